This design comes from an exercise in tuning for small area on the open sky130 flow, not from production work.
At most, simulation tests tie the RTL to the original design; equivalence was not proved.
The runs stand in the order in which they began. Some may have run side by side, so a run need not build on the results above it, and the first need not be the original design.
The series may have gaps, and a smaller design here may also do less where the tests do not look.
The RTL of runs 1, 2 and 4 to 6 was laid out without a check of its function.
The clock port is modelled as an ideal driver; clocking choices that lean on that would not hold on a real chip.
Power figures rest on the tool's default switching activity, not on a simulated workload.

<file path="run.sh">
#!/bin/bash
# synth_recipe.tcl (not shown) runs the flow's synth.tcl, then flattens the netlist and writes it again
# the make line also repeats each setting of config.mk as NAME=value (left out here)
make -C /OpenROAD-flow-scripts/flow DESIGN_CONFIG=/design/flow/config.mk WORK_HOME=/design/flow/orfs CLKGATE_MAP_FILE= SYNTH_SCRIPT=/design/flow/synth_recipe.tcl finish
</file>
<file path="design.v">
module segment (seg_data,seg_led);
  input [3:0] seg_data;
  output [7:0] seg_led;
  reg [7:0] seg_led;
  always @(*) begin
    case (seg_data)
      4'd0: seg_led = 8'h3f;  4'd1: seg_led = 8'h06;  4'd2: seg_led = 8'h5b;
      4'd3: seg_led = 8'h4f;  4'd4: seg_led = 8'h66;  4'd5: seg_led = 8'h6d;
      4'd6: seg_led = 8'h7d;  4'd7: seg_led = 8'h07;  4'd8: seg_led = 8'h7f;
      4'd9: seg_led = 8'h6f;  default: seg_led = 8'h00;
    endcase
  end
endmodule
module counter38 (en, sw, led);
  input en;              
  input [2:0] sw;        
  output reg [7:0] led;  
  always @(*) begin
    if (en) begin
      case(sw)
        3'b000:	led = 8'b0000_0001;        3'b001:	led = 8'b0000_0011;
        3'b010:	led = 8'b0000_0111;        3'b011:	led = 8'b0000_1111;
        3'b100:	led = 8'b0001_1111;        3'b101:	led = 8'b0011_1111;
        3'b110:	led = 8'b0111_1111;        3'b111:	led = 8'b1111_1111;
        default:	;
      endcase
    end
    else    led = 8'b0;
  end
endmodule
module debounce (clk, rst, key, key_pulse);
  input clk;           
  input rst;           
  input key;           
  output key_pulse;    
  reg key_1st_pre;     
  reg key_1st_now;     
  wire key_edge;       
  always@(posedge clk or posedge rst)begin
      if (rst) begin
          key_1st_pre <= 1'b1;         
          key_1st_now <= 1'b1;
      end
      else begin
          key_1st_now <= key;          
          key_1st_pre <= key_1st_now;  
      end
  end
  assign key_edge = key_1st_pre & (~key_1st_now);
  reg [5:0] cnt;                       
  always@(posedge clk or posedge rst) begin
      if (rst)			cnt <= 6'h0;
      else if (key_edge)	cnt <= 6'h0;    
      else				cnt <= cnt + 1'h1;       
  end
  reg key_2nd_pre;                     
  reg key_2nd_now;
  always@(posedge clk or posedge rst)begin
      if (rst)                  key_2nd_now <= 1'b1;
      else if (cnt == 6'h3f)  key_2nd_now <= key;
  end
  always@(posedge clk or posedge rst)begin
      if (rst)  key_2nd_pre <= 1'b1;
      else    key_2nd_pre <= key_2nd_now;
  end
  assign key_pulse = key_2nd_pre & (~key_2nd_now);
endmodule
module divide #
(
  parameter	WIDTH	=	32,          
  parameter	N		=	50_000_000     
)
(
  input   clk,                   
  input   rst_n,                 
  output  clkout                 
);
  reg	[WIDTH-1:0]	cnt_p;
  always @(posedge clk or posedge rst_n) begin
      if(rst_n)                   cnt_p <= 1'b0;
      else if(cnt_p == (N-1))     cnt_p <= 1'b0;
      else                        cnt_p <= cnt_p + 1'b1;
  end
  assign clkout = (cnt_p == (N-1));
endmodule
module sound_divide
(
  input [31:0]  N,               
  input   clk,                   
  input   rst,                   
  input   clr,                   
  output  clkout                 
);
  reg	[31:0]	cnt_p;
  reg	clk_p;
  always @(posedge clk or posedge rst) begin
      if(rst)                     cnt_p <= 1'b0;
      else if(clr)                cnt_p <= 1'b0;
      else if(cnt_p == (N-1))     cnt_p <= 1'b0;
      else                        cnt_p <= cnt_p + 1'b1;
  end
  always @(posedge clk or posedge rst) begin
      if(rst)                     clk_p <= 1'b0;
      else if(clr)                clk_p <= 1'b0;
      else if(cnt_p < (N>>1))     clk_p <= 1'b0;
      else                        clk_p <= 1'b1;
  end
  assign clkout = clk_p;
endmodule
module buzzer(clk, enable, rst, buz_data, buz_sound);
  input clk, rst, enable;
  input [3:0] buz_data;
  output buz_sound;
  reg [19:0] sound_n;           
  wire clk_sound;
  always @(*) begin
    case (buz_data)
      4'd0:    sound_n = 20'd152;   4'd1:    sound_n = 20'd152;    
      4'd2:    sound_n = 20'd144;   4'd3:    sound_n = 20'd128;    
      4'd4:    sound_n = 20'd128;   4'd5:    sound_n = 20'd144;    
      4'd6:    sound_n = 20'd152;   4'd7:    sound_n = 20'd170;    
      4'd8:    sound_n = 20'd192;   4'd9:    sound_n = 20'd192;    
      4'd10:   sound_n = 20'd170;   4'd11:   sound_n = 20'd152;    
      4'd12:   sound_n = 20'd152;   4'd13:   sound_n = 20'd152;    
      default: sound_n = 20'd170;                                  
    endcase
  end
  sound_divide divideSOUND({12'd0,sound_n},clk,rst,~enable,clk_sound);
  assign buz_sound = (enable ? clk_sound : enable);
endmodule
module lattice (onride,lat_Vcnt,lat_Hcnt,lat_led);
  input onride;
  input [2:0] lat_Vcnt;
  input [3:0] lat_Hcnt;
  output reg [7:0] lat_led;
  reg [31:0] rowR;                
  reg [31:0] rowG;                
  always @(*) begin
    case (lat_Vcnt)
      3'd0: begin rowR = 32'h0808_0808; rowG = 32'h1320_1320; end
      3'd1: begin rowR = 32'h3E7F_3E7F; rowG = 32'h6A70_6A70; end
      3'd2: begin rowR = 32'h0455_0455; rowG = 32'h6B4F_6B4F; end
      3'd3: begin rowR = 32'h0A22_0A22; rowG = 32'h6A09_6A09; end
      3'd4: begin rowR = 32'h3F3E_3F3E; rowG = 32'h3A26_3A26; end
      3'd5: begin rowR = 32'h0808_0808; rowG = 32'h2A26_2A26; end
      3'd6: begin rowR = 32'h7F08_7F08; rowG = 32'h0229_0229; end
      default: begin rowR = 32'h087F_087F; rowG = 32'h7D50_7D50; end
    endcase
  end
  always @(*) begin
    if(onride)
      case(lat_Hcnt)
        4'h0:	lat_led = rowG[7:0];
        4'h1:	lat_led = rowG[8:1];
        4'h2:	lat_led = rowG[9:2];
        4'h3:	lat_led = rowG[10:3];
        4'h4:	lat_led = rowG[11:4];
        4'h5:	lat_led = rowG[12:5];
        4'h6:	lat_led = rowG[13:6];
        4'h7:	lat_led = rowG[14:7];
        4'h8:	lat_led = rowG[15:8];
        4'h9:	lat_led = rowG[16:9];
        4'ha:	lat_led = rowG[17:10];
        4'hb:	lat_led = rowG[18:11];
        4'hc:	lat_led = rowG[19:12];
        4'hd:	lat_led = rowG[20:13];
        4'he:	lat_led = rowG[21:14];
        4'hf:	lat_led = rowG[22:15];
        default:	lat_led = 8'b0;
      endcase
    else
      case(lat_Hcnt)
        4'h0:	lat_led = rowR[7:0];
        4'h1:	lat_led = rowR[8:1];
        4'h2:	lat_led = rowR[9:2];
        4'h3:	lat_led = rowR[10:3];
        4'h4:	lat_led = rowR[11:4];
        4'h5:	lat_led = rowR[12:5];
        4'h6:	lat_led = rowR[13:6];
        4'h7:	lat_led = rowR[14:7];
        4'h8:	lat_led = rowR[15:8];
        4'h9:	lat_led = rowR[16:9];
        4'ha:	lat_led = rowR[17:10];
        4'hb:	lat_led = rowR[18:11];
        4'hc:	lat_led = rowR[19:12];
        4'hd:	lat_led = rowR[20:13];
        4'he:	lat_led = rowR[21:14];
        4'hf:	lat_led = rowR[22:15];
        default:	lat_led = 8'b0;
      endcase
  end
endmodule
module lcd_1602_driver (input CLK,
                        input BTN_TRCK,
                        input [127:0]row_1,
                        input [127:0]row_2,
                        output LCD_E,
                        output reg LCD_RS,
                        output reg[7:0]LCD_DATA);
  parameter TIME_20MS  = 64;          
  parameter TIME_500HZ = 16;          
  parameter IDLE         = 8'h00;   parameter SET_FUNCTION = 8'h01;
  parameter DISP_OFF     = 8'h03;   parameter DISP_CLEAR   = 8'h02;
  parameter ENTRY_MODE   = 8'h06;   parameter DISP_ON      = 8'h07;
  parameter ROW1_ADDR    = 8'h05;   parameter ROW1_0       = 8'h04;
  parameter ROW1_1       = 8'h0C;   parameter ROW1_2       = 8'h0D;
  parameter ROW1_3       = 8'h0F;   parameter ROW1_4       = 8'h0E;
  parameter ROW1_5       = 8'h0A;   parameter ROW1_6       = 8'h0B;
  parameter ROW1_7       = 8'h09;   parameter ROW1_8       = 8'h08;
  parameter ROW1_9       = 8'h18;   parameter ROW1_A       = 8'h19;
  parameter ROW1_B       = 8'h1B;   parameter ROW1_C       = 8'h1A;
  parameter ROW1_D       = 8'h1E;   parameter ROW1_E       = 8'h1F;
  parameter ROW1_F       = 8'h1D;   parameter ROW2_ADDR    = 8'h1C;
  parameter ROW2_0       = 8'h14;   parameter ROW2_1       = 8'h15;
  parameter ROW2_2       = 8'h17;   parameter ROW2_3       = 8'h16;
  parameter ROW2_4       = 8'h12;   parameter ROW2_5       = 8'h13;
  parameter ROW2_6       = 8'h11;   parameter ROW2_7       = 8'h10;
  parameter ROW2_8       = 8'h30;   parameter ROW2_9       = 8'h31;
  parameter ROW2_A       = 8'h33;   parameter ROW2_B       = 8'h32;
  parameter ROW2_C       = 8'h36;   parameter ROW2_D       = 8'h37;
  parameter ROW2_E       = 8'h35;   parameter ROW2_F       = 8'h34;
  reg[19:0]cnt_20ms;
  always@(posedge CLK or posedge BTN_TRCK)
    if (BTN_TRCK)                         cnt_20ms <= 1'b0;
    else if (cnt_20ms == TIME_20MS-1'b1)  cnt_20ms <= cnt_20ms;
    else                            cnt_20ms <= cnt_20ms+1'b1 ;
  wire delay_done = (cnt_20ms == TIME_20MS-1)?1'b1:1'b0;
  reg[19:0]cnt_500hz;
  always@(posedge CLK or posedge BTN_TRCK)
    if (BTN_TRCK)         cnt_500hz <= 1'b0;
    else if (delay_done)
      if (cnt_500hz == TIME_500HZ-1'b1)   cnt_500hz <= 1'b0;
      else                      cnt_500hz <= cnt_500hz+1'b1;
    else                  cnt_500hz <= 1'b0;
  assign LCD_E      = (cnt_500hz>(TIME_500HZ-1'b1)/2)?1'b0:1'b1; 
  wire   write_flag;
  assign write_flag = (cnt_500hz == TIME_500HZ-1'b1)?1'b1:1'b0;
  reg[5:0]c_state;
  reg[5:0]n_state;
  always@(posedge CLK or posedge BTN_TRCK)
    if (BTN_TRCK)         c_state <= IDLE;
    else if (write_flag)  c_state <= n_state;
    else                  c_state <= c_state;
  always@(*)
    case (c_state)
      IDLE:n_state         = SET_FUNCTION;  SET_FUNCTION:n_state = DISP_OFF;
      DISP_OFF:n_state     = DISP_CLEAR;    DISP_CLEAR:n_state   = ENTRY_MODE;
      ENTRY_MODE:n_state   = DISP_ON;       DISP_ON:n_state      = ROW1_ADDR;
      ROW1_ADDR:n_state    = ROW1_0;        ROW1_0:n_state       = ROW1_1;
      ROW1_1:n_state       = ROW1_2;        ROW1_2:n_state       = ROW1_3;
      ROW1_3:n_state       = ROW1_4;        ROW1_4:n_state       = ROW1_5;
      ROW1_5:n_state       = ROW1_6;        ROW1_6:n_state       = ROW1_7;
      ROW1_7:n_state       = ROW1_8;        ROW1_8:n_state       = ROW1_9;
      ROW1_9:n_state       = ROW1_A;        ROW1_A:n_state       = ROW1_B;
      ROW1_B:n_state       = ROW1_C;        ROW1_C:n_state       = ROW1_D;
      ROW1_D:n_state       = ROW1_E;        ROW1_E:n_state       = ROW1_F;
      ROW1_F:n_state       = ROW2_ADDR;     ROW2_ADDR:n_state    = ROW2_0;
      ROW2_0:n_state       = ROW2_1;        ROW2_1:n_state       = ROW2_2;
      ROW2_2:n_state       = ROW2_3;        ROW2_3:n_state       = ROW2_4;
      ROW2_4:n_state       = ROW2_5;        ROW2_5:n_state       = ROW2_6;
      ROW2_6:n_state       = ROW2_7;        ROW2_7:n_state       = ROW2_8;
      ROW2_8:n_state       = ROW2_9;        ROW2_9:n_state       = ROW2_A;
      ROW2_A:n_state       = ROW2_B;        ROW2_B:n_state       = ROW2_C;
      ROW2_C:n_state       = ROW2_D;        ROW2_D:n_state       = ROW2_E;
      ROW2_E:n_state       = ROW2_F;        ROW2_F:n_state       = ROW1_ADDR;
      default:n_state      = IDLE;   
    endcase
  always@(posedge CLK or posedge BTN_TRCK)
    if (BTN_TRCK)       LCD_RS <= 1'b0; 
    else if (write_flag)
      if ((n_state == SET_FUNCTION)||(n_state == DISP_OFF)||
          (n_state == DISP_CLEAR)||(n_state == ENTRY_MODE)||
          (n_state == DISP_ON)||(n_state == ROW1_ADDR)||
          (n_state == ROW2_ADDR))         LCD_RS <= 1'b0;
      else  LCD_RS <= 1'b1;
    else                LCD_RS <= LCD_RS;
  always@(posedge CLK or posedge BTN_TRCK)
    if (BTN_TRCK)       LCD_DATA <= 1'b0;
    else if (write_flag)
      case(n_state)
        IDLE:LCD_DATA         <= 8'h00;
        SET_FUNCTION:LCD_DATA <= 8'h38; 
        DISP_OFF:LCD_DATA     <= 8'h08;
        DISP_CLEAR:LCD_DATA   <= 8'h01;
        ENTRY_MODE:LCD_DATA   <= 8'h06;
        DISP_ON:LCD_DATA      <= 8'h0c; 
        ROW1_ADDR:LCD_DATA <= 8'h80; 
        ROW1_0:LCD_DATA    <= row_1[127:120];
        ROW1_1:LCD_DATA    <= row_1[119:112];
        ROW1_2:LCD_DATA    <= row_1[111:104];
        ROW1_3:LCD_DATA    <= row_1[103: 96];
        ROW1_4:LCD_DATA    <= row_1[95: 88];
        ROW1_5:LCD_DATA    <= row_1[87: 80];
        ROW1_6:LCD_DATA    <= row_1[79: 72];
        ROW1_7:LCD_DATA    <= row_1[71: 64];
        ROW1_8:LCD_DATA    <= row_1[63: 56];
        ROW1_9:LCD_DATA    <= row_1[55: 48];
        ROW1_A:LCD_DATA    <= row_1[47: 40];
        ROW1_B:LCD_DATA    <= row_1[39: 32];
        ROW1_C:LCD_DATA    <= row_1[31: 24];
        ROW1_D:LCD_DATA    <= row_1[23: 16];
        ROW1_E:LCD_DATA    <= row_1[15:  8];
        ROW1_F:LCD_DATA    <= row_1[7:  0];
        ROW2_ADDR:LCD_DATA <= 8'hc0; 
        ROW2_0:LCD_DATA    <= row_2[127:120];
        ROW2_1:LCD_DATA    <= row_2[119:112];
        ROW2_2:LCD_DATA    <= row_2[111:104];
        ROW2_3:LCD_DATA    <= row_2[103: 96];
        ROW2_4:LCD_DATA    <= row_2[95: 88];
        ROW2_5:LCD_DATA    <= row_2[87: 80];
        ROW2_6:LCD_DATA    <= row_2[79: 72];
        ROW2_7:LCD_DATA    <= row_2[71: 64];
        ROW2_8:LCD_DATA    <= row_2[63: 56];
        ROW2_9:LCD_DATA    <= row_2[55: 48];
        ROW2_A:LCD_DATA    <= row_2[47: 40];
        ROW2_B:LCD_DATA    <= row_2[39: 32];
        ROW2_C:LCD_DATA    <= row_2[31: 24];
        ROW2_D:LCD_DATA    <= row_2[23: 16];
        ROW2_E:LCD_DATA    <= row_2[15:  8];
        ROW2_F:LCD_DATA    <= row_2[7:  0];
      endcase
    else                LCD_DATA <= LCD_DATA;
endmodule
module taxi (
  clk, rst, mile_v, onride, double, night, subtotal, waiting, stopped,
  seg_cat, seg_AX, speed_led, night_led, double_led, ride_led, clk_sound,
  lattice_row, lattice_Rcol, lattice_Gcol, lcd_en, lcd_rs, lcd_data
);
  input             clk;                 
  input             rst;                 
  input       [2:0] mile_v;              
  input             onride;              
  input             double;              
  input             night;               
  input             subtotal;            
  input             waiting;             
  input             stopped;             
  output reg  [7:0] seg_cat;             
  output      [7:0] seg_AX;              
  output      [7:0] speed_led;           
  output            night_led;           
  output            double_led;          
  output            ride_led;            
  output            clk_sound;           
  output reg  [7:0] lattice_row;         
  output      [7:0] lattice_Rcol;        
  output      [7:0] lattice_Gcol;        
  output            lcd_en;              
  output            lcd_rs;              
  output      [7:0] lcd_data;            
  reg         [3:0] snd_status;          
  reg               sound_on;            
  reg         [8:0] sound_cnt;           
  wire              sound_out;           
  assign clk_sound = sound_out;          
  reg         [3:0] seg_data [7:0];      
  reg         [2:0] seg_cnt;             
  reg         [2:0] lat_Vcnt;            
  reg         [3:0] lat_Hcnt;            
  reg         [8:0] lat_Htimer;          
  wire        [7:0] lattice_Rcol_data;   
  wire        [7:0] lattice_Gcol_data;   
  assign lattice_Rcol = {onride ? 8'b0 : lattice_Rcol_data};
  assign lattice_Gcol = {onride ? lattice_Gcol_data : 8'b0};
  reg         [9:0] mile_mcnt;           
  reg         [2:0] mile_speed;          
  reg         [6:0] mile_cnt;            
  reg         [9:0] wait_mcnt;           
  reg         [3:0] wait_cnt;            
  reg               wait_status;         
  reg               stop_cnt;            
  reg         [3:0] night_cnt;           
  reg         [7:0] people1_price [2:0]; 
  reg         [7:0] people2_price [2:0]; 
  reg         [1:0] sub_cnt;             
  reg         [3:0] Myuan;               
  reg         [3:0] Mjiao;               
  reg         [3:0] Wyuan;               
  reg         [3:0] Wjiao;               
  wire              clk1k;               
  wire              wait_dbs;            
  wire              stop_dbs;            
  wire              sub_dbs;             
  assign double_led = double;
  assign night_led  = night;
  assign ride_led   = ~onride;
  always @(double or night or sub_cnt) begin
    if(sub_cnt == 0)         
      case({double,night})   
        2'b00:    begin  Myuan = 2;  Mjiao = 0;  Wyuan = 1;  Wjiao = 0;  end
        2'b01:    begin  Myuan = 2;  Mjiao = 4;  Wyuan = 1;  Wjiao = 2;  end
        2'b10:    begin  Myuan = 1;  Mjiao = 2;  Wyuan = 0;  Wjiao = 6;  end
        2'b11:    begin  Myuan = 1;  Mjiao = 4;  Wyuan = 0;  Wjiao = 7;  end
        default:  begin  Myuan = 2;  Mjiao = 0;  Wyuan = 1;  Wjiao = 0;  end
      endcase
    else                     
      case({double,night})
        2'b00:    begin  Myuan = 2;  Mjiao = 0;  Wyuan = 1;  Wjiao = 0;  end
        2'b01:    begin  Myuan = 2;  Mjiao = 4;  Wyuan = 1;  Wjiao = 2;  end
        2'b10:    begin  Myuan = 2;  Mjiao = 0;  Wyuan = 1;  Wjiao = 0;  end
        2'b11:    begin  Myuan = 2;  Mjiao = 4;  Wyuan = 1;  Wjiao = 2;  end
        default:  begin  Myuan = 2;  Mjiao = 0;  Wyuan = 1;  Wjiao = 0;  end
      endcase
  end
  always @(posedge clk or posedge rst) begin
    if(rst) begin      
      seg_cnt <= 0;
      lat_Vcnt <= 0;
      snd_status  <=  4'b0;  sound_on    <=  1'b0;
      sound_cnt   <=  9'b0;
      mile_mcnt   <= 10'b0;  mile_speed  <=  3'b0;
      mile_cnt    <=  7'b0;
      wait_mcnt   <= 10'b0;  wait_cnt    <=  4'b0;
      night_cnt   <=  4'b0;
      seg_cat     <=  8'hff; lattice_row <=  8'hff;
      seg_data[0] <=  4'd3;  seg_data[1] <=  4'd1;
      seg_data[2] <=  4'd0;  seg_data[3] <=  4'd0;
      seg_data[4] <=  4'd0;  seg_data[5] <=  4'd9;
      seg_data[6] <=  4'd9;  seg_data[7] <=  4'd9;
      lat_Hcnt    <=  4'b0;  lat_Htimer  <=  9'b0;
      people1_price[0] <= 8'd0; people1_price[1] <= 8'd0; people1_price[2] <= 8'd0;
      people2_price[0] <= 8'd0; people2_price[1] <= 8'd0; people2_price[2] <= 8'd0;
    end
    else if(clk1k) begin     
      if(onride) begin
        seg_cnt <= seg_cnt + 1;              
        seg_cat[seg_cnt] <= 1'b1;            
        seg_cat[seg_cnt+3'b001] <= 1'b0;     
      end
      lat_Vcnt <= lat_Vcnt + 1;              
      lattice_row[lat_Vcnt] <= 1'b1;
      lattice_row[lat_Vcnt+3'b001] <= 1'b0;
      lat_Htimer <= lat_Htimer + 1;
      if(lat_Htimer == 9'd511)
        lat_Hcnt <= lat_Hcnt + 1;
      if(onride && (!stop_cnt && sub_cnt != 1)) begin
        if(sub_cnt == 0)  begin              
          people1_price[2] <= seg_data[2];
          people1_price[1] <= seg_data[1];
          people1_price[0] <= seg_data[0];
          people2_price[2] <= seg_data[2];
          people2_price[1] <= seg_data[1];
          people2_price[0] <= seg_data[0];
        end
        else begin                           
          people1_price[2] <= seg_data[2];
          people1_price[1] <= seg_data[1];
          people1_price[0] <= seg_data[0];
        end
        if(snd_status < 4'd15) begin
          if(sound_cnt == 9'b0_0000_1111)     sound_on <= 1;
          else if(sound_cnt == 9'b1_1111_1111) begin
            snd_status <= snd_status + 1;
            sound_on <= 0;
          end
          sound_cnt <= sound_cnt + 1;
        end
        else  sound_on <= 0;
        if (double && night && seg_data[0] == 4'd3 && seg_data[1] == 4'd1 &&
            seg_data[2] == 4'd0 && seg_data[3] == 4'd0 &&
            seg_data[4] == 4'd0 && seg_data[5] == 4'd0 &&
            seg_data[6] == 4'd0 && seg_data[7] == 4'd0) begin
          seg_data[0] <= 0;
          night_cnt <= 4'd6;
        end      
        else if(night && seg_data[0] == 4'd3 && seg_data[1] == 4'd1 &&
                seg_data[2] == 4'd0 && seg_data[3] == 4'd0 &&
                seg_data[4] == 4'd0 && seg_data[5] == 4'd0 &&
                seg_data[6] == 4'd0 && seg_data[7] == 4'd0) begin
          seg_data[0] <= 6;
          night_cnt <= 4'd6;
        end      
        else if(double && seg_data[0] == 4'd3 && seg_data[1] == 4'd1 &&
                seg_data[2] == 4'd0 && seg_data[3] == 4'd0 &&
                seg_data[4] == 4'd0 && seg_data[5] == 4'd0 &&
                seg_data[6] == 4'd0 && seg_data[7] == 4'd0) begin
          seg_data[1] <= 0;
          seg_data[0] <= 8;
          night_cnt <= 4'd8;
        end      
        if (wait_status) begin
          if(wait_mcnt == 10'd99) begin
            wait_mcnt <= 10'd0;
            if(seg_data[5]==4'd9 && seg_data[4]==4'd0 && seg_data[3]==4'd0);
            else if (seg_data[3] == 4'd9) begin
              seg_data[3] <= 0;
              if (seg_data[4] == 4'd9) begin
                seg_data[4] <= 0;
                seg_data[5] <= seg_data[5] + 1;
              end
              else
                seg_data[4] <= seg_data[4] + 1;
            end
            else
              seg_data[3] <= seg_data[3] + 1;
            if(wait_cnt == 3'h5) begin
              if(seg_data[5]==4'd9&&seg_data[4]==4'd0&&seg_data[3]==4'd0);
              else begin
                if (seg_data[0] + Wyuan + ((night_cnt + Wjiao > 4'd4 &&
                    night_cnt < 4'd5 || night_cnt + Wjiao < night_cnt &&
                    night_cnt + Wjiao + 4'd6 > 4'd4)?4'd1:4'd0) > 4'd9) begin
                  seg_data[0] <= seg_data[0] + Wyuan +
                          ((night_cnt + Wjiao > 4'd4 && night_cnt < 4'd5 ||
                          night_cnt + Wjiao < night_cnt &&
                          night_cnt + Wjiao + 4'd6 > 4'd4) ? 4'd7 : 4'd6);
                  if (seg_data[1] == 4'd9) begin
                    seg_data[1] <= 0;
                    seg_data[2] <= seg_data[2] + 1;
                  end
                  else
                    seg_data[1] <= seg_data[1] + 1;
                end
                else
                  seg_data[0] <= seg_data[0] + Wyuan +
                          ((night_cnt + Wjiao > 4'd4 && night_cnt < 4'd5 ||
                          night_cnt + Wjiao < night_cnt &&
                          night_cnt + Wjiao + 4'd6 > 4'd4) ? 4'd1 : 4'd0);
                night_cnt <= night_cnt + Wjiao +
                          ((night_cnt + Wjiao > 4'd9 ||
                          night_cnt + Wjiao < night_cnt) ? 4'd6 : 4'd0);
              end
              wait_cnt <= wait_cnt + 1;
            end
            else if (wait_cnt == 3'h7) begin
              wait_cnt <= 3'h5;
            end
            else
              wait_cnt <= wait_cnt + 1;
          end
          else
            wait_mcnt <= wait_mcnt + 1;
        end
        else begin
          if(mile_mcnt == 10'd99) begin
            mile_mcnt <= 10'd0;
            if(mile_speed >= mile_v) begin
              mile_speed <= 3'b0;
              if (seg_data[7] == 4'd9 && seg_data[6] == 4'd9);
              else if (seg_data[6] == 4'd9) begin
                seg_data[6] <= 0;
                seg_data[7] <= seg_data[7] + 1;
              end
              else
                seg_data[6] <= seg_data[6] + 1;
              if(mile_cnt > 6'd2) begin
                if (seg_data[7] == 4'd9 && seg_data[6] == 4'd9);
                else begin
                  if(seg_data[0] + Myuan + ((night_cnt + Mjiao > 4'd4 &&
                    night_cnt < 4'd5 || night_cnt + Mjiao < night_cnt &&
                    night_cnt + Mjiao + 4'd6 > 4'd4)?4'd1:4'd0) > 4'd9) begin
                    seg_data[0] <= seg_data[0] + Myuan +
                            ((night_cnt + Mjiao > 4'd4 && night_cnt < 4'd5 ||
                            night_cnt + Mjiao < night_cnt &&
                            night_cnt + Mjiao + 4'd6 > 4'd4) ? 4'd7 : 4'd6);
                    if (seg_data[1] == 4'd9) begin
                      seg_data[1] <= 0;
                      seg_data[2] <= seg_data[2] + 1;
                    end
                    else
                      seg_data[1] <= seg_data[1] + 1;
                  end
                  else
                    seg_data[0] <= seg_data[0] + Myuan +
                            ((night_cnt + Mjiao > 4'd4 && night_cnt < 4'd5 ||
                            night_cnt + Mjiao < night_cnt &&
                            night_cnt + Mjiao + 4'd6 > 4'd4) ? 4'd1 : 4'd0);
                  night_cnt <= night_cnt + Mjiao +
                            ((night_cnt + Mjiao > 4'd9 ||
                            night_cnt + Mjiao < night_cnt) ? 4'd6 : 4'd0);
                end
              end
              mile_cnt <= mile_cnt + 1;        
            end
            else
              mile_speed <= mile_speed + 1;    
          end
          else
            mile_mcnt <= mile_mcnt + 1;
        end
      end
      else if(onride && stop_cnt) begin
        if(snd_status > 4'd0) begin
          if(sound_cnt == 9'b0_0000_1111)     sound_on <= 1;
          else if(sound_cnt == 9'b1_1111_1111) begin
            snd_status <= snd_status - 1;
            sound_on <= 0;
          end
          sound_cnt <= sound_cnt + 1;
        end
        else  sound_on <= 0;
      end
      else if(~onride) begin
        mile_mcnt   <= 10'd0;       mile_speed  <= 3'd0;
        mile_cnt    <= 6'd0;        wait_mcnt   <= 10'd0;
        wait_cnt    <= 3'd0;        night_cnt   <= 4'b0;
        snd_status  <= 9'b0;        sound_on    <= 0;
        seg_cnt     <= 0;           seg_cat     <= 8'hff;
        seg_data[0] <= 4'd3;        seg_data[1] <= 4'd1;
        seg_data[2] <= 4'd0;        seg_data[3] <= 4'd0;
        seg_data[4] <= 4'd0;        seg_data[5] <= 4'd0;
        seg_data[6] <= 4'd0;        seg_data[7] <= 4'd0;
      end
    end
  end
  lattice EMPTY (onride,lat_Vcnt,lat_Hcnt,lattice_Rcol_data);
  lattice WELCOME (onride,lat_Vcnt,lat_Hcnt,lattice_Gcol_data);
  lcd_1602_driver LCD1602 (
    .CLK(clk),
    .BTN_TRCK(rst),
    .row_1(onride?{4'h3,seg_data[7],4'h3,seg_data[6],"km ",4'h3,seg_data[5],
           4'h3,seg_data[4],4'h3,seg_data[3],"s ",8'h31+mile_v,"s/km "}
           :" TAXI - WELCOME "),   
    .row_2(onride?(double?{"RMB 1:",8'h30+people1_price[2],
           8'h30+people1_price[1],8'h30+people1_price[0],", 2:",
           8'h30+people2_price[2],8'h30+people2_price[1],
           8'h30+people2_price[0]}:{"RMB:",4'h3,seg_data[2],
           4'h3,seg_data[1],4'h3,seg_data[0],"         "})
           :" Powered by LYR "),   
    .LCD_E(lcd_en),
    .LCD_RS(lcd_rs),
    .LCD_DATA(lcd_data)
  );
  always @(posedge clk or posedge rst) begin
    if(rst)              wait_status <= 1'b0;
    else if(!onride || stop_cnt)  wait_status <= 1'b0;
    else if(wait_dbs)        wait_status <= ~wait_status;
  end
  debounce waitingKEY (clk,rst,waiting,wait_dbs);         
  always @(posedge clk or posedge rst) begin
    if(rst)              stop_cnt <= 1'b0;
    else if(!onride)        stop_cnt <= 1'b0;
    else if(stop_dbs)        stop_cnt <= 1'b1;
  end
  debounce stoppedKEY (clk,rst,stopped,stop_dbs);         
  always @(posedge clk or posedge rst) begin
    if(rst)              sub_cnt <= 2'b0;
    else if(!onride)        sub_cnt <= 2'b0;
    else if(double&&sub_dbs&&sub_cnt < 2'd2)  sub_cnt <= sub_cnt + 1;
  end
  debounce subKEY (clk,rst,subtotal,sub_dbs);           
  buzzer soundBUZ (clk,sound_on,rst,snd_status,sound_out);   
  divide #(.WIDTH(32),.N(4)) divide1000 (
    .clk(clk),
    .rst_n(rst),
    .clkout(clk1k)
  );
  segment seg_high(seg_data[seg_cnt],seg_AX);           
  counter38 speedLED (onride,mile_speed,speed_led);       
endmodule
</file>
<file path="constraint.sdc">
create_clock -name core_clock -period 10.0 [get_ports {clk}]
set_input_delay 2.0000 -clock core_clock [delete_from_list [all_inputs] [get_ports {clk}]]
set_output_delay 2.0000 -clock core_clock [all_outputs]
set_load 0.01 [all_outputs]
</file>
<file path="config.mk">
export PLATFORM = sky130hd
export DESIGN_NAME = taxi
export DESIGN_NICKNAME = taxi
export VERILOG_FILES = /design/flow/design.v
export SDC_FILE = /design/flow/constraint.sdc
export NUM_CORES = 4
export LEC_CHECK = 0
export CAP_MARGIN = 20
export CORE_MARGIN = 2
export CORE_UTILIZATION = 40
export SLEW_MARGIN = 20
</file>
==> flow_summary_export.csv, run 1 <==
group,metric,value,unit
finish,nets,2423,
clocking,path_clk_slew,0.06,ns
die,rows,81,
timing,finalSetupTns,0,ns
timing,min_period,7.15,ns
timing,rsz0062_at_grt,"no",
clocking,numCtsBuffers,35,
finish,final_common_cell,"dfrtp_1",
place,place.port_buffers,71,
finish,area_growth,12.7,%
synth,syn_inst,2268,
worst_hold_path,hold_path.class,"reg -> reg",
clocking,postCtsSetupBuffers,0,
worst_setup_path,critPathMaxStageDelay,0.77,ns
pwr,power_leakage,0.00923,uW
clocking,cts_max_level,2,
flow_run,max-cap-violations,0,
synth,yosysUniqueCellTypes,95,
clocking,cts_resized,0,
pwr,vdd_drop_max,109,uV
worst_setup_path,start_kind,"flop",
synth,synth.ff_latch_count,297,
worst_setup_path,cp.required,8.00,ns
clocking,cts_sinks,297,
clocking,hold_buffers,0,
timing,finalClockSkew,0.0282,ns
worst_setup_path,cp_common_cell,"ha_1",
timing,report.final.hold_viol_count,0,
routing,vias_per_cell,5.89,
routing,wirelength,56.2,mm
synth,async_flop_share,100,%
clocking,cts_tree,"yes",
run_status,status,"no timing/DRC/antenna violations",
clocking,clockBufferDepth,3,
global_routing,grt_overflow,0,
worst_setup_path,worstPathMaxFanout,17,
worst_setup_path,cp.buffers_inverters,2,
clocking,clkLatencyLatePin,0.55,ns
die,die_w,227,um
routing,ant_nets,0,
routing,firstDrtPassIters,8,
place,place_inst,2919,
synth,synth-edff-count,0,
worst_setup_path,crit_chain,"inv_1 -> ha_1 -> ha_1 -> or4_1 -> nor2_1 -> a21oi_1 -> nand2b_1 -> a21o_1 -> a31oi_1 -> a221oi_1 -> clkdlybuf4s50_1",
routing,drt_iter0_drc,1644,
routing,vias,17600,
place,finalWeightedCongestion,0.989,
die,chipHeight,227,um
finish,final_cell_mix,"260 x dfrtp_1, 223 x nor2_1, 215 x nand2_1",
worst_setup_path,critical_path_class,"reg -> out",
worst_setup_path,crit_arrival,5.15,ns
global_routing,antenna_found_initial,0,
synth,ys_seq_area_share,37.8,%
synth,synth_fp_nets,2398,
worst_setup_path,cp_top_family,"simple AND/OR/NAND/NOR gates",
synth,synthesis.area,19800,um2
global_routing,grt_pass1_wl,91.7,mm
die,die_area,51300,um2
timing,tightest_slew,1.14,ns
timing,setup_viol,0,
synth,yosysWarnings,15,
timing,maxSlewHeadroom,23.9,%
timing,fin_crit_sh,71.5,%
synth,syn_avg_cell_area,8.73,um2
die,core,49000,um2
global_routing,grt_max_degree,181,
finish,final_util,45.6,%
die,start_util,40.5,%
worst_setup_path,end_kind,"output pin",
routing,route.detailed.drc,0,
routing,wl_per_cell,18.8,um
clocking,clock-root-buffer,"clkbuf_16",
die,io_pins,73,
global_routing,grt_pass1_vias,17000,
worst_setup_path,critPathSlowestCell,"nor2_1",
timing,slew_violations,0,
pwr,power_density,151,nW/um2
timing,fmax,140,MHz
finish,final_cells,2984,
global_routing,grt.total_usage,22.1,%
place,dp_hpwl,39.5,mm
synth,synth_flop_cell,"dfrtp_1",
finish,drive_above_1_share,8.15,%
## registers in the layout (all words and copies together) (netlist names), 4 cells and up
| signal | cells |
|---|---|
| LCD1602.LCD_DATA | 8 |
| divide1000.cnt_p | 32 |
| lat_Hcnt | 4 |
| seg_cat | 8 |
| soundBUZ.divideSOUND.cnt_p | 32 |
| LCD1602.cnt_500hz | 20 |
| mile_cnt | 7 |
| lat_Htimer | 9 |
| mile_mcnt | 10 |
| subKEY.cnt | 6 |
| snd_status | 4 |
| stoppedKEY.cnt | 6 |
| wait_mcnt | 10 |
| lattice_row | 8 |
| people2_price | 12 |
| LCD1602.c_state | 6 |
| waitingKEY.cnt | 6 |
| night_cnt | 4 |
| sound_cnt | 9 |
| seg_data | 32 |
| wait_cnt | 4 |
| LCD1602.cnt_20ms | 20 |
| people1_price | 12 |
## cell families (layout without fill, tap and decap cells)
family,Yosys count,after routing,synth area share (%)
AO/OA/AOI/OAI,544,544,17.9
XOR/XNOR,164,164,7.37
adder cells (fa/ha/maj),119,119,7.71
buffers and inverters,198,249,3.92
flip-flops,297,297,37.8
multiplexers,52,52,2.92
other,1,2,0.0189
AND/OR/NAND/NOR,893,893,22.4
## worst paths after layout
path | startpoint | to | slack [ns] | depth (start not counted)
setup reg to reg | sub_cnt[1]$_DFFE_PP0P_ | seg_data[2][0]$_DFFE_PP0P_ | 4.98 | 20
hold / removal | stoppedKEY.key_1st_now$_DFF_PP1_ | stoppedKEY.key_1st_pre$_DFF_PP1_ | 0.36 | 0
min in group asynchronous | rst | waitingKEY.cnt[3]$_DFF_PP0_ | 2.05 | 3
hold reg to reg | stoppedKEY.key_1st_now$_DFF_PP1_ | stoppedKEY.key_1st_pre$_DFF_PP1_ | 0.36 | 0
max in group asynchronous | rst | soundBUZ.divideSOUND.cnt_p[26]$_DFF_PP0_ | 6.58 | 4
setup / recovery | lat_Vcnt[0]$_DFFE_PP0N_ | lattice_Gcol[4] | 2.85 | 11
## routing by layer
| layer | GRT usage (%) | up-vias | wire length, um |
|---|---|---|---|
| met5 | 0 | - | 0 |
| met4 | 7.64 | 0 | 1560 |
| met3 | 3.54 | 124 | 4060 |
| met2 | 34.2 | 652 | 24900 |
| met1 | 31.3 | 8526 | 25700 |
| li1 | - | 8268 | - |
## layout make-up
type,count,area [um2]
diodes,1,2.50
multi-input cells,1773,11600
flip-flops and latches,297,7480
inverters,92,349
fillers,4743,26600
well taps,664,831
repair buffers,94,888
clock buffers,48,1000
clock inverters,15,173
## power by group
| group | internal [uW] | switching (uW) | leakage (uW) |
|---|---|---|---|
| Clock | 787 | 522 | 0.000591 |
| Combinational | 297 | 387 | 0.00474 |
| Sequential | 1280 | 96.8 | 0.00390 |
## worst reg2reg max path: cells and delay by family (launching register included)
family                   cells  cell delay, ns
AND/OR/NAND/NOR              4            0.64
buffers and inverters        3            0.28
XOR/XNOR                     2            0.76
flip-flops                   1            0.40
adder cells (fa/ha/maj)      5            1.46
AO/OA/AOI/OAI                6            1.33
## synthesized netlist by cell type, types with 21 or more instances
| library cell | n | area (um2) |
|---|---|---|
| a221oi_1 | 21 | 184 |
| clkbuf_1 | 75 | 282 |
| nand2_1 | 215 | 807 |
| nand4_1 | 43 | 269 |
| xnor2_1 | 102 | 893 |
| nor3_1 | 39 | 195 |
| nor2_1 | 223 | 837 |
| ha_1 | 114 | 1430 |
| o31ai_1 | 21 | 158 |
| and2_1 | 21 | 131 |
| o21ai_0 | 129 | 646 |
| inv_1 | 91 | 342 |
| and3_1 | 48 | 300 |
| a21oi_1 | 126 | 631 |
| o22ai_1 | 35 | 219 |
| nor4_1 | 46 | 288 |
| nand2b_1 | 39 | 244 |
| mux2_2 | 36 | 405 |
| dfstp_2 | 37 | 972 |
| a31oi_1 | 35 | 219 |
| nor2b_1 | 31 | 194 |
| dfrtp_1 | 260 | 6510 |
| nand3_1 | 108 | 541 |
| xor2_1 | 60 | 526 |
## per-stage QoR
step	setup slack, ns	power (uW)	cell area, um2	hold slack, ns
global route	2.41	3560	22300	0.372
finish	2.85	3370	22300	0.365
floorplan	3.73	1860	19800	0.354
CTS	2.86	3410	22300	0.366
detailed placement	2.99	2080	21100	0.359
global placement	3.15	2060	21100	0.357
==> run 2, diff against run 1 <==
==> design.v (replaced) <==
module debounce (clk, rst, key, key_pulse);
  input clk;           
  input rst;           
  input key;           
  output key_pulse;    
  reg key_1st_pre;     
  reg key_1st_now;     
  wire key_edge;       
  always@(posedge clk or posedge rst)begin
      if (rst) begin
          key_1st_pre <= 1'b1;         
          key_1st_now <= 1'b1;
      end
      else begin
          key_1st_now <= key;          
          key_1st_pre <= key_1st_now;  
      end
  end
  assign key_edge = key_1st_pre & (~key_1st_now);
  reg [5:0] cnt;                       
  always@(posedge clk or posedge rst) begin
      if (rst)			cnt <= 6'h0;
      else if (key_edge)	cnt <= 6'h0;    
      else				cnt <= cnt + 1'h1;       
  end
  reg key_2nd_pre;                     
  reg key_2nd_now;
  always@(posedge clk or posedge rst)begin
      if (rst)                  key_2nd_now <= 1'b1;
      else if (cnt == 6'h3f)  key_2nd_now <= key;
  end
  always@(posedge clk or posedge rst)begin
      if (rst)  key_2nd_pre <= 1'b1;
      else    key_2nd_pre <= key_2nd_now;
  end
  assign key_pulse = key_2nd_pre & (~key_2nd_now);
endmodule
module taxi (
  clk, rst, mile_v, onride, double, night, subtotal, waiting, stopped,
  seg_cat, seg_AX, speed_led, night_led, double_led, ride_led, clk_sound,
  lattice_row, lattice_Rcol, lattice_Gcol, lcd_en, lcd_rs, lcd_data
);
  input             clk;
  input             rst;
  input       [2:0] mile_v;
  input             onride;
  input             double;
  input             night;
  input             subtotal;
  input             waiting;
  input             stopped;
  output      [7:0] seg_cat;
  output reg  [7:0] seg_AX;
  output      [7:0] speed_led;
  output            night_led;
  output            double_led;
  output            ride_led;
  output            clk_sound;
  output      [7:0] lattice_row;
  output      [7:0] lattice_Rcol;
  output      [7:0] lattice_Gcol;
  output            lcd_en;
  output            lcd_rs;
  output      [7:0] lcd_data;
  assign double_led = double;
  assign night_led  = night;
  assign ride_led   = ~onride;
  reg  [14:0] gcnt;
  reg         lcd_go;                  
  always @(posedge clk or posedge rst)
    if (rst) gcnt <= 15'd0;
    else     gcnt <= gcnt + 15'd1;
  always @(posedge clk or posedge rst)
    if (rst)                     lcd_go <= 1'b0;
    else if (gcnt[5:0] == 6'd62) lcd_go <= 1'b1;
  wire tick = &gcnt[1:0];
  wire [2:0] lat_v  = gcnt[4:2];
  wire [3:0] lat_h  = gcnt[14:11];
  wire       lat_on = lcd_go | (|gcnt[5:2]);      
  assign lattice_row = lat_on ? ~(8'd1 << lat_v) : 8'hff;
  reg [15:0] patR, patG;
  always @(*) begin
    case (lat_v)
      3'd0: begin patR = 16'h0808; patG = 16'h1320; end
      3'd1: begin patR = 16'h3E7F; patG = 16'h6A70; end
      3'd2: begin patR = 16'h0455; patG = 16'h6B4F; end
      3'd3: begin patR = 16'h0A22; patG = 16'h6A09; end
      3'd4: begin patR = 16'h3F3E; patG = 16'h3A26; end
      3'd5: begin patR = 16'h0808; patG = 16'h2A26; end
      3'd6: begin patR = 16'h7F08; patG = 16'h0229; end
      default: begin patR = 16'h087F; patG = 16'h7D50; end
    endcase
  end
  wire [31:0] rotR = {patR, patR} >> lat_h;
  wire [31:0] rotG = {patG, patG} >> lat_h;
  assign lattice_Rcol = onride ? 8'b0 : rotR[7:0];
  assign lattice_Gcol = onride ? rotG[7:0] : 8'b0;
  wire wait_dbs, stop_dbs, sub_dbs;
  debounce waitingKEY (clk, rst, waiting,  wait_dbs);
  debounce stoppedKEY (clk, rst, stopped,  stop_dbs);
  debounce subKEY     (clk, rst, subtotal, sub_dbs);
  reg       wait_st;                   
  reg       stop_c;                    
  reg [1:0] sub_c;                     
  always @(posedge clk or posedge rst)
    if (rst)                    wait_st <= 1'b0;
    else if (!onride || stop_c) wait_st <= 1'b0;
    else if (wait_dbs)          wait_st <= ~wait_st;
  always @(posedge clk or posedge rst)
    if (rst)           stop_c <= 1'b0;
    else if (!onride)  stop_c <= 1'b0;
    else if (stop_dbs) stop_c <= 1'b1;
  always @(posedge clk or posedge rst)
    if (rst)                                  sub_c <= 2'd0;
    else if (!onride)                         sub_c <= 2'd0;
    else if (double && sub_dbs && !sub_c[1])  sub_c <= sub_c + 2'd1;
  reg  [2:0] seg_cnt;                  
  reg        seg_on;                   
  reg  [6:0] mile_ms, wait_ms;         
  reg  [2:0] mile_spd;                 
  reg  [2:0] wait_c;                   
  reg  [3:0] nc;                       
  reg  [3:0] d0, d1;                   
  reg  [2:0] d2;                       
  reg  [3:0] d3, d4, d5;               
  reg  [3:0] d6, d7;                   
  reg  [3:0] p1_0, p1_1, p2_0, p2_1;   
  reg  [2:0] p1_2, p2_2;
  reg  [3:0] snd;                      
  reg        snd_on;
  reg  [8:0] scnt;                     
  wire d3_9 = d3[3] & d3[0];
  wire d4_9 = d4[3] & d4[0];
  wire d1_9 = d1[3] & d1[0];
  wire d6_9 = d6[3] & d6[0];
  wire wsat = d5[3] & d5[0];           
  wire msat = d7[3] & d7[0] & d6_9;    
  wire km_gt2 = (d7 != 4'd0) | (d6 > 4'd2);
  wire fresh = (d7 == 4'd0) & (d6 == 4'd0) & (d5 == 4'd0) & (d4 == 4'd0) &
               (d3 == 4'd0) & d0[0];
  wire ride = onride & ~stop_c & (sub_c != 2'd1);
  wire pm   = double & (sub_c == 2'd0);    
  wire [1:0] fy = wait_st ? (pm ? 2'd0 : 2'd1) : (pm ? 2'd1 : 2'd2);
  wire [2:0] fj = wait_st ? (pm ? (night ? 3'd7 : 3'd6) : (night ? 3'd2 : 3'd0))
                          : (night ? 3'd4 : (pm ? 3'd2 : 3'd0));
  wire [4:0] ft   = {1'b0, nc} + {2'b0, fj};
  wire       fr   = (nc < 4'd5) ? (ft > 5'd4) : ft[4];
  wire [3:0] nc_n = (ft > 5'd9) ? ft[3:0] - 4'd10 : ft[3:0];
  wire [3:0] fu   = d0 + {2'b0, fy} + {3'b0, fr};
  wire       fc   = fu > 4'd9;
  wire [3:0] d0_n = fc ? fu - 4'd10 : fu;
  wire wait_sec = wait_st & (wait_ms == 7'd99);
  wire mile_km  = ~wait_st & (mile_ms == 7'd99) & (mile_spd >= mile_v);
  wire fee = wait_sec ? (wait_c == 3'd5) & ~wsat : mile_km & ~msat & km_gt2;
  wire music = ride ? (snd != 4'd15) : (snd != 4'd0);
  always @(posedge clk or posedge rst) begin
    if (rst) begin
      seg_cnt <= 3'd0;  seg_on <= 1'b0;
      mile_ms <= 7'd0;  wait_ms <= 7'd0;  mile_spd <= 3'd0;  wait_c <= 3'd0;
      nc <= 4'd0;
      d0 <= 4'd3;  d1 <= 4'd1;  d2 <= 3'd0;
      d3 <= 4'd0;  d4 <= 4'd0;  d5 <= 4'd9;  d6 <= 4'd9;  d7 <= 4'd9;
      p1_0 <= 4'd0; p1_1 <= 4'd0; p1_2 <= 3'd0;
      p2_0 <= 4'd0; p2_1 <= 4'd0; p2_2 <= 3'd0;
      snd <= 4'd0;  snd_on <= 1'b0;  scnt <= 9'd0;
    end
    else if (tick) begin
      if (onride) begin
        seg_cnt <= seg_cnt + 3'd1;
        seg_on  <= 1'b1;
      end
      if (onride && (ride || stop_c)) begin
        if (music) begin
          if (scnt == 9'd15) snd_on <= 1'b1;
          else if (scnt == 9'd511) begin
            snd    <= ride ? snd + 4'd1 : snd - 4'd1;
            snd_on <= 1'b0;
          end
          scnt <= scnt + 9'd1;
        end
        else snd_on <= 1'b0;
      end
      if (ride) begin
        p1_2 <= d2;  p1_1 <= d1;  p1_0 <= d0;
        if (sub_c == 2'd0) begin
          p2_2 <= d2;  p2_1 <= d1;  p2_0 <= d0;
        end
        if (fresh) begin
          if (double && night)  begin d0 <= 4'd0; nc <= 4'd6; end
          else if (night)       begin d0 <= 4'd6; nc <= 4'd6; end
          else if (double)      begin d1 <= 4'd0; d0 <= 4'd8; nc <= 4'd8; end
        end
        if (wait_st) begin
          if (wait_ms == 7'd99) begin
            wait_ms <= 7'd0;
            if (!wsat) begin
              if (d3_9) begin
                d3 <= 4'd0;
                if (d4_9) begin d4 <= 4'd0; d5 <= d5 + 4'd1; end
                else d4 <= d4 + 4'd1;
              end
              else d3 <= d3 + 4'd1;
            end
            if (wait_c == 3'd7) wait_c <= 3'd5;
            else                wait_c <= wait_c + 3'd1;
          end
          else wait_ms <= wait_ms + 7'd1;
        end
        else begin
          if (mile_ms == 7'd99) begin
            mile_ms <= 7'd0;
            if (mile_spd >= mile_v) begin
              mile_spd <= 3'd0;
              if (!msat) begin
                if (d6_9) begin d6 <= 4'd0; d7 <= d7 + 4'd1; end
                else d6 <= d6 + 4'd1;
              end
            end
            else mile_spd <= mile_spd + 3'd1;
          end
          else mile_ms <= mile_ms + 7'd1;
        end
        if (fee) begin
          d0 <= d0_n;
          nc <= nc_n;
          if (fc) begin
            if (d1_9) begin d1 <= 4'd0; d2 <= d2 + 3'd1; end
            else d1 <= d1 + 4'd1;
          end
        end
      end
      else if (!onride) begin
        mile_ms <= 7'd0;  mile_spd <= 3'd0;  wait_ms <= 7'd0;  wait_c <= 3'd0;
        nc <= 4'd0;  snd <= 4'd0;  snd_on <= 1'b0;
        seg_cnt <= 3'd0;  seg_on <= 1'b0;
        d0 <= 4'd3;  d1 <= 4'd1;  d2 <= 3'd0;  d3 <= 4'd0;
        d4 <= 4'd0;  d5 <= 4'd0;  d6 <= 4'd0;  d7 <= 4'd0;
      end
    end
  end
  assign seg_cat = seg_on ? ~(8'd1 << seg_cnt) : 8'hff;
  reg [3:0] dsel;
  always @(*) begin
    case (seg_cnt)
      3'd0: dsel = d0;          3'd1: dsel = d1;
      3'd2: dsel = {1'b0, d2};  3'd3: dsel = d3;
      3'd4: dsel = d4;          3'd5: dsel = d5;
      3'd6: dsel = d6;          default: dsel = d7;
    endcase
    case (dsel)
      4'd0: seg_AX = 8'h3f;  4'd1: seg_AX = 8'h06;  4'd2: seg_AX = 8'h5b;
      4'd3: seg_AX = 8'h4f;  4'd4: seg_AX = 8'h66;  4'd5: seg_AX = 8'h6d;
      4'd6: seg_AX = 8'h7d;  4'd7: seg_AX = 8'h07;  4'd8: seg_AX = 8'h7f;
      4'd9: seg_AX = 8'h6f;  default: seg_AX = 8'h00;
    endcase
  end
  assign speed_led = onride ? ~(8'hfe << mile_spd) : 8'h00;
  reg [6:0] bh;
  reg       bph, bclk;
  reg [6:0] half_m1;
  always @(*) begin
    case (snd)
      4'd0, 4'd1, 4'd6, 4'd11, 4'd12, 4'd13: half_m1 = 7'd75;    
      4'd2, 4'd5:                             half_m1 = 7'd71;    
      4'd3, 4'd4:                             half_m1 = 7'd63;    
      4'd8, 4'd9:                             half_m1 = 7'd95;    
      default:                                half_m1 = 7'd84;    
    endcase
  end
  wire bwrap = (bh == half_m1);
  always @(posedge clk or posedge rst)
    if (rst)          begin bh <= 7'd0; bph <= 1'b0; bclk <= 1'b0; end
    else if (!snd_on) begin bh <= 7'd0; bph <= 1'b0; bclk <= 1'b0; end
    else begin
      bh   <= bwrap ? 7'd0 : bh + 7'd1;
      bph  <= bph ^ bwrap;
      bclk <= bph;
    end
  assign clk_sound = snd_on & bclk;
  reg       lcd_row;
  reg [4:0] lcd_p;
  reg [6:0] lcd_d;
  wire lcd_wr   = lcd_go & (gcnt[3:0] == 4'd14);
  wire lcd_last = (lcd_p == 5'd15);
  wire [4:0] np = lcd_last ? 5'd31 : lcd_p + 5'd1;
  wire       nrow = lcd_row ^ lcd_last;
  reg [6:0] ch;
  always @(*) begin
    if (np[4]) begin
      case (np[2:0])
        3'd2: ch = 7'h38;  3'd3: ch = 7'h08;  3'd4: ch = 7'h01;
        3'd5: ch = 7'h06;  3'd6: ch = 7'h0c;  3'd7: ch = nrow ? 7'h40 : 7'h00;
        default: ch = 7'h00;
      endcase
    end
    else if (!nrow) begin
      if (onride)
        case (np[3:0])
          4'd0:  ch = {3'h3, d7};   4'd1:  ch = {3'h3, d6};
          4'd2:  ch = "k";          4'd3:  ch = "m";
          4'd4:  ch = " ";          4'd5:  ch = {3'h3, d5};
          4'd6:  ch = {3'h3, d4};   4'd7:  ch = {3'h3, d3};
          4'd8:  ch = "s";          4'd9:  ch = " ";
          4'd10: ch = 7'h31 + mile_v;
          4'd11: ch = "s";          4'd12: ch = "/";
          4'd13: ch = "k";          4'd14: ch = "m";
          default: ch = " ";
        endcase
      else
        case (np[3:0])
          4'd0:  ch = " ";  4'd1:  ch = "T";  4'd2:  ch = "A";  4'd3:  ch = "X";
          4'd4:  ch = "I";  4'd5:  ch = " ";  4'd6:  ch = "-";  4'd7:  ch = " ";
          4'd8:  ch = "W";  4'd9:  ch = "E";  4'd10: ch = "L";  4'd11: ch = "C";
          4'd12: ch = "O";  4'd13: ch = "M";  4'd14: ch = "E";  default: ch = " ";
        endcase
    end
    else begin
      if (onride && double)
        case (np[3:0])
          4'd0:  ch = "R";  4'd1:  ch = "M";  4'd2:  ch = "B";  4'd3:  ch = " ";
          4'd4:  ch = "1";  4'd5:  ch = ":";
          4'd6:  ch = {4'h6, p1_2};  4'd7:  ch = {3'h3, p1_1};  4'd8:  ch = {3'h3, p1_0};
          4'd9:  ch = ",";  4'd10: ch = " ";  4'd11: ch = "2";  4'd12: ch = ":";
          4'd13: ch = {4'h6, p2_2};  4'd14: ch = {3'h3, p2_1};  default: ch = {3'h3, p2_0};
        endcase
      else if (onride)
        case (np[3:0])
          4'd0:  ch = "R";  4'd1:  ch = "M";  4'd2:  ch = "B";  4'd3:  ch = ":";
          4'd4:  ch = {4'h6, d2};  4'd5:  ch = {3'h3, d1};  4'd6:  ch = {3'h3, d0};
          default: ch = " ";
        endcase
      else
        case (np[3:0])
          4'd0:  ch = " ";  4'd1:  ch = "P";  4'd2:  ch = "o";  4'd3:  ch = "w";
          4'd4:  ch = "e";  4'd5:  ch = "r";  4'd6:  ch = "e";  4'd7:  ch = "d";
          4'd8:  ch = " ";  4'd9:  ch = "b";  4'd10: ch = "y";  4'd11: ch = " ";
          4'd12: ch = "L";  4'd13: ch = "Y";  4'd14: ch = "R";  default: ch = " ";
        endcase
    end
  end
  always @(posedge clk or posedge rst)
    if (rst) begin
      lcd_row <= 1'b0;  lcd_p <= 5'd25;  lcd_d <= 7'd0;
    end
    else if (lcd_wr) begin
      lcd_row <= nrow;  lcd_p <= np;  lcd_d <= ch;
    end
  assign lcd_en   = ~(lcd_go & (gcnt[3:0] >= 4'd7) & (gcnt[3:0] != 4'd15));
  assign lcd_rs   = ~lcd_p[4];
  assign lcd_data = {lcd_p[4] & lcd_p[2] & lcd_p[1] & lcd_p[0], lcd_d};
endmodule
--- a/config.mk
+++ b/config.mk
@@ -7,2 +7,3 @@
 export LEC_CHECK = 0
+export ABC_AREA = 1
 export CAP_MARGIN = 20
==> run 2 against run 1 <==
Sequential power decreased by about 40%. Highest routed layer unchanged. Routed wire length down 41%. Clock-buffer cell count is 31 lower. First-iteration DRC count shrank 53%. Utilization rose by 0.58 points. Largest power group unchanged. Clock power down 44%.
==> flow_summary_export.csv, run 2 <==
group,metric,value,unit
flow_run,max-cap-violations,0,
clocking,postCtsSetupBuffers,0,
place,finalWeightedCongestion,0.968,
timing,maxSlewHeadroom,35.7,%
timing,finalSetupTns,0,ns
pwr,seq_power_share,42.9,%
clocking,cts_max_level,4,
finish,reg_top3,"gcnt (15), scnt (9)",
global_routing,top_usage_layer,"met2",
timing,fmax,162,MHz
synth,ys_top_cells_by_count,"397 x nand2_1, 197 x inv_1, 159 x o21ai_0, 143 x dfrtp_1, 137 x nor2_1",
place,place.port_buffers,71,
synth,synth.ff_latch_count,167,
clocking,path_clk_slew,0.08,ns
routing,firstDrtPassIters,5,
synth,yosysWarnings,2,
timing,fin_crit_sh,61.6,%
finish,antennaDiodeCount,0,
worst_setup_path,r2r_start,"sub_c[0]$_DFFE_PP0P_",
worst_setup_path,crit_arrival,4.16,ns
pwr,clockPowerShare,37.7,%
synth,ys_seq_area_share,35.3,%
global_routing,grt_max_degree,99,
synth,synth.most_common_cell,"nand2_1",
clocking,numCtsBuffers,17,
die,chipHeight,177,um
pwr,vdd_drop_max,103,uV
finish,final_common_cell,"nand2_1",
global_routing,grt.total_usage,22.2,%
pwr,switchingPower,638,uW
worst_hold_path,hold_path.class,"reg -> reg",
synth,syn_avg_cell_area,7.15,um2
pwr,combPwrFrac,19.4,%
place,dpl_worst_slack,3.78,ns
pwr,power_leakage,0.00644,uW
run_status,status,"no timing/DRC/antenna violations",
finish,nets,1808,
routing,ant_nets,0,
routing,wirelength,33.3,mm
global_routing,antenna_found_initial,0,
synth,synth_fp_nets,1758,
finish,largest_reg_flops,15,
timing,slew_violations,0,
worst_setup_path,worstPathMaxFanout,29,
die,io_pins,73,
clocking,clockBufferDepth,2,
worst_setup_path,start_kind,"input pin",
routing,vias,11200,
place,dp_hpwl,25.0,mm
die,core,29500,um2
clocking,cts_sinks,167,
clocking,clock-root-buffer,"clkbuf_16",
routing,drt_iter0_drc,777,
global_routing,grt_overflow,0,
synth,synth_flop_cell,"dfrtp_1",
synth,async_flop_share,100,%
clocking,hold_buffers,0,
worst_setup_path,cp.required,8.00,ns
global_routing,grt.met1_usage,29.4,%
die,rows,63,
pwr,switching_share,33.0,%
synth,synthesis.area,11900,um2
worst_hold_path,min_from,"stoppedKEY.key_2nd_now$_DFFE_PP1N_",
global_routing,gr-usage-met2,36.6,%
timing,tightest_slew,0.958,ns
finish,drive_above_1_share,7.39,%
timing,min_period,6.16,ns
timing,worst_slack,3.84,ns
worst_setup_path,critical_path_class,"in -> out",
synth,synth-edff-count,0,
global_routing,use_met3,3.52,%
finish,final_cell_mix,"397 x nand2_1, 196 x inv_1, 159 x o21ai_0",
clocking,cts_resized,0,
synth,yosys-top-cells-area,"dfrtp_1 30%, nand2_1 12%, ha_1 7.9%",
global_routing,grt_pass1_vias,10800,
die,die_w,177,um
clocking,cts_tree,"yes",
die,start_util,40.4,%
worst_setup_path,crit_start,"onride",
timing,report.final.hold_viol_count,0,
synth,yosysUniqueCellTypes,60,
timing,setup_viol,0,
clocking,clkLatencyLatePin,0.44,ns
finish,largest-register,"gcnt",
pwr,intPower,1290,uW
timing,rsz0062_at_grt,"no",
timing,finalClockSkew,0.0162,ns
die,die_area,31200,um2
synth,syn_inst,1668,
routing,vias_per_cell,5.29,
finish,final_util,46.2,%
worst_setup_path,end_kind,"output pin",
pwr,power_density,142,nW/um2
synth,yosysTopAreaCellShare,30.0,%
routing,wl_per_cell,15.7,um
global_routing,grt_pass1_wl,55.5,mm
synth,yosys.area.top_type,"dfrtp_1",
finish,area_growth,14.1,%
routing,route.detailed.drc,0,
## run 2: cell types whose count changed after synthesis, moves of 39 or more
cell	delta
dfrtp_1	-117
clkbuf_1	-51
and3_1	-47
xnor2_1	-92
ha_1	-39
nor2_1	-86
nand2_1	+182
nand2b_1	-39
inv_1	+106
nor4_1	-44
## run 2: path summary, 6_finish.rpt
path / to / cells past startpoint / slack [ns]
min in group asynchronous: stoppedKEY.cnt[2]$_DFF_PP0_ / 2 / 2.12
max reg2reg: d2[1]$_DFFE_PP0P_ / 20 / 5.74
max in group asynchronous: lcd_d[3]$_DFFE_PP0P_ / 3 / 6.32
min: stoppedKEY.key_2nd_pre$_DFF_PP1_ / 0 / 0.37
max: speed_led[2] / 6 / 3.84
min reg2reg: stoppedKEY.key_2nd_pre$_DFF_PP1_ / 0 / 0.37
## run 2: layout make-up
| cell class | instances | area [um2] |
|---|---|---|
| clock buffer | 17 | 425 |
| clock inverter | 15 | 231 |
| inverter | 215 | 812 |
| timing repair buffer | 76 | 748 |
| multi-input combinational | 1241 | 6700 |
| sequential | 167 | 4210 |
| fill | 3047 | 15900 |
| tap | 390 | 488 |
## run 2: power groups by stage
stage | registers (uW) | logic [uW] | clock network [uW]
after floorplan | 817 | 261 | 0
after global placement | 840 | 368 | 0
after detailed placement | 841 | 376 | 0
after CTS | 828 | 379 | 747
after global routing | 841 | 433 | 773
final | 829 | 376 | 728
## run 2: critical path, cell delays in order
cell and delay (ns):
clkdlybuf4s50_1 0.46, buf_4 0.34, inv_1 0.31, buf_4 0.33
a21oi_1 0.15, clkdlybuf4s50_1 0.55
## run 2: logic make-up after synthesis
kind of cell | synth area share [%]
buffers and inverters | 8.54
adder cells (fa/ha/maj) | 8.54
AO/OA/AOI/OAI | 15.5
XOR/XNOR | 2.86
multiplexers | 0.0839
AND/OR/NAND/NOR | 29.2
other | 0.0314
flip-flops | 35.3
## run 2: stage by stage
stage / total power, uW / cells / hold slack, ns / instance area [um2]
detailed placement: 1220 / 2089 / 0.357 / 13000
CTS: 1950 / 2121 / 0.368 / 13600
finish: 1930 / 2121 / 0.367 / 13600
global route: 2050 / 2121 / 0.372 / 13600
floorplan: 1080 / 1668 / 0.354 / 11900
global placement: 1210 / 2089 / 0.354 / 13000
## run 2: per-layer routing
layer	wire, um	vias to the layer above
met1	15400	5287
li1	-	5601
met5	0	-
met3	1520	66
met4	896	0
met2	15500	273
==> run 3, diff against run 2 <==
--- a/design.v
+++ b/design.v
@@ -1,36 +1,31 @@
 module debounce (clk, rst, key, key_pulse);
-  input clk;           
-  input rst;           
-  input key;           
-  output key_pulse;    
-  reg key_1st_pre;     
-  reg key_1st_now;     
-  wire key_edge;       
-  always@(posedge clk or posedge rst)begin
-      if (rst) begin
-          key_1st_pre <= 1'b1;         
-          key_1st_now <= 1'b1;
-      end
-      else begin
-          key_1st_now <= key;          
-          key_1st_pre <= key_1st_now;  
-      end
-  end
-  assign key_edge = key_1st_pre & (~key_1st_now);
-  reg [5:0] cnt;                       
-  always@(posedge clk or posedge rst) begin
-      if (rst)			cnt <= 6'h0;
-      else if (key_edge)	cnt <= 6'h0;    
-      else				cnt <= cnt + 1'h1;       
-  end
-  reg key_2nd_pre;                     
+  input  clk;
+  input  rst;
+  input  key;
+  output key_pulse;
+  reg key_1st_pre;
+  reg key_1st_now;
+  always @(posedge clk or posedge rst)
+    if (rst) begin
+      key_1st_pre <= 1'b1;
+      key_1st_now <= 1'b1;
+    end
+    else begin
+      key_1st_now <= key;
+      key_1st_pre <= key_1st_now;
+    end
+  wire key_edge = key_1st_pre & (~key_1st_now);
+  reg [5:0] cnt;
+  always @(posedge clk or posedge rst)
+    if (rst)           cnt <= 6'h0;
+    else if (key_edge) cnt <= 6'h0;
+    else               cnt <= {cnt[4:0], cnt[5] ^ cnt[4] ^ (cnt[4:0] == 5'd0)};
+  reg key_2nd_pre;
   reg key_2nd_now;
-  always@(posedge clk or posedge rst)begin
-      if (rst)                  key_2nd_now <= 1'b1;
-      else if (cnt == 6'h3f)  key_2nd_now <= key;
-  end
-  always@(posedge clk or posedge rst)begin
-      if (rst)  key_2nd_pre <= 1'b1;
-      else    key_2nd_pre <= key_2nd_now;
-  end
+  always @(posedge clk or posedge rst)
+    if (rst)                     key_2nd_now <= 1'b1;
+    else if (cnt == 6'b100000)   key_2nd_now <= key;
+  always @(posedge clk or posedge rst)
+    if (rst)  key_2nd_pre <= 1'b1;
+    else      key_2nd_pre <= key_2nd_now;
   assign key_pulse = key_2nd_pre & (~key_2nd_now);
@@ -80,19 +75,21 @@
   assign lattice_row = lat_on ? ~(8'd1 << lat_v) : 8'hff;
-  reg [15:0] patR, patG;
+  reg [14:0] pat;
   always @(*) begin
-    case (lat_v)
-      3'd0: begin patR = 16'h0808; patG = 16'h1320; end
-      3'd1: begin patR = 16'h3E7F; patG = 16'h6A70; end
-      3'd2: begin patR = 16'h0455; patG = 16'h6B4F; end
-      3'd3: begin patR = 16'h0A22; patG = 16'h6A09; end
-      3'd4: begin patR = 16'h3F3E; patG = 16'h3A26; end
-      3'd5: begin patR = 16'h0808; patG = 16'h2A26; end
-      3'd6: begin patR = 16'h7F08; patG = 16'h0229; end
-      default: begin patR = 16'h087F; patG = 16'h7D50; end
+    case ({onride, lat_v})
+      4'd0:  pat = 15'h0808;  4'd1:  pat = 15'h3E7F;
+      4'd2:  pat = 15'h0455;  4'd3:  pat = 15'h0A22;
+      4'd4:  pat = 15'h3F3E;  4'd5:  pat = 15'h0808;
+      4'd6:  pat = 15'h7F08;  4'd7:  pat = 15'h087F;
+      4'd8:  pat = 15'h1320;  4'd9:  pat = 15'h6A70;
+      4'd10: pat = 15'h6B4F;  4'd11: pat = 15'h6A09;
+      4'd12: pat = 15'h3A26;  4'd13: pat = 15'h2A26;
+      4'd14: pat = 15'h0229;  default: pat = 15'h7D50;
     endcase
   end
-  wire [31:0] rotR = {patR, patR} >> lat_h;
-  wire [31:0] rotG = {patG, patG} >> lat_h;
-  assign lattice_Rcol = onride ? 8'b0 : rotR[7:0];
-  assign lattice_Gcol = onride ? rotG[7:0] : 8'b0;
+  wire [14:0] rs1 = lat_h[3] ? {pat[6:0], 1'b0, pat[14:8]} : pat;
+  wire [10:0] rs2 = lat_h[2] ? rs1[14:4] : rs1[10:0];
+  wire [8:0]  rs3 = lat_h[1] ? rs2[10:2] : rs2[8:0];
+  wire [7:0]  rs4 = lat_h[0] ? rs3[8:1]  : rs3[7:0];
+  assign lattice_Rcol = onride ? 8'b0 : rs4;
+  assign lattice_Gcol = onride ? rs4 : 8'b0;
   wire wait_dbs, stop_dbs, sub_dbs;
@@ -120,3 +117,3 @@
   reg  [2:0] mile_spd;                 
-  reg  [2:0] wait_c;                   
+  reg  [1:0] wait_m3;                  
   reg  [3:0] nc;                       
@@ -137,2 +134,3 @@
   wire msat = d7[3] & d7[0] & d6_9;    
+  wire w_ge5 = (d5 != 4'd0) | (d4 != 4'd0) | (d3 > 4'd4);
   wire km_gt2 = (d7 != 4'd0) | (d6 > 4'd2);
@@ -146,3 +144,4 @@
   wire [4:0] ft   = {1'b0, nc} + {2'b0, fj};
-  wire       fr   = (nc < 4'd5) ? (ft > 5'd4) : ft[4];
+  wire       nc5  = nc[3] | (nc[2] & (nc[1] | nc[0]));    
+  wire       fr   = ((ft > 5'd4) & ~nc5) | ft[4];
   wire [3:0] nc_n = (ft > 5'd9) ? ft[3:0] - 4'd10 : ft[3:0];
@@ -153,3 +152,3 @@
   wire mile_km  = ~wait_st & (mile_ms == 7'd99) & (mile_spd >= mile_v);
-  wire fee = wait_sec ? (wait_c == 3'd5) & ~wsat : mile_km & ~msat & km_gt2;
+  wire fee = wait_sec ? (wait_m3 == 2'd2) & w_ge5 & ~wsat : mile_km & ~msat & km_gt2;
   wire music = ride ? (snd != 4'd15) : (snd != 4'd0);
@@ -158,3 +157,3 @@
       seg_cnt <= 3'd0;  seg_on <= 1'b0;
-      mile_ms <= 7'd0;  wait_ms <= 7'd0;  mile_spd <= 3'd0;  wait_c <= 3'd0;
+      mile_ms <= 7'd0;  wait_ms <= 7'd0;  mile_spd <= 3'd0;  wait_m3 <= 2'd0;
       nc <= 4'd0;
@@ -203,4 +202,3 @@
             end
-            if (wait_c == 3'd7) wait_c <= 3'd5;
-            else                wait_c <= wait_c + 3'd1;
+            wait_m3 <= wait_m3[1] ? 2'd0 : wait_m3 + 2'd1;
           end
@@ -232,3 +230,3 @@
       else if (!onride) begin
-        mile_ms <= 7'd0;  mile_spd <= 3'd0;  wait_ms <= 7'd0;  wait_c <= 3'd0;
+        mile_ms <= 7'd0;  mile_spd <= 3'd0;  wait_ms <= 7'd0;  wait_m3 <= 2'd0;
         nc <= 4'd0;  snd <= 4'd0;  snd_on <= 1'b0;
@@ -249,28 +247,31 @@
     endcase
-    case (dsel)
-      4'd0: seg_AX = 8'h3f;  4'd1: seg_AX = 8'h06;  4'd2: seg_AX = 8'h5b;
-      4'd3: seg_AX = 8'h4f;  4'd4: seg_AX = 8'h66;  4'd5: seg_AX = 8'h6d;
-      4'd6: seg_AX = 8'h7d;  4'd7: seg_AX = 8'h07;  4'd8: seg_AX = 8'h7f;
-      4'd9: seg_AX = 8'h6f;  default: seg_AX = 8'h00;
-    endcase
+    seg_AX[0] = dsel[3] | dsel[1] | (dsel[2] & dsel[0]) | (~dsel[2] & ~dsel[0]);
+    seg_AX[1] = ~dsel[2] | (dsel[1] & dsel[0]) | (~dsel[1] & ~dsel[0]);
+    seg_AX[2] = dsel[2] | ~dsel[1] | dsel[0];
+    seg_AX[3] = dsel[3] | (~dsel[2] & ~dsel[0]) | (dsel[1] & ~dsel[0]) |
+                (~dsel[2] & dsel[1]) | (dsel[2] & ~dsel[1] & dsel[0]);
+    seg_AX[4] = (~dsel[2] & ~dsel[0]) | (dsel[1] & ~dsel[0]);
+    seg_AX[5] = dsel[3] | (~dsel[1] & ~dsel[0]) | (dsel[2] & ~dsel[1]) | (dsel[2] & ~dsel[0]);
+    seg_AX[6] = dsel[3] | (dsel[2] & ~dsel[1]) | (~dsel[2] & dsel[1]) | (dsel[1] & ~dsel[0]);
+    seg_AX[7] = 1'b0;
   end
   assign speed_led = onride ? ~(8'hfe << mile_spd) : 8'h00;
-  reg [6:0] bh;
+  reg [6:0] bs;
   reg       bph, bclk;
-  reg [6:0] half_m1;
+  reg [6:0] bst;
   always @(*) begin
     case (snd)
-      4'd0, 4'd1, 4'd6, 4'd11, 4'd12, 4'd13: half_m1 = 7'd75;    
-      4'd2, 4'd5:                             half_m1 = 7'd71;    
-      4'd3, 4'd4:                             half_m1 = 7'd63;    
-      4'd8, 4'd9:                             half_m1 = 7'd95;    
-      default:                                half_m1 = 7'd84;    
+      4'd0, 4'd1, 4'd6, 4'd11, 4'd12, 4'd13: bst = 7'b0010011;    
+      4'd2, 4'd5:                             bst = 7'b0110110;    
+      4'd3, 4'd4:                             bst = 7'b0110111;    
+      4'd8, 4'd9:                             bst = 7'b0011111;    
+      default:                                bst = 7'b0011100;    
     endcase
   end
-  wire bwrap = (bh == half_m1);
+  wire bwrap = (bs == 7'd10);
   always @(posedge clk or posedge rst)
-    if (rst)          begin bh <= 7'd0; bph <= 1'b0; bclk <= 1'b0; end
-    else if (!snd_on) begin bh <= 7'd0; bph <= 1'b0; bclk <= 1'b0; end
+    if (rst)          begin bs <= 7'b0010011; bph <= 1'b0; bclk <= 1'b0; end
+    else if (!snd_on) begin bs <= bst; bph <= 1'b0; bclk <= 1'b0; end
     else begin
-      bh   <= bwrap ? 7'd0 : bh + 7'd1;
+      bs   <= bwrap ? bst : {bs[5:0], bs[6] ^ bs[5]};
       bph  <= bph ^ bwrap;
==> flow/run.sh (new file) <==
#!/bin/bash
# Own layout flow: the standard ORFS flow, with an area-oriented synthesis
# (no half/full-adder cell extraction, an area-recovering ABC script) and small
# port buffers / clock-tree buffers. Registers are those of the standard synthesis.
set -euo pipefail
W=$(pwd)
F=$W/flow
export MY_ABC_SCRIPT=$F/area.abc
cat > $W/own_synth.tcl <<EOT
proc abc {args} {
  set i [lsearch \$args -script]
  if {\$i >= 0} { lset args [expr {\$i+1}] \$::env(MY_ABC_SCRIPT) }
  yosys abc {*}\$args
}
proc extract_fa {args} {}
source $W/synth_recipe.tcl
EOT
bash standard.sh SYNTH_SCRIPT=$W/own_synth.tcl synth > $W/synth.log 2>&1
bash standard.sh "BUFFER_PORTS_ARGS=-buffer_cell sky130_fd_sc_hd__buf_1" \
  "CTS_ARGS=-sink_clustering_enable -repair_clock_nets -dont_use_dummy_load -buf_list sky130_fd_sc_hd__clkbuf_8" \
  finish > $W/layout.log 2>&1
==> flow/area.abc (new file) <==
strash
&get -n
&st
&dch -f
&nf -R 1000
&put
mfs2 -a
strash
&get -n
&st
&dch -f
&nf -R 1000
&put
==> standard.sh (new file) <==
#!/bin/bash
# synth_recipe.tcl (not shown) runs the flow's synth.tcl, then flattens the netlist and writes it again
# the make line also repeats each setting of config.mk as NAME=value (left out here)
make -C /OpenROAD-flow-scripts/flow DESIGN_CONFIG=/design/flow/config.mk WORK_HOME=/design/flow/orfs CLKGATE_MAP_FILE= SYNTH_SCRIPT=/design/flow/synth_recipe.tcl "${@:-finish}"
--- a/config.mk
+++ b/config.mk
@@ -10,3 +10,3 @@
 export CORE_MARGIN = 2
-export CORE_UTILIZATION = 40
+export CORE_UTILIZATION = 55
 export SLEW_MARGIN = 20
removed: run.sh
==> run 3 against run 2 <==
Sequential cell count is 1 lower. Clock-buffer cell count did not move. Non-clock buffer count increased by 4. Global-route usage rose by 5.9 points. Critical path depth up 5. Utilization rose by 15 points. Design area shrank 27%. Critical path type unchanged. Clock power down 49%. Largest power group unchanged. Maximum frequency is 12% lower. Sequential power increased by 11%. Register-to-register slack got worse by 0.68 ns. Still clean on timing, DRC and antenna. Highest routed layer unchanged.
==> flow_summary_export.csv, run 3 <==
group,metric,value,unit
routing,wirelength,24.3,mm
pwr,combPwrFrac,21.5,%
routing,route.detailed.drc,0,
timing,report.final.hold_viol_count,0,
finish,largest_reg_flops,15,
worst_setup_path,end_kind,"output pin",
flow_run,max-cap-violations,0,
clocking,cts_resized,0,
global_routing,grt_max_degree,98,
die,core,16300,um2
worst_setup_path,critPathSlowestCell,"clkinv_1",
global_routing,grt.total_usage,28.1,%
synth,synth_compound_area_share,20.6,%
synth,synth_mux_area_share,2.08,%
pwr,clockPowerShare,22.6,%
synth,synth_adder_area_share,0.440,%
timing,slew_violations,0,
clocking,clockBufferDepth,2,
synth,synth.most_common_cell,"nor2_1",
clocking,cts_sinks,166,
routing,vias,8379,
global_routing,antenna_found_initial,0,
timing,setup_viol,0,
synth,yosys-top-cells-area,"dfrtp_1 38%, nor2_1 8.1%, dfstp_2 7.8%",
pwr,intPower,1090,uW
worst_setup_path,cp_top_family,"buffers and inverters",
global_routing,grt_overflow,0,
timing,fmax,143,MHz
finish,largest-register,"gcnt",
place,dp_hpwl,17.0,mm
synth,yosysWarnings,2,
synth,synth_top_family_by_area,"simple AND/OR/NAND/NOR gates",
synth,async_flop_share,100,%
clocking,postCtsSetupBuffers,0,
clocking,hold_buffers,0,
place,finalWeightedCongestion,0.983,
synth,ys_top_cells_by_count,"196 x nor2_1, 139 x dfrtp_1, 134 x a21oi_1, 126 x nand2_1, 81 x o21ai_0",
pwr,power_density,166,nW/um2
worst_setup_path,cp.buffers_inverters,3,
synth,ys_seq_area_share,46.0,%
timing,min_period,7.01,ns
pwr,seq_power_share,55.9,%
finish,area_growth,9.08,%
routing,vias_per_cell,5.99,
routing,drt_iter0_drc,878,
clocking,clock-root-buffer,"clkbuf_8",
routing,wl_per_cell,17.4,um
finish,final_util,60.7,%
clocking,cts_tree,"yes",
clocking,clkLatencyLatePin,0.48,ns
finish,reg_top3,"gcnt (15), scnt (9)",
finish,nets,1191,
die,chipHeight,133,um
worst_setup_path,cp.required,8.00,ns
die,rows,47,
die,die_area,17600,um2
finish,final_cell_mix,"196 x nor2_1, 139 x dfrtp_1, 134 x a21oi_1",
clocking,numCtsBuffers,17,
finish,antennaDiodeCount,0,
routing,firstDrtPassIters,5,
synth,syn_avg_cell_area,8.38,um2
finish,final_common_cell,"nor2_1",
pwr,power,1640,uW
global_routing,grt_pass1_vias,7592,
timing,finalClockSkew,0.0461,ns
worst_setup_path,crit_chain,"clkbuf_2 -> clkinv_1 -> a21oi_1 -> nor2_1 -> nand2_1 -> o21ai_0 -> mux2_1 -> mux2_1 -> o21ai_0 -> nor2_1 -> buf_1",
synth,synthesis.area,9090,um2
worst_hold_path,hold_path.class,"reg -> reg",
worst_setup_path,crit_arrival,5.01,ns
global_routing,grt_pass1_wl,39.4,mm
synth,synth_flop_cell,"dfrtp_1",
timing,tightest_slew,1.07,ns
routing,ant_nets,0,
finish,drive_above_1_share,4.75,%
pwr,switchingPower,555,uW
die,die_w,133,um
clocking,cts_max_level,4,
timing,finalSetupTns,0,ns
pwr,vdd_drop_max,132,uV
synth,synth-simple-area-share,26.3,%
worst_setup_path,critPathMaxStageDelay,0.81,ns
worst_setup_path,worstPathMaxFanout,24,
worst_setup_path,critical_path_class,"in -> out",
synth,yosys.area.top_type,"dfrtp_1",
die,io_pins,73,
timing,maxSlewHeadroom,28.7,%
timing,rsz0062_at_grt,"no",
pwr,switching_share,33.8,%
pwr,power_leakage,0.00409,uW
synth,yosysUniqueCellTypes,57,
clocking,path_clk_slew,0.09,ns
worst_setup_path,start_kind,"input pin",
synth,synth.ff_latch_count,166,
synth,yosysTopAreaCellShare,38.2,%
die,start_util,55.6,%
timing,fin_crit_sh,70.1,%
synth,synth_fp_nets,1096,
synth,synth-edff-count,0,
place,place.port_buffers,71,
synth,syn_inst,1085,
synth,synth_xor_area_share,3.27,%
run_status,status,"no timing/DRC/antenna violations",
[run 3: cell count changes after synthesis, moves of 17 or more]
cell | before | now
ha_1 | 75 | 0
nor3_1 | 23 | 40
nand2_1 | 397 | 126
clkbuf_1 | 24 | 0
nor2_1 | 137 | 196
and2_0 | 0 | 31
inv_1 | 197 | 0
a21oi_1 | 98 | 134
nand4_1 | 36 | 10
nand3_1 | 127 | 30
nand2_2 | 18 | 0
o21ai_0 | 159 | 81
[run 3: layer usage]
metal	share of wire [%]	GRT usage (%)	up-vias
met3	6.6	5.82	42
met2	43	41.6	305
met5	0	0	-
li1	-	-	4101
met4	2.3	8.72	0
met1	48	41.7	3931
[run 3: kinds of logic after synthesis]
family	after synthesis
adder cells (fa/ha/maj)	4
other	1
XOR/XNOR	34
AND/OR/NAND/NOR	520
multiplexers	17
buffers and inverters	26
flip-flops	166
AO/OA/AOI/OAI	317
[run 3: path summary, 6_finish.rpt]
check	from	cells past startpoint	slack [ns]	to
setup / recovery	onride	11	2.99	lattice_Gcol[3]
hold / removal	waitingKEY.key_1st_now$_DFF_PP1_	0	0.37	waitingKEY.key_1st_pre$_DFF_PP1_
setup reg to reg	sub_c[1]$_DFFE_PP0P_	12	5.06	d5[2]$_DFFE_PP0P_
hold reg to reg	waitingKEY.key_1st_now$_DFF_PP1_	0	0.37	waitingKEY.key_1st_pre$_DFF_PP1_
max in group asynchronous	rst	3	6.83	d7[1]$_DFFE_PP0P_
min in group asynchronous	rst	2	1.72	stoppedKEY.cnt[5]$_DFF_PP0_
[run 3: cell type report]
| type | instances | area, um2 |
|---|---|---|
| Multi-Input combinational cell | 893 | 4800 |
| Sequential cell | 166 | 4190 |
| Timing Repair Buffer | 80 | 335 |
| Inverter | 22 | 87.6 |
| Clock buffer | 17 | 234 |
| Fill cell | 1558 | 6430 |
| Tap cell | 220 | 275 |
[run 3: worst register-to-register path: cells and delay by family, from the launching register on]
family / cells / cell delay [ns]
AND/OR/NAND/NOR: 6 / 2.58
AO/OA/AOI/OAI: 5 / 1.67
buffers and inverters: 1 / 0.19
flip-flops: 1 / 0.41
[run 3: power by group through the flow]
stage / clock network, uW / registers, uW / logic (uW)
after detailed placement: 0 / 926 / 354
final: 372 / 918 / 354
after global routing: 401 / 936 / 403
after global placement: 0 / 924 / 348
after CTS: 378 / 915 / 355
after floorplan: 0 / 885 / 273
[run 3: stage by stage]
stage / std cells / worst slack (ns) / hold slack (ns) / instance area, um2
finish: 1398 / 2.99 / 0.368 / 9920
global route: 1398 / 2.68 / 0.373 / 9920
CTS: 1398 / 3.06 / 0.369 / 9920
detailed placement: 1381 / 2.91 / 0.355 / 9690
global placement: 1381 / 3.15 / 0.356 / 9690
floorplan: 1085 / 4.28 / 0.351 / 9090
==> run 4, diff against run 3 <==
--- a/design.v
+++ b/design.v
@@ -115,2 +115,5 @@
   reg        seg_on;                   
+  localparam [6:0] MS_END = 7'b1001011;
+  localparam [8:0] SC_ON  = 9'b000110000;
+  localparam [8:0] SC_END = 9'b100000000;
   reg  [6:0] mile_ms, wait_ms;         
@@ -150,4 +153,4 @@
   wire [3:0] d0_n = fc ? fu - 4'd10 : fu;
-  wire wait_sec = wait_st & (wait_ms == 7'd99);
-  wire mile_km  = ~wait_st & (mile_ms == 7'd99) & (mile_spd >= mile_v);
+  wire wait_sec = wait_st & (wait_ms == MS_END);
+  wire mile_km  = ~wait_st & (mile_ms == MS_END) & (mile_spd >= mile_v);
   wire fee = wait_sec ? (wait_m3 == 2'd2) & w_ge5 & ~wsat : mile_km & ~msat & km_gt2;
@@ -172,4 +175,4 @@
         if (music) begin
-          if (scnt == 9'd15) snd_on <= 1'b1;
-          else if (scnt == 9'd511) begin
+          if (scnt == SC_ON) snd_on <= 1'b1;
+          else if (scnt == SC_END) begin
             snd    <= ride ? snd + 4'd1 : snd - 4'd1;
@@ -177,3 +180,3 @@
           end
-          scnt <= scnt + 9'd1;
+          scnt <= {scnt[7:0], scnt[8] ^ scnt[4] ^ (scnt[7:0] == 8'd0)};
         end
@@ -192,3 +195,3 @@
         if (wait_st) begin
-          if (wait_ms == 7'd99) begin
+          if (wait_ms == MS_END) begin
             wait_ms <= 7'd0;
@@ -204,6 +207,6 @@
           end
-          else wait_ms <= wait_ms + 7'd1;
+          else wait_ms <= {wait_ms[5:0], ~(wait_ms[6] ^ wait_ms[5])};
         end
         else begin
-          if (mile_ms == 7'd99) begin
+          if (mile_ms == MS_END) begin
             mile_ms <= 7'd0;
@@ -218,3 +221,3 @@
           end
-          else mile_ms <= mile_ms + 7'd1;
+          else mile_ms <= {mile_ms[5:0], ~(mile_ms[6] ^ mile_ms[5])};
         end
--- a/flow/run.sh
+++ b/flow/run.sh
@@ -19,3 +19,3 @@
 bash standard.sh "BUFFER_PORTS_ARGS=-buffer_cell sky130_fd_sc_hd__buf_1" \
-  "CTS_ARGS=-sink_clustering_enable -repair_clock_nets -dont_use_dummy_load -buf_list sky130_fd_sc_hd__clkbuf_8" \
+  "CTS_ARGS=-sink_clustering_enable -repair_clock_nets -dont_use_dummy_load -buf_list sky130_fd_sc_hd__clkbuf_8 -sink_clustering_size 20" \
   finish > $W/layout.log 2>&1
==> run 4 against run 3 <==
Clock power fell by 3%. Design area grew 0.11%. Worst hold slack better by 0.0017 ns. Global-route usage fell by 0.65 points. Sequential share of layout area hardly changed. Register-to-register slack gained 0.39 ns. Final cell count fell by 3.8%. Routed wire length decreased by 3.3%. Critical path type unchanged. Sequential cell count unchanged. Maximum frequency up 13%. Sequential power is 5.6% higher. Setup slack gained 0.83 ns.
==> flow_summary_export.csv, run 4 <==
group,metric,value,unit
timing,tightest_slew,0.916,ns
clocking,numCtsBuffers,17,
routing,wirelength,23.5,mm
die,core,16000,um2
pwr,intPower,1150,uW
die,io_pins,73,
routing,route.detailed.drc,0,
finish,n_fill_cell,1471,
global_routing,antenna_found_initial,0,
clocking,cts_resized,0,
finish,multi_input_area,4780,um2
routing,ant_nets,0,
timing,fin_crit_sh,61.8,%
timing,finalClockSkew,0.0356,ns
pwr,combPwrFrac,24.3,%
worst_setup_path,end_kind,"output pin",
global_routing,grt_overflow,0,
routing,met2_length,10.5,mm
finish,largest_reg_flops,15,
worst_setup_path,worstRegToRegCells,21,
finish,largest-register,"gcnt",
routing,top_layer,"met4",
routing,firstDrtPassIters,8,
die,die_w,132,um
pwr,switching_share,34.4,%
worst_setup_path,crit_start,"onride",
routing,vias_per_cell,6.14,
synth,synth_fp_nets,1042,
timing,report.final.hold_viol_count,0,
synth,synth_mux_area_share,4.55,%
worst_setup_path,worstPathMaxFanout,29,
synth,synth_adder_area_share,0.110,%
synth,synth_flop_cell,"dfrtp_1",
timing,setup_viol,0,
place,finalWeightedCongestion,0.967,
finish,drive_above_1_share,5.40,%
synth,yosys.area.top_type,"dfrtp_1",
routing,drt_iter0_drc,883,
synth,synth.ff_latch_count,166,
flow_run,max-cap-violations,0,
finish,final_common_cell,"dfrtp_1",
die,rows,46,
pwr,seq_power_share,55.3,%
worst_setup_path,cp.required,8.00,ns
synth,ys_seq_area_share,46.1,%
place,place.port_buffers,71,
worst_hold_path,holdPathStages,0,
synth,yosys-top-cells-area,"dfrtp_1 38%, dfstp_2 7.8%, a21oi_1 6.1%",
routing,vias,8264,
die,die_area,17600,um2
synth,syn_inst,1031,
routing,wl_per_cell,17.5,um
global_routing,grt_max_degree,100,
synth,syn_avg_cell_area,8.81,um2
synth,synth-simple-area-share,22.9,%
clocking,cts_tree,"yes",
worst_setup_path,critical_path_class,"in -> out",
timing,slew_violations,0,
clocking,clkLatencyLatePin,0.46,ns
die,start_util,56.7,%
timing,min_period,6.18,ns
clocking,clockBufferDepth,2,
worst_setup_path,start_kind,"input pin",
clocking,postCtsSetupBuffers,0,
clocking,cts_sinks,166,
pwr,vdd_drop_max,148,uV
synth,yosysTopAreaCellShare,38.3,%
clocking,hold_buffers,0,
die,chipHeight,132,um
synth,synth.most_common_cell,"dfrtp_1",
synth,synthesis.area,9080,um2
clocking,cts_max_level,4,
synth,synth_xor_area_share,3.38,%
routing,wl_met1,10.9,mm
pwr,clockPowerShare,20.4,%
finish,reg_top3,"gcnt (15), scnt (9)",
worst_hold_path,hold_path.class,"reg -> reg",
pwr,power_leakage,0.00405,uW
timing,rsz0062_at_grt,"no",
synth,synth_top_family_by_area,"simple AND/OR/NAND/NOR gates",
finish,antennaDiodeCount,0,
pwr,switchingPower,603,uW
timing,finalSetupTns,0,ns
timing,fmax,162,MHz
global_routing,grt_pass1_vias,7651,
finish,seqCellArea,4190,um2
place,dp_hpwl,16.6,mm
synth,yosysUniqueCellTypes,56,
synth,ys_top_cells_by_count,"139 x dfrtp_1, 134 x nand2_1, 132 x nor2_1, 110 x a21oi_1, 90 x o21ai_0",
synth,synth-edff-count,0,
worst_setup_path,r2r_start,"wait_st$_DFFE_PP0P_",
synth,async_flop_share,100,%
run_status,status,"no timing/DRC/antenna violations",
timing,maxSlewHeadroom,38.7,%
worst_setup_path,crit_arrival,4.18,ns
worst_hold_path,min_from,"stoppedKEY.key_1st_now$_DFF_PP1_",
synth,synth_compound_area_share,21.6,%
finish,area_growth,9.38,%
finish,nets,1142,
pwr,power,1750,uW
clocking,path_clk_slew,0.10,ns
clocking,clock-root-buffer,"clkbuf_8",
finish,final_cell_mix,"139 x dfrtp_1, 134 x nand2_1, 132 x nor2_1",
global_routing,grt.total_usage,27.4,%
routing,wl_met3,1.67,mm
synth,yosysWarnings,2,
pwr,power_density,177,nW/um2
global_routing,grt_pass1_wl,39.2,mm
[run 4: cell types whose count changed after synthesis, sizes merged, moves of 7 or more]
cell,previous run,this run
mux2,15,32
nand2,126,134
nor2b,13,6
nor2,196,132
a32o,2,10
nor3,40,28
a21oi,134,110
o21ai,81,90
a222oi,2,9
[run 4: path summary, 6_finish.rpt]
kind | end | slack [ns]
max | lattice_Gcol[5] | 3.82
min in group asynchronous | subKEY.cnt[1]$_DFF_PP0_ | 1.74
max in group asynchronous | d5[1]$_DFFE_PP0P_ | 6.83
max reg2reg | d2[1]$_DFFE_PP0P_ | 5.45
min | stoppedKEY.key_1st_pre$_DFF_PP1_ | 0.37
min reg2reg | stoppedKEY.key_1st_pre$_DFF_PP1_ | 0.37
[run 4: critical path: stages]
cell	delay, ns
clkbuf_2	0.47
and2_0	0.30
o21ai_0	0.11
o21ai_0	0.13
nor2_1	0.07
a21oi_1	0.15
o21ai_0	0.12
mux2_1	0.34
nand2_1	0.07
o21ai_0	0.10
and2_0	0.19
buf_1	0.12
[run 4: cell families after synthesis]
logic type | after synthesis
buf+inv | 27
other cells | 1
compound gates | 321
xor+xnor | 35
flops | 166
mux | 36
fa+ha+maj | 1
simple gates | 444
[run 4: stage by stage]
stage	area, um2	setup slack, ns	hold WS [ns]	instances	utilization [%]
finish	9930	3.82	0.370	1345	62.1
global route	9930	3.53	0.378	1345	62.1
CTS	9930	3.86	0.372	1345	62.1
detailed placement	9700	3.81	0.357	1328	60.6
global placement	9700	3.91	0.353	1328	60.6
floorplan	9080	4.48	0.351	1031	-
[run 4: layer usage]
metal  GRT usage [%]  vias up
li1                -     3992
met1            40.5     3921
met2            41.5      316
met3            5.52       35
met4            7.35        0
met5               0        -
[run 4: layout make-up]
class,instances,share of cell area [%]
Multi-Input combinational cell,838,48.1
Tap cell,216,2.72
Clock buffer,17,2.36
Inverter,23,0.920
Sequential cell,166,42.2
Timing Repair Buffer,85,3.75
[run 4: power groups by stage]
stage	Sequential [uW]	Clock, uW	Combinational [uW]
global route	989	392	488
floorplan	921	0	339
global placement	976	0	415
detailed placement	977	0	426
CTS	966	368	427
finish	969	359	426
==> run 5, diff against run 4 <==
--- a/design.v
+++ b/design.v
@@ -63,13 +63,20 @@
   reg  [14:0] gcnt;
-  reg         lcd_go;                  
+  wire        g_lo_end = &gcnt[4:0];
+  wire        g_mid_end = (gcnt[10:5] == 6'b100000);
   always @(posedge clk or posedge rst)
     if (rst) gcnt <= 15'd0;
-    else     gcnt <= gcnt + 15'd1;
-  always @(posedge clk or posedge rst)
-    if (rst)                     lcd_go <= 1'b0;
-    else if (gcnt[5:0] == 6'd62) lcd_go <= 1'b1;
+    else begin
+      gcnt[4:0] <= gcnt[4:0] + 5'd1;
+      if (g_lo_end)
+        gcnt[10:5] <= {gcnt[9:5], gcnt[10] ^ gcnt[9] ^ (gcnt[9:5] == 5'd0)};
+      if (g_lo_end & g_mid_end)
+        gcnt[14:11] <= gcnt[14:11] + 4'd1;
+    end
   wire tick = &gcnt[1:0];
+  reg       lcd_row;                   
+  reg [4:0] lcd_p;
+  wire       lcd_go =  ~(lcd_p[4] & ~lcd_p[2] & ~lcd_p[1] & ~lcd_p[0]);    
   wire [2:0] lat_v  = gcnt[4:2];
   wire [3:0] lat_h  = gcnt[14:11];
-  wire       lat_on = lcd_go | (|gcnt[5:2]);      
+  wire       lat_on = lcd_go | gcnt[5] | (|gcnt[4:2]);    
   assign lattice_row = lat_on ? ~(8'd1 << lat_v) : 8'hff;
@@ -283,4 +290,2 @@
   assign clk_sound = snd_on & bclk;
-  reg       lcd_row;
-  reg [4:0] lcd_p;
   reg [6:0] lcd_d;
@@ -346,3 +351,6 @@
     if (rst) begin
-      lcd_row <= 1'b0;  lcd_p <= 5'd25;  lcd_d <= 7'd0;
+      lcd_row <= 1'b0;  lcd_p <= 5'd24;  lcd_d <= 7'd0;
+    end
+    else if (!lcd_go) begin
+      if (gcnt[4:0] == 5'd30 && gcnt[5]) lcd_p <= 5'd25;
     end
--- a/flow/run.sh
+++ b/flow/run.sh
@@ -19,3 +19,3 @@
 bash standard.sh "BUFFER_PORTS_ARGS=-buffer_cell sky130_fd_sc_hd__buf_1" \
-  "CTS_ARGS=-sink_clustering_enable -repair_clock_nets -dont_use_dummy_load -buf_list sky130_fd_sc_hd__clkbuf_8 -sink_clustering_size 20" \
+  "CTS_ARGS=-sink_clustering_enable -repair_clock_nets -dont_use_dummy_load -buf_list sky130_fd_sc_hd__clkbuf_8" \
   finish > $W/layout.log 2>&1
==> flow/area.abc (replaced) <==
strash
&get -n
&st
&dch -f
&nf -R 1000
&put
mfs2 -a
strash
&get -n
&st
&dch -f
&nf -R 1000
&put
mfs2 -a
strash
&get -n
&st
&dch -f
&nf -R 1000
&put
mfs2 -a
strash
&get -n
&st
&dch -f
&nf -R 1000
&put
mfs2 -a
strash
&get -n
&st
&dch -f
&nf -R 1000
&put
mfs2 -a
strash
&get -n
&st
&dch -f
&nf -R 1000
&put
mfs2 -a
strash
&get -n
&st
&dch -f
&nf -R 1000
&put
==> run 5 against run 4 <==
Largest power group unchanged. Sequential share of layout area about the same. Via count down 1.5%. Clock skew down 0.0012 ns. Critical endpoint is now lattice_Rcol[0]. Utilization down 0.23 points. Still clean on timing, DRC and antenna.
==> flow_summary_export.csv, run 5 <==
group,metric,value,unit
clocking,cts_tree,"yes",
worst_hold_path,min_from,"subKEY.key_1st_now$_DFF_PP1_",
timing,tightest_slew,0.956,ns
worst_setup_path,worstRegToRegCells,19,
pwr,vdd_drop_max,139,uV
synth,async_flop_share,100,%
timing,finalSetupTns,0,ns
finish,final_cell_mix,"139 x nor2_1, 139 x dfrtp_1, 130 x nand2_1",
worst_setup_path,r2r-end,"d2[2]$_DFFE_PP0P_",
place,placed_area,9630,um2
worst_setup_path,critPathMaxStageDelay,0.64,ns
worst_setup_path,crit_arrival,4.88,ns
die,chipHeight,132,um
routing,wirelength,23.1,mm
die,die_area,17400,um2
synth,synthesis.area,9020,um2
finish,n_fill_cell,1442,
finish,largest-register,"gcnt",
finish,reg_top3,"gcnt (15), scnt (9)",
worst_setup_path,start_kind,"input pin",
clocking,clockBufferDepth,2,
synth,yosysWarnings,2,
synth,yosysTopAreaCellShare,38.6,%
synth,syn_avg_cell_area,8.82,um2
global_routing,grt_overflow,0,
die,core,15900,um2
clocking,cts_sinks,165,
worst_setup_path,end_kind,"output pin",
place,finalWeightedCongestion,0.940,
worst_hold_path,holdPathStages,0,
synth,ys_top_cells_by_count,"139 x dfrtp_1, 139 x nor2_1, 130 x nand2_1, 102 x a21oi_1, 87 x o21ai_0",
synth,synth-edff-count,0,
synth,synth_flop_cell,"dfrtp_1",
timing,maxSlewHeadroom,36.3,%
worst_setup_path,rrSetupSlack,5.54,ns
synth,yosys.area.top_type,"dfrtp_1",
finish,antennaDiodeCount,0,
worst_hold_path,hold_end,"subKEY.key_1st_pre$_DFF_PP1_",
worst_setup_path,critical_path_class,"in -> out",
timing,min_period,6.88,ns
synth,syn_inst,1023,
synth,yosysUniqueCellTypes,56,
clocking,cts_max_level,4,
worst_setup_path,critPathSlowestCell,"clkinv_1",
die,die_w,132,um
timing,setup_viol,0,
finish,drive_above_1_share,5.09,%
pwr,power_density,171,nW/um2
clocking,cts_resized,0,
run_status,status,"no timing/DRC/antenna violations",
timing,fin_crit_sh,68.8,%
clocking,path_clk_slew,0.08,ns
global_routing,grt_max_degree,76,
place,place.port_buffers,71,
synth,yosys-top-cells-area,"dfrtp_1 39%, dfstp_2 7.6%, nor2_1 5.8%",
global_routing,grt.total_usage,27.6,%
pwr,power_leakage,0.00407,uW
routing,route.detailed.drc,0,
worst_hold_path,hold_path.class,"reg -> reg",
synth,synth_fp_nets,1034,
clocking,postCtsSetupBuffers,0,
clocking,hold_buffers,0,
timing,rsz0062_at_grt,"no",
finish,nets,1132,
clocking,clock-root-buffer,"clkbuf_8",
timing,report.final.hold_viol_count,0,
die,rows,46,
timing,finalClockSkew,0.0344,ns
clocking,numCtsBuffers,17,
worst_setup_path,crit_chain,"clkbuf_2 -> buf_4 -> clkinv_1 -> or3_1 -> o21ai_0 -> nor2_1 -> a21oi_1 -> nor2_1 -> nand2_1 -> o21ai_0 -> a22o_1 -> and2_0 -> buf_1",
routing,wl_per_cell,17.3,um
worst_setup_path,worstPathMaxFanout,54,
routing,vias_per_cell,6.10,
clocking,clkLatencyLatePin,0.47,ns
flow_run,max-cap-violations,0,
routing,ant_nets,0,
finish,stdcell_area,9860,um2
worst_setup_path,r2r_start,"sub_c[1]$_DFFE_PP0P_",
routing,drt_iter0_drc,897,
die,start_util,56.6,%
finish,largest_reg_flops,15,
worst_setup_path,cp.required,8.00,ns
finish,area_growth,9.28,%
global_routing,grt_pass1_vias,7557,
synth,ys_seq_area_share,46.1,%
global_routing,antenna_found_initial,0,
timing,slew_violations,0,
timing,fmax,145,MHz
routing,vias,8142,
die,io_pins,73,
place,dp_hpwl,16.7,mm
global_routing,grt_pass1_wl,39.0,mm
routing,firstDrtPassIters,9,
synth,synth.ff_latch_count,165,
==> run 5: cell count changes after synthesis, sizes merged, moves of 5 or more <==
cell / delta
a211oi: -8
a21oi: -8
nor2b: +8
nor2: +7
or3: +6
and2: +5
mux2: +5
mux2i: +5
xnor2: -5
==> run 5: critical path: cells and delay by family <==
| kind | cells | cell delay (ns) |
|---|---|---|
| AOI/OAI and AO/OA | 4 | 0.67 |
| buffers and inverters | 4 | 1.27 |
| and+or+nand+nor | 5 | 0.91 |
==> run 5: stage by stage <==
step	setup slack [ns]	total power (uW)	hold WS, ns	cells	utilization, %
floorplan	4.29	1200	0.351	1023	-
global placement	3.21	1320	0.354	1318	60.4
detailed placement	3.16	1340	0.356	1318	60.4
CTS	3.16	1690	0.368	1335	61.8
global route	2.81	1800	0.373	1335	61.8
finish	3.12	1680	0.366	1335	61.8
==> run 5: worst max-delay path by stage <==
stage,startpoint,to
global route,onride,lattice_Rcol[0]
detailed placement,onride,lattice_Rcol[0]
finish,onride,lattice_Rcol[0]
global placement,onride,lattice_Rcol[0]
floorplan,onride,lattice_Gcol[0]
CTS,onride,lattice_Rcol[0]
==> run 5: kinds of logic after synthesis <==
| kind of cell | share of synthesized area (%) |
|---|---|
| simple gates | 23.9 |
| compound gates | 20.1 |
| flops | 46.1 |
| mux | 5.51 |
| xor+xnor | 3.01 |
| buf+inv | 1.12 |
| fa+ha+maj | 0.222 |
| other cells | 0.0416 |
==> run 5: final cells by class <==
type / instances / area [um2] / share of cell area, %
Tap cell: 216 / 270 / 2.74
Inverter: 19 / 76.3 / 0.774
Clock buffer: 17 / 234 / 2.37
Timing Repair Buffer: 83 / 358 / 3.63
Sequential cell: 165 / 4160 / 42.2
Multi-Input combinational cell: 835 / 4760 / 48.3
==> run 5: where the power goes <==
| part | switching, uW | leakage, uW | internal (uW) |
|---|---|---|---|
| clock network | 206 | 0.000122 | 150 |
| registers | 141 | 0.00208 | 804 |
| logic | 225 | 0.00187 | 159 |
==> run 5: routing by layer <==
layer | GRT usage [%] | wire length (um)
met5 | 0 | 0
met1 | 39.7 | 10600
met4 | 7.79 | 464
met3 | 5.61 | 1520
met2 | 42.6 | 10600
==> run 6, diff against run 5 <==
--- a/config.mk
+++ b/config.mk
@@ -8,5 +8,6 @@
 export ABC_AREA = 1
-export CAP_MARGIN = 20
+export CAP_MARGIN = 0
 export CORE_MARGIN = 2
 export CORE_UTILIZATION = 55
-export SLEW_MARGIN = 20
+export GPL_TIMING_DRIVEN = 0
+export SLEW_MARGIN = 0
==> run 6 against run 5 <==
First-iteration DRC count down 15%. Global-route usage down 1.1 points. Combinational power about the same. Largest power group unchanged. Utilization up 0.063 points. Clock power about the same. Synthesized area unchanged. Highest routed layer unchanged. Clock skew down 0.0070 ns. Largest cell class unchanged. Critical path depth down 1. Sequential share of layout area about the same. Still clean on timing, DRC and antenna.
==> flow_summary_export.csv, run 6 <==
group,metric,value,unit
timing,finalSetupTns,0,ns
routing,ant_nets,0,
clocking,cts_tree,"yes",
clocking,cts_max_level,4,
routing,vias_per_cell,6.04,
pwr,power_density,171,nW/um2
pwr,power,1680,uW
synth,yosysUniqueCellTypes,56,
timing,tightest_slew,1.37,ns
pwr,seq_power_share,56.0,%
timing,slew_violations,0,
flow_run,max-cap-violations,0,
clocking,clock-root-buffer,"clkbuf_8",
worst_hold_path,min_from,"waitingKEY.key_1st_now$_DFF_PP1_",
synth,synth_flop_cell,"dfrtp_1",
clocking,cts_resized,0,
synth,async_flop_share,100,%
synth,ys_seq_area_share,46.1,%
place,finalWeightedCongestion,0.944,
timing,maxSlewHeadroom,8.01,%
synth,yosysWarnings,2,
routing,wirelength,22.6,mm
finish,final_common_cell,"dfrtp_1",
synth,ys_top_cells_by_count,"139 x dfrtp_1, 139 x nor2_1, 130 x nand2_1, 102 x a21oi_1, 87 x o21ai_0",
clocking,cts_sinks,165,
worst_hold_path,hold_path.class,"reg -> reg",
synth,syn_inst,1023,
worst_setup_path,r2r_start,"stop_c$_DFFE_PP0P_",
timing,min_period,6.83,ns
pwr,power_leakage,0.00406,uW
timing,worst_slack,3.17,ns
routing,vias,8027,
global_routing,grt_overflow,0,
worst_setup_path,worstPathMaxFanout,50,
worst_setup_path,crit_arrival,4.83,ns
synth,yosysTopAreaCellShare,38.6,%
pwr,combPwrFrac,22.9,%
synth,yosys.area.top_type,"dfrtp_1",
timing,rsz0062_at_grt,"no",
pwr,switchingPower,568,uW
timing,fin_crit_sh,68.3,%
clocking,numCtsBuffers,17,
finish,n_fill_cell,1445,
place,dp_hpwl,16.2,mm
die,die_w,132,um
clocking,postCtsSetupBuffers,0,
die,io_pins,73,
synth,yosys-top-cells-area,"dfrtp_1 39%, dfstp_2 7.6%, nor2_1 5.8%",
die,chipHeight,132,um
pwr,vdd_drop_max,118,uV
finish,reg_top3,"gcnt (15), scnt (9)",
synth,synthesis.area,9020,um2
synth,synth-edff-count,0,
clocking,clkLatencyLatePin,0.46,ns
global_routing,grt_max_degree,100,
die,start_util,56.6,%
finish,largest_reg_flops,15,
synth,syn_avg_cell_area,8.82,um2
global_routing,grt_pass1_vias,7396,
worst_setup_path,end_kind,"output pin",
die,rows,46,
finish,antennaDiodeCount,0,
finish,final_cells,1330,
routing,wl_per_cell,17.0,um
routing,firstDrtPassIters,6,
synth,synth.ff_latch_count,165,
worst_setup_path,crit_chain,"buf_2 -> buf_12 -> clkinv_1 -> or3_1 -> o21ai_0 -> a21oi_1 -> nand2_1 -> o21ai_0 -> mux2i_1 -> mux2i_1 -> and2_0 -> buf_1",
clocking,path_clk_slew,0.08,ns
timing,report.final.hold_viol_count,0,
die,die_area,17400,um2
timing,fmax,146,MHz
routing,route.detailed.drc,0,
timing,setup_viol,0,
global_routing,grt.total_usage,26.5,%
finish,nets,1127,
worst_setup_path,crit_start,"onride",
finish,largest-register,"gcnt",
die,core,15900,um2
place,place.port_buffers,71,
run_status,status,"no timing/DRC/antenna violations",
place,dpl_worst_slack,2.39,ns
clocking,hold_buffers,0,
finish,final_cell_mix,"139 x dfrtp_1, 138 x nor2_1, 130 x nand2_1",
synth,synth_fp_nets,1034,
pwr,clockPowerShare,21.1,%
global_routing,grt_pass1_wl,37.6,mm
clocking,clockBufferDepth,2,
worst_setup_path,start_kind,"input pin",
worst_setup_path,critPathMaxStageDelay,0.61,ns
finish,area_growth,9.39,%
place,place_inst,1313,
finish,drive_above_1_share,4.85,%
worst_setup_path,critical_path_class,"in -> out",
routing,drt_iter0_drc,760,
worst_setup_path,critPathSlowestCell,"clkinv_1",
global_routing,antenna_found_initial,0,
pwr,intPower,1110,uW
worst_setup_path,cp.required,8.00,ns
timing,finalClockSkew,0.0274,ns
pwr,switching_share,33.8,%
[run 6: cell counts after synthesis]
Identical to the previous run, type by type.
[run 6: cell families (layout without fill, tap and decap cells)]
logic type,after synthesis,count (layout),share of synthesized area (%)
and+or+nand+nor,459,459,23.9
other,1,1,0.0416
AOI/OAI and AO/OA,297,297,20.1
xor gates and xnor gates,31,31,3.01
DFF,165,165,46.1
buffers and inverters,23,114,1.12
muxes,45,45,5.51
adders and majority gates,2,2,0.222
[run 6: metal layers]
layer / vias to the layer above / part of all wire, % / global-route usage [%]
li1: 3915 / - / -
met1: 3766 / 46 / 37.6
met2: 305 / 45 / 41.1
met3: 41 / 6.6 / 5.65
met4: 0 / 2.2 / 8.21
met5: - / 0 / 0
[run 6: final timing paths]
kind	to	slack [ns]	depth (start not counted)
min	waitingKEY.key_1st_pre$_DFF_PP1_	0.37	0
max in group asynchronous	lcd_p[3]$_DFFE_PP1P_	7.48	3
max	lattice_Rcol[4]	3.17	12
min reg2reg	waitingKEY.key_1st_pre$_DFF_PP1_	0.37	0
max reg2reg	d5[2]$_DFFE_PP0P_	5.05	11
min in group asynchronous	waitingKEY.cnt[2]$_DFF_PP0_	1.60	2
[run 6: area by class of cell]
class                           instances  area, um2  share of cell area [%]
Multi-Input combinational cell        835       4770                    48.3
Sequential cell                       165       4160                    42.2
Timing Repair Buffer                   74        330                    3.35
Tap cell                              216        270                    2.74
Clock buffer                           17        234                    2.37
Inverter                               19       76.3                   0.773
Buffer                                  4       30.0                   0.304
[run 6: critical path: cells and delay by family]
kind	cells	cell delay, ns
AO/OA/AOI/OAI	3	0.40
buffers and inverters	4	1.13
multiplexers	2	0.40
AND/OR/NAND/NOR	3	0.87
[run 6: metrics by stage]
| step | cell area (um2) | util [%] | hold WS (ns) |
|---|---|---|---|
| floorplan | 9020 | - | 0.351 |
| global placement | 9560 | 60.0 | 0.351 |
| detailed placement | 9640 | 60.4 | 0.357 |
| CTS | 9870 | 61.9 | 0.372 |
| global route | 9870 | 61.9 | 0.377 |
| finish | 9870 | 61.9 | 0.368 |
[run 6: power by group through the flow]
stage	Sequential, uW	Combinational (uW)	Clock (uW)
2_1_floorplan	904	300	0
3_3_place_gp	947	373	0
3_5_place_dp	949	386	0
4_1_cts	938	386	365
5_1_grt	961	436	392
6_report	943	385	355
==> run 7, diff against run 6 <==
--- a/design.v
+++ b/design.v
@@ -63,13 +63,5 @@
   reg  [14:0] gcnt;
-  wire        g_lo_end = &gcnt[4:0];
-  wire        g_mid_end = (gcnt[10:5] == 6'b100000);
   always @(posedge clk or posedge rst)
     if (rst) gcnt <= 15'd0;
-    else begin
-      gcnt[4:0] <= gcnt[4:0] + 5'd1;
-      if (g_lo_end)
-        gcnt[10:5] <= {gcnt[9:5], gcnt[10] ^ gcnt[9] ^ (gcnt[9:5] == 5'd0)};
-      if (g_lo_end & g_mid_end)
-        gcnt[14:11] <= gcnt[14:11] + 4'd1;
-    end
+    else     gcnt <= gcnt + 15'd1;
   wire tick = &gcnt[1:0];
@@ -80,3 +72,3 @@
   wire [3:0] lat_h  = gcnt[14:11];
-  wire       lat_on = lcd_go | gcnt[5] | (|gcnt[4:2]);    
+  wire       lat_on = lcd_go | (|gcnt[5:2]);      
   assign lattice_row = lat_on ? ~(8'd1 << lat_v) : 8'hff;
@@ -122,5 +114,5 @@
   reg        seg_on;                   
-  localparam [6:0] MS_END = 7'b1001011;
-  localparam [8:0] SC_ON  = 9'b000110000;
-  localparam [8:0] SC_END = 9'b100000000;
+  localparam [6:0] MS_END = 7'd99;
+  localparam [8:0] SC_ON  = 9'd15;
+  localparam [8:0] SC_END = 9'd511;
   reg  [6:0] mile_ms, wait_ms;         
@@ -187,3 +179,3 @@
           end
-          scnt <= {scnt[7:0], scnt[8] ^ scnt[4] ^ (scnt[7:0] == 8'd0)};
+          scnt <= scnt + 9'd1;
         end
@@ -214,3 +206,3 @@
           end
-          else wait_ms <= {wait_ms[5:0], ~(wait_ms[6] ^ wait_ms[5])};
+          else wait_ms <= wait_ms + 7'd1;
         end
@@ -228,3 +220,3 @@
           end
-          else mile_ms <= {mile_ms[5:0], ~(mile_ms[6] ^ mile_ms[5])};
+          else mile_ms <= mile_ms + 7'd1;
         end
@@ -354,3 +346,3 @@
     else if (!lcd_go) begin
-      if (gcnt[4:0] == 5'd30 && gcnt[5]) lcd_p <= 5'd25;
+      if (gcnt[5:0] == 6'd62) lcd_p <= 5'd25;
     end
--- a/config.mk
+++ b/config.mk
@@ -8,6 +8,5 @@
 export ABC_AREA = 1
-export CAP_MARGIN = 0
+export CAP_MARGIN = 20
 export CORE_MARGIN = 2
-export CORE_UTILIZATION = 55
-export GPL_TIMING_DRIVEN = 0
-export SLEW_MARGIN = 0
+export CORE_UTILIZATION = 70
+export SLEW_MARGIN = 20
==> run 7 against run 6 <==
Still clean on timing, DRC and antenna. Final cell count down 2.1%. Routed wire length fell by 0.27%. Synthesized area shrank 1.6%. Utilization grew 15 points. Sequential power increased by 1%. First-iteration DRC count up 25%. Critical path type unchanged.
==> flow_summary_export.csv, run 7 <==
group,metric,value,unit
clocking,postCtsSetupBuffers,0,
clocking,clock-root-buffer,"clkbuf_8",
pwr,power_density,179,nW/um2
synth,ys_top_cells_by_count,"155 x nand2_1, 149 x nor2_1, 139 x dfrtp_1, 116 x a21oi_1, 77 x o21ai_0",
timing,maxSlewHeadroom,31.0,%
timing,finalClockSkew,0.0396,ns
synth,yosysWarnings,2,
timing,report.final.hold_viol_count,0,
finish,drive_above_1_share,4.69,%
global_routing,grt_pass1_wl,35.9,mm
pwr,power_leakage,0.00410,uW
clocking,cts_tree,"yes",
die,chipHeight,117,um
timing,worst_slack,3.13,ns
synth,synth_flop_cell,"dfrtp_1",
finish,n_fill_cell,950,
finish,area_growth,8.47,%
routing,firstDrtPassIters,7,
timing,slew_violations,0,
die,io_pins,73,
timing,tightest_slew,1.03,ns
die,core,12500,um2
synth,yosysTopAreaCellShare,39.2,%
synth,ys_seq_area_share,46.9,%
finish,antennaDiodeCount,0,
synth,yosys-top-cells-area,"dfrtp_1 39%, dfstp_2 7.7%, nand2_1 6.6%",
pwr,vdd_drop_max,156,uV
die,die_area,13600,um2
worst_setup_path,r2r_start,"stop_c$_DFFE_PP0P_",
worst_setup_path,end_kind,"output pin",
synth,syn_inst,1038,
pwr,seq_power_share,55.4,%
routing,ant_nets,0,
finish,reg_top3,"gcnt (15), scnt (9)",
synth,yosys.area.top_type,"dfrtp_1",
worst_setup_path,cp.required,8.00,ns
global_routing,grt_pass1_vias,7467,
global_routing,antenna_found_initial,0,
pwr,switchingPower,595,uW
timing,fin_crit_sh,68.7,%
worst_setup_path,rrSetupSlack,5.18,ns
clocking,clkLatencyLatePin,0.46,ns
worst_setup_path,crit_start,"onride",
clocking,cts_sinks,165,
clocking,cts_max_level,4,
worst_setup_path,start_kind,"input pin",
place,placed_area,9400,um2
worst_hold_path,hold_path.class,"reg -> reg",
worst_setup_path,worstPathMaxFanout,55,
finish,largest_reg_flops,15,
place,dpl_worst_slack,3.13,ns
routing,drt_iter0_drc,950,
timing,fmax,146,MHz
finish,nets,1143,
worst_setup_path,crit_end,"lattice_Rcol[6]",
timing,rsz0062_at_grt,"no",
pwr,intPower,1130,uW
finish,largest-register,"gcnt",
place,dp_hpwl,15.9,mm
clocking,hold_buffers,0,
place,finalWeightedCongestion,0.977,
pwr,clockPowerShare,20.5,%
die,rows,41,
worst_setup_path,crit_arrival,4.87,ns
worst_setup_path,worstRegToRegCells,15,
global_routing,grt_max_degree,98,
synth,synth_fp_nets,1049,
timing,setup_viol,0,
routing,vias_per_cell,6.44,
die,start_util,70.9,%
finish,final_common_cell,"nand2_1",
finish,stdcell_area,9630,um2
pwr,combPwrFrac,24.2,%
synth,synthesis.area,8880,um2
timing,min_period,6.87,ns
run_status,status,"no timing/DRC/antenna violations",
global_routing,grt_overflow,0,
die,die_w,117,um
clocking,path_clk_slew,0.09,ns
clocking,numCtsBuffers,17,
place,place.port_buffers,71,
synth,yosysUniqueCellTypes,51,
synth,synth.ff_latch_count,165,
finish,final_cell_mix,"155 x nand2_1, 149 x nor2_1, 139 x dfrtp_1",
clocking,cts_resized,0,
flow_run,max-cap-violations,0,
global_routing,grt.total_usage,34.1,%
clocking,clockBufferDepth,2,
synth,async_flop_share,100,%
routing,vias,8382,
synth,syn_avg_cell_area,8.55,um2
synth,synth.most_common_cell,"nand2_1",
routing,route.detailed.drc,0,
worst_setup_path,r2r-end,"d5[2]$_DFFE_PP0P_",
synth,synth-edff-count,0,
timing,finalSetupTns,0,ns
routing,wl_per_cell,17.3,um
pwr,power,1730,uW
routing,wirelength,22.6,mm
pwr,switching_share,34.4,%
worst_setup_path,critical_path_class,"in -> out",
[run 7: cell types whose count changed in the layout (fill, tap and decap cells not counted), moves of 6 or more]
cell | before | now
a21oi_1 | 102 | 116
a32o_1 | 7 | 1
and2_0 | 41 | 35
and3_1 | 12 | 24
mux2_1 | 37 | 15
mux2i_1 | 8 | 2
nand2_1 | 130 | 155
nor2_1 | 138 | 149
nor2b_1 | 14 | 8
nor3_1 | 28 | 38
o21ai_0 | 85 | 77
or3_1 | 11 | 5
xnor2_1 | 14 | 23
[run 7: metal layers]
metal  global-route usage [%]  wire length [um]
met1                     46.7              9450
met2                     54.1             10500
met3                     7.21              1900
met4                     12.8               688
met5                        0                 0
[run 7: kinds of logic (layout without fill, tap and decap cells)]
group	count (synthesis)	count (layout)	share of synthesized area, %
xor+xnor	41	41	4.04
simple gates	487	487	25.2
compound gates	299	299	20.2
flops	165	165	46.9
mux	17	17	2.13
buf+inv	25	117	1.23
other cells	1	1	0.0422
fa+ha+maj	3	3	0.338
[run 7: worst max-delay path: stages]
cell and delay [ns]:
clkbuf_2 0.08, buf_4 0.48, clkinv_1 0.77, nor2_1 0.26, nand2_1 0.08, o21ai_0 0.10, a21oi_1 0.11, o21ai_0 0.25
nand2_1 0.09, o21ai_0 0.12, nor2_1 0.07, a21oi_1 0.22, nor2_1 0.06, buf_1 0.15
[run 7: how the worst min path moves through the flow]
stage	endpoint	depth (start not counted)	from
global placement	subKEY.key_1st_pre$_DFF_PP1_	0	subKEY.key_1st_now$_DFF_PP1_
finish	stoppedKEY.key_2nd_pre$_DFF_PP1_	0	stoppedKEY.key_2nd_now$_DFFE_PP1N_
floorplan	stoppedKEY.key_1st_pre$_DFF_PP1_	0	stoppedKEY.key_1st_now$_DFF_PP1_
detailed placement	stoppedKEY.key_1st_pre$_DFF_PP1_	0	stoppedKEY.key_1st_now$_DFF_PP1_
CTS	stoppedKEY.key_2nd_pre$_DFF_PP1_	0	stoppedKEY.key_2nd_now$_DFFE_PP1N_
global route	stoppedKEY.key_2nd_pre$_DFF_PP1_	0	stoppedKEY.key_2nd_now$_DFFE_PP1N_
[run 7: stage by stage]
step | hold WS [ns] | utilization (%) | std cells
after floorplan | 0.351 | - | 1038
after global placement | 0.354 | 75.1 | 1285
after detailed placement | 0.356 | 75.1 | 1285
after CTS | 0.349 | 76.9 | 1302
after global routing | 0.354 | 76.9 | 1302
final | 0.347 | 76.9 | 1302
[run 7: area by class of cell]
| type | count | area [um2] | area share [%] |
|---|---|---|---|
| Multi-Input combinational cell | 848 | 4610 | 47.9 |
| Inverter | 21 | 83.8 | 0.870 |
| Tap cell | 172 | 215 | 2.23 |
| Sequential cell | 165 | 4160 | 43.2 |
| Clock buffer | 17 | 234 | 2.43 |
| Timing Repair Buffer | 79 | 328 | 3.40 |
[run 7: power by group through the flow]
stage	Combinational, uW	Clock, uW	Sequential [uW]
final	418	353	956
after global routing	475	386	971
after CTS	418	359	949
after detailed placement	414	0	960
after global placement	399	0	953
after floorplan	327	0	908
==> run 8, diff against run 7 <==
--- a/config.mk
+++ b/config.mk
@@ -10,3 +10,3 @@
 export CORE_MARGIN = 2
-export CORE_UTILIZATION = 70
+export CORE_UTILIZATION = 55
 export SLEW_MARGIN = 20
==> run 8 against run 7 <==
Still clean on timing, DRC and antenna. Worst hold slack better by 0.018 ns. Non-clock buffer count is the same. Combinational power decreased by 2%. Die area increased by 26%. Critical path depth unchanged.
==> flow_summary_export.csv, run 8 <==
group,metric,value,unit
timing,rsz0062_at_grt,"no",
synth,syn_inst,1038,
worst_hold_path,hold_path.class,"reg -> reg",
place,placed_area,9460,um2
finish,nets,1143,
synth,synth-edff-count,0,
synth,async_flop_share,100,%
synth,ys_top_cells_by_count,"155 x nand2_1, 149 x nor2_1, 139 x dfrtp_1, 116 x a21oi_1, 77 x o21ai_0",
worst_setup_path,cp.required,8.00,ns
worst_setup_path,end_kind,"output pin",
place,finalWeightedCongestion,0.954,
timing,fin_crit_sh,65.9,%
finish,reg_top3,"gcnt (15), scnt (9)",
finish,stdcell_area,9690,um2
synth,synth.ff_latch_count,165,
routing,drt_iter0_drc,613,
global_routing,grt_pass1_wl,37.8,mm
clocking,cts_sinks,165,
die,die_w,131,um
routing,wl_per_cell,17.2,um
place,dp_hpwl,16.5,mm
finish,largest_reg_flops,15,
finish,antennaDiodeCount,0,
synth,synth.most_common_cell,"nand2_1",
synth,yosysUniqueCellTypes,51,
synth,yosysTopAreaCellShare,39.2,%
finish,final_cell_mix,"155 x nand2_1, 149 x nor2_1, 139 x dfrtp_1",
global_routing,grt_pass1_vias,7298,
routing,vias,8104,
run_status,status,"no timing/DRC/antenna violations",
die,core,15800,um2
flow_run,max-cap-violations,0,
routing,wl_met1,10.8,mm
global_routing,antenna_found_initial,0,
place,place.port_buffers,71,
synth,yosys-top-cells-area,"dfrtp_1 39%, dfstp_2 7.7%, nand2_1 6.6%",
synth,yosys.area.top_type,"dfrtp_1",
die,die_area,17200,um2
routing,met2_length,10.7,mm
timing,fmax,152,MHz
timing,finalSetupTns,0,ns
worst_setup_path,worstPathMaxFanout,27,
routing,firstDrtPassIters,5,
worst_hold_path,holdPathStages,0,
global_routing,grt_max_degree,93,
pwr,switchingPower,590,uW
timing,setup_viol,0,
routing,wirelength,23.2,mm
global_routing,grt_overflow,0,
clocking,postCtsSetupBuffers,0,
worst_setup_path,r2r-end,"d5[2]$_DFFE_PP0P_",
synth,syn_avg_cell_area,8.55,um2
pwr,switching_share,34.2,%
pwr,power,1720,uW
clocking,clkLatencyLatePin,0.45,ns
worst_setup_path,start_kind,"input pin",
worst_hold_path,hold_end,"subKEY.key_1st_pre$_DFF_PP1_",
finish,drive_above_1_share,4.78,%
clocking,cts_max_level,4,
worst_setup_path,rrSetupSlack,5.25,ns
finish,area_growth,9.16,%
synth,synth_flop_cell,"dfrtp_1",
clocking,clock-root-buffer,"clkbuf_8",
timing,maxSlewHeadroom,31.3,%
timing,tightest_slew,1.03,ns
pwr,seq_power_share,55.5,%
synth,synthesis.area,8880,um2
timing,min_period,6.59,ns
timing,report.final.hold_viol_count,0,
synth,yosysWarnings,2,
routing,vias_per_cell,6.02,
pwr,intPower,1130,uW
clocking,cts_resized,0,
synth,ys_seq_area_share,46.9,%
worst_hold_path,min_from,"subKEY.key_1st_now$_DFF_PP1_",
pwr,vdd_drop_max,143,uV
finish,n_fill_cell,1499,
clocking,numCtsBuffers,17,
timing,slew_violations,0,
clocking,hold_buffers,0,
routing,top_layer,"met4",
worst_setup_path,worstRegToRegCells,15,
finish,largest-register,"gcnt",
clocking,clockBufferDepth,2,
pwr,power_leakage,0.00411,uW
routing,ant_nets,0,
routing,wl_met3,1.29,mm
timing,finalClockSkew,0.0398,ns
routing,route.detailed.drc,0,
synth,synth_fp_nets,1049,
die,start_util,56.1,%
pwr,clockPowerShare,20.7,%
global_routing,grt.total_usage,28.2,%
place,dpl_worst_slack,3.29,ns
die,chipHeight,131,um
worst_setup_path,crit_arrival,4.59,ns
clocking,cts_tree,"yes",
clocking,path_clk_slew,0.07,ns
worst_setup_path,critical_path_class,"in -> out",
pwr,combPwrFrac,23.8,%
finish,final_common_cell,"nand2_1",
timing,worst_slack,3.41,ns
die,io_pins,73,
worst_setup_path,r2r_start,"stop_c$_DFFE_PP0P_",
pwr,power_density,178,nW/um2
die,rows,46,
[run 8: per-layer routing]
layer / global-route usage (%) / vias to the layer above
li1: - / 3915
met1: 41.1 / 3902
met2: 43.9 / 258
met3: 4.83 / 29
met4: 8.20 / 0
met5: 0 / -
[run 8: cell families (layout without fill, tap and decap cells)]
logic type                 Yosys count  count (layout)  synth area share, %
adders and majority gates            3               3                0.338
muxes                               17              17                 2.13
buffers and inverters               25             117                 1.23
xor gates and xnor gates            41              41                 4.04
DFF                                165             165                 46.9
AOI/OAI and AO/OA                  299             299                 20.2
and+or+nand+nor                    487             487                 25.2
other                                1               1               0.0422
[run 8: area by class of cell]
cell class | instances | area (um2) | share of cell area (%)
multi-input combinational | 848 | 4620 | 47.6
timing repair buffer | 79 | 328 | 3.38
clock buffer | 17 | 234 | 2.41
sequential | 165 | 4160 | 42.9
tap | 216 | 270 | 2.79
inverter | 21 | 83.8 | 0.865
[run 8: worst max-delay path by stage]
stage                      start  cells past startpoint           endpoint
after floorplan           double                     20  d2[1]$_DFFE_PP0P_
after global placement    onride                     17  d5[2]$_DFFE_PP0P_
after detailed placement  onride                     17  d5[2]$_DFFE_PP0P_
after CTS                 onride                     14    lattice_Gcol[6]
after global routing      onride                     14    lattice_Gcol[6]
final                     onride                     14    lattice_Gcol[6]
[run 8: per-stage QoR]
step | hold WS (ns) | cells | util (%)
floorplan | 0.351 | 1038 | -
global placement | 0.353 | 1329 | 59.8
detailed placement | 0.355 | 1329 | 59.8
CTS | 0.367 | 1346 | 61.2
global route | 0.372 | 1346 | 61.2
finish | 0.365 | 1346 | 61.2
[run 8: critical path, cell delays in order]
cell      delay (ns)
clkbuf_2        0.09
buf_4           0.30
clkinv_1        0.69
nor2_1          0.28
nand2_1         0.09
o21ai_0         0.10
a21oi_1         0.11
o21ai_0         0.27
nand2_1         0.09
o21ai_0         0.11
nor2_1          0.06
a21oi_1         0.18
nor2_1          0.05
buf_1           0.14
[run 8: power groups by stage]
stage,sequential [uW],clock (uW),combinational [uW]
after floorplan,908,0,327
after global placement,961,0,404
after detailed placement,964,0,412
after CTS,953,365,413
after global routing,975,393,475
final,956,356,410
==> run 9, diff against run 8 <==
--- a/flow/area.abc
+++ b/flow/area.abc
@@ -48 +48,50 @@
 &put
+mfs2 -a
+strash
+&get -n
+&st
+&dch -f
+&nf -R 1000
+&put
+mfs2 -a
+strash
+&get -n
+&st
+&dch -f
+&nf -R 1000
+&put
+mfs2 -a
+strash
+&get -n
+&st
+&dch -f
+&nf -R 1000
+&put
+mfs2 -a
+strash
+&get -n
+&st
+&dch -f
+&nf -R 1000
+&put
+mfs2 -a
+strash
+&get -n
+&st
+&dch -f
+&nf -R 1000
+&put
+mfs2 -a
+strash
+&get -n
+&st
+&dch -f
+&nf -R 1000
+&put
+mfs2 -a
+strash
+&get -n
+&st
+&dch -f
+&nf -R 1000
+&put
==> run 9 against run 8 <==
Worst hold slack improved by 0.0017 ns. Combinational power is 5.4% higher. Die area fell by 0.53%. Clock power about the same. Critical path depth fell by 2. Maximum frequency rose by 1.7%. Final cell count fell by 0.59%. Design area hardly changed. Sequential share of layout area about the same. Largest power group unchanged. Highest routed layer unchanged.
==> flow_summary_export.csv, run 9 <==
group,metric,value,unit
global_routing,grt_pass1_vias,7313,
finish,largest-register,"gcnt",
synth,yosys-top-cells-area,"dfrtp_1 39%, dfstp_2 7.7%, a21oi_1 6.6%",
synth,yosys.area.top_type,"dfrtp_1",
finish,final_cell_mix,"149 x nor2_1, 139 x dfrtp_1, 138 x nand2_1",
pwr,switchingPower,614,uW
flow_run,max-cap-violations,0,
timing,maxSlewHeadroom,34.9,%
synth,synth.ff_latch_count,165,
synth,synth_fp_nets,1036,
worst_hold_path,hold_path.class,"reg -> reg",
clocking,clockBufferDepth,2,
routing,ant_nets,0,
pwr,clockPowerShare,20.3,%
worst_setup_path,cp_common_cell,"o21ai_0",
pwr,switching_share,35.0,%
routing,wirelength,23.7,mm
worst_setup_path,crit_arrival,4.48,ns
synth,yosysUniqueCellTypes,53,
die,core,15800,um2
place,dp_hpwl,16.9,mm
timing,finalClockSkew,0.0326,ns
synth,syn_inst,1025,
timing,tightest_slew,0.977,ns
worst_setup_path,r2r-end,"d5[2]$_DFFE_PP0P_",
run_status,status,"no timing/DRC/antenna violations",
die,start_util,56.0,%
worst_setup_path,cp.buffers_inverters,3,
synth,async_flop_share,100,%
finish,drive_above_1_share,5.35,%
place,place.port_buffers,71,
die,chipHeight,131,um
synth,synth_flop_cell,"dfrtp_1",
worst_setup_path,critical_path_class,"in -> out",
pwr,vdd_drop_max,150,uV
synth,synth.most_common_cell,"nor2_1",
finish,antennaDiodeCount,0,
clocking,clkLatencyLatePin,0.46,ns
routing,vias_per_cell,6.00,
synth,syn_avg_cell_area,8.62,um2
clocking,clock-root-buffer,"clkbuf_8",
clocking,path_clk_slew,0.08,ns
die,die_w,131,um
timing,min_period,6.48,ns
clocking,cts_tree,"yes",
worst_setup_path,crit_chain,"clkbuf_2 -> buf_4 -> nand2_1 -> o21ai_0 -> a21oi_1 -> a31oi_1 -> a21oi_1 -> o21ai_0 -> nand2_1 -> o21ai_0 -> and2_0 -> buf_1",
worst_setup_path,start_kind,"input pin",
worst_setup_path,rrSetupSlack,5.38,ns
worst_setup_path,end_kind,"output pin",
worst_setup_path,worstRegToRegCells,15,
timing,slew_violations,0,
synth,ys_top_cells_by_count,"150 x nor2_1, 139 x dfrtp_1, 138 x nand2_1, 116 x a21oi_1, 75 x o21ai_0",
global_routing,grt_pass1_wl,38.0,mm
pwr,combPwrFrac,24.6,%
routing,route.detailed.drc,0,
pwr,seq_power_share,55.1,%
global_routing,grt_overflow,0,
die,io_pins,73,
clocking,hold_buffers,0,
worst_setup_path,r2r_start,"sub_c[1]$_DFFE_PP0P_",
worst_setup_path,cp.required,8.00,ns
finish,area_growth,9.65,%
worst_hold_path,hold_end,"waitingKEY.key_1st_pre$_DFF_PP1_",
synth,ys_seq_area_share,47.1,%
worst_hold_path,holdPathStages,0,
pwr,power_density,181,nW/um2
global_routing,grt.total_usage,28.8,%
routing,drt_iter0_drc,881,
worst_setup_path,critPathMaxStageDelay,0.47,ns
timing,finalSetupTns,0,ns
pwr,intPower,1140,uW
die,die_area,17100,um2
clocking,cts_resized,0,
global_routing,antenna_found_initial,0,
clocking,cts_sinks,165,
finish,reg_top3,"gcnt (15), scnt (9)",
timing,rsz0062_at_grt,"no",
finish,final_common_cell,"nor2_1",
worst_setup_path,worstPathMaxFanout,35,
clocking,postCtsSetupBuffers,0,
timing,report.final.hold_viol_count,0,
synth,synth-edff-count,0,
timing,fin_crit_sh,64.8,%
routing,firstDrtPassIters,5,
timing,whs,0.367,ns
global_routing,grt_max_degree,88,
finish,nets,1135,
timing,fmax,154,MHz
timing,setup_viol,0,
clocking,cts_max_level,4,
worst_setup_path,cp_top_family,"compound AO/OA/AOI/OAI gates",
routing,vias,8024,
finish,largest_reg_flops,15,
synth,yosysWarnings,2,
die,rows,46,
worst_hold_path,min_from,"waitingKEY.key_1st_now$_DFF_PP1_",
synth,synthesis.area,8830,um2
synth,yosysTopAreaCellShare,39.4,%
place,finalWeightedCongestion,0.970,
pwr,power_leakage,0.00408,uW
clocking,numCtsBuffers,17,
worst_setup_path,critPathSlowestCell,"buf_4",
routing,wl_per_cell,17.7,um
[run 9: how the worst max path moves through the flow]
| stage | start | endpoint | slack, ns | cells past startpoint |
|---|---|---|---|---|
| floorplan | onride | lattice_Gcol[6] | 4.22 | 12 |
| global placement | onride | d5[2]$_DFFE_PP0P_ | 3.55 | 15 |
| detailed placement | onride | d5[2]$_DFFE_PP0P_ | 3.27 | 15 |
| CTS | onride | lattice_Gcol[4] | 3.58 | 12 |
| global route | onride | lattice_Gcol[4] | 3.29 | 12 |
| finish | onride | lattice_Gcol[4] | 3.52 | 12 |
[run 9: worst reg2reg max path, delay by kind of cell (launching register included)]
kind / cells / cell delay, ns
flops: 1 / 0.43
compound gates: 4 / 1.30
simple gates: 10 / 2.67
buf+inv: 1 / 0.15
[run 9: kinds of logic after synthesis]
family / share of synthesized area (%)
flops: 47.1
compound gates: 21.1
other cells: 0.0425
simple gates: 24.4
fa+ha+maj: 0.227
buf+inv: 1.10
xor+xnor: 3.87
mux: 2.12
[run 9: layout make-up]
cell class | count | area, um2
fill | 1460 | 6090
multi-input combinational | 838 | 4580
sequential | 165 | 4160
timing repair buffer | 84 | 365
tap | 216 | 270
clock buffer | 17 | 234
inverter | 18 | 72.6
[run 9: routing by layer]
layer / vias up / GRT usage, % / share of wire (%)
met1: 3765 / 42.0 / 46
met5: - / 0 / 0
met3: 39 / 5.66 / 6.4
li1: 3912 / - / -
met2: 308 / 43.3 / 45
met4: 0 / 9.64 / 2.1
[run 9: power groups by stage]
stage                     sequential (uW)  clock, uW  combinational, uW
final                                 965        356                432
after global routing                  985        396                490
after floorplan                       918          0                329
after CTS                             962        364                432
after global placement                970          0                423
after detailed placement              972          0                430
[run 9: metrics by stage]
step / setup WS [ns] / std cells / power [uW] / cell area [um2] / util, %
finish: 3.52 / 1338 / 1750 / 9680 / 61.4
detailed placement: 3.27 / 1321 / 1400 / 9450 / 59.9
global route: 3.29 / 1338 / 1870 / 9680 / 61.4
CTS: 3.58 / 1338 / 1760 / 9680 / 61.4
global placement: 3.55 / 1320 / 1390 / 9440 / 59.9
floorplan: 4.22 / 1025 / 1250 / 8830 / -
==> run 10, diff against run 9 <==
==> flow/run.sh (replaced) <==
#!/bin/bash
# Own layout flow: the standard ORFS flow, with
#  - an area-oriented synthesis (no half/full-adder cell extraction, an
#    iterated ABC area script); the registers are those of the standard synthesis
#  - small port buffers
#  - a two-level clock tree built after placement (clk port -> one root buffer
#    -> one leaf buffer per placement region), instead of TritonCTS's tree
# Each tool's output goes to its own log file in this folder.
set -euo pipefail
W=$(pwd)
F=$W/flow
export MY_ABC_SCRIPT=$F/area.abc
cat > $W/own_synth.tcl <<EOT
proc abc {args} {
  set i [lsearch \$args -script]
  if {\$i >= 0} { lset args [expr {\$i+1}] \$::env(MY_ABC_SCRIPT) }
  yosys abc {*}\$args
}
proc extract_fa {args} {}
source $W/synth_recipe.tcl
EOT
bash standard.sh SYNTH_SCRIPT=$W/own_synth.tcl synth > $W/synth.log 2>&1
bash standard.sh "BUFFER_PORTS_ARGS=-buffer_cell sky130_fd_sc_hd__buf_1" place > $W/place.log 2>&1
R=$W/orfs/results/$FLOW_PLATFORM/taxi/base
P=$FLOW_HOME/platforms/$FLOW_PLATFORM
cat > $W/clocktree_run.tcl <<EOT
read_liberty $P/lib/sky130_fd_sc_hd__tt_025C_1v80.lib
read_db $R/3_place.odb
read_sdc $R/3_place.sdc
source $P/setRC.tcl
source $F/clocktree.tcl
detailed_placement
size_leaves 0.115 sky130_fd_sc_hd__clkbuf_8
detailed_placement
check_placement
write_db $R/3_place.odb
EOT
CLKNET=clk SPLITS="0 1 0 1" ROOTBUF=sky130_fd_sc_hd__clkbuf_16 LEAFBUF=sky130_fd_sc_hd__clkbuf_4 \
  openroad -no_init -exit $W/clocktree_run.tcl > $W/clocktree.log 2>&1
bash standard.sh "BUFFER_PORTS_ARGS=-buffer_cell sky130_fd_sc_hd__buf_1" \
  "CTS_ARGS=-clk_nets clk -dont_use_dummy_load -buf_list sky130_fd_sc_hd__clkbuf_8" \
  finish > $W/layout.log 2>&1
==> flow/area.abc (replaced) <==
strash
&get -n
&st
&dch -f
&nf -R 1000
&put
mfs2 -a
strash
&get -n
&st
&dch -f
&nf -R 1000
&put
mfs2 -a
strash
&get -n
&st
&dch -f
&nf -R 1000
&put
mfs2 -a
strash
&get -n
&st
&dch -f
&nf -R 1000
&put
mfs2 -a
strash
&get -n
&st
&dch -f
&nf -R 1000
&put
mfs2 -a
strash
&get -n
&st
&dch -f
&nf -R 1000
&put
mfs2 -a
strash
&get -n
&st
&dch -f
&nf -R 1000
&put
==> flow/clocktree.tcl (new file) <==
# Manual clock tree: clk port -> one root buffer -> K leaf buffers, each driving
# the flip-flops of one placement region (split at the median x, then median y).
set block [ord::get_db_block]
set db [ord::get_db]
set clknet [$block findNet $::env(CLKNET)]
set sinks {}
foreach it [$clknet getITerms] { lappend sinks $it }
puts "clock sinks: [llength $sinks]"
proc loc {it} { set b [[$it getInst] getBBox]; return [list [expr {([$b xMin]+[$b xMax])/2}] [expr {([$b yMin]+[$b yMax])/2}]] }
proc median {l} { set s [lsort -integer $l]; return [lindex $s [expr {[llength $s]/2}]] }
proc split {group axis} {
  set vals {}
  foreach it $group { lappend vals [lindex [loc $it] $axis] }
  set m [median $vals]
  set a {}; set b {}
  foreach it $group { if {[lindex [loc $it] $axis] < $m} { lappend a $it } else { lappend b $it } }
  return [list $a $b]
}
set groups [list $sinks]
foreach axis $::env(SPLITS) {
  set ng {}
  foreach g $groups { foreach h [split $g $axis] { if {[llength $h]} { lappend ng $h } } }
  set groups $ng
}
set rootm [$db findMaster $::env(ROOTBUF)]
set leafm [$db findMaster $::env(LEAFBUF)]
set root [odb::dbInst_create $block $rootm "ctsroot"]
set rootnet [odb::dbNet_create $block "clknet_root"]
$rootnet setSigType CLOCK
# root near the centroid of all sinks
set sx 0; set sy 0
foreach it $sinks { set l [loc $it]; incr sx [lindex $l 0]; incr sy [lindex $l 1] }
$root setLocation [expr {$sx/[llength $sinks]}] [expr {$sy/[llength $sinks]}]
$root setPlacementStatus PLACED
foreach it $sinks { $it disconnect }
[$root findITerm A] connect $clknet
[$root findITerm X] connect $rootnet
set i 0
foreach g $groups {
  set leaf [odb::dbInst_create $block $leafm "ctsleaf_$i"]
  set net [odb::dbNet_create $block "clknet_leaf_$i"]
  $net setSigType CLOCK
  set gx 0; set gy 0
  foreach it $g { set l [loc $it]; incr gx [lindex $l 0]; incr gy [lindex $l 1]; $it connect $net }
  $leaf setLocation [expr {$gx/[llength $g]}] [expr {$gy/[llength $g]}]
  $leaf setPlacementStatus PLACED
  [$leaf findITerm A] connect $rootnet
  [$leaf findITerm X] connect $net
  puts "leaf $i: [llength $g] sinks"
  incr i
}

# Upsize the leaf buffers whose flip-flops see a slow clock edge (estimated from
# placement), so that every clock pin stays well inside the slew limit.
proc size_leaves {limit bigbuf} {
  set block [ord::get_db_block]
  set big [[ord::get_db] findMaster $bigbuf]
  set_propagated_clock [all_clocks]
  estimate_parasitics -placement
  set changed 0
  foreach inst [$block getInsts] {
    if {![string match "ctsleaf_*" [$inst getName]]} { continue }
    set net [[$inst findITerm X] getNet]
    set worst 0
    foreach pin [get_pins -of_objects [get_nets [$net getName]] -filter "direction == input"] {
      foreach e {rise fall} {
        set s [get_property $pin slew_max_$e]
        if {$s > $worst} { set worst $s }
      }
    }
    if {$worst > $limit} {
      puts "[$inst getName]: worst clock slew $worst, upsized to $bigbuf"
      $inst swapMaster $big
      incr changed
    }
  }
  return $changed
}
==> run 10 against run 9 <==
Clock skew up 0.0075 ns. Routed wire length fell by 2.4%. Sequential share of layout area up 0.22 points. Sequential cell count unchanged. Synthesized cell count up 1.3%. Utilization down 0.53 points. Die area increased by 0.53%. Critical path type unchanged. Largest cell class unchanged. Global-route usage fell by 1.5 points.
==> flow_summary_export.csv, run 10 <==
group,metric,value,unit
run_status,status,"no timing/DRC/antenna violations",
synth,yosysTopAreaCellShare,39.2,%
clocking,postCtsSetupBuffers,0,
routing,wirelength,23.1,mm
finish,stdcell_area,9640,um2
global_routing,grt.total_usage,27.3,%
synth,yosys.area.top_type,"dfrtp_1",
place,placed_area,9460,um2
place,place_inst,1329,
clocking,clkLatencyLatePin,0.41,ns
routing,route.detailed.drc,0,
die,chipHeight,131,um
global_routing,grt_pass1_wl,37.9,mm
synth,synthesis.area,8880,um2
finish,drive_above_1_share,4.78,%
worst_setup_path,cp.required,8.00,ns
global_routing,grt_overflow,0,
worst_setup_path,worstPathMaxFanout,27,
finish,largest_reg_flops,15,
routing,ant_nets,0,
place,place.port_buffers,71,
routing,vias,8034,
routing,drt_iter0_drc,624,
worst_setup_path,crit_arrival,4.52,ns
finish,final_common_cell,"nand2_1",
pwr,power,1690,uW
clocking,cts_resized,0,
finish,final_cell_mix,"155 x nand2_1, 149 x nor2_1, 139 x dfrtp_1",
flow_run,max-cap-violations,0,
finish,final_util,60.9,%
synth,syn_inst,1038,
worst_setup_path,end_kind,"output pin",
global_routing,grt_max_degree,93,
timing,finalSetupTns,0,ns
timing,maxSlewHeadroom,30.1,%
synth,synth.most_common_cell,"nand2_1",
synth,syn_avg_cell_area,8.55,um2
finish,reg_top3,"gcnt (15), scnt (9)",
die,rows,46,
timing,min_period,6.52,ns
place,finalWeightedCongestion,0.954,
worst_setup_path,critPathSlowestCell,"clkinv_1",
routing,wl_per_cell,17.2,um
timing,setup_viol,0,
global_routing,grt_pass1_vias,7343,
clocking,hold_buffers,0,
pwr,power_leakage,0.00408,uW
worst_setup_path,critical_path_class,"in -> out",
routing,firstDrtPassIters,7,
synth,yosysWarnings,2,
place,dp_hpwl,16.5,mm
worst_setup_path,critPathMaxStageDelay,0.65,ns
routing,vias_per_cell,5.97,
timing,rsz0062_at_grt,"no",
die,core,15800,um2
finish,final_cells,1346,
die,io_pins,73,
timing,fin_crit_sh,65.2,%
timing,slew_violations,0,
finish,n_fill_cell,1502,
worst_setup_path,crit_chain,"clkbuf_2 -> buf_4 -> clkinv_1 -> nor2_1 -> nand2_1 -> o21ai_0 -> a21oi_1 -> o21ai_0 -> nand2_1 -> o21ai_0 -> nor2_1 -> a21oi_1 -> nor2_1 -> buf_1",
worst_setup_path,start_kind,"input pin",
synth,yosys-top-cells-area,"dfrtp_1 39%, dfstp_2 7.7%, nand2_1 6.6%",
global_routing,antenna_found_initial,0,
worst_hold_path,hold_path.class,"reg -> reg",
synth,synth.ff_latch_count,165,
finish,antennaDiodeCount,0,
finish,nets,1143,
synth,synth-edff-count,0,
synth,synth_flop_cell,"dfrtp_1",
finish,largest-register,"gcnt",
synth,synth_fp_nets,1049,
die,die_area,17200,um2
timing,report.final.hold_viol_count,0,
timing,fmax,153,MHz
clocking,path_clk_slew,0.08,ns
synth,async_flop_share,100,%
pwr,vdd_drop_max,135,uV
timing,finalClockSkew,0.0401,ns
synth,ys_seq_area_share,46.9,%
finish,area_growth,8.51,%
die,die_w,131,um
timing,tightest_slew,1.04,ns
synth,ys_top_cells_by_count,"155 x nand2_1, 149 x nor2_1, 139 x dfrtp_1, 116 x a21oi_1, 77 x o21ai_0",
die,start_util,56.1,%
synth,yosysUniqueCellTypes,51,
pwr,power_density,175,nW/um2
## run 10: cell types whose count changed after synthesis, sizes merged, moves of 4 or more
cell	change
a222oi	+4
nand2	+17
nor3	-4
nor4	-4
and2	+6
nand3	-4
a211oi	-5
a22oi	-4
## run 10: worst paths after layout
path	startpoint	end	slack, ns	cells after the start
setup / recovery	onride	lattice_Gcol[6]	3.48	14
hold / removal	stoppedKEY.key_1st_now$_DFF_PP1_	stoppedKEY.key_1st_pre$_DFF_PP1_	0.37	0
setup reg to reg	stop_c$_DFFE_PP0P_	d5[2]$_DFFE_PP0P_	5.23	15
hold reg to reg	stoppedKEY.key_1st_now$_DFF_PP1_	stoppedKEY.key_1st_pre$_DFF_PP1_	0.37	0
max in group asynchronous	rst	p1_1[0]$_DFFE_PP0P_	6.84	3
min in group asynchronous	rst	bs[2]$_DFF_PP0_	1.75	2
## run 10: critical path: cells and delay by family
family,cells,cell delay (ns)
buffers and inverters,4,1.18
AOI/OAI and AO/OA,5,0.77
and+or+nand+nor,5,0.56
## run 10: per-stage QoR
| step | hold WS [ns] | worst slack, ns |
|---|---|---|
| after floorplan | 0.351 | 4.37 |
| after global placement | 0.353 | 3.52 |
| after detailed placement | 0.355 | 3.29 |
| after CTS | 0.355 | 3.29 |
| after global routing | 0.373 | 3.14 |
| final | 0.367 | 3.48 |
## run 10: logic make-up after synthesis
family / count (synthesis) / share of synthesized area (%)
mux: 17 / 2.13
xor+xnor: 41 / 4.04
compound gates: 299 / 20.2
buf+inv: 25 / 1.23
fa+ha+maj: 3 / 0.338
simple gates: 487 / 25.2
flops: 165 / 46.9
other cells: 1 / 0.0422
## run 10: final cells by class
cell class / instances / area (um2) / share of cell area (%)
Timing Repair Buffer: 79 / 328 / 3.40
Sequential cell: 165 / 4160 / 43.2
Tap cell: 216 / 270 / 2.80
Buffer: 17 / 176 / 1.83
Multi-Input combinational cell: 848 / 4620 / 47.9
Inverter: 21 / 83.8 / 0.870
## run 10: power breakdown
| part | switching (uW) | internal, uW | total, uW |
|---|---|---|---|
| sequential | 151 | 805 | 956 |
| clock | 207 | 114 | 321 |
| combinational | 232 | 177 | 410 |
| total | 590 | 1100 | 1690 |
## run 10: layer usage
metal	GRT usage [%]	up-vias	wire [um]
li1	-	3932	-
met1	40.8	3820	10800
met2	43.5	241	10500
met3	2.60	41	1260
met4	6.32	0	561
met5	0	-	0
==> run 11, diff against run 10 <==
--- a/flow/run.sh
+++ b/flow/run.sh
@@ -2,4 +2,5 @@
 # Own layout flow: the standard ORFS flow, with
-#  - an area-oriented synthesis (no half/full-adder cell extraction, an
-#    iterated ABC area script); the registers are those of the standard synthesis
+#  - an area-oriented synthesis (no half/full-adder cell extraction; iterated
+#    ABC area scripts, keeping the smallest result); the registers are those of
+#    the standard synthesis
 #  - small port buffers
@@ -11,12 +12,30 @@
 F=$W/flow
-export MY_ABC_SCRIPT=$F/area.abc
-cat > $W/own_synth.tcl <<EOT
+# ABC runs once per script in flow/abc_*.script; the smallest netlist is kept
+export MY_ABC_SCRIPTS="$(ls $F/abc_*.script | tr '\n' ' ')"
+cat > $W/own_synth.tcl <<'EOT'
 proc abc {args} {
-  set i [lsearch \$args -script]
-  if {\$i >= 0} { lset args [expr {\$i+1}] \$::env(MY_ABC_SCRIPT) }
-  yosys abc {*}\$args
+  set lib [lindex $args [expr {[lsearch $args -liberty] + 1}]]
+  set si [expr {[lsearch $args -script] + 1}]
+  design -save pre_abc
+  set best 1e30
+  set bi -1
+  set i 0
+  foreach sc $::env(MY_ABC_SCRIPTS) {
+    design -load pre_abc
+    set a $args
+    lset a $si $sc
+    yosys abc {*}$a
+    set st [tee -q -s result.string stat {*}[list -liberty $lib]]
+    regexp {Chip area for module [^:]*: ([0-9.]+)} $st -> area
+    puts "ABC script $sc: area $area"
+    if {$area < $best} { set best $area; set bi $i }
+    design -save abc_$i
+    incr i
+  }
+  puts "ABC best: [lindex $::env(MY_ABC_SCRIPTS) $bi] ($best)"
+  design -load abc_$bi
 }
 proc extract_fa {args} {}
-source $W/synth_recipe.tcl
 EOT
+echo "source $W/synth_recipe.tcl" >> $W/own_synth.tcl
 bash standard.sh SYNTH_SCRIPT=$W/own_synth.tcl synth > $W/synth.log 2>&1
==> flow/abc_it14.script (new file) <==
strash
&get -n
&st
&dch -f
&nf -R 1000
&put
mfs2 -a
strash
&get -n
&st
&dch -f
&nf -R 1000
&put
mfs2 -a
strash
&get -n
&st
&dch -f
&nf -R 1000
&put
mfs2 -a
strash
&get -n
&st
&dch -f
&nf -R 1000
&put
mfs2 -a
strash
&get -n
&st
&dch -f
&nf -R 1000
&put
mfs2 -a
strash
&get -n
&st
&dch -f
&nf -R 1000
&put
mfs2 -a
strash
&get -n
&st
&dch -f
&nf -R 1000
&put
mfs2 -a
strash
&get -n
&st
&dch -f
&nf -R 1000
&put
mfs2 -a
strash
&get -n
&st
&dch -f
&nf -R 1000
&put
mfs2 -a
strash
&get -n
&st
&dch -f
&nf -R 1000
&put
mfs2 -a
strash
&get -n
&st
&dch -f
&nf -R 1000
&put
mfs2 -a
strash
&get -n
&st
&dch -f
&nf -R 1000
&put
mfs2 -a
strash
&get -n
&st
&dch -f
&nf -R 1000
&put
mfs2 -a
strash
&get -n
&st
&dch -f
&nf -R 1000
&put
==> flow/abc_it18.script (new file) <==
strash
&get -n
&st
&dch -f
&nf -R 1000
&put
mfs2 -a
strash
&get -n
&st
&dch -f
&nf -R 1000
&put
mfs2 -a
strash
&get -n
&st
&dch -f
&nf -R 1000
&put
mfs2 -a
strash
&get -n
&st
&dch -f
&nf -R 1000
&put
mfs2 -a
strash
&get -n
&st
&dch -f
&nf -R 1000
&put
mfs2 -a
strash
&get -n
&st
&dch -f
&nf -R 1000
&put
mfs2 -a
strash
&get -n
&st
&dch -f
&nf -R 1000
&put
mfs2 -a
strash
&get -n
&st
&dch -f
&nf -R 1000
&put
mfs2 -a
strash
&get -n
&st
&dch -f
&nf -R 1000
&put
mfs2 -a
strash
&get -n
&st
&dch -f
&nf -R 1000
&put
mfs2 -a
strash
&get -n
&st
&dch -f
&nf -R 1000
&put
mfs2 -a
strash
&get -n
&st
&dch -f
&nf -R 1000
&put
mfs2 -a
strash
&get -n
&st
&dch -f
&nf -R 1000
&put
mfs2 -a
strash
&get -n
&st
&dch -f
&nf -R 1000
&put
mfs2 -a
strash
&get -n
&st
&dch -f
&nf -R 1000
&put
mfs2 -a
strash
&get -n
&st
&dch -f
&nf -R 1000
&put
mfs2 -a
strash
&get -n
&st
&dch -f
&nf -R 1000
&put
mfs2 -a
strash
&get -n
&st
&dch -f
&nf -R 1000
&put
==> flow/abc_it9.script (new file) <==
strash
&get -n
&st
&dch -f
&nf -R 1000
&put
mfs2 -a
strash
&get -n
&st
&dch -f
&nf -R 1000
&put
mfs2 -a
strash
&get -n
&st
&dch -f
&nf -R 1000
&put
mfs2 -a
strash
&get -n
&st
&dch -f
&nf -R 1000
&put
mfs2 -a
strash
&get -n
&st
&dch -f
&nf -R 1000
&put
mfs2 -a
strash
&get -n
&st
&dch -f
&nf -R 1000
&put
mfs2 -a
strash
&get -n
&st
&dch -f
&nf -R 1000
&put
mfs2 -a
strash
&get -n
&st
&dch -f
&nf -R 1000
&put
mfs2 -a
strash
&get -n
&st
&dch -f
&nf -R 1000
&put
==> flow/abc_nf2k12.script (new file) <==
strash
&get -n
&st
&dch -f
&nf -R 2000
&put
mfs2 -a
strash
&get -n
&st
&dch -f
&nf -R 2000
&put
mfs2 -a
strash
&get -n
&st
&dch -f
&nf -R 2000
&put
mfs2 -a
strash
&get -n
&st
&dch -f
&nf -R 2000
&put
mfs2 -a
strash
&get -n
&st
&dch -f
&nf -R 2000
&put
mfs2 -a
strash
&get -n
&st
&dch -f
&nf -R 2000
&put
mfs2 -a
strash
&get -n
&st
&dch -f
&nf -R 2000
&put
mfs2 -a
strash
&get -n
&st
&dch -f
&nf -R 2000
&put
mfs2 -a
strash
&get -n
&st
&dch -f
&nf -R 2000
&put
mfs2 -a
strash
&get -n
&st
&dch -f
&nf -R 2000
&put
mfs2 -a
strash
&get -n
&st
&dch -f
&nf -R 2000
&put
mfs2 -a
strash
&get -n
&st
&dch -f
&nf -R 2000
&put
--- a/config.mk
+++ b/config.mk
@@ -10,3 +10,3 @@
 export CORE_MARGIN = 2
-export CORE_UTILIZATION = 55
+export CORE_UTILIZATION = 65
 export SLEW_MARGIN = 20
removed: flow/area.abc
==> run 11 against run 10 <==
Via count is 3.3% higher. Utilization increased by 11 points. Global-route usage up 4.5 points. First-iteration DRC count increased by 43%. Largest power group unchanged.
==> flow_summary_export.csv, run 11 <==
group,metric,value,unit
synth,async_flop_share,100,%
timing,worst_slack,3.58,ns
timing,slew_violations,0,
worst_setup_path,end_kind,"flop",
synth,synthesis.area,8830,um2
routing,wl_per_cell,17.8,um
finish,n_fill_cell,1075,
timing,fmax,156,MHz
worst_setup_path,cp.required,10.35,ns
worst_setup_path,critPathMaxStageDelay,0.84,ns
timing,finalSetupTns,0,ns
clocking,path_clk_slew,0.12,ns
global_routing,grt.total_usage,31.8,%
worst_setup_path,start_kind,"input pin",
timing,fin_crit_sh,64.2,%
finish,nets,1134,
place,dp_hpwl,16.4,mm
die,die_w,121,um
worst_setup_path,crit_arrival,6.77,ns
worst_setup_path,critPathSlowestCell,"nor2_1",
global_routing,grt_pass1_vias,7719,
timing,report.final.hold_viol_count,0,
synth,synth.ff_latch_count,165,
timing,finalClockSkew,0.0400,ns
timing,maxSlewHeadroom,33.3,%
worst_setup_path,cp.buffers_inverters,2,
routing,ant_nets,0,
finish,multi_input_area,4570,um2
place,placed_area,9380,um2
synth,yosys.area.top_type,"dfrtp_1",
die,start_util,66.7,%
routing,vias,8300,
synth,synth_flop_cell,"dfrtp_1",
die,core,13200,um2
global_routing,antenna_found_initial,0,
die,die_area,14500,um2
finish,drive_above_1_share,5.08,%
clocking,cts_resized,0,
synth,ys_seq_area_share,47.1,%
synth,yosysUniqueCellTypes,53,
flow_run,max-cap-violations,0,
worst_setup_path,worstPathMaxFanout,24,
routing,firstDrtPassIters,7,
synth,ys_top_cells_by_count,"150 x nor2_1, 139 x dfrtp_1, 138 x nand2_1, 116 x a21oi_1, 75 x o21ai_0",
timing,tightest_slew,0.991,ns
timing,setup_viol,0,
finish,area_growth,8.13,%
clocking,hold_buffers,0,
finish,reg_top3,"gcnt (15), scnt (9)",
clocking,postCtsSetupBuffers,0,
finish,largest_reg_flops,15,
timing,min_period,6.42,ns
finish,final_common_cell,"nor2_1",
finish,antennaDiodeCount,0,
finish,stdcell_area,9550,um2
synth,syn_avg_cell_area,8.62,um2
place,place.port_buffers,71,
die,chipHeight,121,um
routing,wirelength,23.0,mm
clocking,clkLatencyLatePin,0.41,ns
pwr,vdd_drop_max,141,uV
worst_hold_path,hold_path.class,"reg -> reg",
die,io_pins,73,
synth,syn_inst,1025,
finish,largest-register,"gcnt",
synth,synth.most_common_cell,"nor2_1",
synth,yosysTopAreaCellShare,39.4,%
run_status,status,"no timing/DRC/antenna violations",
worst_setup_path,crit_chain,"clkbuf_2 -> nand3b_1 -> nor2_1 -> nor2_1 -> a211oi_1 -> clkinv_1 -> a31oi_1 -> nand3_1 -> nand2_1 -> and2_0 -> nand2_1 -> nand2_1 -> and3_1 -> o21ai_0 -> a21oi_1",
synth,yosys-top-cells-area,"dfrtp_1 39%, dfstp_2 7.7%, a21oi_1 6.6%",
global_routing,grt_pass1_wl,37.8,mm
worst_setup_path,cp_common_cell,"nand2_1",
routing,drt_iter0_drc,891,
synth,synth_fp_nets,1036,
timing,rsz0062_at_grt,"no",
synth,yosysWarnings,2,
global_routing,grt_max_degree,94,
finish,final_cell_mix,"150 x nor2_1, 139 x dfrtp_1, 138 x nand2_1",
finish,seqCellArea,4160,um2
place,finalWeightedCongestion,0.972,
place,dpl_worst_slack,3.35,ns
worst_setup_path,cp_top_family,"simple AND/OR/NAND/NOR gates",
routing,vias_per_cell,6.40,
worst_setup_path,critical_path_class,"in -> reg",
die,rows,42,
pwr,power_leakage,0.00405,uW
synth,synth-edff-count,0,
pwr,power_density,179,nW/um2
routing,route.detailed.drc,0,
global_routing,grt_overflow,0,
run 11: power by group:
group | internal (uW) | total, uW | switching [uW]
registers | 812 | 966 | 154
logic | 176 | 431 | 255
clock network | 106 | 308 | 202
run 11: routing by layer:
metal / share of wire (%) / global-route usage [%] / vias up
li1: - / - / 3933
met1: 43 / 46.3 / 3924
met2: 46 / 51.6 / 398
met3: 8.1 / 3.77 / 45
met4: 2.2 / 7.70 / 0
met5: 0 / 0 / -
run 11: cells by family (layout without fill, tap and decap cells):
group           after synthesis  count (layout)  share of synthesized area [%]
fa+ha+maj                     2               2                          0.227
other cells                   1               1                         0.0425
flops                       165             165                           47.1
simple gates                470             470                           24.4
xor+xnor                     39              39                           3.87
buf+inv                      22             118                           1.10
mux                          17              17                           2.12
compound gates              309             309                           21.1
run 11: final timing paths:
kind	startpoint	to	slack [ns]	cells past startpoint
worst max-delay path	onride	d5[2]$_DFFE_PP0P_	3.58	15
worst min-delay path	subKEY.key_1st_now$_DFF_PP1_	subKEY.key_1st_pre$_DFF_PP1_	0.37	0
worst max register to register	sub_c[1]$_DFFE_PP0P_	d5[2]$_DFFE_PP0P_	5.05	15
worst min register to register	subKEY.key_1st_now$_DFF_PP1_	subKEY.key_1st_pre$_DFF_PP1_	0.37	0
max in group asynchronous	rst	lcd_d[0]$_DFFE_PP0P_	7.08	3
min in group asynchronous	rst	snd[3]$_DFFE_PP0P_	1.68	2
run 11: layout make-up:
class / count / area share (%)
flip-flops and latches: 165 / 43.6
well taps: 176 / 2.31
inverters: 18 / 0.760
plain buffers: 17 / 1.72
repair buffers: 83 / 3.76
multi-input cells: 838 / 47.9
run 11: per-stage QoR:
stage          hold slack, ns  total power (uW)  utilization [%]  instances
4_1_cts                 0.356              1620             72.1       1296
6_report                0.367              1710             72.1       1297
3_5_place_dp            0.356              1400             70.8       1279
3_3_place_gp            0.355              1380             70.8       1279
5_1_grt                 0.374              1810             72.1       1297
2_1_floorplan           0.351              1250                -       1025
==> run 12, diff against run 11 <==
--- a/config.mk
+++ b/config.mk
@@ -10,3 +10,3 @@
 export CORE_MARGIN = 2
-export CORE_UTILIZATION = 65
+export CORE_UTILIZATION = 55
 export SLEW_MARGIN = 20
==> run 12 against run 11 <==
Synthesized cell count unchanged. Setup slack worse by 0.050 ns. Routed wire length up 3.6%. Maximum frequency down 0.77%. Clock skew down 0.0031 ns. Synthesized area unchanged. Combinational power about the same. Total power up 0.85%. Still clean on timing, DRC and antenna. Sequential power about the same. Utilization down 11 points. Highest routed layer unchanged. Clock power up 4%. Sequential share of layout area down 0.35 points.
==> flow_summary_export.csv, run 12 <==
group,metric,value,unit
clocking,clkLatencyLatePin,0.42,ns
timing,tightest_slew,0.981,ns
worst_setup_path,worstRegToRegCells,15,
worst_setup_path,cp_common_cell,"o21ai_0",
worst_setup_path,cp.required,8.00,ns
finish,multi_input_area,4580,um2
synth,synth_adder_area_share,0.227,%
timing,maxSlewHeadroom,34.6,%
finish,antennaDiodeCount,0,
routing,wirelength,23.8,mm
worst_hold_path,holdPathStages,0,
worst_setup_path,crit_chain,"clkbuf_2 -> buf_4 -> nand2_1 -> o21ai_0 -> a21oi_1 -> a31oi_1 -> a21oi_1 -> o21ai_0 -> nand2_1 -> o21ai_0 -> and2_0 -> buf_1",
finish,nets,1135,
worst_setup_path,critical_path_class,"in -> out",
synth,yosysUniqueCellTypes,53,
die,die_w,131,um
synth,ys_seq_area_share,47.1,%
worst_setup_path,end_kind,"output pin",
die,die_area,17100,um2
routing,drt_iter0_drc,848,
finish,drive_above_1_share,5.35,%
global_routing,antenna_found_initial,0,
synth,yosysWarnings,2,
synth,synth_fp_nets,1036,
synth,synth_xor_area_share,3.87,%
die,io_pins,73,
worst_hold_path,hold_end,"stoppedKEY.key_2nd_pre$_DFF_PP1_",
worst_setup_path,start_kind,"input pin",
synth,synth_top_family_by_area,"simple AND/OR/NAND/NOR gates",
worst_setup_path,worstPathMaxFanout,35,
routing,ant_nets,0,
global_routing,grt_overflow,0,
worst_setup_path,crit_arrival,4.47,ns
timing,finalClockSkew,0.0369,ns
timing,setup_viol,0,
synth,syn_avg_cell_area,8.62,um2
worst_setup_path,rrSetupSlack,5.37,ns
finish,n_fill_cell,1468,
routing,wl_per_cell,17.8,um
place,finalWeightedCongestion,0.970,
worst_setup_path,critPathMaxStageDelay,0.47,ns
finish,reg_top3,"gcnt (15), scnt (9)",
routing,route.detailed.drc,0,
synth,synth_mux_area_share,2.12,%
worst_hold_path,hold_path.class,"reg -> reg",
timing,finalSetupTns,0,ns
worst_hold_path,min_from,"stoppedKEY.key_2nd_now$_DFFE_PP1N_",
worst_setup_path,critPathSlowestCell,"buf_4",
synth,synth-edff-count,0,
timing,fin_crit_sh,64.7,%
timing,rsz0062_at_grt,"no",
routing,vias_per_cell,6.02,
finish,area_growth,9.00,%
place,placed_area,9450,um2
synth,syn_inst,1025,
die,rows,46,
finish,final_cell_mix,"149 x nor2_1, 139 x dfrtp_1, 138 x nand2_1",
place,dp_hpwl,16.9,mm
timing,min_period,6.47,ns
synth,synth_flop_cell,"dfrtp_1",
pwr,power_density,179,nW/um2
finish,largest_reg_flops,15,
finish,largest-register,"gcnt",
finish,final_common_cell,"nor2_1",
worst_setup_path,r2r-end,"d5[2]$_DFFE_PP0P_",
synth,ys_top_cells_by_count,"150 x nor2_1, 139 x dfrtp_1, 138 x nand2_1, 116 x a21oi_1, 75 x o21ai_0",
die,core,15800,um2
worst_setup_path,r2r_start,"sub_c[1]$_DFFE_PP0P_",
synth,async_flop_share,100,%
global_routing,grt_pass1_vias,7353,
routing,firstDrtPassIters,6,
synth,synth-simple-area-share,24.4,%
pwr,power_leakage,0.00406,uW
timing,report.final.hold_viol_count,0,
timing,fmax,154,MHz
global_routing,grt.total_usage,27.8,%
global_routing,grt_pass1_wl,38.2,mm
routing,vias,8058,
synth,yosysTopAreaCellShare,39.4,%
synth,yosys.area.top_type,"dfrtp_1",
clocking,cts_resized,0,
synth,yosys-top-cells-area,"dfrtp_1 39%, dfstp_2 7.7%, a21oi_1 6.6%",
synth,synth_compound_area_share,21.1,%
finish,seqCellArea,4160,um2
synth,synthesis.area,8830,um2
clocking,path_clk_slew,0.09,ns
run_status,status,"no timing/DRC/antenna violations",
pwr,vdd_drop_max,136,uV
flow_run,max-cap-violations,0,
timing,slew_violations,0,
synth,synth.ff_latch_count,165,
clocking,postCtsSetupBuffers,0,
global_routing,grt_max_degree,88,
die,start_util,56.0,%
finish,stdcell_area,9630,um2
die,chipHeight,131,um
timing,whs,0.360,ns
clocking,hold_buffers,0,
synth,synth.most_common_cell,"nor2_1",
place,place.port_buffers,71,
-- run 12: how the worst max path moves through the flow --
stage,from,end,cells after the start
final,onride,lattice_Gcol[4],12
after global routing,onride,lattice_Gcol[4],12
after CTS,onride,d5[2]$_DFFE_PP0P_,15
after detailed placement,onride,d5[2]$_DFFE_PP0P_,15
after global placement,onride,d5[2]$_DFFE_PP0P_,15
after floorplan,onride,lattice_Gcol[6],12
-- run 12: metrics by stage --
| stage | cells | total power, uW | util, % | setup slack, ns |
|---|---|---|---|---|
| floorplan | 1025 | 1250 | - | 4.22 |
| global placement | 1320 | 1390 | 59.9 | 3.55 |
| detailed placement | 1321 | 1400 | 59.9 | 3.27 |
| CTS | 1338 | 1640 | 61.0 | 3.27 |
| global route | 1338 | 1830 | 61.0 | 3.29 |
| finish | 1338 | 1720 | 61.0 | 3.53 |
-- run 12: kinds of logic after synthesis --
family | count (synthesis)
buf+inv | 22
simple gates | 470
xor+xnor | 39
compound gates | 309
fa+ha+maj | 2
other cells | 1
flops | 165
mux | 17
-- run 12: final cells by class --
| class | instances | area share (%) |
|---|---|---|
| inverter | 18 | 0.754 |
| buffer | 17 | 1.83 |
| tap | 216 | 2.81 |
| sequential | 165 | 43.2 |
| timing repair buffer | 84 | 3.80 |
| multi-input combinational | 838 | 47.6 |
-- run 12: report_power, final --
| group | internal, uW | switching, uW |
|---|---|---|
| Clock | 114 | 206 |
| Combinational | 176 | 257 |
| Sequential | 812 | 154 |
| Total | 1100 | 617 |
-- run 12: per-layer routing --
metal / wire, um / up-vias / global-route usage [%]
li1: - / 3911 / -
met4: 512 / 0 / 7.32
met1: 11000 / 3821 / 42.2
met5: 0 / - / 0
met2: 10900 / 282 / 43.2
met3: 1420 / 44 / 2.61
-- run 12: worst max-delay path, delay by kind of cell --
family / cells / cell delay [ns]
AOI/OAI and AO/OA: 6 / 1.11
and+or+nand+nor: 3 / 0.40
buffers and inverters: 3 / 0.97
==> run 13, diff against run 12 <==
--- a/design.v
+++ b/design.v
@@ -8,10 +8,6 @@
   always @(posedge clk or posedge rst)
-    if (rst) begin
-      key_1st_pre <= 1'b1;
-      key_1st_now <= 1'b1;
-    end
-    else begin
-      key_1st_now <= key;
-      key_1st_pre <= key_1st_now;
-    end
+    if (rst) key_1st_now <= 1'b1;
+    else     key_1st_now <= key;
+  always @(posedge clk)
+    key_1st_pre <= key_1st_now;
   wire key_edge = key_1st_pre & (~key_1st_now);
@@ -27,5 +23,4 @@
     else if (cnt == 6'b100000)   key_2nd_now <= key;
-  always @(posedge clk or posedge rst)
-    if (rst)  key_2nd_pre <= 1'b1;
-    else      key_2nd_pre <= key_2nd_now;
+  always @(posedge clk)
+    key_2nd_pre <= key_2nd_now;
   assign key_pulse = key_2nd_pre & (~key_2nd_now);
@@ -159,4 +154,3 @@
       seg_cnt <= 3'd0;  seg_on <= 1'b0;
-      mile_ms <= 7'd0;  wait_ms <= 7'd0;  mile_spd <= 3'd0;  wait_m3 <= 2'd0;
-      nc <= 4'd0;
+      mile_ms <= 7'd0;  mile_spd <= 3'd0;
       d0 <= 4'd3;  d1 <= 4'd1;  d2 <= 3'd0;
@@ -189,5 +183,5 @@
         if (fresh) begin
-          if (double && night)  begin d0 <= 4'd0; nc <= 4'd6; end
-          else if (night)       begin d0 <= 4'd6; nc <= 4'd6; end
-          else if (double)      begin d1 <= 4'd0; d0 <= 4'd8; nc <= 4'd8; end
+          if (double && night)  d0 <= 4'd0;
+          else if (night)       d0 <= 4'd6;
+          else if (double)      begin d1 <= 4'd0; d0 <= 4'd8; end
         end
@@ -195,3 +189,2 @@
           if (wait_ms == MS_END) begin
-            wait_ms <= 7'd0;
             if (!wsat) begin
@@ -204,5 +197,3 @@
             end
-            wait_m3 <= wait_m3[1] ? 2'd0 : wait_m3 + 2'd1;
           end
-          else wait_ms <= wait_ms + 7'd1;
         end
@@ -224,3 +215,2 @@
           d0 <= d0_n;
-          nc <= nc_n;
           if (fc) begin
@@ -232,4 +222,4 @@
       else if (!onride) begin
-        mile_ms <= 7'd0;  mile_spd <= 3'd0;  wait_ms <= 7'd0;  wait_m3 <= 2'd0;
-        nc <= 4'd0;  snd <= 4'd0;  snd_on <= 1'b0;
+        mile_ms <= 7'd0;  mile_spd <= 3'd0;
+        snd <= 4'd0;  snd_on <= 1'b0;
         seg_cnt <= 3'd0;  seg_on <= 1'b0;
@@ -240,2 +230,23 @@
   end
+  always @(posedge clk) begin
+    if (tick) begin
+      if (ride) begin
+        if (fresh) begin
+          if (night)       nc <= 4'd6;
+          else if (double) nc <= 4'd8;
+        end
+        if (wait_st) begin
+          if (wait_ms == MS_END) begin
+            wait_ms <= 7'd0;
+            wait_m3 <= wait_m3[1] ? 2'd0 : wait_m3 + 2'd1;
+          end
+          else wait_ms <= wait_ms + 7'd1;
+        end
+        if (fee) nc <= nc_n;
+      end
+      else if (!onride) begin
+        wait_ms <= 7'd0;  wait_m3 <= 2'd0;  nc <= 4'd0;
+      end
+    end
+  end
   assign seg_cat = seg_on ? ~(8'd1 << seg_cnt) : 8'hff;
@@ -273,5 +284,4 @@
   wire bwrap = (bs == 7'd10);
-  always @(posedge clk or posedge rst)
-    if (rst)          begin bs <= 7'b0010011; bph <= 1'b0; bclk <= 1'b0; end
-    else if (!snd_on) begin bs <= bst; bph <= 1'b0; bclk <= 1'b0; end
+  always @(posedge clk)
+    if (!snd_on) begin bs <= bst; bph <= 1'b0; bclk <= 1'b0; end
     else begin
==> run 13 against run 12 <==
Still clean. Synthesized cell count fell by 0.49%. Synthesized area fell by 0.42%. Clock power is 3% lower. First-iteration DRC count decreased by 26%. Register-to-register slack gained 0.24 ns. Die area down 0.41%. Clock skew down 0.0033 ns. Global-route usage down 1.2 points.
==> flow_summary_export.csv, run 13 <==
group,metric,value,unit
finish,drive_above_1_share,4.39,%
routing,drt_iter0_drc,628,
worst_setup_path,r2r-end,"d2[2]$_DFFE_PP0P_",
worst_setup_path,critical_path_class,"in -> out",
timing,fmax,159,MHz
routing,route.detailed.drc,0,
routing,ant_nets,0,
finish,largest_reg_flops,15,
finish,area_growth,8.78,%
timing,fin_crit_sh,62.9,%
synth,syn_inst,1020,
pwr,seq_power_share,57.8,%
timing,tightest_slew,1.00,ns
timing,setup_viol,0,
finish,n_fill_cell,1449,
timing,finalClockSkew,0.0336,ns
finish,antennaDiodeCount,0,
worst_setup_path,worstPathMaxFanout,22,
timing,min_period,6.29,ns
routing,wirelength,22.5,mm
place,finalWeightedCongestion,0.928,
timing,maxSlewHeadroom,32.9,%
worst_setup_path,start_kind,"input pin",
finish,nets,1129,
synth,yosysUniqueCellTypes,55,
routing,vias,7970,
die,io_pins,73,
worst_setup_path,crit_chain,"clkbuf_2 -> clkinv_1 -> nor2_1 -> a21oi_1 -> clkinv_1 -> o22ai_1 -> nor2_1 -> a21oi_1 -> nand2_1 -> o21ai_0 -> mux2i_1 -> nand2_1 -> o21ai_0 -> and2_0 -> buf_1",
synth,ys_top_cells_by_count,"149 x nor2_1, 134 x nand2_1, 120 x dfrtp_1, 108 x a21oi_1, 69 x o21ai_0",
synth,synthesis.area,8790,um2
pwr,switching_share,34.2,%
die,die_w,130,um
pwr,power_leakage,0.00392,uW
synth,syn_avg_cell_area,8.62,um2
synth,synth_flop_cell,"dfrtp_1",
pwr,intPower,1040,uW
timing,whs,0.407,ns
global_routing,grt_overflow,0,
pwr,switchingPower,539,uW
synth,synth_fp_nets,1031,
worst_setup_path,crit_end,"lattice_Gcol[1]",
flow_run,max-cap-violations,0,
synth,synth.ff_latch_count,165,
pwr,vdd_drop_max,107,uV
worst_setup_path,critPathMaxStageDelay,0.57,ns
worst_setup_path,cp_top_family,"buffers and inverters",
worst_setup_path,rrSetupSlack,5.61,ns
global_routing,grt_pass1_vias,7314,
worst_setup_path,cp.buffers_inverters,4,
global_routing,grt_pass1_wl,36.8,mm
timing,slew_violations,0,
clocking,hold_buffers,0,
die,core,15800,um2
finish,reg_top3,"gcnt (15), scnt (9)",
timing,finalSetupTns,0,ns
routing,firstDrtPassIters,8,
clocking,postCtsSetupBuffers,0,
clocking,path_clk_slew,0.08,ns
global_routing,grt.total_usage,26.6,%
worst_setup_path,cp.required,8.00,ns
finish,largest-register,"gcnt",
place,dp_hpwl,16.1,mm
finish,final_common_cell,"nor2_1",
synth,yosys.area.top_type,"dfrtp_1",
worst_setup_path,crit_arrival,4.29,ns
worst_setup_path,crit_start,"onride",
routing,wl_per_cell,16.9,um
die,start_util,55.8,%
timing,report.final.hold_viol_count,0,
clocking,cts_resized,0,
synth,ys_seq_area_share,47.1,%
synth,async_flop_share,83.0,%
worst_hold_path,hold_path.class,"reg -> reg",
routing,vias_per_cell,5.98,
synth,synth.most_common_cell,"nor2_1",
worst_setup_path,r2r_start,"sub_c[1]$_DFFE_PP0P_",
pwr,combPwrFrac,22.4,%
worst_setup_path,critPathSlowestCell,"clkinv_1",
global_routing,grt_max_degree,75,
finish,final_cell_mix,"149 x nor2_1, 134 x nand2_1, 120 x dfrtp_1",
synth,yosys-top-cells-area,"dfrtp_1 34%, nor2_1 6.4%, a21oi_1 6.1%",
worst_setup_path,end_kind,"output pin",
clocking,clkLatencyLatePin,0.41,ns
place,place.port_buffers,71,
synth,synth-edff-count,13,
run_status,status,"no timing/DRC/antenna violations",
die,chipHeight,130,um
worst_setup_path,crit_cells,15,
die,rows,46,
timing,rsz0062_at_grt,"no",
pwr,power_density,165,nW/um2
worst_setup_path,worstRegToRegCells,20,
synth,yosysWarnings,2,
pwr,clockPowerShare,19.8,%
global_routing,antenna_found_initial,0,
synth,yosysTopAreaCellShare,34.1,%
die,die_area,17000,um2
run 13: changes by cell type after synthesis, sizes merged, moves of 8 or more:
cell    previous run  this run
dfrtp            139       120
dfstp             26        17
edfxtp             0        13
dfxtp              0        15
nand2b            12        22
a21oi            116       108
run 13: worst reg2reg max path: stages, from the launching register on:
cell and delay [ns]:
dfrtp_1 0.45, nor3b_1 0.43, nand2_1 0.21, nor3_1 0.33, nor2_1 0.10, nor2_1 0.17, o21ai_0 0.11, o21a_1 0.14
nand2b_1 0.20, a22oi_1 0.24, nor2b_1 0.19, or2_0 0.15, nand2_1 0.08, o22ai_1 0.28, nor2_1 0.09, nor2_1 0.23
nand3_1 0.22, nor2_1 0.24, o21a_1 0.21, a21oi_1 0.08, nor3_1 0.18
run 13: logic make-up after synthesis:
group	share of synthesized area (%)
buf+inv	1.28
compound gates	19.4
mux	2.36
other cells	0.0426
fa+ha+maj	0.114
xor+xnor	4.18
simple gates	25.6
flops	47.1
run 13: final cells by class:
| class | instances | area, um2 | share of cell area, % |
|---|---|---|---|
| timing repair buffer | 83 | 358 | 3.74 |
| buffer | 17 | 164 | 1.71 |
| tap | 216 | 270 | 2.83 |
| inverter | 22 | 87.6 | 0.916 |
| multi-input combinational | 829 | 4550 | 47.5 |
| sequential | 165 | 4140 | 43.3 |
run 13: through the flow:
stage / setup slack [ns] / instance area [um2] / total power, uW / utilization, % / cells
finish: 3.71 / 9570 / 1580 / 60.7 / 1332
global route: 3.39 / 9570 / 1680 / 60.7 / 1332
CTS: 3.68 / 9560 / 1500 / 60.6 / 1332
detailed placement: 3.68 / 9400 / 1280 / 59.6 / 1315
global placement: 3.78 / 9400 / 1270 / 59.6 / 1315
floorplan: 4.40 / 8790 / 1140 / - / 1020
run 13: worst min-delay path by stage:
stage | from | end | slack [ns] | depth (start not counted)
floorplan | stoppedKEY.key_1st_now$_DFF_PP1_ | stoppedKEY.key_1st_pre$_DFF_P_ | 0.39 | 0
global placement | subKEY.key_1st_now$_DFF_PP1_ | subKEY.key_1st_pre$_DFF_P_ | 0.39 | 0
detailed placement | subKEY.key_1st_now$_DFF_PP1_ | subKEY.key_1st_pre$_DFF_P_ | 0.40 | 0
CTS | subKEY.key_1st_now$_DFF_PP1_ | subKEY.key_1st_pre$_DFF_P_ | 0.40 | 0
global route | waitingKEY.key_1st_now$_DFF_PP1_ | waitingKEY.key_1st_pre$_DFF_P_ | 0.42 | 0
finish | waitingKEY.key_1st_now$_DFF_PP1_ | waitingKEY.key_1st_pre$_DFF_P_ | 0.41 | 0
run 13: power groups by stage:
stage               Sequential [uW]  Combinational, uW  Clock, uW
global route                    928                406        348
global placement                921                347          0
finish                          913                354        312
floorplan                       869                274          0
detailed placement              922                353          0
CTS                             923                356        220
run 13: per-layer routing:
| layer | vias to the layer above | share of wire (%) | global-route usage, % | routed length (um) |
|---|---|---|---|---|
| li1 | 3888 | - | - | - |
| met1 | 3755 | 46 | 38.7 | 10300 |
| met2 | 271 | 45 | 42.9 | 10100 |
| met3 | 56 | 6.5 | 2.48 | 1450 |
| met4 | 0 | 3.2 | 8.20 | 725 |
| met5 | - | 0 | 0 | 0 |
==> run 14, diff against run 13 <==
==> flow/abc_it16.script (new file) <==
strash
&get -n
&st
&dch -f
&nf -R 1000
&put
mfs2 -a
strash
&get -n
&st
&dch -f
&nf -R 1000
&put
mfs2 -a
strash
&get -n
&st
&dch -f
&nf -R 1000
&put
mfs2 -a
strash
&get -n
&st
&dch -f
&nf -R 1000
&put
mfs2 -a
strash
&get -n
&st
&dch -f
&nf -R 1000
&put
mfs2 -a
strash
&get -n
&st
&dch -f
&nf -R 1000
&put
mfs2 -a
strash
&get -n
&st
&dch -f
&nf -R 1000
&put
mfs2 -a
strash
&get -n
&st
&dch -f
&nf -R 1000
&put
mfs2 -a
strash
&get -n
&st
&dch -f
&nf -R 1000
&put
mfs2 -a
strash
&get -n
&st
&dch -f
&nf -R 1000
&put
mfs2 -a
strash
&get -n
&st
&dch -f
&nf -R 1000
&put
mfs2 -a
strash
&get -n
&st
&dch -f
&nf -R 1000
&put
mfs2 -a
strash
&get -n
&st
&dch -f
&nf -R 1000
&put
mfs2 -a
strash
&get -n
&st
&dch -f
&nf -R 1000
&put
mfs2 -a
strash
&get -n
&st
&dch -f
&nf -R 1000
&put
mfs2 -a
strash
&get -n
&st
&dch -f
&nf -R 1000
&put
--- a/config.mk
+++ b/config.mk
@@ -11,2 +11,3 @@
 export CORE_UTILIZATION = 55
+export GPL_TIMING_DRIVEN = 0
 export SLEW_MARGIN = 20
==> run 14 against run 13 <==
Utilization rose by 0.095 points. First-iteration DRC count rose by 21%. Largest power group unchanged. Highest routed layer unchanged. Final cell count rose by 0.15%. Still clean. Critical endpoint is now lattice_Rcol[4]. Register-to-register slack got worse by 0.39 ns. Sequential cell count did not move. Die area barely moved. Clock power rose by 3%. Total power rose by 0.88%.
==> flow_summary_export.csv, run 14 <==
group,metric,value,unit
routing,firstDrtPassIters,6,
global_routing,grt_overflow,0,
synth,synth_fp_nets,1037,
routing,route.detailed.drc,0,
finish,nets,1131,
die,die_w,130,um
worst_setup_path,end_kind,"output pin",
finish,area_growth,9.06,%
finish,final_cell_mix,"153 x nor2_1, 147 x nand2_1, 120 x dfrtp_1",
finish,final_cells,1334,
finish,reg_top3,"gcnt (15), scnt (9)",
pwr,power_density,166,nW/um2
synth,synth_flop_cell,"dfrtp_1",
global_routing,antenna_found_initial,0,
clocking,hold_buffers,0,
clocking,path_clk_slew,0.08,ns
run_status,status,"no timing/DRC/antenna violations",
pwr,power,1590,uW
worst_setup_path,rrSetupSlack,5.22,ns
place,place.port_buffers,71,
finish,antennaDiodeCount,0,
pwr,vdd_drop_max,111,uV
die,io_pins,73,
worst_hold_path,hold_path.class,"reg -> reg",
routing,wl_per_cell,17.0,um
synth,ys_top_cells_by_count,"154 x nor2_1, 147 x nand2_1, 120 x dfrtp_1, 107 x a21oi_1, 79 x o21ai_0",
routing,wirelength,22.7,mm
routing,vias_per_cell,5.95,
worst_setup_path,worstRegToRegCells,16,
synth,yosys.area.top_type,"dfrtp_1",
place,place_inst,1316,
clocking,postCtsSetupBuffers,0,
pwr,power_leakage,0.00394,uW
global_routing,grt.total_usage,26.2,%
die,chipHeight,130,um
synth,syn_inst,1026,
synth,synthesis.area,8790,um2
timing,fin_crit_sh,66.4,%
timing,setup_viol,0,
finish,multi_input_area,4550,um2
routing,ant_nets,0,
place,finalWeightedCongestion,0.918,
timing,min_period,6.64,ns
worst_setup_path,worstPathMaxFanout,40,
worst_setup_path,critical_path_class,"in -> out",
timing,whs,0.404,ns
clocking,clkLatencyLatePin,0.41,ns
finish,final_common_cell,"nor2_1",
finish,largest_reg_flops,15,
finish,largest-register,"gcnt",
finish,final_util,60.8,%
synth,synth.ff_latch_count,165,
die,die_area,17000,um2
synth,yosys-top-cells-area,"dfrtp_1 34%, nor2_1 6.6%, nand2_1 6.3%",
global_routing,grt_pass1_vias,7044,
worst_hold_path,holdPathStages,0,
timing,report.final.hold_viol_count,0,
synth,yosysWarnings,2,
die,rows,46,
timing,rsz0062_at_grt,"no",
die,start_util,55.7,%
timing,fmax,151,MHz
timing,maxSlewHeadroom,29.8,%
synth,async_flop_share,83.0,%
finish,seqCellArea,4140,um2
worst_setup_path,start_kind,"input pin",
routing,vias,7934,
flow_run,max-cap-violations,0,
global_routing,grt_pass1_wl,36.1,mm
timing,finalSetupTns,0,ns
routing,drt_iter0_drc,758,
finish,drive_above_1_share,4.20,%
die,core,15800,um2
worst_setup_path,crit_arrival,4.64,ns
timing,tightest_slew,1.05,ns
timing,slew_violations,0,
synth,synth-edff-count,13,
place,dp_hpwl,16.5,mm
synth,yosysUniqueCellTypes,55,
synth,synth.most_common_cell,"nor2_1",
synth,yosysTopAreaCellShare,34.2,%
timing,finalClockSkew,0.0392,ns
synth,syn_avg_cell_area,8.56,um2
worst_setup_path,cp.required,8.00,ns
synth,ys_seq_area_share,47.1,%
global_routing,grt_max_degree,76,
clocking,cts_resized,0,
finish,n_fill_cell,1488,
## run 14: cell types whose count changed after synthesis, moves of 4 or more
cell / previous run / this run
nor2_1: 149 / 154
o21ai_0: 69 / 79
nand4_1: 11 / 7
a31oi_1: 22 / 18
nand2_1: 134 / 147
nor3_1: 47 / 38
## run 14: kinds of logic (layout without fill, tap and decap cells)
family / after synthesis / count (layout) / share of synthesized area (%)
muxes: 16 / 16 / 2.02
and+or+nand+nor: 486 / 486 / 25.4
DFF: 165 / 165 / 47.1
buffers and inverters: 25 / 117 / 1.24
AOI/OAI and AO/OA: 291 / 291 / 20.0
other: 1 / 1 / 0.0427
adders and majority gates: 1 / 1 / 0.114
xor gates and xnor gates: 41 / 41 / 4.09
## run 14: metrics by stage
step / setup WS (ns) / instance area, um2
finish: 3.36 / 9580
CTS: 2.85 / 9570
detailed placement: 2.83 / 9390
global placement: 1.45 / 9320
global route: 3.02 / 9580
floorplan: 4.50 / 8790
## run 14: report_power, final
| part | leakage [uW] | switching (uW) | internal (uW) | total (uW) |
|---|---|---|---|---|
| sequential | 0.00198 | 113 | 789 | 902 |
| combinational | 0.00186 | 225 | 144 | 369 |
| clock | 0.0000989 | 207 | 114 | 322 |
## run 14: layout make-up
cell class	count	share of cell area [%]
timing repair buffer	75	3.45
tap	216	2.82
sequential	165	43.2
buffer	21	2.15
multi-input combinational	836	47.5
inverter	21	0.875
## run 14: routing by layer
layer / track usage (%) / routed length (um) / vias to the layer above
met5: 0 / 0 / -
met4: 5.51 / 468 / 0
met3: 2.32 / 1560 / 35
met2: 40.5 / 9850 / 278
met1: 40.7 / 10900 / 3738
li1: - / - / 3883
## run 14: final timing paths
kind                                                   start                          to
worst min-delay path            subKEY.key_1st_now$_DFF_PP1_  subKEY.key_1st_pre$_DFF_P_
worst max-delay path                                  onride             lattice_Rcol[4]
min in group asynchronous                                rst           d0[3]$_DFFE_PP0P_
worst min register to register  subKEY.key_1st_now$_DFF_PP1_  subKEY.key_1st_pre$_DFF_P_
worst max register to register            stop_c$_DFFE_PP0P_           d5[2]$_DFFE_PP0P_
max in group asynchronous                                rst           d5[0]$_DFFE_PP1P_
## run 14: critical path, cell delays in order
cell and delay, ns:
buf_2 0.20, buf_12 0.23, clkinv_1 0.70, nand2_1 0.32, nand2_1 0.10, nor2_1 0.09, a21oi_1 0.07, o21ai_0 0.26
mux2i_1 0.13, o21ai_0 0.20, and2_0 0.15, buf_1 0.15

==> what the ideal ports hide <==
In the flow no input, the clock included, has a driving cell. The finished layouts below were timed again as built, in two steps.
Step 1 sets driving cells, clkbuf_16 on the clock port and buf_2 on the other inputs (assumed; they add their load-dependent delay and slew).
Step 2 moves the port delays by t, midway between the first and last clock arrival at a register: inputs arrive t later, outputs are due t later. That takes back most of the time a late clock gives input paths.
Three values: ideal ports, drivers, drivers and shift; two values: the first two.
| run | t (ns) | slack for setup (ns) | worst hold slack (ns) | worst setup path at the end | slew at the worst register clock pin (ns) |
|---|---|---|---|---|---|
| run 1 | 0.591 | 2.851 / 2.797 / 3.009 | 0.365 / 0.365 / 0.365 | input to register | 0.06 / 0.06 |
| run 2 | 0.489 | 3.844 / 3.813 / 3.761 | 0.367 / 0.367 / 0.367 | input to register | 0.09 / 0.09 |
| run 3 | 0.497 | 2.987 / 2.966 / 2.830 | 0.368 / 0.368 / 0.368 | input to register | 0.11 / 0.11 |
| run 4 | 0.487 | 3.817 / 3.794 / 3.721 | 0.370 / 0.370 / 0.370 | input to register | 0.10 / 0.10 |
| run 5 | 0.490 | 3.121 / 3.096 / 3.096 | 0.366 / 0.366 / 0.366 | input to output | 0.11 / 0.11 |
| run 6 | 0.483 | 3.169 / 3.146 / 3.085 | 0.368 / 0.368 / 0.368 | input to register | 0.09 / 0.09 |
| run 7 | 0.479 | 3.133 / 3.109 / 2.991 | 0.347 / 0.347 / 0.347 | input to register | 0.10 / 0.10 |
| run 8 | 0.475 | 3.414 / 3.391 / 3.320 | 0.365 / 0.365 / 0.365 | input to register | 0.10 / 0.10 |
| run 9 | 0.486 | 3.521 / 3.488 / 3.488 | 0.367 / 0.367 / 0.367 | input to output | 0.10 / 0.10 |
| run 10 | 0.433 | 3.476 / 3.453 / 3.269 | 0.367 / 0.367 / 0.367 | input to register | 0.12 / 0.12 |
| run 11 | 0.436 | 3.577 / 3.571 / 3.160 | 0.367 / 0.367 / 0.367 | input to register | 0.12 / 0.12 |
| run 12 | 0.438 | 3.527 / 3.493 / 3.493 | 0.360 / 0.360 / 0.360 | input to output | 0.12 / 0.12 |
| run 13 | 0.426 | 3.709 / 3.686 / 3.686 | 0.407 / 0.407 / 0.407 | input to output | 0.12 / 0.12 |
| run 14 | 0.435 | 3.364 / 3.342 / 3.271 | 0.404 / 0.404 / 0.404 | input to register | 0.12 / 0.12 |
After both steps setup and hold are still met in every run listed. The setup slack of run 11, which loses most, moves by -0.006 ns with the drivers and by -0.417 ns with both steps.
